This design comes from an exercise in tuning for small area on the open sky130 flow, not from production work. In this exercise RTL edits were held to simulation tests only and were not proved equivalent to the original. Order is by start time. A run may have started before the one above it ended, and the first run may already hold edits. Some runs may be left out. An edit can pass the tests and still lose a function that they never use. The clock port is modelled as an ideal driver; clocking choices that lean on that would not hold on a real chip. Power and IR drop assume default switching activity.

<file path="design/flow/design.v">
`timescale 1ns / 1ps
module display(
    input [2:0] NUM, 
    input [3:0] BITS, 
    output reg [7:0] ZERO_ONE,
    output [3:0] LED_BITS
    );
    assign LED_BITS = BITS;
    always @(*)
      begin
        case(NUM)
        0:ZERO_ONE=8'b11111100;
        1:ZERO_ONE=8'b01100000;
        2:ZERO_ONE=8'b10011110; 
        3:ZERO_ONE=8'b00000000;
        4:ZERO_ONE=8'b11111101; 
        5:ZERO_ONE=8'b01100001; 
        default:ZERO_ONE=8'b00000001;
        endcase
      end
endmodule
module project_basic(
    input clk,
    input clr,
    input x1,
    input x0,
    input add,
    input sub,
    input result,
    output [7:0] zero_one,
    output [7:0] sign_zero_one,
    output [3:0] led_bits,
    output [3:0] sign_led_bits
    );
    reg [3:0] a;
    reg [3:0] b;
    reg a_or_b;
    integer i; 
    integer cnt; 
    reg carry;
    reg [3:0] bcom;  
    reg [30:0] count; 
    reg [4:0] ans;   
    reg [3:0] t_led_bits;
    reg [3:0] sign_t_led_bits;
    reg [2:0] num;
    reg [2:0] signnum;
    reg error;
    reg ifadd; 
    reg ifsub; 
    reg ifresult; 
    reg sw01;
    reg if_delay_count;
    reg [11:0] delay;
    reg [3:0] v_a, v_b, n_a, n_b;
    reg v_a_or_b;
    integer v_cnt;
    reg [30:0] v_count;
    reg [4:0] v_ans;
    reg v_error, v_ifadd, v_ifsub, v_ifresult, v_sw01, v_if_delay_count;
    reg [11:0] v_delay;
    always @ (posedge clk)
        begin
        v_a = a; v_b = b; v_a_or_b = a_or_b; v_cnt = cnt; v_count = count;
        v_ans = ans; v_error = error; v_ifadd = ifadd; v_ifsub = ifsub;
        v_ifresult = ifresult; v_sw01 = sw01; v_if_delay_count = if_delay_count;
        v_delay = delay;
        carry = 0;
        bcom = 0;
        if (clr)
            begin
            v_count = 0;
            v_ans = 0;
            v_a = 0;
            v_b = 0;
            v_ifadd = 0;
            v_ifsub = 0;
            v_ifresult = 0;
            v_cnt = 0;
            v_error = 0;
            v_a_or_b = 1;
            v_sw01 = 0;
            v_if_delay_count = 0;
            v_delay = 0;
            end
        else v_count = v_count + 1;
        if (v_cnt == 4)
        begin
        v_a_or_b = ~v_a_or_b;
        v_cnt = 0;
        end
        n_a = v_a;
        n_b = v_b;
        if (x1| x0)
            begin
            v_if_delay_count = 1;
            if (v_a_or_b)
                begin
                if (x1) n_a[3-v_cnt] = 1;
                else if (x0) n_a[3-v_cnt] = 0;
                end
            else
                begin
                if (x1) n_b[3-v_cnt] = 1;
                else if (x0) n_b[3-v_cnt] = 0;
                end
            v_sw01 = 1;
            end
        else if (v_sw01 & ~v_if_delay_count)
            begin
            v_cnt = v_cnt + 1;
            v_sw01 = 0;
            end
        if (v_if_delay_count)
            begin
            v_delay = v_delay + 1;
            if (v_delay[11])
                begin
                v_delay = 0;
                v_if_delay_count = 0;
                end
            end
        if (add)
            begin
            v_ifadd = 1;
            v_ifsub = 0;
            end
        if (sub)
            begin
            v_ifsub = 1;
            v_ifadd = 0;
            end
        if (result)
            begin
            if (v_ifadd)
                begin
                carry = 0;
                for(i = 0; i < 4; i = i + 1)
                    begin
                    v_ans[i] = (v_a[i]^v_b[i])^carry;
                    carry = (v_a[i]&v_b[i])|((v_a[i]^v_b[i])&carry);
                    end
                v_error = carry;
                v_ans[4] = 0;
                end
            else if (v_ifsub)
                begin
                bcom = ~v_b;
                carry = 1;
                for (i = 0; i < 4; i = i + 1)
                    begin
                    v_ans[i] = (v_a[i]^bcom[i])^carry;
                    carry = (v_a[i]&bcom[i])|((v_a[i]^bcom[i])&carry);
                    end
                v_ans[4] = ~carry;
                v_error = 0;
                end
            v_ifresult = 1;
            end
        a <= n_a;
        b <= n_b;
        a_or_b <= v_a_or_b;
        cnt <= v_cnt;
        count <= v_count;
        ans <= v_ans;
        error <= v_error;
        ifadd <= v_ifadd;
        ifsub <= v_ifsub;
        ifresult <= v_ifresult;
        sw01 <= v_sw01;
        if_delay_count <= v_if_delay_count;
        delay <= v_delay;
        end
    always@(*)
        begin
        if (~ifresult)
            begin
            if (error)
            case(count[15:14])
            0:begin num <= 2;signnum <= 2;t_led_bits <= 4'b0001;sign_t_led_bits <= 4'b0001;end
            1:begin num <= 2;signnum <= 2;t_led_bits <= 4'b0010;sign_t_led_bits <= 4'b0010;end
            2:begin num <= 2;signnum <= 2;t_led_bits <= 4'b0100;sign_t_led_bits <= 4'b0100;end
            3:begin num <= 2;signnum <= 2;t_led_bits <= 4'b1000;sign_t_led_bits <= 4'b1000;end
            endcase
            else if (ifadd)
            case(count[15:14])
            0:begin num <= b[0] + 4;signnum <= a[0];t_led_bits <= 4'b0001;sign_t_led_bits <= 4'b0001;end
            1:begin num <= b[1] + 4;signnum <= a[1];t_led_bits <= 4'b0010;sign_t_led_bits <= 4'b0010;end
            2:begin num <= b[2] + 4;signnum <= a[2];t_led_bits <= 4'b0100;sign_t_led_bits <= 4'b0100;end
            3:begin num <= b[3] + 4;signnum <= a[3];t_led_bits <= 4'b1000;sign_t_led_bits <= 4'b1000;end
            endcase
            else if (ifsub)
            case(count[15:14])
            0:begin num <= b[0];signnum <= a[0] + 4;t_led_bits <= 4'b0001;sign_t_led_bits <= 4'b0001;end
            1:begin num <= b[1];signnum <= a[1] + 4;t_led_bits <= 4'b0010;sign_t_led_bits <= 4'b0010;end
            2:begin num <= b[2];signnum <= a[2] + 4;t_led_bits <= 4'b0100;sign_t_led_bits <= 4'b0100;end
            3:begin num <= b[3];signnum <= a[3] + 4;t_led_bits <= 4'b1000;sign_t_led_bits <= 4'b1000;end
            endcase
            else
            case(count[15:14])
            0:begin num <= b[0];signnum <= a[0];t_led_bits <= 4'b0001;sign_t_led_bits <= 4'b0001;end
            1:begin num <= b[1];signnum <= a[1];t_led_bits <= 4'b0010;sign_t_led_bits <= 4'b0010;end
            2:begin num <= b[2];signnum <= a[2];t_led_bits <= 4'b0100;sign_t_led_bits <= 4'b0100;end
            3:begin num <= b[3];signnum <= a[3];t_led_bits <= 4'b1000;sign_t_led_bits <= 4'b1000;end
            endcase
            end
        else
            begin
            if (~error & ans[4])
            case(count[14:13])
            0:begin num <= ans[0];signnum <= 1;t_led_bits <= 4'b0001;sign_t_led_bits <= 4'b0001;end
            1:begin num <= ans[1];signnum <= 3;t_led_bits <= 4'b0010;sign_t_led_bits <= 4'b0010;end
            2:begin num <= ans[2];signnum <= 3;t_led_bits <= 4'b0100;sign_t_led_bits <= 4'b0100;end
            3:begin num <= ans[3];signnum <= 3;t_led_bits <= 4'b1000;sign_t_led_bits <= 4'b1000;end
            endcase
            else if (~error)
            case(count[15:14])
            0:begin num <= ans[0];signnum <= 3;t_led_bits <= 4'b0001;sign_t_led_bits <= 4'b0001;end
            1:begin num <= ans[1];signnum <= 3;t_led_bits <= 4'b0010;sign_t_led_bits <= 4'b0010;end
            2:begin num <= ans[2];signnum <= 3;t_led_bits <= 4'b0100;sign_t_led_bits <= 4'b0100;end
            3:begin num <= ans[3];signnum <= 3;t_led_bits <= 4'b1000;sign_t_led_bits <= 4'b1000;end
            endcase
            else
            case(count[15:14])
            0:begin num <= 2;signnum <= 2;t_led_bits <= 4'b0001;sign_t_led_bits <= 4'b0001;end
            1:begin num <= 2;signnum <= 2;t_led_bits <= 4'b0010;sign_t_led_bits <= 4'b0010;end
            2:begin num <= 2;signnum <= 2;t_led_bits <= 4'b0100;sign_t_led_bits <= 4'b0100;end
            3:begin num <= 2;signnum <= 2;t_led_bits <= 4'b1000;sign_t_led_bits <= 4'b1000;end
            endcase
            end
        end
      display display1(.NUM(num),.BITS(t_led_bits),.ZERO_ONE(zero_one),.LED_BITS(led_bits));
      display display2(.NUM(signnum),.BITS(sign_t_led_bits),.ZERO_ONE(sign_zero_one),.LED_BITS(sign_led_bits));
endmodule
</file>
<file path="design/flow/constraint.sdc">
create_clock -name core_clock -period 10.0 [get_ports {clk}]
set_input_delay 2.0000 -clock core_clock [delete_from_list [all_inputs] [get_ports {clk}]]
set_output_delay 2.0000 -clock core_clock [all_outputs]
set_load 0.01 [all_outputs]
</file>
<file path="design/flow/config.mk">
export PLATFORM = sky130hd
export DESIGN_NAME = project_basic
export DESIGN_NICKNAME = project_basic
export VERILOG_FILES = /design/flow/design.v
export SDC_FILE = /design/flow/constraint.sdc
export NUM_CORES = 4
export LEC_CHECK = 0
export CAP_MARGIN = 20
export CORE_MARGIN = 2
export CORE_UTILIZATION = 40
export SLEW_MARGIN = 20
</file>
<file path="design/flow/run.sh">
#!/bin/bash
# synth_recipe.tcl (not shown) runs the flow's synth.tcl, then flattens the netlist and writes it again
# the make line also repeats each setting of config.mk as NAME=value (left out here)
make -C /OpenROAD-flow-scripts/flow DESIGN_CONFIG=/design/flow/config.mk WORK_HOME=/design/flow/orfs CLKGATE_MAP_FILE= SYNTH_SCRIPT=/design/flow/synth_recipe.tcl finish
</file>
==> results of run 1 <==
## layer usage
| metal | track usage [%] | up-vias | share of wire (%) |
|---|---|---|---|
| met1 | 28.82 | 2821 | 49 |
| met2 | 31.82 | 140 | 45 |
| met5 | 0 | - | 0 |
| met4 | 9.074 | 0 | 2.4 |
| met3 | 2.850 | 30 | 3.7 |
| li1 | - | 3004 | - |
## power groups by stage
stage,clock network (uW),registers [uW],logic [uW]
floorplan,0,334,30.7
global placement,0,336,42.0
detailed placement,0,336,42.3
CTS,390,329,42.6
global route,401,330,47.4
finish,378,329,42.3
## synthesized netlist by cell type, types with 7 or more instances
cell type                  instances  share of area (%)
sky130_fd_sc_hd__inv_1            27                1.6
sky130_fd_sc_hd__and3_1           23                2.2
sky130_fd_sc_hd__xnor2_1          29                3.9
sky130_fd_sc_hd__dfxtp_1          80                 25
sky130_fd_sc_hd__buf_4            13                1.5
sky130_fd_sc_hd__mux2i_1           8                1.2
sky130_fd_sc_hd__or3_1            11                1.1
sky130_fd_sc_hd__a21oi_1          30                2.3
sky130_fd_sc_hd__xor2_1           37                5.0
sky130_fd_sc_hd__o21ai_0          40                3.1
sky130_fd_sc_hd__nand2b_1         10               0.97
sky130_fd_sc_hd__nand2_1          70                4.1
sky130_fd_sc_hd__ha_1              8                1.6
sky130_fd_sc_hd__nor2_1           82                4.8
sky130_fd_sc_hd__nand3_1          43                3.3
sky130_fd_sc_hd__nor2b_1          19                1.8
sky130_fd_sc_hd__buf_2             9               0.70
sky130_fd_sc_hd__a31oi_1          12                1.2
sky130_fd_sc_hd__nor3_1           30                2.3
sky130_fd_sc_hd__clkbuf_1         41                2.4
sky130_fd_sc_hd__nand4_1          23                2.2
sky130_fd_sc_hd__nor3b_1          11                1.3
sky130_fd_sc_hd__a22o_1            7               0.95
sky130_fd_sc_hd__nor4_1           18                1.7
sky130_fd_sc_hd__or4_1             9                1.0
## through the flow
step	cells	hold WS, ps
floorplan	839	397.9
global placement	1020	409.8
detailed placement	1020	425.6
CTS	1036	436.3
global route	1036	480.9
finish	1036	429.6
## registers in the layout, indices dropped and copies added (netlist names), 4 cells and up
register  cells
b             4
delay        12
count        16
ans           5
cnt          32
a             4
## layout make-up
cell class,count,area share [%]
sequential,80,22.70
tap,216,3.831
inverter,28,1.490
timing repair buffer,35,4.753
clock inverter,7,1.525
clock buffer,9,3.193
multi-input combinational,661,62.50
## cell families (layout without fill, tap and decap cells)
group / after synthesis / after routing / share of synthesized area (%)
mux: 14 / 14 / 2.986
fa+ha+maj: 14 / 14 / 3.412
flops: 80 / 80 / 24.82
buf+inv: 98 / 79 / 6.863
xor+xnor: 66 / 66 / 8.957
simple gates: 402 / 402 / 35.60
compound gates: 165 / 165 / 17.37
## final timing paths
| check | start | endpoint | slack, ps |
|---|---|---|---|
| min reg2reg | count[0] | count[0] | 430 |
| max | clr | a[0] | 2670 |
| max reg2reg | cnt[20] | a[0] | 3200 |
| min | count[0] | count[0] | 430 |
==> notes.md, run 1 <==
- Worst min-delay path category: reg -> reg
- Clk Tree Root Cell: sky130_fd_sc_hd__clkbuf_16
- GRT Total Usage: 20.67%
- First-pass GRT wire length: 28090 um
- Minimum clock period: 7334 ps
- Final hold violation count: 0
- Fraction of power consumed by sequential logic: a little over two fifths
- Number of primary I/O pins: 31
- Master of the slowest instance on the critical path: sky130_fd_sc_hd__or4_1
- Area after DPL: 6721 um2
- Headroom to the max-slew limit: 42.20%
- Unrepaired setup endpoints after global routing: false
- Length of the first detailed-routing pass in iterations: 5
- Port Buffer Count: 30
- Clock tree from TritonCTS: done
- Growth of design area from synthesis to finish: 9.306%
- Hold path cells: 1
- Max VDD drop: about 0.084 mV
- Final worst-path setup slack: 2666 ps
- Share of the clock period used by the worst path: 73.34%
- Sequential Area: 1602 um2
- Remaining design rule violation count: 0
- Longest individual stage delay on the worst path: about 750 ps
- Final design utilization: 44.57%
- Routed via count: 5995
- Static Leakage: between 0.002 and 0.003 uW
- Maximum level of the CTS H-tree: 3
- Maxcap violations: 0
- Count of cells resized by post-cts repair: 0
- Max Fclk: 136.3 MHz
- Number of design-rule violations left by the first detailed-router iteration: 510
- Post-place setup slack: roughly 2400 ps
- TritonCTS buffer count: 9
- Max-slew violation total from the final report: 0
- Sort of element at the end of the critical path: flop
- Actual transition at the worst max-transition pin: 859.1 ps
- Area of all placed cells without fillers: about 7000 um2
- Number of setup buffers added after CTS: 0
- Largest net degree at the start of global routing: 69
- Cell chain of the critical path: buf_4 > nor2_1 > nand2_1 > ha_1 > inv_1 > nor4b_1 > nor3_1 > o31ai_2 > nand4_2 > or4_1 > or4b_1 > o311a_1 > a211o_1 > or4b_4 > nor3_4 > a22o_1
- Core Area: 15830 um2
- Part of the power in combinational logic: 5.6%
- Area enclosed by the die boundary: 17170 um2
- Diodes inserted: 0
- Synth Area per Inst: 7.692 um2
- Area of the multi-input gates: 4409 um2
- Number of buffers on the longest clock path: 2
- Total design power: 749.9 uW
- Sequential cell area fraction in the yosys report: between 20 and 25%
- Stages on worst setup path: 16
- Required time of the critical path: 10300 ps
- Cts-stage hold buffer count: 0
- Cell count of the worst reg-to-reg path: 17
- Setup TNS: 0 ps
- Detailed placement HPWL: between 10000 and 15000 um
- Worst-case clock skew: 5.293 ps
- Number of cell rows: 46
- Int Pwr: 566.2 uW
- Filler cells: 1584
- Most used flip-flop cell after synthesis: sky130_fd_sc_hd__dfxtp_1
- Commonest cells after routing, fill and taps aside: 82 x sky130_fd_sc_hd__nor2_1, 80 x sky130_fd_sc_hd__dfxtp_1, 70 x sky130_fd_sc_hd__nand2_1, 43 x sky130_fd_sc_hd__nand3_1, 40 x sky130_fd_sc_hd__o21ai_0
- CTS Sinks: 80
- Fraction of final layout cells with drive strength greater than 1: 7.805%
- Post-synthesis instance total: 839
- Critical Path Fanout Max: 32
- Remaining Overflow, GRT: 0
- Critical path type: in -> reg
- Number of enable flip-flop cells after synthesis: 0
- Async S/R FF share, synth: 0%
- PD cells: 106.3 nW/um2
- Cell family with the largest share of critical-path delay: simple AND/OR/NAND/NOR gates
- Final GP Congestion: 0.9354
- Die H: around 130 um
- Clock Latency Late Sink: approximately 350 ps
- Outcome: finished clean
- Commonest non-fill, non-tap cell in the layout: sky130_fd_sc_hd__nor2_1
- Reported net switching power: between 150 and 200 uW
- Final wirelength: 17040 um
- Critical path buffers and inverters: 2
- Warnings from Yosys: 2
- Number of synthesized register bits: 80
- Setup crit start kind: input port
- Synth cell types: 89
- Syn_nets: 860
- Sw Share: 24.50%
- Number of antenna violations at the first check in global routing: 0
- Starting density of the core: just over 40%
- Die span in x: approximately 130 um
- Average wire length per cell after detail routing: about 16 um
- Critical path data arrival time: 7630 ps
- Proportion of power drawn by the clock network: 50.5%
- Final number of setup-violating endpoints: 0
- Netlist Area Pre-Place: approximately 6500 um2
- Worst-path clk slew: 70 ps
- Total Nets Final: roughly 840
- Number of routed nets with antenna violations: 0
- Vias per Instance: 5.787
- Via count of the first global-routing pass: 5477
==> run 2, diff against run 1 <==
==> design/flow/design.v (replaced) <==
`timescale 1ns / 1ps
module project_basic(
    input clk,
    input clr,
    input x1,
    input x0,
    input add,
    input sub,
    input result,
    output [7:0] zero_one,
    output [7:0] sign_zero_one,
    output [3:0] led_bits,
    output [3:0] sign_led_bits
    );
    reg [3:0] a, b;
    reg [2:0] pos;       
    reg sw01;            
    reg [10:0] delay;    
    reg [15:0] count;    
    reg [4:0] ans;       
    reg error, ifadd, ifsub, ifresult;
    wire key = x1 | x0;
    wire busy = |delay;
    wire [3:0] ca = clr ? 4'd0 : a;
    wire [3:0] cb = clr ? 4'd0 : b;
    wire [2:0] cpos = clr ? 3'd0 : pos;
    wire csw = ~clr & sw01;
    wire cbusy = ~clr & busy;
    wire cadd = ~clr & ifadd;
    wire csub = ~clr & ifsub;
    wire nadd = sub ? 1'b0 : (add | cadd);
    wire nsub = sub | (~add & csub);
    wire [4:0] sum = {1'b0, ca} + {1'b0, cb};
    wire [4:0] dif = {1'b0, ca} - {1'b0, cb};
    integer i;
    reg [3:0] na, nb;
    always @(*) begin
        na = ca; nb = cb;
        for (i = 0; i < 4; i = i + 1) begin
            if (key && !cpos[2] && cpos[1:0] == 3 - i) na[i] = x1;
            if (key &&  cpos[2] && cpos[1:0] == 3 - i) nb[i] = x1;
        end
    end
    always @(posedge clk) begin
        a <= na;
        b <= nb;
        count <= clr ? 16'd0 : count + 16'd1;
        delay <= (key | cbusy) ? (clr ? 11'd0 : delay) + 11'd1 : 11'd0;
        if (key) sw01 <= 1'b1;
        else if (csw & ~cbusy) sw01 <= 1'b0;
        else sw01 <= csw;
        pos <= (~key & csw & ~cbusy) ? cpos + 3'd1 : cpos;
        ifadd <= nadd;
        ifsub <= nsub;
        if (result & nadd) begin
            ans <= {1'b0, sum[3:0]};
            error <= sum[4];
        end else if (result & nsub) begin
            ans <= dif;
            error <= 1'b0;
        end else if (clr) begin
            ans <= 5'd0;
            error <= 1'b0;
        end
        ifresult <= result | (~clr & ifresult);
    end
    wire neg = ifresult & ~error & ans[4];
    wire [1:0] sel = neg ? count[14:13] : count[15:14];
    wire [3:0] onehot = 4'b0001 << sel;
    assign led_bits = onehot;
    assign sign_led_bits = onehot;
    wire vm = ifresult ? ans[sel] : b[sel];
    wire vs = ifresult ? (neg & sel == 2'd0) : a[sel];
    wire blank = ifresult & ~error & ~(neg & sel == 2'd0);
    wire E = ifresult & error;
    assign zero_one[6:5] = {2{~E}};
    assign zero_one[1] = E;
    assign {zero_one[7], zero_one[4:2]} = {4{E | ~vm}};
    assign zero_one[0] = ~ifresult & ifadd;
    assign sign_zero_one[6:5] = {2{~E & ~blank}};
    assign sign_zero_one[1] = E;
    assign {sign_zero_one[7], sign_zero_one[4:2]} = {4{E | (~blank & ~vs)}};
    assign sign_zero_one[0] = ~ifresult & ifsub;
endmodule
==> notes.md, run 2 <==
- Required time of the critical path: 8000 ps (was 10300 ps)
- Diodes inserted: 0 (unchanged)
- Max Fclk: 207.0 MHz (was 136.3 MHz)
- Post-synthesis instance total: 317 (was 839)
- Outcome: finished clean (unchanged)
- Commonest cells after routing, fill and taps aside: 43 x sky130_fd_sc_hd__dfxtp_1, 36 x sky130_fd_sc_hd__nor2_1, 30 x sky130_fd_sc_hd__clkdlybuf4s50_1, 20 x sky130_fd_sc_hd__nand2_1 (was 82 x sky130_fd_sc_hd__nor2_1, 80 x sky130_fd_sc_hd__dfxtp_1, 70 x sky130_fd_sc_hd__nand2_1, 43 x sky130_fd_sc_hd__nand3_1, 40 x sky130_fd_sc_hd__o21ai_0)
- TritonCTS buffer count: 5 (was 9)
- Routed via count: 2214 (was 5995)
- Average wire length per cell after detail routing: 13.38 um (was 16.45 um)
- Maxcap violations: 0 (unchanged)
- Clock tree from TritonCTS: done (unchanged)
- Number of setup buffers added after CTS: 0 (unchanged)
- Netlist Area Pre-Place: 2774 um2 (was 6454 um2)
- Vias per Instance: 5.400 (was 5.787)
- Port Buffer Count: 30 (unchanged)
- Length of the first detailed-routing pass in iterations: 4 (was 5)
- Cts-stage hold buffer count: 0 (unchanged)
- Critical path type: reg -> out (was in -> reg)
- Biggest regs: count (16), delay (11), ans (5) (was cnt (32), count (16), delay (12))
- Unrepaired setup endpoints after global routing: false (unchanged)
- Sequential cell area fraction in the yosys report: 36.45% (was 24.82%)
- Warnings from Yosys: 1 (was 2)
- Worst-path clk slew: 80 ps (was 70 ps)
- Filler cells: 656 (was 1584)
- Commonest non-fill, non-tap cell in the layout: sky130_fd_sc_hd__dfxtp_1 (was sky130_fd_sc_hd__nor2_1)
- Cell type with the largest total area after synthesis: sky130_fd_sc_hd__dfxtp_1 (unchanged)
- Minimum clock period: 4830 ps (was 7334 ps)
- Die span in x: 87.28 um (was 131.0 um)
- Share of the clock period used by the worst path: 48.30% (was 73.34%)
- Number of routed nets with antenna violations: 0 (unchanged)
- Synth Area per Inst: 8.751 um2 (was 7.692 um2)
- PD cells: 116.5 nW/um2 (was 106.3 nW/um2)
- Starting density of the core: 41.06% (was 40.77%)
- Critical path data arrival time: 2830 ps (was 7630 ps)
- Final GP Congestion: 0.7906 (was 0.9354)
- Worst min-delay path category: reg -> reg (unchanged)
- Most used standard cells in the synthesized netlist: 43 x sky130_fd_sc_hd__dfxtp_1, 36 x sky130_fd_sc_hd__nor2_1, 20 x sky130_fd_sc_hd__nand2_1, 16 x sky130_fd_sc_hd__nor2b_1, 16 x sky130_fd_sc_hd__xor2_1 (was 82 x sky130_fd_sc_hd__nor2_1, 80 x sky130_fd_sc_hd__dfxtp_1, 70 x sky130_fd_sc_hd__nand2_1, 43 x sky130_fd_sc_hd__nand3_1, 41 x sky130_fd_sc_hd__clkbuf_1)
- First-pass GRT wire length: 9508 um (was 28090 um)
- Remaining Overflow, GRT: 0 (unchanged)
- Number of antenna violations at the first check in global routing: 0 (unchanged)
- Total Nets Final: 351 (was 836)
- Via count of the first global-routing pass: 1992 (was 5477)
- Max-slew violation total from the final report: 0 (unchanged)
- Maximum level of the CTS H-tree: 2 (was 3)
- Remaining design rule violation count: 0 (unchanged)
- CTS Sinks: 48 (was 80)
- Die H: 87.28 um (was 131.0 um)
- Area enclosed by the die boundary: 7617 um2 (was 17170 um2)
- Fraction of final layout cells with drive strength greater than 1: 6.061% (was 7.805%)
- Critical Path Fanout Max: 10 (was 32)
- Growth of design area from synthesis to finish: 12.04% (was 9.306%)
- Flip-flop count of the largest register after layout: 16 (was 32)
- Syn_nets: 338 (was 860)
- Number of primary I/O pins: 31 (unchanged)
- Clk Tree Root Cell: sky130_fd_sc_hd__clkbuf_8 (was sky130_fd_sc_hd__clkbuf_16)
- Number of enable flip-flop cells after synthesis: 5 (was 0)
- Max VDD drop: 0.05212 mV (was 0.08398 mV)
- Headroom to the max-slew limit: 66.30% (was 42.20%)
- Final hold violation count: 0 (unchanged)
- Register ranked first by flip-flop count: count (was cnt)
- Top post-synthesis cells by area: sky130_fd_sc_hd__dfxtp_1 31%, sky130_fd_sc_hd__ha_1 6.3%, sky130_fd_sc_hd__edfxtp_1 5.4%, sky130_fd_sc_hd__xor2_1 5.1%, sky130_fd_sc_hd__nor2_1 4.9% (was sky130_fd_sc_hd__dfxtp_1 25%, sky130_fd_sc_hd__xor2_1 5.0%, sky130_fd_sc_hd__nor2_1 4.8%, sky130_fd_sc_hd__nand2_1 4.1%, sky130_fd_sc_hd__xnor2_1 3.9%)
- Core Area: 6756 um2 (was 15830 um2)
- Number of cell rows: 30 (was 46)
- Number of synthesized register bits: 48 (was 80)
- Number of design-rule violations left by the first detailed-router iteration: 150 (was 510)
- Static Leakage: 0.001245 uW (was 0.002799 uW)
- Synth cell types: 63 (was 89)
- Actual transition at the worst max-transition pin: 505.4 ps (was 859.1 ps)
- Setup TNS: 0 ps (unchanged)
- Sequential Area: 1011 um2 (was 1602 um2)
- Setup crit start kind: flop (was input port)
- Final wirelength: 5484 um (was 17040 um)
- Sort of element at the end of the critical path: primary output (was flop)
- Largest net degree at the start of global routing: 50 (was 69)
- Final worst-path setup slack: 5170 ps (was 2666 ps)
- Async S/R FF share, synth: 0% (unchanged)
- Clock Latency Late Sink: 310 ps (was 350 ps)
- Post-place setup slack: 5380 ps (was 2397 ps)
- Count of cells resized by post-cts repair: 0 (unchanged)
- Hold path cells: 2 (was 1)
- Worst-case clock skew: 5.307 ps (was 5.293 ps)
- Number of buffers on the longest clock path: 2 (unchanged)
- Most frequently used cell type in the post-synthesis netlist: sky130_fd_sc_hd__dfxtp_1 (was sky130_fd_sc_hd__nor2_1)
- Cell count of the worst reg-to-reg path: 6 (was 17)
- Area of the multi-input gates: 1544 um2 (was 4409 um2)
- Most used flip-flop cell after synthesis: sky130_fd_sc_hd__dfxtp_1 (unchanged)
- Detailed placement HPWL: 4029 um (was 12360 um)
- Share of Yosys cell area claimed by the top area cell type: 31.03% (was 24.82%)
- GRT Total Usage: 15.67% (was 20.67%)
- Final number of setup-violating endpoints: 0 (unchanged)
run 2: final timing paths:
check / from / end / slack, ps
hold / removal: sw01 / sw01 / 460
hold reg to reg: sw01 / sw01 / 460
setup reg to reg: a[2] / ans[3] / 8150
setup / recovery: ifresult / zero_one[3] / 5170
run 2: cell families after synthesis:
family                   share of synthesized area, %
AND/OR/NAND/NOR                                 25.21
AO/OA/AOI/OAI                                   13.98
flip-flops                                      36.45
buffers and inverters                           7.893
XOR/XNOR                                        6.946
adder cells (fa/ha/maj)                         6.676
multiplexers                                    2.841
run 2: worst max-delay path, stage by stage, from the launching register on:
cell and delay (ps):
sky130_fd_sc_hd__dfxtp_1 580, sky130_fd_sc_hd__nand3b_4 170, sky130_fd_sc_hd__mux2i_2 390, sky130_fd_sc_hd__mux4_2 560, sky130_fd_sc_hd__o221ai_2 240, sky130_fd_sc_hd__clkdlybuf4s50_1 590
run 2: power by group:
part	switching (uW)	internal (uW)	leakage (uW)	total [uW]
registers	5.49	201	0.000404	206
logic	22.1	21.4	0.000801	43.5
clock network	65.0	47.4	0.0000400	112
total	92.6	270	0.00124	362
run 2: area by class of cell:
| class | instances | area share, % |
|---|---|---|
| Multi-Input combinational cell | 227 | 49.68 |
| Sequential cell | 48 | 32.53 |
| Timing Repair Buffer | 31 | 9.903 |
| Tap cell | 80 | 3.221 |
| Clock buffer | 5 | 2.214 |
| Inverter | 17 | 2.053 |
| Clock inverter | 2 | 0.4026 |
run 2: through the flow:
stage | utilization (%) | cells | hold WS, ps | total power, uW | instance area, um2
after floorplan | - | 317 | 426.4 | 240.8 | 2774
after global placement | 44.80 | 403 | 441.3 | 254.3 | 3027
after detailed placement | 44.80 | 403 | 448.0 | 254.6 | 3027
after CTS | 46.00 | 410 | 460.9 | 367.3 | 3108
after global routing | 46.00 | 410 | 493.3 | 381.9 | 3108
final | 46.00 | 410 | 456.7 | 362.2 | 3108
run 2: per-layer routing:
layer / global-route usage, % / up-vias / wire length (um)
li1: - / 1126 / -
met1: 21.99 / 1040 / 2771
met2: 24.38 / 42 / 2459
met3: 3.128 / 6 / 190
met4: 4.615 / 0 / 63
met5: 0 / - / 0
==> run 3, diff against run 2 <==
==> design/flow/design.v (replaced) <==
`timescale 1ns / 1ps
module project_basic(
    input clk,
    input clr,
    input x1,
    input x0,
    input add,
    input sub,
    input result,
    output [7:0] zero_one,
    output [7:0] sign_zero_one,
    output [3:0] led_bits,
    output [3:0] sign_led_bits
    );
    reg [3:0] a, b;
    reg [2:0] pos;       
    reg sw01;            
    localparam [10:0] DM = 11'b01010101010;
    localparam [12:0] CM = 13'b0101010101010;
    reg [10:0] dlq;      
    reg [12:0] clq;      
    wire [10:0] dl = dlq ^ DM;   
    wire [12:0] cl = clq ^ CM;   
    reg [2:0] hi;        
    reg [3:0] ans;
    reg neg, error, ifadd, ifsub, ifresult;
    wire key = x1 | x0;
    wire [3:0] ca = clr ? 4'd0 : a;
    wire [3:0] cb = clr ? 4'd0 : b;
    wire [2:0] cpos = clr ? 3'd0 : pos;
    wire [10:0] cdl = clr ? 11'd0 : dl;
    wire [12:0] ccl = clr ? 13'd0 : cl;
    wire csw = ~clr & sw01;
    wire cadd = ~clr & ifadd;
    wire csub = ~clr & ifsub;
    wire dlow0 = ~|cdl[9:0];
    wire cbusy = cdl[10] | ~dlow0;
    wire dfb = cdl[10] ^ cdl[8] ^ (dlow0 & (cdl[10] | key));
    wire clow0 = ~|cl[11:0];
    wire tick = cl[12] & clow0;      
    wire cfb = ccl[12] ^ ccl[3] ^ ccl[2] ^ ccl[0] ^ (~|ccl[11:0]);
    wire nadd = ~sub & (add | cadd);
    wire nsub = sub | (~add & csub);
    wire [3:0] bx = cb ^ {4{nsub}};
    wire [4:0] c;
    wire [3:0] s;
    assign c[0] = nsub;
    genvar g;
    generate for (g = 0; g < 4; g = g + 1) begin : rca
        assign s[g] = ca[g] ^ bx[g] ^ c[g];
        assign c[g+1] = (ca[g] & bx[g]) | (ca[g] & c[g]) | (bx[g] & c[g]);
    end endgenerate
    wire ld = clr | (result & (nadd | nsub));
    wire [3:0] wbit = {cpos[1:0] == 2'd0, cpos[1:0] == 2'd1, cpos[1:0] == 2'd2, cpos[1:0] == 2'd3};
    wire [3:0] wa = {4{key & ~cpos[2]}} & wbit;
    wire [3:0] wb = {4{key & cpos[2]}} & wbit;
    wire inc = ~key & csw & ~cbusy;
    always @(posedge clk) begin
        a <= (wa & {4{x1}}) | (~wa & ca);
        b <= (wb & {4{x1}}) | (~wb & cb);
        clq <= (clr ? 13'd0 : {cl[11:0], cfb}) ^ CM;
        hi[0] <= ~clr & (hi[0] ^ tick);
        hi[1] <= ~clr & (hi[1] ^ (tick & hi[0]));
        hi[2] <= ~clr & (hi[2] ^ (tick & hi[0] & hi[1]));
        dlq <= {cdl[9:0], dfb} ^ DM;
        sw01 <= key | (csw & cbusy);
        pos[0] <= cpos[0] ^ inc;
        pos[1] <= cpos[1] ^ (inc & cpos[0]);
        pos[2] <= cpos[2] ^ (inc & cpos[0] & cpos[1]);
        ifadd <= nadd;
        ifsub <= nsub;
        if (ld) begin
            ans <= s;
            neg <= nsub & ~c[4];
            error <= ~nsub & c[4];
        end
        ifresult <= result | (~clr & ifresult);
    end
    wire rneg = ifresult & neg;
    wire [1:0] sel = rneg ? hi[1:0] : hi[2:1];
    wire [3:0] onehot = 4'b0001 << sel;
    assign led_bits = onehot;
    assign sign_led_bits = onehot;
    wire first = rneg & (sel == 2'd0);
    wire vm = ifresult ? ans[sel] : b[sel];
    wire vs = ifresult ? first : a[sel];
    wire blank = ifresult & ~error & ~first;
    wire E = ifresult & error;
    assign zero_one[6:5] = {2{~E}};
    assign zero_one[1] = E;
    assign {zero_one[7], zero_one[4:2]} = {4{E | ~vm}};
    assign zero_one[0] = ~ifresult & ifadd;
    assign sign_zero_one[6:5] = {2{~E & ~blank}};
    assign sign_zero_one[1] = E;
    assign {sign_zero_one[7], sign_zero_one[4:2]} = {4{E | (~blank & ~vs)}};
    assign sign_zero_one[0] = ~ifresult & ifsub;
endmodule
==> notes.md, run 3 <==
- Worst-path clk slew: 90 ps (was 80 ps)
- Critical Path Fanout Max: 33 (was 10)
- Cell type with the largest total area after synthesis: sky130_fd_sc_hd__dfxtp_1 (unchanged)
- Final number of setup-violating endpoints: 0 (unchanged)
- Syn_nets: 233 (was 338)
- Number of primary I/O pins: 31 (unchanged)
- Commonest cells after routing, fill and taps aside: 42 x sky130_fd_sc_hd__dfxtp_1, 30 x sky130_fd_sc_hd__clkdlybuf4s50_1, 25 x sky130_fd_sc_hd__nor2_1, 22 x sky130_fd_sc_hd__nand2_1, 11 x sky130_fd_sc_hd__nor2b_1 (was 43 x sky130_fd_sc_hd__dfxtp_1, 36 x sky130_fd_sc_hd__nor2_1, 30 x sky130_fd_sc_hd__clkdlybuf4s50_1, 20 x sky130_fd_sc_hd__nand2_1)
- Sequential cell area fraction in the yosys report: 47.72% (was 36.45%)
- Post-synthesis instance total: 219 (was 317)
- Warnings from Yosys: 1 (unchanged)
- Clk Tree Root Cell: sky130_fd_sc_hd__clkbuf_8 (unchanged)
- Average wire length per cell after detail routing: 13.27 um (was 13.38 um)
- Register ranked first by flip-flop count: clq (was count)
- Cell count of the worst reg-to-reg path: 8 (was 6)
- Port Buffer Count: 30 (unchanged)
- Fraction of final layout cells with drive strength greater than 1: 6.383% (was 6.061%)
- Sort of element at the end of the critical path: flop (was primary output)
- Longest individual stage delay on the worst path: 450 ps (was 590 ps)
- Max Fclk: 209.6 MHz (was 207.0 MHz)
- Number of design-rule violations left by the first detailed-router iteration: 68 (was 150)
- Max-slew violation total from the final report: 0 (unchanged)
- Critical path type: in -> reg (was reg -> out)
- Via count of the first global-routing pass: 1395 (was 1992)
- Core Area: 5140 um2 (was 6756 um2)
- PD cells: 161.8 nW/um2 (was 116.5 nW/um2)
- Number of buffers on the longest clock path: 2 (unchanged)
- Remaining Overflow, GRT: 0 (unchanged)
- Actual transition at the worst max-transition pin: 614.4 ps (was 505.4 ps)
- Routed via count: 1496 (was 2214)
- Final worst hold slack: 387.6 ps (was 456.7 ps)
- Number of cell rows: 26 (was 30)
- Setup TNS: 0 ps (unchanged)
- Async S/R FF share, synth: 0% (unchanged)
- Remaining design rule violation count: 0 (unchanged)
- CTS Sinks: 48 (unchanged)
- Die H: 77.14 um (was 87.28 um)
- R2R setup slack: 7490 ps (was 8150 ps)
- Vias per Instance: 4.905 (was 5.400)
- Number of enable flip-flop cells after synthesis: 6 (was 5)
- Number of antenna violations at the first check in global routing: 0 (unchanged)
- Flip-flop count of the largest register after layout: 13 (was 16)
- Critical R2R Capture: ans[3] (unchanged)
- Clock tree from TritonCTS: done (unchanged)
- Final GP Congestion: 0.7663 (was 0.7906)
- Headroom to the max-slew limit: 58.61% (was 66.30%)
- Area enclosed by the die boundary: 5950 um2 (was 7617 um2)
- Largest net degree at the start of global routing: 34 (was 50)
- Minimum clock period: 4771 ps (was 4830 ps)
- Required time of the critical path: 10170 ps (was 8000 ps)
- Share of the clock period used by the worst path: 47.71% (was 48.30%)
- Critical path data arrival time: 4940 ps (was 2830 ps)
- Count of cells resized by post-cts repair: 0 (unchanged)
- Number of routed nets with antenna violations: 0 (unchanged)
- Final design utilization: 48.56% (was 46.00%)
- Diodes inserted: 0 (unchanged)
- Worst-case clock skew: 9.303 ps (was 5.307 ps)
- Synth Area per Inst: 9.770 um2 (was 8.751 um2)
- Post-place setup slack: 4923 ps (was 5380 ps)
- Starting density of the core: 41.63% (was 41.06%)
- Number of synthesized register bits: 48 (unchanged)
- TritonCTS buffer count: 5 (unchanged)
- Final wirelength: 4048 um (was 5484 um)
- Most frequently used cell type in the post-synthesis netlist: sky130_fd_sc_hd__dfxtp_1 (unchanged)
- Final hold violation count: 0 (unchanged)
- Master of the slowest instance on the critical path: sky130_fd_sc_hd__clkdlybuf4s50_1 (unchanged)
- Share of Yosys cell area claimed by the top area cell type: 39.30% (was 31.03%)
- Commonest non-fill, non-tap cell in the layout: sky130_fd_sc_hd__dfxtp_1 (unchanged)
- Biggest regs: clq (13), dlq (11) (was count (16), delay (11), ans (5))
- Maximum level of the CTS H-tree: 2 (unchanged)
- Total Nets Final: 248 (was 351)
- Outcome: finished clean (unchanged)
- Synth cell types: 44 (was 63)
- Cts-stage hold buffer count: 0 (unchanged)
- Clock Latency Late Sink: 290 ps (was 310 ps)
- Maxcap violations: 0 (unchanged)
- First-pass GRT wire length: 6589 um (was 9508 um)
- Max VDD drop: 0.1001 mV (was 0.05212 mV)
- Top post-synthesis cells by area: sky130_fd_sc_hd__dfxtp_1 39%, sky130_fd_sc_hd__edfxtp_1 8.4%, sky130_fd_sc_hd__buf_4 5.3%, sky130_fd_sc_hd__nor2_1 4.4%, sky130_fd_sc_hd__nand2_1 3.9% (was sky130_fd_sc_hd__dfxtp_1 31%, sky130_fd_sc_hd__ha_1 6.3%, sky130_fd_sc_hd__edfxtp_1 5.4%, sky130_fd_sc_hd__xor2_1 5.1%, sky130_fd_sc_hd__nor2_1 4.9%)
- Final worst-path setup slack: 5229 ps (was 5170 ps)
- Setup crit start kind: input port (was flop)
- Area of all placed cells without fillers: 2496 um2 (was 3108 um2)
- GRT Total Usage: 13.76% (was 15.67%)
- End point of the critical path: ans[3] (was zero_one[3])
- Static Leakage: 0.0009856 uW (was 0.001245 uW)
- Cell chain of the critical path: clkdlybuf4s50_1 > buf_4 > inv_1 > nand2_1 > mux2_2 > fa_1 > fa_1 > inv_1 > fa_1 > inv_1 (was nand3b_4 > mux2i_2 > mux4_2 > o221ai_2 > clkdlybuf4s50_1)
- Most used flip-flop cell after synthesis: sky130_fd_sc_hd__dfxtp_1 (unchanged)
- Unrepaired setup endpoints after global routing: false (unchanged)
- Die span in x: 77.14 um (was 87.28 um)
- Detailed placement HPWL: 2984 um (was 4029 um)
- Netlist Area Pre-Place: 2140 um2 (was 2774 um2)
- Worst setup path startpoint: clr (was ifresult)
- Most used standard cells in the synthesized netlist: 42 x sky130_fd_sc_hd__dfxtp_1, 25 x sky130_fd_sc_hd__nor2_1, 22 x sky130_fd_sc_hd__nand2_1, 15 x sky130_fd_sc_hd__buf_4, 11 x sky130_fd_sc_hd__nor2b_1 (was 43 x sky130_fd_sc_hd__dfxtp_1, 36 x sky130_fd_sc_hd__nor2_1, 20 x sky130_fd_sc_hd__nand2_1, 16 x sky130_fd_sc_hd__nor2b_1, 16 x sky130_fd_sc_hd__xor2_1)
- Worst min-delay path category: reg -> reg (unchanged)
- Length of the first detailed-routing pass in iterations: 4 (unchanged)
- Number of setup buffers added after CTS: 0 (unchanged)
- Growth of design area from synthesis to finish: 16.67% (was 12.04%)
- Area after DPL: 2390 um2 (was 3027 um2)
- Worst r2r src: ifsub (was a[2])
[run 3: cell count changes after synthesis, moves of 6 or more]
cell / previous run / this run
sky130_fd_sc_hd__ha_1: 14 / 4
sky130_fd_sc_hd__nor2_1: 36 / 25
sky130_fd_sc_hd__xor2_1: 16 / 2
sky130_fd_sc_hd__nand3_1: 14 / 0
sky130_fd_sc_hd__inv_1: 15 / 9
sky130_fd_sc_hd__a21oi_1: 13 / 5
[run 3: logic make-up after synthesis]
group | Yosys count | synth area share [%]
simple gates | 89 | 22.11
xor+xnor | 9 | 4.328
buf+inv | 32 | 8.362
compound gates | 25 | 7.954
fa+ha+maj | 7 | 5.146
flops | 48 | 47.72
mux | 9 | 4.386
[run 3: how the worst min path moves through the flow]
stage                          to  cells after the start  slack, ps     from
final                     clq[11]                      1        390  clq[10]
after global routing      clq[11]                      1        400  clq[10]
after CTS                 clq[11]                      1        390  clq[10]
after detailed placement  clq[11]                      1        370  clq[10]
after global placement     dlq[3]                      1        380   dlq[2]
after floorplan           clq[11]                      1        360  clq[10]
[run 3: layer usage]
| layer | up-vias | GRT usage [%] | wire (um) |
|---|---|---|---|
| li1 | 758 | - | - |
| met1 | 696 | 18.47 | 1957 |
| met2 | 40 | 22.35 | 1868 |
| met3 | 2 | 3.059 | 198 |
| met4 | 0 | 3.750 | 24 |
| met5 | - | 0 | 0 |
[run 3: critical path: cells and delay by family]
family                     cells  cell delay, ps
muxes                          1             350
and+or+nand+nor                1             150
buffers and inverters          5            1260
adders and majority gates      3            1180
[run 3: area by class of cell]
type / count / area, um2
timing repair buffer: 31 / 307.8
clock buffer: 5 / 68.82
inverter: 9 / 33.78
sequential: 48 / 1021
fill: 490 / 2644
clock inverter: 3 / 37.54
tap: 70 / 87.58
multi-input combinational: 139 / 939.7
[run 3: report_power, final]
part / total (uW) / leakage (uW) / switching (uW) / internal (uW)
sequential: 213 / 0.000404 / 7.70 / 206
combinational: 56.0 / 0.000528 / 24.6 / 31.5
clock: 135 / 0.0000532 / 61.8 / 72.9
total: 404 / 0.000986 / 94.0 / 310
[run 3: stage by stage]
stage	cells	power [uW]
final	305	403.9
after global routing	305	420.3
after CTS	305	408.3
after global placement	297	273.1
after detailed placement	297	273.8
after floorplan	219	258.1
==> run 4, diff against run 3 <==
==> design/flow/flow/run.sh (new file) <==
#!/bin/bash
# The standard layout, with the smallest buffer on each port and power
# recovery (which downsizes gates that have slack) after global routing.
set -euo pipefail
export BUFFER_PORTS_ARGS="-buffer_cell sky130_fd_sc_hd__buf_1"
export RECOVER_POWER=100
bash standard.sh > standard.log 2>&1
==> design/flow/standard.sh (new file) <==
#!/bin/bash
# synth_recipe.tcl (not shown) runs the flow's synth.tcl, then flattens the netlist and writes it again
# the make line also repeats each setting of config.mk as NAME=value (left out here)
make -C /OpenROAD-flow-scripts/flow DESIGN_CONFIG=/design/flow/config.mk WORK_HOME=/design/flow/orfs CLKGATE_MAP_FILE= SYNTH_SCRIPT=/design/flow/synth_recipe.tcl "${@:-finish}"
removed: design/flow/run.sh
==> notes.md, run 4 <==
- Warnings from Yosys: 1 (unchanged)
- Area of all placed cells without fillers: 2316 um2 (was 2496 um2)
- Cell family with the largest share of critical-path delay: buffers and inverters (unchanged)
- Vias per Instance: 4.875 (was 4.905)
- Actual transition at the worst max-transition pin: 1368 ps (was 614.4 ps)
- Unrepaired setup endpoints after global routing: false (unchanged)
- Outcome: finished clean (unchanged)
- Cts-stage hold buffer count: 0 (unchanged)
- Worst min-delay path category: reg -> reg (unchanged)
- Share of Yosys cell area claimed by the top area cell type: 39.30% (unchanged)
- Final wirelength: 3848 um (was 4048 um)
- Static Leakage: 0.0009066 uW (was 0.0009856 uW)
- Number of synthesized register bits: 48 (unchanged)
- Critical path type: in -> reg (unchanged)
- CTS Sinks: 48 (unchanged)
- Synth Area in Compound Gates: 7.953% (unchanged)
- Most used standard cells in the synthesized netlist: 42 x sky130_fd_sc_hd__dfxtp_1, 25 x sky130_fd_sc_hd__nor2_1, 22 x sky130_fd_sc_hd__nand2_1, 15 x sky130_fd_sc_hd__buf_4, 11 x sky130_fd_sc_hd__nor2b_1 (unchanged)
- Final number of setup-violating endpoints: 0 (unchanged)
- Final hold violation count: 0 (unchanged)
- Dominant combinational cell family by area after synthesis: simple AND/OR/NAND/NOR gates (unchanged)
- Critical Path Fanout Max: 33 (unchanged)
- Routed via count: 1487 (was 1496)
- Area enclosed by the die boundary: 5950 um2 (unchanged)
- Number of cell rows: 26 (unchanged)
- Portion of netlist area occupied by mux cells: 4.386% (unchanged)
- Worst-case clock skew: 6.538 ps (was 9.303 ps)
- Fraction of final layout cells with drive strength greater than 1: 6.383% (unchanged)
- Sequential cell area fraction in the yosys report: 47.72% (unchanged)
- Average wire length per cell after detail routing: 12.62 um (was 13.27 um)
- Largest net degree at the start of global routing: 34 (unchanged)
- Number of enable flip-flop cells after synthesis: 6 (unchanged)
- Final worst-path setup slack: 4549 ps (was 5229 ps)
- Final design utilization: 45.06% (was 48.56%)
- Synth cell types: 44 (unchanged)
- Die span in x: 77.14 um (unchanged)
- Detail Route met2 WL: 1694 um (was 1868 um)
- Die H: 77.14 um (unchanged)
- Post-place setup slack: 5323 ps (was 4923 ps)
- Area after DPL: 2202 um2 (was 2390 um2)
- Number of antenna violations at the first check in global routing: 0 (unchanged)
- Flip-flop count of the largest register after layout: 13 (unchanged)
- Cell chain of the critical path: buf_1 > clkbuf_1 > inv_1 > nand2_1 > mux2_2 > fa_1 > fa_1 > inv_1 > fa_1 > inv_1 (was clkdlybuf4s50_1 > buf_4 > inv_1 > nand2_1 > mux2_2 > fa_1 > fa_1 > inv_1 > fa_1 > inv_1)
- Count of cells resized by post-cts repair: 0 (unchanged)
- Maxcap violations: 0 (unchanged)
- Core Area: 5140 um2 (unchanged)
- Critical path buffers and inverters: 5 (unchanged)
- Setup TNS: 0 ps (unchanged)
- Max VDD drop: 0.1032 mV (was 0.1001 mV)
- Total Nets Final: 248 (unchanged)
- Uppermost layer routed: met4 (unchanged)
- Final GP Congestion: 0.7815 (was 0.7663)
- Biggest regs: clq (13), dlq (11) (unchanged)
- Master of the slowest instance on the critical path: sky130_fd_sc_hd__clkbuf_1 (was sky130_fd_sc_hd__clkdlybuf4s50_1)
- Maximum level of the CTS H-tree: 2 (unchanged)
- Synth Area per Inst: 9.770 um2 (unchanged)
- First-pass GRT wire length: 6679 um (was 6589 um)
- XOR/XNOR share of the synthesized area: 4.327% (unchanged)
- Synthesized-area fraction occupied by adder cells: 5.146% (unchanged)
- Port Buffer Count: 30 (unchanged)
- Number of setup buffers added after CTS: 0 (unchanged)
- Simple-gate area share of the yosys netlist: 22.11% (unchanged)
- Number of design-rule violations left by the first detailed-router iteration: 59 (was 68)
- Number of buffers on the longest clock path: 2 (unchanged)
- Detailed placement HPWL: 2762 um (was 2984 um)
- Headroom to the max-slew limit: 8.778% (was 58.61%)
- Via count of the first global-routing pass: 1431 (was 1395)
- Required time of the critical path: 10170 ps (about the same)
- Async S/R FF share, synth: 0% (unchanged)
- Worst-path clk slew: 80 ps (was 90 ps)
- Register ranked first by flip-flop count: clq (unchanged)
- Most frequently used cell type in the post-synthesis netlist: sky130_fd_sc_hd__dfxtp_1 (unchanged)
- Max-slew violation total from the final report: 0 (unchanged)
- Diodes inserted: 0 (unchanged)
- GRT Total Usage: 14.30% (was 13.76%)
- Clock tree from TritonCTS: done (unchanged)
- Commonest non-fill, non-tap cell in the layout: sky130_fd_sc_hd__dfxtp_1 (unchanged)
- Longest individual stage delay on the worst path: 990 ps (was 450 ps)
- Most used flip-flop cell after synthesis: sky130_fd_sc_hd__dfxtp_1 (unchanged)
- Setup crit start kind: input port (unchanged)
- Remaining design rule violation count: 0 (unchanged)
- Detailed route wirelength on metal3: 192 um (was 198 um)
- Growth of design area from synthesis to finish: 8.246% (was 16.67%)
- Critical path data arrival time: 5620 ps (was 4940 ps)
- Sort of element at the end of the critical path: flop (unchanged)
- TritonCTS buffer count: 5 (unchanged)
- Clk Tree Root Cell: sky130_fd_sc_hd__clkbuf_8 (unchanged)
- Length of the first detailed-routing pass in iterations: 4 (unchanged)
- Share of the clock period used by the worst path: 54.51% (was 47.71%)
- DRT met1 WL: 1917 um (was 1957 um)
- Commonest cells after routing, fill and taps aside: 42 x sky130_fd_sc_hd__dfxtp_1, 30 x sky130_fd_sc_hd__buf_1, 25 x sky130_fd_sc_hd__nor2_1, 22 x sky130_fd_sc_hd__nand2_1, 11 x sky130_fd_sc_hd__nor2b_1 (was 42 x sky130_fd_sc_hd__dfxtp_1, 30 x sky130_fd_sc_hd__clkdlybuf4s50_1, 25 x sky130_fd_sc_hd__nor2_1, 22 x sky130_fd_sc_hd__nand2_1, 11 x sky130_fd_sc_hd__nor2b_1)
- Starting density of the core: 41.63% (unchanged)
- Cell type with the largest total area after synthesis: sky130_fd_sc_hd__dfxtp_1 (unchanged)
- Remaining Overflow, GRT: 0 (unchanged)
- Top post-synthesis cells by area: sky130_fd_sc_hd__dfxtp_1 39%, sky130_fd_sc_hd__edfxtp_1 8.4%, sky130_fd_sc_hd__buf_4 5.3%, sky130_fd_sc_hd__nor2_1 4.4%, sky130_fd_sc_hd__nand2_1 3.9% (unchanged)
- Minimum clock period: 5451 ps (was 4771 ps)
- Number of routed nets with antenna violations: 0 (unchanged)
- Post-synthesis instance total: 219 (unchanged)
- Number of primary I/O pins: 31 (unchanged)
- Netlist Area Pre-Place: 2140 um2 (unchanged)
- Syn_nets: 233 (unchanged)
- PD cells: 174.7 nW/um2 (was 161.8 nW/um2)
- Max Fclk: 183.5 MHz (was 209.6 MHz)
- Clock Latency Late Sink: 300 ps (was 290 ps)
==> run 4: cell counts after synthesis <==
No cell type changed its count.
==> run 4: logic make-up after synthesis <==
kind of cell,count (synthesis)
flip-flops,48
AO/OA/AOI/OAI,25
multiplexers,9
buffers and inverters,32
XOR/XNOR,9
AND/OR/NAND/NOR,89
adder cells (fa/ha/maj),7
==> run 4: final timing paths <==
path         cells after the start  slack [ps]    start  endpoint
max                             10        4550      clr    ans[3]
min                              1         390  clq[10]   clq[11]
max reg2reg                      8        7470    ifsub    ans[3]
min reg2reg                      1         390  clq[10]   clq[11]
==> run 4: where the power goes <==
part | leakage, uW | total (uW) | internal, uW | switching [uW]
logic | 0.000441 | 46.7 | 23.0 | 23.6
registers | 0.000404 | 213 | 205 | 7.70
clock network | 0.0000614 | 145 | 81.7 | 63.0
total | 0.000907 | 405 | 310 | 94.3
==> run 4: final cells by class <==
| type | count | area, um2 |
|---|---|---|
| Clock inverter | 2 | 38.79 |
| Inverter | 9 | 33.78 |
| Multi-Input combinational cell | 139 | 935.9 |
| Timing Repair Buffer | 31 | 116.4 |
| Sequential cell | 48 | 1021 |
| Tap cell | 70 | 87.58 |
| Fill cell | 526 | 2824 |
| Clock buffer | 6 | 82.58 |
==> run 4: worst reg2reg max path, delay by kind of cell (launching register included) <==
kind            cells  cell delay, ps
fa+ha+maj           3            1170
flops               1             330
buf+inv             3             320
mux                 1             310
compound gates      1             280
==> run 4: layer usage <==
layer  vias to the layer above  GRT usage, %
met5                         -             0
met4                         0         4.821
met3                         5         4.588
met2                        40         21.83
met1                       682         19.14
li1                        760             -
==> run 4: metrics by stage <==
| stage | total power, uW | std cells | hold slack [ps] |
|---|---|---|---|
| 2_1_floorplan | 258.1 | 219 | 361.1 |
| 3_3_place_gp | 264.3 | 297 | 376.8 |
| 3_5_place_dp | 265.1 | 297 | 370.8 |
| 4_1_cts | 410.5 | 305 | 391.6 |
| 5_1_grt | 425.8 | 305 | 414.7 |
| 6_report | 404.6 | 305 | 387.9 |
==> run 5, diff against run 4 <==
--- a/design/flow/design.v
+++ b/design/flow/design.v
@@ -78,4 +78,3 @@
     end
-    wire rneg = ifresult & neg;
-    wire [1:0] sel = rneg ? hi[1:0] : hi[2:1];
+    wire [1:0] sel = neg ? hi[1:0] : hi[2:1];
     wire [3:0] onehot = 4'b0001 << sel;
@@ -83,7 +82,7 @@
     assign sign_led_bits = onehot;
-    wire first = rneg & (sel == 2'd0);
-    wire vm = ifresult ? ans[sel] : b[sel];
-    wire vs = ifresult ? first : a[sel];
+    wire first = neg & (sel == 2'd0);
+    wire vm = ans[sel] | (~ifresult & b[sel]);
+    wire vs = first | (~ifresult & a[sel]);
     wire blank = ifresult & ~error & ~first;
-    wire E = ifresult & error;
+    wire E = error;
     assign zero_one[6:5] = {2{~E}};
==> design/flow/flow/run.sh (replaced) <==
#!/bin/bash
# The standard layout (standard.sh), with three changes:
#  - synthesis maps the logic with an area-oriented ABC script (flow/abc_area.script)
#    in place of ORFS's speed script; everything else in synth_recipe.tcl is kept,
#    so the registers and their names are those of the standard synthesis
#  - each port gets the smallest buffer, buf_1
#  - clock tree synthesis uses clkbuf_4 buffers
set -euo pipefail
W=$PWD
{
  cat <<'EOT'
proc abc {args} {
  set i [lsearch $args -script]
  if {$i >= 0} { lset args [expr {$i + 1}] $::env(MY_ABC_SCRIPT) }
  yosys abc {*}$args
}
EOT
  cat "$W/synth_recipe.tcl"
} > "$W/flow_synth.tcl"
sed -e "s|SYNTH_SCRIPT=[^ ]*|SYNTH_SCRIPT=$W/flow_synth.tcl|" "$W/standard.sh" > "$W/flow_standard.sh"
grep -q "SYNTH_SCRIPT=$W/flow_synth.tcl" "$W/flow_standard.sh"
export MY_ABC_SCRIPT=$W/flow/abc_area.script
export BUFFER_PORTS_ARGS="-buffer_cell sky130_fd_sc_hd__buf_1"
export CTS_ARGS="-sink_clustering_enable -repair_clock_nets -buf_list sky130_fd_sc_hd__clkbuf_8 -root_buf sky130_fd_sc_hd__clkbuf_8 -sink_clustering_size 24 -dont_use_dummy_load"
bash "$W/flow_standard.sh" > "$W/flow_standard.log" 2>&1
==> design/flow/flow/abc_area.script (new file) <==
strash
dch -f
amap
topo
==> notes.md, run 5 <==
- Outcome: finished clean (unchanged)
- Busiest layer in global routing: met2 (unchanged)
- Syn_nets: 236 (was 233)
- PD cells: 169.8 nW/um2 (was 174.7 nW/um2)
- Warnings from Yosys: 1 (unchanged)
- Async S/R FF share, synth: 0% (unchanged)
- Average wire length per cell after detail routing: 11.82 um (was 12.62 um)
- Worst min-delay path category: reg -> reg (unchanged)
- Die H: 73.92 um (was 77.14 um)
- Synthesized-area fraction occupied by adder cells: 5.630% (was 5.146%)
- Share of Yosys cell area claimed by the top area cell type: 42.99% (was 39.30%)
- Fraction of final layout cells with drive strength greater than 1: 2.459% (was 6.383%)
- Actual transition at the worst max-transition pin: 831.9 ps (was 1368 ps)
- Max VDD drop: 0.05363 mV (was 0.1032 mV)
- Unrepaired setup endpoints after global routing: false (unchanged)
- Remaining design rule violation count: 0 (unchanged)
- Total Nets Final: 260 (was 248)
- Number of design-rule violations left by the first detailed-router iteration: 130 (was 59)
- Flip-flop count of the largest register after layout: 13 (unchanged)
- Clock Latency Late Sink: 300 ps (about the same)
- Vias per Instance: 4.778 (was 4.875)
- Required time of the critical path: 10180 ps (was 10170 ps)
- Met3 track demand over resource in global routing: 4.527% (was 4.588%)
- Minimum clock period: 5083 ps (was 5451 ps)
- End point of the critical path: ans[3] (unchanged)
- Die span in x: 73.92 um (was 77.14 um)
- Critical path data arrival time: 5260 ps (was 5620 ps)
- Static Leakage: 0.0008241 uW (was 0.0009066 uW)
- Count of cells resized by post-cts repair: 0 (unchanged)
- Port Buffer Count: 30 (unchanged)
- Final number of setup-violating endpoints: 0 (unchanged)
- Sequential Area: 1021 um2 (unchanged)
- Number of setup buffers added after CTS: 0 (unchanged)
- Diodes inserted: 0 (unchanged)
- Synth Area per Inst: 8.809 um2 (was 9.770 um2)
- Synth cell types: 26 (was 44)
- Starting density of the core: 41.40% (was 41.63%)
- Top post-synthesis cells by area: sky130_fd_sc_hd__dfxtp_1 43%, sky130_fd_sc_hd__edfxtp_1 9.2%, sky130_fd_sc_hd__nor2_1 7.3%, sky130_fd_sc_hd__buf_4 5.4%, sky130_fd_sc_hd__nand2_1 5.0% (was sky130_fd_sc_hd__dfxtp_1 39%, sky130_fd_sc_hd__edfxtp_1 8.4%, sky130_fd_sc_hd__buf_4 5.3%, sky130_fd_sc_hd__nor2_1 4.4%, sky130_fd_sc_hd__nand2_1 3.9%)
- Synth Area in Compound Gates: 12.48% (was 7.953%)
- Final worst hold slack: 394.2 ps (was 387.9 ps)
- Worst setup path startpoint: clr (unchanged)
- Growth of design area from synthesis to finish: 8.573% (was 8.246%)
- Cts-stage hold buffer count: 0 (unchanged)
- Met2 GRT Util: 21.92% (was 21.83%)
- Max Fclk: 196.7 MHz (was 183.5 MHz)
- Register ranked first by flip-flop count: clq (unchanged)
- Final hold violation count: 0 (unchanged)
- Simple-gate area share of the yosys netlist: 20.28% (was 22.11%)
- Final design utilization: 44.95% (was 45.06%)
- Core Area: 4723 um2 (was 5140 um2)
- Cell count of the worst reg-to-reg path: 9 (was 8)
- Area enclosed by the die boundary: 5464 um2 (was 5950 um2)
- Most used standard cells in the synthesized netlist: 42 x sky130_fd_sc_hd__dfxtp_1, 38 x sky130_fd_sc_hd__nor2_1, 26 x sky130_fd_sc_hd__nand2_1, 21 x sky130_fd_sc_hd__clkinv_1, 17 x sky130_fd_sc_hd__a21oi_1 (was 42 x sky130_fd_sc_hd__dfxtp_1, 25 x sky130_fd_sc_hd__nor2_1, 22 x sky130_fd_sc_hd__nand2_1, 15 x sky130_fd_sc_hd__buf_4, 11 x sky130_fd_sc_hd__nor2b_1)
- Biggest regs: clq (13), dlq (11) (unchanged)
- Filler cells: 473 (was 526)
- Number of antenna violations at the first check in global routing: 0 (unchanged)
- Clk Tree Root Cell: sky130_fd_sc_hd__clkbuf_8 (unchanged)
- Routed via count: 1486 (was 1487)
- R2R setup slack: 7360 ps (was 7470 ps)
- Maxcap violations: 0 (unchanged)
- Via count of the first global-routing pass: 1278 (was 1431)
- Worst-case clock skew: 26.02 ps (was 6.538 ps)
- Netlist Area Pre-Place: 1956 um2 (was 2140 um2)
- Sequential cell area fraction in the yosys report: 52.21% (was 47.72%)
- TritonCTS buffer count: 5 (unchanged)
- Worst-path clk slew: 90 ps (was 80 ps)
- Number of primary I/O pins: 31 (unchanged)
- Remaining Overflow, GRT: 0 (unchanged)
- Portion of netlist area occupied by mux cells: 0% (was 4.386%)
- Post-synthesis instance total: 222 (was 219)
- Dominant combinational cell family by area after synthesis: simple AND/OR/NAND/NOR gates (unchanged)
- Max-slew violation total from the final report: 0 (unchanged)
- CTS Sinks: 48 (unchanged)
- First-pass GRT wire length: 5989 um (was 6679 um)
- Number of synthesized register bits: 48 (unchanged)
- Detailed placement HPWL: 2770 um (was 2762 um)
- Cell type with the largest total area after synthesis: sky130_fd_sc_hd__dfxtp_1 (unchanged)
- Critical R2R Capture: ans[3] (unchanged)
- Setup TNS: 0 ps (unchanged)
- Share of the clock period used by the worst path: 50.83% (was 54.51%)
- Worst r2r src: ifsub (unchanged)
- Clock tree from TritonCTS: done (unchanged)
- Headroom to the max-slew limit: 43.95% (was 8.778%)
- XOR/XNOR share of the synthesized area: 0% (was 4.327%)
- Number of cell rows: 25 (was 26)
- Most used flip-flop cell after synthesis: sky130_fd_sc_hd__dfxtp_1 (unchanged)
- Commonest cells after routing, fill and taps aside: 42 x sky130_fd_sc_hd__dfxtp_1, 38 x sky130_fd_sc_hd__nor2_1, 30 x sky130_fd_sc_hd__buf_1, 26 x sky130_fd_sc_hd__nand2_1, 21 x sky130_fd_sc_hd__clkinv_1 (was 42 x sky130_fd_sc_hd__dfxtp_1, 30 x sky130_fd_sc_hd__buf_1, 25 x sky130_fd_sc_hd__nor2_1, 22 x sky130_fd_sc_hd__nand2_1, 11 x sky130_fd_sc_hd__nor2b_1)
- Maximum level of the CTS H-tree: 2 (unchanged)
- Most frequently used cell type in the post-synthesis netlist: sky130_fd_sc_hd__dfxtp_1 (unchanged)
- Length of the first detailed-routing pass in iterations: 4 (unchanged)
- Met1 GRT Util: 19.88% (was 19.14%)
- Number of enable flip-flop cells after synthesis: 6 (unchanged)
- Largest net degree at the start of global routing: 26 (was 34)
- Sort of element at the end of the critical path: flop (unchanged)
- Final GP Congestion: 0.8859 (was 0.7815)
- Number of routed nets with antenna violations: 0 (unchanged)
- Critical path type: in -> reg (unchanged)
- Critical Path Fanout Max: 25 (was 33)
- Commonest non-fill, non-tap cell in the layout: sky130_fd_sc_hd__dfxtp_1 (unchanged)
- Final wirelength: 3677 um (was 3848 um)
- Number of buffers on the longest clock path: 2 (unchanged)
- Setup crit start kind: input port (unchanged)
- GRT Total Usage: 14.71% (was 14.30%)
- Area of the multi-input gates: 750.7 um2 (was 935.9 um2)
-- run 5: cell count changes after synthesis, sizes merged, moves of 4 or more --
cell and change:
clkinv +21, nor2 +13, a21oi +12, inv -9, mux2i -6, xnor2 -6, clkbuf -5, nor3 +5
o21ai +5, buf -4, nand2 +4
-- run 5: worst max-delay path, stage by stage --
cell and delay (ps):
sky130_fd_sc_hd__buf_1 70, sky130_fd_sc_hd__buf_4 260, sky130_fd_sc_hd__clkinv_1 550, sky130_fd_sc_hd__a31oi_1 550, sky130_fd_sc_hd__clkinv_1 290, sky130_fd_sc_hd__nor2_1 150, sky130_fd_sc_hd__a21oi_1 70, sky130_fd_sc_hd__fa_1 430
sky130_fd_sc_hd__fa_1 380, sky130_fd_sc_hd__clkinv_1 70, sky130_fd_sc_hd__fa_1 400, sky130_fd_sc_hd__clkinv_1 50
-- run 5: final cells by class --
cell class                 count  share of cell area, %
sequential                    48                  48.08
inverter                      21                  3.712
clock buffer                   5                  3.241
multi-input combinational    139                  35.36
tap                           67                  3.948
timing repair buffer          31                  5.657
-- run 5: where the power goes --
part | internal, uW | leakage [uW] | switching [uW]
clock network | 45.2 | 0.0000359 | 57.3
logic | 16.2 | 0.000384 | 32.0
registers | 205 | 0.000404 | 5.10
-- run 5: per-stage QoR --
step,total power [uW],area [um2],instances,setup WS [ps]
2_1_floorplan,255.0,1956,222,5482
3_3_place_gp,261.9,2054,306,4728
3_5_place_dp,262.8,2054,306,4586
4_1_cts,364.9,2123,311,4903
5_1_grt,378.7,2123,311,4613
6_report,360.5,2123,311,4917
-- run 5: per-layer routing --
layer	up-vias	routed length [um]
li1	780	-
met1	654	1772
met2	46	1621
met3	6	214
met4	0	68
met5	-	0
-- run 5: worst min path at each step --
stage / to / slack (ps) / depth (start not counted) / from
final: dlq[10] / 390 / 1 / dlq[9]
after global routing: dlq[4] / 420 / 1 / dlq[3]
after CTS: dlq[10] / 400 / 1 / dlq[9]
after detailed placement: dlq[1] / 380 / 1 / dlq[0]
after global placement: dlq[1] / 370 / 1 / dlq[0]
after floorplan: clq[11] / 360 / 1 / clq[10]
-- run 5: cells by family after synthesis --
logic type,Yosys count
compound gates,41
buf+inv,35
simple gates,91
flops,48
fa+ha+maj,7
==> run 6, diff against run 5 <==
--- a/design/flow/config.mk
+++ b/design/flow/config.mk
@@ -9,3 +9,4 @@
 export CORE_MARGIN = 2
-export CORE_UTILIZATION = 40
+export CORE_UTILIZATION = 85
+export PLACE_DENSITY = 0.9
 export SLEW_MARGIN = 20
==> notes.md, run 6 <==
- Outcome: finished clean (unchanged)
- Clk Tree Root Cell: sky130_fd_sc_hd__clkbuf_8 (unchanged)
- Fraction of final layout cells with drive strength greater than 1: 2.459% (unchanged)
- Area enclosed by the die boundary: 2700 um2 (was 5464 um2)
- Core Area: 2191 um2 (was 4723 um2)
- Register ranked first by flip-flop count: clq (unchanged)
- Fraction of power consumed by sequential logic: 57.5% (was 58.2%)
- Number of enable flip-flop cells after synthesis: 6 (unchanged)
- Critical path buffers and inverters: 6 (unchanged)
- Number of design-rule violations left by the first detailed-router iteration: 130 (unchanged)
- Average wire length per cell after detail routing: 18.46 um (was 11.82 um)
- Maxcap violations: 0 (unchanged)
- Final GP Congestion: 0.8991 (was 0.8859)
- Unrepaired setup endpoints after global routing: false (unchanged)
- Sequential cell area fraction in the yosys report: 52.21% (unchanged)
- Commonest cells after routing, fill and taps aside: 42 x sky130_fd_sc_hd__dfxtp_1, 38 x sky130_fd_sc_hd__nor2_1, 30 x sky130_fd_sc_hd__buf_1, 26 x sky130_fd_sc_hd__nand2_1, 21 x sky130_fd_sc_hd__clkinv_1 (unchanged)
- Length of the first detailed-routing pass in iterations: 7 (was 4)
- Hold Startpoint: clq[10] (was dlq[9])
- Busiest layer in global routing: met2 (unchanged)
- Final design utilization: 94.69% (was 44.95%)
- Port Buffer Count: 30 (unchanged)
- Cell family with the largest share of critical-path delay: buffers and inverters (unchanged)
- Vias per Instance: 6.438 (was 4.778)
- Post-synthesis instance total: 222 (unchanged)
- Sort of element at the end of the critical path: flop (unchanged)
- Setup crit start kind: input port (unchanged)
- Worst min-delay path category: reg -> reg (unchanged)
- Biggest regs: clq (13), dlq (11) (unchanged)
- Synthesized-area fraction occupied by adder cells: 5.630% (unchanged)
- Critical R2R Capture: ans[3] (unchanged)
- XOR/XNOR share of the synthesized area: 0% (unchanged)
- Flip-flop count of the largest register after layout: 13 (unchanged)
- Critical path's most frequent cell: sky130_fd_sc_hd__clkinv_1 (unchanged)
- PD cells: 177.1 nW/um2 (was 169.8 nW/um2)
- Via count of the first global-routing pass: 1656 (was 1278)
- Syn_nets: 236 (unchanged)
- Cell chain of the critical path: buf_1 > buf_4 > clkinv_1 > a31oi_1 > clkinv_1 > nor2_1 > a21oi_1 > fa_1 > fa_1 > clkinv_1 > fa_1 > clkinv_1 (unchanged)
- Stages on worst setup path: 12 (unchanged)
- Number of synthesized register bits: 48 (unchanged)
- Final hold violation count: 0 (unchanged)
- Met3 track demand over resource in global routing: 12.93% (was 4.527%)
- End point of the critical path: ans[3] (unchanged)
- Cell count of the worst reg-to-reg path: 9 (unchanged)
- Final wirelength: 5021 um (was 3677 um)
- Worst-path clk slew: 80 ps (was 90 ps)
- Critical Path Fanout Max: 25 (unchanged)
- Static Leakage: 0.0008241 uW (unchanged)
- Synth Area per Inst: 8.809 um2 (unchanged)
- Required time of the critical path: 10160 ps (was 10180 ps)
- Proportion of power drawn by the clock network: 28.2% (was 28.4%)
- Dominant combinational cell family by area after synthesis: simple AND/OR/NAND/NOR gates (unchanged)
- Netlist Area Pre-Place: 1956 um2 (unchanged)
- Minimum clock period: 5228 ps (was 5083 ps)
- GRT Total Usage: 41.56% (was 14.71%)
- Growth of design area from synthesis to finish: 6.078% (was 8.573%)
- Headroom to the max-slew limit: 43.16% (was 43.95%)
- Die span in x: 51.97 um (was 73.92 um)
- Number of routed nets with antenna violations: 0 (unchanged)
- Share of the clock period used by the worst path: 52.28% (was 50.83%)
- Diodes inserted: 0 (unchanged)
- Setup TNS: 0 ps (unchanged)
- Starting density of the core: 89.26% (was 41.40%)
- Most used flip-flop cell after synthesis: sky130_fd_sc_hd__dfxtp_1 (unchanged)
- Total Nets Final: 260 (unchanged)
- Reported net switching power: 101.0 uW (was 94.38 uW)
- Cell type with the largest total area after synthesis: sky130_fd_sc_hd__dfxtp_1 (unchanged)
- Maximum level of the CTS H-tree: 2 (unchanged)
- Clock Latency Late Sink: 300 ps (about the same)
- Worst setup path startpoint: clr (unchanged)
- TritonCTS buffer count: 5 (unchanged)
- Critical path data arrival time: 5390 ps (was 5260 ps)
- Cts-stage hold buffer count: 0 (unchanged)
- Final number of setup-violating endpoints: 0 (unchanged)
- Most used standard cells in the synthesized netlist: 42 x sky130_fd_sc_hd__dfxtp_1, 38 x sky130_fd_sc_hd__nor2_1, 26 x sky130_fd_sc_hd__nand2_1, 21 x sky130_fd_sc_hd__clkinv_1, 17 x sky130_fd_sc_hd__a21oi_1 (unchanged)
- Max VDD drop: 0.2165 mV (was 0.05363 mV)
- Synth cell types: 26 (unchanged)
- Sw Share: 27.50% (was 26.18%)
- Remaining design rule violation count: 0 (unchanged)
- Most frequently used cell type in the post-synthesis netlist: sky130_fd_sc_hd__dfxtp_1 (unchanged)
- Number of setup buffers added after CTS: 0 (unchanged)
- Number of cell rows: 17 (was 25)
- Count of cells resized by post-cts repair: 0 (unchanged)
- Synth Area in Compound Gates: 12.48% (unchanged)
- Top post-synthesis cells by area: sky130_fd_sc_hd__dfxtp_1 43%, sky130_fd_sc_hd__edfxtp_1 9.2%, sky130_fd_sc_hd__nor2_1 7.3%, sky130_fd_sc_hd__buf_4 5.4%, sky130_fd_sc_hd__nand2_1 5.0% (unchanged)
- Met2 GRT Util: 69.41% (was 21.92%)
- Worst r2r src: ifsub (unchanged)
- Portion of netlist area occupied by mux cells: 0% (unchanged)
- Warnings from Yosys: 1 (unchanged)
- Simple-gate area share of the yosys netlist: 20.28% (unchanged)
- Critical path type: in -> reg (unchanged)
- Filler cells: 66 (was 473)
- Share of Yosys cell area claimed by the top area cell type: 42.99% (unchanged)
- Master of the slowest instance on the critical path: sky130_fd_sc_hd__a31oi_1 (was sky130_fd_sc_hd__clkinv_1)
- Int Pwr: 266.4 uW (was 266.1 uW)
- R2R setup slack: 7230 ps (was 7360 ps)
- Commonest non-fill, non-tap cell in the layout: sky130_fd_sc_hd__dfxtp_1 (unchanged)
- Clock tree from TritonCTS: done (unchanged)
- Async S/R FF share, synth: 0% (unchanged)
- Met1 GRT Util: 47.69% (was 19.88%)
- Number of buffers on the longest clock path: 2 (unchanged)
- Number of antenna violations at the first check in global routing: 0 (unchanged)
- Die H: 51.97 um (was 73.92 um)
- Detailed placement HPWL: 3188 um (was 2770 um)
- Longest individual stage delay on the worst path: 570 ps (was 550 ps)
- Number of primary I/O pins: 31 (unchanged)
- Worst-case clock skew: 16.42 ps (was 26.02 ps)
- Largest net degree at the start of global routing: 26 (unchanged)
- Max Fclk: 191.3 MHz (was 196.7 MHz)
- Actual transition at the worst max-transition pin: 843.7 ps (was 831.9 ps)
- First-pass GRT wire length: 7755 um (was 5989 um)
- Routed via count: 1751 (was 1486)
- Max-slew violation total from the final report: 0 (unchanged)
- Part of the power in combinational logic: 14.4% (was 13.4%)
- Remaining Overflow, GRT: 0 (unchanged)
- CTS Sinks: 48 (unchanged)
==> run 6: cell counts after synthesis <==
Identical to the previous run, type by type.
==> run 6: worst min-delay path by stage <==
stage                   end  slack [ps]  cells past startpoint
detailed placement  clq[11]         380                      1
floorplan           clq[11]         360                      1
CTS                 clq[11]         400                      1
global route        dlq[10]         410                      1
global placement    clq[11]         380                      1
finish              clq[11]         400                      1
==> run 6: area by class of cell <==
cell class	count	area [um2]	share of cell area [%]
clock buffers	5	68.82	3.317
flip-flops and latches	48	1021	49.22
multi-input cells	139	750.7	36.19
inverters	21	78.83	3.800
repair buffers	31	120.1	5.790
well taps	28	35.03	1.689
==> run 6: power by group through the flow <==
stage	registers, uW	clock network [uW]	logic, uW
floorplan	213	0	42.4
global placement	214	0	46.2
detailed placement	215	0	49.5
CTS	211	102	51.8
global route	212	111	57.6
finish	211	104	52.7
==> run 6: cell families (layout without fill, tap and decap cells) <==
family / count (synthesis) / in the layout
adders and majority gates: 7 / 7
AOI/OAI and AO/OA: 41 / 41
DFF: 48 / 48
buffers and inverters: 35 / 57
and+or+nand+nor: 91 / 91
==> run 6: metal layers <==
layer / vias up / part of all wire [%] / wire, um
met5: - / 0 / 0
met4: 0 / 5.2 / 263
met3: 37 / 10 / 518
met2: 141 / 48 / 2387
met1: 792 / 37 / 1852
li1: 781 / - / -
==> run 6: per-stage QoR <==
step | hold WS (ps) | cell area (um2) | cells | setup slack, ps | total power [uW]
detailed placement | 384.4 | 2006 | 267 | 4741 | 264.1
CTS | 399.4 | 2074 | 272 | 4869 | 365.0
finish | 403.7 | 2074 | 272 | 4772 | 367.4
floorplan | 361.2 | 1956 | 222 | 5482 | 255.0
global route | 413.2 | 2074 | 272 | 4562 | 380.0
global placement | 375.3 | 2006 | 267 | 4860 | 259.9
==> run 7, diff against run 6 <==
--- a/design/flow/flow/run.sh
+++ b/design/flow/flow/run.sh
@@ -1,3 +1,3 @@
 #!/bin/bash
-# The standard layout (standard.sh), with three changes:
+# The standard layout (standard.sh), with these changes:
 #  - synthesis maps the logic with an area-oriented ABC script (flow/abc_area.script)
@@ -6,3 +6,5 @@
 #  - each port gets the smallest buffer, buf_1
-#  - clock tree synthesis uses clkbuf_4 buffers
+#  - clock tree synthesis uses clkbuf_8 buffers without dummy loads, and then
+#    flow/post_cts.tcl downsizes each clock buffer as far as the clock-pin slew allows
+# Each tool's output goes to ORFS's own logs (orfs/logs/...) and to flow_standard.log.
 set -euo pipefail
@@ -23,3 +25,4 @@
 export BUFFER_PORTS_ARGS="-buffer_cell sky130_fd_sc_hd__buf_1"
-export CTS_ARGS="-sink_clustering_enable -repair_clock_nets -buf_list sky130_fd_sc_hd__clkbuf_8 -root_buf sky130_fd_sc_hd__clkbuf_8 -sink_clustering_size 24 -dont_use_dummy_load"
+export CTS_ARGS="-sink_clustering_enable -repair_clock_nets -buf_list sky130_fd_sc_hd__clkbuf_8 -root_buf sky130_fd_sc_hd__clkbuf_8 -dont_use_dummy_load"
+export POST_CTS_TCL=$W/flow/post_cts.tcl
 bash "$W/flow_standard.sh" > "$W/flow_standard.log" 2>&1
==> design/flow/flow/post_cts.tcl (new file) <==
proc my_max_clk_slew {} {
  set mx 0
  foreach pin [get_pins -hierarchical */CLK] {
    foreach p {slew_max_rise slew_max_fall} {
      set s [get_property $pin $p]
      if {$s > $mx} { set mx $s }
    }
  }
  return $mx
}

estimate_parasitics -placement
puts "post_cts: max clock-pin slew before [my_max_clk_slew]"
foreach c [get_cells clkbuf_*] {
  set orig [get_property $c ref_name]
  foreach size {1 2 4 8} {
    set cell sky130_fd_sc_hd__clkbuf_$size
    if {$cell == $orig} { break }
    replace_cell $c $cell
    estimate_parasitics -placement
    set s [my_max_clk_slew]
    if {$s <= 0.110} {
      puts "post_cts: [get_full_name $c] $orig -> $cell, max clock-pin slew $s"
      break
    }
    replace_cell $c $orig
    estimate_parasitics -placement
  }
}
puts "post_cts: max clock-pin slew after [my_max_clk_slew]"
detailed_placement
check_placement -verbose
estimate_parasitics -placement
--- a/design/flow/config.mk
+++ b/design/flow/config.mk
@@ -9,4 +9,4 @@
 export CORE_MARGIN = 2
-export CORE_UTILIZATION = 85
-export PLACE_DENSITY = 0.9
+export CORE_UTILIZATION = 40
+export GPL_TIMING_DRIVEN = 0
 export SLEW_MARGIN = 20
==> notes.md, run 7 <==
- Max VDD drop: 0.04894 mV (was 0.2165 mV)
- Worst min-delay path category: reg -> reg (unchanged)
- Detailed route wirelength on metal3: 157 um (was 518 um)
- Most used standard cells in the synthesized netlist: 42 x sky130_fd_sc_hd__dfxtp_1, 38 x sky130_fd_sc_hd__nor2_1, 26 x sky130_fd_sc_hd__nand2_1, 21 x sky130_fd_sc_hd__clkinv_1, 17 x sky130_fd_sc_hd__a21oi_1 (unchanged)
- Vias per Instance: 4.657 (was 6.438)
- Critical path data arrival time: 6110 ps (was 5390 ps)
- Area after DPL: 2152 um2 (was 2006 um2)
- Fraction of final layout cells with drive strength greater than 1: 7.004% (was 2.459%)
- First-pass GRT wire length: 5947 um (was 7755 um)
- Clock Latency Late Sink: 530 ps (was 300 ps)
- Most frequently used cell type in the post-synthesis netlist: sky130_fd_sc_hd__dfxtp_1 (unchanged)
- Number of antenna violations at the first check in global routing: 0 (unchanged)
- Async S/R FF share, synth: 0% (unchanged)
- GRT Total Usage: 14.64% (was 41.56%)
- Die span in x: 73.92 um (was 51.97 um)
- Post-synthesis instance total: 222 (unchanged)
- Critical Path Fanout Max: 25 (unchanged)
- Remaining Overflow, GRT: 0 (unchanged)
- Critical path buffers and inverters: 5 (was 6)
- Synth Area per Inst: 8.809 um2 (unchanged)
- Final hold violation count: 0 (unchanged)
- Final GP Congestion: 0.7944 (was 0.8991)
- Setup TNS: 0 ps (unchanged)
- Uppermost layer routed: met4 (unchanged)
- Worst-path clk slew: 70 ps (was 80 ps)
- Syn_nets: 236 (unchanged)
- Unrepaired setup endpoints after global routing: false (unchanged)
- Number of cell rows: 25 (was 17)
- Max Fclk: 175.4 MHz (was 191.3 MHz)
- Number of enable flip-flop cells after synthesis: 6 (unchanged)
- Netlist Area Pre-Place: 1956 um2 (unchanged)
- Detail Route met2 WL: 1551 um (was 2387 um)
- Port Buffer Count: 30 (unchanged)
- Via count of the first global-routing pass: 1297 (was 1656)
- Area of all placed cells without fillers: 2211 um2 (was 2074 um2)
- Number of routed nets with antenna violations: 0 (unchanged)
- Sort of element at the end of the critical path: flop (unchanged)
- Longest individual stage delay on the worst path: 860 ps (was 570 ps)
- Number of design-rule violations left by the first detailed-router iteration: 66 (was 130)
- Flip-flop count of the largest register after layout: 13 (unchanged)
- Cell chain of the critical path: buf_1 > clkinv_1 > a31oi_1 > clkinv_1 > nor2_1 > a21oi_1 > fa_1 > fa_1 > clkinv_1 > fa_1 > clkinv_1 (was buf_1 > buf_4 > clkinv_1 > a31oi_1 > clkinv_1 > nor2_1 > a21oi_1 > fa_1 > fa_1 > clkinv_1 > fa_1 > clkinv_1)
- Share of the clock period used by the worst path: 57.02% (was 52.28%)
- CTS Sinks: 48 (unchanged)
- Most used flip-flop cell after synthesis: sky130_fd_sc_hd__dfxtp_1 (unchanged)
- Final wirelength: 3633 um (was 5021 um)
- Share of Yosys cell area claimed by the top area cell type: 42.99% (unchanged)
- Die H: 73.92 um (was 51.97 um)
- Core Area: 4723 um2 (was 2191 um2)
- Headroom to the max-slew limit: 32.64% (was 43.16%)
- R2R setup slack: 7260 ps (was 7230 ps)
- Register ranked first by flip-flop count: clq (unchanged)
- Worst-case clock skew: 11.81 ps (was 16.42 ps)
- Detailed placement HPWL: 2763 um (was 3188 um)
- Max-slew violation total from the final report: 0 (unchanged)
- Total Nets Final: 273 (was 260)
- Critical path's most frequent cell: sky130_fd_sc_hd__clkinv_1 (unchanged)
- Cell type with the largest total area after synthesis: sky130_fd_sc_hd__dfxtp_1 (unchanged)
- Final number of setup-violating endpoints: 0 (unchanged)
- Length of the first detailed-routing pass in iterations: 4 (was 7)
- Commonest cells after routing, fill and taps aside: 42 x sky130_fd_sc_hd__dfxtp_1, 38 x sky130_fd_sc_hd__nor2_1, 30 x sky130_fd_sc_hd__buf_1, 26 x sky130_fd_sc_hd__nand2_1, 21 x sky130_fd_sc_hd__clkinv_1 (unchanged)
- Minimum clock period: 5702 ps (was 5228 ps)
- Largest net degree at the start of global routing: 26 (unchanged)
- DRT met1 WL: 1841 um (was 1852 um)
- Average wire length per cell after detail routing: 11.21 um (was 18.46 um)
- Static Leakage: 0.0008814 uW (was 0.0008241 uW)
- Maxcap violations: 0 (unchanged)
- Cell family with the largest share of critical-path delay: buffers and inverters (unchanged)
- Critical path type: in -> reg (unchanged)
- Growth of design area from synthesis to finish: 13.05% (was 6.078%)
- Warnings from Yosys: 1 (unchanged)
- Clock tree from TritonCTS: done (unchanged)
- Biggest regs: clq (13), dlq (11) (unchanged)
- Master of the slowest instance on the critical path: sky130_fd_sc_hd__clkinv_1 (was sky130_fd_sc_hd__a31oi_1)
- Number of primary I/O pins: 31 (unchanged)
- Required time of the critical path: 10410 ps (was 10160 ps)
- Routed via count: 1509 (was 1751)
- Top post-synthesis cells by area: sky130_fd_sc_hd__dfxtp_1 43%, sky130_fd_sc_hd__edfxtp_1 9.2%, sky130_fd_sc_hd__nor2_1 7.3%, sky130_fd_sc_hd__buf_4 5.4%, sky130_fd_sc_hd__nand2_1 5.0% (unchanged)
- Actual transition at the worst max-transition pin: 1010 ps (was 843.7 ps)
- Diodes inserted: 0 (unchanged)
- Final design utilization: 46.81% (was 94.69%)
- Starting density of the core: 41.40% (was 89.26%)
- PD cells: 163.4 nW/um2 (was 177.1 nW/um2)
- Synth cell types: 26 (unchanged)
- Commonest non-fill, non-tap cell in the layout: sky130_fd_sc_hd__dfxtp_1 (unchanged)
- Total design power: 361.3 uW (was 367.4 uW)
- Remaining design rule violation count: 0 (unchanged)
- Area enclosed by the die boundary: 5464 um2 (was 2700 um2)
- Sequential cell area fraction in the yosys report: 52.21% (unchanged)
- Outcome: finished clean (unchanged)
- Setup crit start kind: input port (unchanged)
- Number of synthesized register bits: 48 (unchanged)
## run 7: layer usage
layer / vias to the layer above / global-route usage (%)
met2: 40 / 22.22
met5: - / 0
met4: 0 / 7.273
met1: 656 / 19.13
li1: 806 / -
met3: 7 / 4.115
## run 7: worst paths after layout
kind,from,to,depth (start not counted)
max,clr,ans[3],11
min,dlq[9],dlq[10],1
max reg2reg,ifsub,ans[3],9
min reg2reg,dlq[9],dlq[10],1
## run 7: area by class of cell
type	instances	area (um2)
inverters	21	78.83
repair buffers	30	112.6
flip-flops and latches	48	1021
fillers	487	2512
well taps	67	83.83
plain buffers	14	105.1
clock buffers	5	58.81
multi-input cells	139	750.7
## run 7: logic make-up after synthesis
kind of cell	after synthesis	synth area share [%]
AO/OA/AOI/OAI	41	12.48
buffers and inverters	35	9.405
flip-flops	48	52.21
adder cells (fa/ha/maj)	7	5.630
AND/OR/NAND/NOR	91	20.28
## run 7: through the flow
| stage | hold WS [ps] | worst slack (ps) | cells |
|---|---|---|---|
| floorplan | 361.2 | 5482 | 222 |
| global placement | 372.6 | 3649 | 319 |
| detailed placement | 377.3 | 3664 | 319 |
| global route | 406.5 | 3901 | 324 |
| finish | 391.2 | 4298 | 324 |
## run 7: where the power goes
part / switching [uW] / total, uW / internal [uW]
sequential: 4.62 / 209 / 205
combinational: 33.9 / 58.4 / 24.4
clock: 56.8 / 93.6 / 36.8
==> run 8, diff against run 7 <==
--- a/design/flow/config.mk
+++ b/design/flow/config.mk
@@ -10,3 +10,2 @@
 export CORE_UTILIZATION = 40
-export GPL_TIMING_DRIVEN = 0
 export SLEW_MARGIN = 20
==> notes.md, run 8 <==
- Outcome: finished clean (unchanged)
- Sequential cell area fraction in the yosys report: 52.21% (unchanged)
- Share of Yosys cell area claimed by the top area cell type: 42.99% (unchanged)
- Required time of the critical path: 10380 ps (was 10410 ps)
- Total design power: 347.4 uW (was 361.3 uW)
- Routed via count: 1490 (was 1509)
- Die H: 73.92 um (unchanged)
- Number of antenna violations at the first check in global routing: 0 (unchanged)
- Most used flip-flop cell after synthesis: sky130_fd_sc_hd__dfxtp_1 (unchanged)
- Most used standard cells in the synthesized netlist: 42 x sky130_fd_sc_hd__dfxtp_1, 38 x sky130_fd_sc_hd__nor2_1, 26 x sky130_fd_sc_hd__nand2_1, 21 x sky130_fd_sc_hd__clkinv_1, 17 x sky130_fd_sc_hd__a21oi_1 (unchanged)
- Worst min-delay path category: reg -> reg (unchanged)
- Critical R2R Capture: ans[3] (unchanged)
- Minimum clock period: 4879 ps (was 5702 ps)
- Worst setup path startpoint: clr (unchanged)
- Growth of design area from synthesis to finish: 7.741% (was 13.05%)
- Commonest cells after routing, fill and taps aside: 42 x sky130_fd_sc_hd__dfxtp_1, 38 x sky130_fd_sc_hd__nor2_1, 30 x sky130_fd_sc_hd__buf_1, 26 x sky130_fd_sc_hd__nand2_1, 21 x sky130_fd_sc_hd__clkinv_1 (unchanged)
- Worst-path clk slew: 90 ps (was 70 ps)
- PD cells: 164.9 nW/um2 (was 163.4 nW/um2)
- Setup crit start kind: input port (unchanged)
- Post-synthesis instance total: 222 (unchanged)
- Async S/R FF share, synth: 0% (unchanged)
- Fraction of final layout cells with drive strength greater than 1: 2.049% (was 7.004%)
- Maxcap violations: 0 (unchanged)
- Total Nets Final: 260 (was 273)
- Area enclosed by the die boundary: 5464 um2 (unchanged)
- Final worst-path setup slack: 5121 ps (was 4298 ps)
- Vias per Instance: 4.791 (was 4.657)
- Unrepaired setup endpoints after global routing: false (unchanged)
- Remaining Overflow, GRT: 0 (unchanged)
- Via count of the first global-routing pass: 1278 (was 1297)
- Length of the first detailed-routing pass in iterations: 4 (unchanged)
- Number of enable flip-flop cells after synthesis: 6 (unchanged)
- Core Area: 4723 um2 (unchanged)
- Cell count of the worst reg-to-reg path: 9 (unchanged)
- Critical Path Fanout Max: 25 (unchanged)
- Area after DPL: 2054 um2 (was 2152 um2)
- Port Buffer Count: 30 (unchanged)
- Die span in x: 73.92 um (unchanged)
- Headroom to the max-slew limit: 45.73% (was 32.64%)
- Critical path data arrival time: 5260 ps (was 6110 ps)
- Register ranked first by flip-flop count: clq (unchanged)
- Cell type with the largest total area after synthesis: sky130_fd_sc_hd__dfxtp_1 (unchanged)
- Worst r2r src: ifsub (unchanged)
- R2R setup slack: 7360 ps (was 7260 ps)
- Syn_nets: 236 (unchanged)
- Flip-flop count of the largest register after layout: 13 (unchanged)
- Number of cell rows: 25 (unchanged)
- Area of all placed cells without fillers: 2107 um2 (was 2211 um2)
- Final design utilization: 44.61% (was 46.81%)
- Worst-case clock skew: 16.00 ps (was 11.81 ps)
- Commonest non-fill, non-tap cell in the layout: sky130_fd_sc_hd__dfxtp_1 (unchanged)
- GRT Total Usage: 14.71% (was 14.64%)
- Sort of element at the end of the critical path: flop (unchanged)
- First-pass GRT wire length: 5989 um (was 5947 um)
- Most frequently used cell type in the post-synthesis netlist: sky130_fd_sc_hd__dfxtp_1 (unchanged)
- Number of design-rule violations left by the first detailed-router iteration: 130 (was 66)
- Static Leakage: 0.0008155 uW (was 0.0008814 uW)
- Synth cell types: 26 (unchanged)
- Detailed placement HPWL: 2770 um (was 2763 um)
- Final hold violation count: 0 (unchanged)
- Max VDD drop: 0.05343 mV (was 0.04894 mV)
- Final GP Congestion: 0.8859 (was 0.7944)
- Final number of setup-violating endpoints: 0 (unchanged)
- Clock Latency Late Sink: 510 ps (was 530 ps)
- Synth Area per Inst: 8.809 um2 (unchanged)
- Average wire length per cell after detail routing: 11.84 um (was 11.21 um)
- Setup TNS: 0 ps (unchanged)
- Clock tree from TritonCTS: done (unchanged)
- Netlist Area Pre-Place: 1956 um2 (unchanged)
- Starting density of the core: 41.40% (unchanged)
- Critical path type: in -> reg (unchanged)
- Max-slew violation total from the final report: 0 (unchanged)
- CTS Sinks: 48 (unchanged)
- Post-place setup slack: 4586 ps (was 3664 ps)
- Largest net degree at the start of global routing: 26 (unchanged)
- Number of routed nets with antenna violations: 0 (unchanged)
- End point of the critical path: ans[3] (unchanged)
- Biggest regs: clq (13), dlq (11) (unchanged)
- Warnings from Yosys: 1 (unchanged)
- Hold path cells: 1 (unchanged)
- Actual transition at the worst max-transition pin: 805.6 ps (was 1010 ps)
- Number of synthesized register bits: 48 (unchanged)
- Top post-synthesis cells by area: sky130_fd_sc_hd__dfxtp_1 43%, sky130_fd_sc_hd__edfxtp_1 9.2%, sky130_fd_sc_hd__nor2_1 7.3%, sky130_fd_sc_hd__buf_4 5.4%, sky130_fd_sc_hd__nand2_1 5.0% (unchanged)
- Share of the clock period used by the worst path: 48.79% (was 57.02%)
- Number of primary I/O pins: 31 (unchanged)
- Max Fclk: 205.0 MHz (was 175.4 MHz)
- Remaining design rule violation count: 0 (unchanged)
- Final wirelength: 3681 um (was 3633 um)
- Diodes inserted: 0 (unchanged)
==> run 8: stage by stage <==
step	hold WS, ps	instances
after floorplan	361.2	222
after global placement	374.6	306
after detailed placement	378.1	306
after global routing	417.2	311
final	394.6	311
==> run 8: how the worst min path moves through the flow <==
| stage | to | startpoint | slack, ps |
|---|---|---|---|
| 6_report | dlq[10] | dlq[9] | 390 |
| 2_1_floorplan | clq[11] | clq[10] | 360 |
| 5_1_grt | dlq[4] | dlq[3] | 420 |
| 3_3_place_gp | dlq[1] | dlq[0] | 370 |
| 3_5_place_dp | dlq[1] | dlq[0] | 380 |
==> run 8: layer usage <==
metal  track usage, %  wire (um)  up-vias
met5                0          0        -
met4            6.061         49        0
met3            4.527        200        4
met2            21.92       1637       46
met1            19.88       1794      657
li1                 -          -      783
==> run 8: worst max-delay path, stage by stage <==
cell	delay, ps
sky130_fd_sc_hd__buf_1	70
sky130_fd_sc_hd__buf_4	260
sky130_fd_sc_hd__clkinv_1	550
sky130_fd_sc_hd__a31oi_1	550
sky130_fd_sc_hd__clkinv_1	290
sky130_fd_sc_hd__nor2_1	150
sky130_fd_sc_hd__a21oi_1	70
sky130_fd_sc_hd__fa_1	430
sky130_fd_sc_hd__fa_1	380
sky130_fd_sc_hd__clkinv_1	60
sky130_fd_sc_hd__fa_1	400
sky130_fd_sc_hd__clkinv_1	50
==> run 8: cells by family after synthesis <==
group           after synthesis  share of synthesized area [%]
flops                        48                          52.21
compound gates               41                          12.48
buf+inv                      35                          9.405
simple gates                 91                          20.28
fa+ha+maj                     7                          5.630
==> run 8: area by class of cell <==
class	count	area (um2)
Clock buffer	5	52.55
Fill cell	475	2616
Inverter	21	78.83
Multi-Input combinational cell	139	750.7
Sequential cell	48	1021
Tap cell	67	83.83
Timing Repair Buffer	31	120.1
==> run 8: report_power, final <==
part | internal, uW | leakage [uW] | total, uW | switching (uW)
Combinational | 16.2 | 0.000384 | 48.1 | 31.9
Clock | 32.6 | 0.0000274 | 89.5 | 56.9
Sequential | 205 | 0.000404 | 210 | 5.10
Total | 254 | 0.000815 | 347 | 93.9
==> run 9, diff against run 8 <==
--- a/design/flow/design.v
+++ b/design/flow/design.v
@@ -25,3 +25,3 @@
     reg [3:0] ans;
-    reg neg, error, ifadd, ifsub, ifresult;
+    reg nr, er, ifadd, ifsub;
     wire key = x1 | x0;
@@ -71,9 +71,11 @@
         ifsub <= nsub;
-        if (ld) begin
-            ans <= s;
-            neg <= nsub & ~c[4];
-            error <= ~nsub & c[4];
+        if (ld) ans <= s;
+        if (clr | result) begin
+            nr <= ~result | (nsub & ~c[4]);
+            er <= ~result | (nadd & c[4]);
         end
-        ifresult <= result | (~clr & ifresult);
     end
+    wire ifresult = ~(nr & er);
+    wire neg = nr & ~er;
+    wire error = er & ~nr;
     wire [1:0] sel = neg ? hi[1:0] : hi[2:1];
==> notes.md, run 9 <==
- Total Nets Final: 265 (was 260)
- Critical path data arrival time: 2710 ps (was 5260 ps)
- Area enclosed by the die boundary: 5448 um2 (was 5464 um2)
- Fraction of power consumed by sequential logic: 59.3% (was 60.4%)
- Final hold violation count: 0 (unchanged)
- Sw Share: 26.61% (was 27.02%)
- R2R setup slack: 7420 ps (was 7360 ps)
- Number of primary I/O pins: 31 (unchanged)
- PD cells: 163.0 nW/um2 (was 164.9 nW/um2)
- Die H: 73.81 um (was 73.92 um)
- Worst r2r src: ifsub (unchanged)
- Maxcap violations: 0 (unchanged)
- Final number of setup-violating endpoints: 0 (unchanged)
- Sort of element at the end of the critical path: primary output (was flop)
- Setup crit start kind: flop (was input port)
- Number of synthesized register bits: 47 (was 48)
- Remaining design rule violation count: 0 (unchanged)
- Worst-case clock skew: 5.874 ps (was 16.00 ps)
- Synth Area per Inst: 8.588 um2 (was 8.809 um2)
- Cell type with the largest total area after synthesis: sky130_fd_sc_hd__dfxtp_1 (unchanged)
- Part of the power in combinational logic: 13.6% (was 13.9%)
- Fraction of final layout cells with drive strength greater than 1: 2.008% (was 2.049%)
- Die span in x: 73.81 um (was 73.92 um)
- Minimum clock period: 4711 ps (was 4879 ps)
- Length of the first detailed-routing pass in iterations: 5 (was 4)
- Critical path's most frequent cell: sky130_fd_sc_hd__clkinv_1 (unchanged)
- Average wire length per cell after detail routing: 11.66 um (was 11.84 um)
- Master of the slowest instance on the critical path: sky130_fd_sc_hd__edfxtp_1 (was sky130_fd_sc_hd__clkinv_1)
- Most used flip-flop cell after synthesis: sky130_fd_sc_hd__dfxtp_1 (unchanged)
- Worst-path clk slew: 80 ps (was 90 ps)
- Critical R2R Capture: ans[3] (unchanged)
- Clock Latency Late Sink: 510 ps (about the same)
- Share of Yosys cell area claimed by the top area cell type: 42.11% (was 42.99%)
- Synth cell types: 27 (was 26)
- Actual transition at the worst max-transition pin: 640.1 ps (was 805.6 ps)
- Critical Path Fanout Max: 6 (was 25)
- Growth of design area from synthesis to finish: 8.087% (was 7.741%)
- Hold Path End: dlq[10] (unchanged)
- Setup TNS: 0 ps (unchanged)
- CTS Sinks: 47 (was 48)
- Register ranked first by flip-flop count: clq (unchanged)
- Worst min-delay path category: reg -> reg (unchanged)
- Warnings from Yosys: 1 (unchanged)
- Top post-synthesis cells by area: sky130_fd_sc_hd__dfxtp_1 42%, sky130_fd_sc_hd__edfxtp_1 9.2%, sky130_fd_sc_hd__nor2_1 7.5%, sky130_fd_sc_hd__nand2_1 6.7%, sky130_fd_sc_hd__buf_4 5.4% (was sky130_fd_sc_hd__dfxtp_1 43%, sky130_fd_sc_hd__edfxtp_1 9.2%, sky130_fd_sc_hd__nor2_1 7.3%, sky130_fd_sc_hd__buf_4 5.4%, sky130_fd_sc_hd__nand2_1 5.0%)
- Filler cells: 496 (was 475)
- Cell chain of the critical path: clkinv_1 > nand2_1 > clkinv_1 > o22ai_1 > clkinv_1 > nor2_1 > a222oi_1 > o21ai_0 > nand2_1 > buf_1 (was buf_1 > buf_4 > clkinv_1 > a31oi_1 > clkinv_1 > nor2_1 > a21oi_1 > fa_1 > fa_1 > clkinv_1 > fa_1 > clkinv_1)
- Flip-flop count of the largest register after layout: 13 (unchanged)
- Required time of the critical path: 8000 ps (was 10380 ps)
- Most frequently used cell type in the post-synthesis netlist: sky130_fd_sc_hd__dfxtp_1 (unchanged)
- Biggest regs: clq (13), dlq (11) (unchanged)
- Core Area: 4723 um2 (unchanged)
- Unrepaired setup endpoints after global routing: false (unchanged)
- Number of antenna violations at the first check in global routing: 0 (unchanged)
- Int Pwr: 252.0 uW (was 253.5 uW)
- Number of placed instances with taps included: 311 (was 306)
- Async S/R FF share, synth: 0% (unchanged)
- Routed via count: 1480 (was 1490)
- Detailed placement HPWL: 2768 um (was 2770 um)
- Cell family with the largest share of critical-path delay: compound AO/OA/AOI/OAI gates (was buffers and inverters)
- Cell count of the worst reg-to-reg path: 9 (unchanged)
- Reported net switching power: 91.37 uW (was 93.89 uW)
- Number of enable flip-flop cells after synthesis: 6 (unchanged)
- GRT Total Usage: 13.98% (was 14.71%)
- Number of routed nets with antenna violations: 0 (unchanged)
- Static Leakage: 0.0008228 uW (was 0.0008155 uW)
- Number of design-rule violations left by the first detailed-router iteration: 52 (was 130)
- Hold Startpoint: dlq[9] (unchanged)
- Syn_nets: 241 (was 236)
- Non-filler instance count after layout: 316 (was 311)
- Headroom to the max-slew limit: 57.06% (was 45.73%)
- Final wirelength: 3683 um (was 3681 um)
- Share of the clock period used by the worst path: 47.11% (was 48.79%)
- Via count of the first global-routing pass: 1284 (was 1278)
- Proportion of power drawn by the clock network: 27.1% (was 25.8%)
- Most used standard cells in the synthesized netlist: 41 x sky130_fd_sc_hd__dfxtp_1, 39 x sky130_fd_sc_hd__nor2_1, 35 x sky130_fd_sc_hd__nand2_1, 21 x sky130_fd_sc_hd__clkinv_1, 19 x sky130_fd_sc_hd__a21oi_1 (was 42 x sky130_fd_sc_hd__dfxtp_1, 38 x sky130_fd_sc_hd__nor2_1, 26 x sky130_fd_sc_hd__nand2_1, 21 x sky130_fd_sc_hd__clkinv_1, 17 x sky130_fd_sc_hd__a21oi_1)
- First-pass GRT wire length: 5747 um (was 5989 um)
- Hold path cells: 1 (unchanged)
- Largest net degree at the start of global routing: 27 (was 26)
- Longest individual stage delay on the worst path: 420 ps (was 550 ps)
- Remaining Overflow, GRT: 0 (unchanged)
- Final GP Congestion: 0.7966 (was 0.8859)
- Starting density of the core: 41.27% (was 41.40%)
- Max Fclk: 212.3 MHz (was 205.0 MHz)
- Commonest cells after routing, fill and taps aside: 41 x sky130_fd_sc_hd__dfxtp_1, 39 x sky130_fd_sc_hd__nor2_1, 35 x sky130_fd_sc_hd__nand2_1, 30 x sky130_fd_sc_hd__buf_1, 21 x sky130_fd_sc_hd__clkinv_1 (was 42 x sky130_fd_sc_hd__dfxtp_1, 38 x sky130_fd_sc_hd__nor2_1, 30 x sky130_fd_sc_hd__buf_1, 26 x sky130_fd_sc_hd__nand2_1, 21 x sky130_fd_sc_hd__clkinv_1)
- Commonest non-fill, non-tap cell in the layout: sky130_fd_sc_hd__dfxtp_1 (unchanged)
- Post-synthesis instance total: 227 (was 222)
- Port Buffer Count: 30 (unchanged)
- Critical path type: reg -> out (was in -> reg)
- Sequential cell area fraction in the yosys report: 51.35% (was 52.21%)
- Max VDD drop: 0.1114 mV (was 0.05343 mV)
- Vias per Instance: 4.684 (was 4.791)
- Diodes inserted: 0 (unchanged)
- Critical path buffers and inverters: 4 (was 6)
- Number of cell rows: 25 (unchanged)
- Netlist Area Pre-Place: 1949 um2 (was 1956 um2)
- Max-slew violation total from the final report: 0 (unchanged)
- Clock tree from TritonCTS: done (unchanged)
- Outcome: finished clean (unchanged)
## run 9: cell count changes in the layout (fill, tap and decap cells not counted), moves of 2 or more
cell,change
sky130_fd_sc_hd__nand2_1,+9
sky130_fd_sc_hd__o21ai_0,-5
sky130_fd_sc_hd__nor2b_1,-4
sky130_fd_sc_hd__a21oi_1,+2
sky130_fd_sc_hd__and3_1,+2
## run 9: cells by family after synthesis
logic type      after synthesis  share of synthesized area, %
simple gates                 99                         21.63
flops                        47                         51.35
compound gates               39                         11.94
buf+inv                      35                         9.435
fa+ha+maj                     7                         5.648
## run 9: final cells by class
type / count / area (um2) / area share [%]
Sequential cell: 47 / 1001 / 47.51
Multi-Input combinational cell: 145 / 764.5 / 36.28
Timing Repair Buffer: 31 / 120.1 / 5.701
Tap cell: 67 / 83.83 / 3.979
Inverter: 21 / 78.83 / 3.741
Clock buffer: 5 / 58.81 / 2.791
## run 9: worst register-to-register path, stage by stage (launching register included)
cell and delay (ps):
sky130_fd_sc_hd__dfxtp_1 330, sky130_fd_sc_hd__a21oi_1 380, sky130_fd_sc_hd__clkinv_1 240, sky130_fd_sc_hd__nor2_1 130, sky130_fd_sc_hd__a21oi_1 70, sky130_fd_sc_hd__fa_1 420
sky130_fd_sc_hd__fa_1 380, sky130_fd_sc_hd__clkinv_1 70, sky130_fd_sc_hd__fa_1 400, sky130_fd_sc_hd__clkinv_1 50
## run 9: metrics by stage
step / setup WS [ps] / cell area (um2) / hold WS (ps) / util (%) / total power [uW]
finish: 5289 / 2107 / 390.6 / 44.61 / 343.4
global placement: 5207 / 2048 / 384.3 / 43.36 / 254.8
global route: 5035 / 2107 / 407.7 / 44.61 / 359.9
detailed placement: 5116 / 2048 / 379.6 / 43.36 / 255.5
floorplan: 5917 / 1949 / 370.4 / - / 246.7
## run 9: worst max path at each step
stage                     cells past startpoint  slack, ps     endpoint  from
after global placement                       11       5210       ans[3]   clr
after detailed placement                     11       5120       ans[3]   clr
after global routing                         10       5030  zero_one[3]    er
final                                        10       5290  zero_one[3]    er
after floorplan                              10       5920       ans[3]   clr
## run 9: layer usage
| metal | vias up | track usage, % | part of all wire, % |
|---|---|---|---|
| met5 | - | 0 | 0 |
| met4 | 0 | 5.455 | 1.5 |
| met3 | 5 | 2.881 | 4.0 |
| met2 | 43 | 22.02 | 44 |
| met1 | 633 | 18.75 | 51 |
| li1 | 799 | - | - |
## run 9: power groups by stage
stage                     combinational (uW)  clock (uW)  sequential, uW
final                                   46.8        92.9             204
after detailed placement                47.3           0             208
after floorplan                         39.9           0             207
after global placement                  46.7           0             208
after global routing                    53.7         102             204
==> run 10, diff against run 9 <==
--- a/design/flow/flow/run.sh
+++ b/design/flow/flow/run.sh
@@ -25,3 +25,3 @@
 export BUFFER_PORTS_ARGS="-buffer_cell sky130_fd_sc_hd__buf_1"
-export CTS_ARGS="-sink_clustering_enable -repair_clock_nets -buf_list sky130_fd_sc_hd__clkbuf_8 -root_buf sky130_fd_sc_hd__clkbuf_8 -dont_use_dummy_load"
+export CTS_ARGS="-sink_clustering_enable -repair_clock_nets -buf_list sky130_fd_sc_hd__clkbuf_4 -root_buf sky130_fd_sc_hd__clkbuf_4 -sink_clustering_size 10 -sink_clustering_max_diameter 30 -dont_use_dummy_load"
 export POST_CTS_TCL=$W/flow/post_cts.tcl
==> notes.md, run 10 <==
- Static Leakage: 0.0008159 uW (was 0.0008228 uW)
- Die H: 73.81 um (unchanged)
- Largest net degree at the start of global routing: 27 (unchanged)
- Setup crit start kind: flop (unchanged)
- Hold Startpoint: dlq[9] (unchanged)
- Setup TNS: 0 ps (unchanged)
- Headroom to the max-slew limit: 57.06% (about the same)
- CTS Sinks: 47 (unchanged)
- Critical Path Fanout Max: 6 (unchanged)
- Critical path type: reg -> out (unchanged)
- Share of Yosys cell area claimed by the top area cell type: 42.11% (unchanged)
- Filler cells: 496 (unchanged)
- Most used flip-flop cell after synthesis: sky130_fd_sc_hd__dfxtp_1 (unchanged)
- Final worst-path setup slack: 5433 ps (was 5289 ps)
- Average wire length per cell after detail routing: 11.65 um (was 11.66 um)
- Via count of the first global-routing pass: 1288 (was 1284)
- Sort of element at the end of the critical path: primary output (unchanged)
- Outcome: finished clean (unchanged)
- Fraction of final layout cells with drive strength greater than 1: 2.410% (was 2.008%)
- Unrepaired setup endpoints after global routing: false (unchanged)
- Hold Path End: dlq[10] (unchanged)
- Die span in x: 73.81 um (unchanged)
- Starting density of the core: 41.27% (unchanged)
- Clock tree from TritonCTS: done (unchanged)
- Final wirelength: 3681 um (was 3683 um)
- Met3 track demand over resource in global routing: 4.115% (was 2.881%)
- Final GP Congestion: 0.7966 (unchanged)
- Routed via count: 1480 (unchanged)
- Most frequently used cell type in the post-synthesis netlist: sky130_fd_sc_hd__dfxtp_1 (unchanged)
- Number of antenna violations at the first check in global routing: 0 (unchanged)
- Cell count of the worst reg-to-reg path: 9 (unchanged)
- Cell type with the largest total area after synthesis: sky130_fd_sc_hd__dfxtp_1 (unchanged)
- Longest individual stage delay on the worst path: 430 ps (was 420 ps)
- Commonest non-fill, non-tap cell in the layout: sky130_fd_sc_hd__dfxtp_1 (unchanged)
- Area enclosed by the die boundary: 5448 um2 (unchanged)
- Worst-path clk slew: 120 ps (was 80 ps)
- Number of synthesized register bits: 47 (unchanged)
- Register ranked first by flip-flop count: clq (unchanged)
- Area of all placed cells without fillers: 2086 um2 (was 2107 um2)
- Remaining Overflow, GRT: 0 (unchanged)
- Diodes inserted: 0 (unchanged)
- GRT Total Usage: 14.15% (was 13.98%)
- Critical path data arrival time: 2570 ps (was 2710 ps)
- Top post-synthesis cells by area: sky130_fd_sc_hd__dfxtp_1 42%, sky130_fd_sc_hd__edfxtp_1 9.2%, sky130_fd_sc_hd__nor2_1 7.5%, sky130_fd_sc_hd__nand2_1 6.7%, sky130_fd_sc_hd__buf_4 5.4% (unchanged)
- Clock Latency Late Sink: 340 ps (was 510 ps)
- Flip-flop count of the largest register after layout: 13 (unchanged)
- Number of enable flip-flop cells after synthesis: 6 (unchanged)
- Met2 GRT Util: 22.42% (was 22.02%)
- Master of the slowest instance on the critical path: sky130_fd_sc_hd__edfxtp_1 (unchanged)
- First-pass GRT wire length: 5768 um (was 5747 um)
- Commonest cells after routing, fill and taps aside: 41 x sky130_fd_sc_hd__dfxtp_1, 39 x sky130_fd_sc_hd__nor2_1, 35 x sky130_fd_sc_hd__nand2_1, 30 x sky130_fd_sc_hd__buf_1, 21 x sky130_fd_sc_hd__clkinv_1 (unchanged)
- Final hold violation count: 0 (unchanged)
- Minimum clock period: 4567 ps (was 4711 ps)
- Core Area: 4723 um2 (unchanged)
- Biggest regs: clq (13), dlq (11) (unchanged)
- Met1 GRT Util: 18.41% (was 18.75%)
- Sequential cell area fraction in the yosys report: 51.35% (unchanged)
- Synth cell types: 27 (unchanged)
- Detailed placement HPWL: 2768 um (unchanged)
- Synth Area per Inst: 8.588 um2 (unchanged)
- Number of cell rows: 25 (unchanged)
- Number of routed nets with antenna violations: 0 (unchanged)
- Port Buffer Count: 30 (unchanged)
- Critical path's most frequent cell: sky130_fd_sc_hd__clkinv_1 (unchanged)
- Most used standard cells in the synthesized netlist: 41 x sky130_fd_sc_hd__dfxtp_1, 39 x sky130_fd_sc_hd__nor2_1, 35 x sky130_fd_sc_hd__nand2_1, 21 x sky130_fd_sc_hd__clkinv_1, 19 x sky130_fd_sc_hd__a21oi_1 (unchanged)
- Share of the clock period used by the worst path: 45.67% (was 47.11%)
- Length of the first detailed-routing pass in iterations: 4 (was 5)
- Hold path cells: 1 (unchanged)
- Max VDD drop: 0.06598 mV (was 0.1114 mV)
- Worst min-delay path category: reg -> reg (unchanged)
- Growth of design area from synthesis to finish: 6.996% (was 8.087%)
- Total Nets Final: 265 (unchanged)
- R2R setup slack: 7410 ps (was 7420 ps)
- Warnings from Yosys: 1 (unchanged)
- Required time of the critical path: 8000 ps (about the same)
- Worst-case clock skew: 10.36 ps (was 5.874 ps)
- Sequential Area: 1001 um2 (unchanged)
- Non-filler instance count after layout: 316 (unchanged)
- Area after DPL: 2048 um2 (unchanged)
- Critical R2R Capture: ans[3] (unchanged)
- Post-place setup slack: 5116 ps (unchanged)
- Netlist Area Pre-Place: 1949 um2 (unchanged)
- Syn_nets: 241 (unchanged)
- Worst r2r src: ifsub (unchanged)
- Area of the multi-input gates: 764.5 um2 (unchanged)
- Actual transition at the worst max-transition pin: 640.1 ps (about the same)
- Async S/R FF share, synth: 0% (unchanged)
- Max-slew violation total from the final report: 0 (unchanged)
- Busiest layer in global routing: met2 (unchanged)
- Vias per Instance: 4.684 (unchanged)
- Number of design-rule violations left by the first detailed-router iteration: 62 (was 52)
- Maxcap violations: 0 (unchanged)
- Cell chain of the critical path: clkinv_1 > nand2_1 > clkinv_1 > o22ai_1 > clkinv_1 > nor2_1 > a222oi_1 > o21ai_0 > nand2_1 > buf_1 (unchanged)
- Number of placed instances with taps included: 311 (unchanged)
- Number of primary I/O pins: 31 (unchanged)
- Post-synthesis instance total: 227 (unchanged)
- PD cells: 156.7 nW/um2 (was 163.0 nW/um2)
- Final number of setup-violating endpoints: 0 (unchanged)
- Remaining design rule violation count: 0 (unchanged)
- Max Fclk: 219.0 MHz (was 212.3 MHz)
-- run 10: changes by cell type in the layout (fill, tap and decap cells not counted) --
cell	previous run	this run
sky130_fd_sc_hd__clkbuf_4	0	5
sky130_fd_sc_hd__clkbuf_8	4	0
sky130_fd_sc_hd__clkbuf_1	1	0
-- run 10: stage by stage --
step	total power, uW	util, %	hold slack [ps]
after floorplan	246.7	-	370.4
after detailed placement	255.5	43.36	379.6
after global placement	254.8	43.36	384.3
after global routing	345.3	44.16	414.1
final	326.7	44.16	396.1
-- run 10: kinds of logic (layout without fill, tap and decap cells) --
family / count (synthesis) / count (layout) / synth area share [%]
AOI/OAI and AO/OA: 39 / 39 / 11.94
adders and majority gates: 7 / 7 / 5.648
buffers and inverters: 35 / 57 / 9.435
DFF: 47 / 47 / 51.35
and+or+nand+nor: 99 / 99 / 21.63
-- run 10: where the power goes --
group          internal (uW)  leakage [uW]  total (uW)  switching [uW]
Combinational           15.3      0.000399        46.9            31.6
Sequential               200      0.000394         204            3.73
Clock                   23.6     0.0000230        76.0            52.4
Total                    239      0.000816         327            87.7
-- run 10: metal layers --
layer / routed length (um) / vias to the layer above / part of all wire (%)
met5: 0 / - / 0
li1: - / 805 / -
met4: 21 / 0 / 0.57
met3: 131 / 2 / 3.6
met1: 1867 / 639 / 51
met2: 1660 / 34 / 45
-- run 10: how the worst max path moves through the flow --
stage / from / to / slack, ps / cells after the start
floorplan: clr / ans[3] / 5920 / 10
global route: er / zero_one[3] / 5160 / 10
finish: er / zero_one[3] / 5430 / 10
detailed placement: clr / ans[3] / 5120 / 11
global placement: clr / ans[3] / 5210 / 11
-- run 10: cell type report --
cell class              count  share of cell area, %
clock buffers               5                  1.800
inverters                  21                  3.779
multi-input cells         145                  36.65
flip-flops and latches     47                  47.99
well taps                  67                  4.019
repair buffers             31                  5.759
-- run 10: worst max-delay path: cells and delay by family, from the launching register on --
kind                   cells  cell delay, ps
AOI/OAI and AO/OA          3             680
and+or+nand+nor            3             590
DFF                        1             430
buffers and inverters      4             520
==> run 11, diff against run 10 <==
--- a/design/flow/flow/run.sh
+++ b/design/flow/flow/run.sh
@@ -25,3 +25,3 @@
 export BUFFER_PORTS_ARGS="-buffer_cell sky130_fd_sc_hd__buf_1"
-export CTS_ARGS="-sink_clustering_enable -repair_clock_nets -buf_list sky130_fd_sc_hd__clkbuf_4 -root_buf sky130_fd_sc_hd__clkbuf_4 -sink_clustering_size 10 -sink_clustering_max_diameter 30 -dont_use_dummy_load"
+export CTS_ARGS="-sink_clustering_enable -repair_clock_nets -buf_list sky130_fd_sc_hd__clkbuf_4 -root_buf sky130_fd_sc_hd__clkbuf_4 -sink_clustering_size 8 -sink_clustering_max_diameter 25 -sink_clustering_levels 1 -dont_use_dummy_load"
 export POST_CTS_TCL=$W/flow/post_cts.tcl
==> notes.md, run 11 <==
- Outcome: finished clean (unchanged)
- CTS Sinks: 47 (unchanged)
- Worst-case clock skew: 10.36 ps (unchanged)
- Max-slew violation total from the final report: 0 (unchanged)
- Remaining Overflow, GRT: 0 (unchanged)
- Setup TNS: 0 ps (unchanged)
- Die H: 73.81 um (unchanged)
- Commonest non-fill, non-tap cell in the layout: sky130_fd_sc_hd__dfxtp_1 (unchanged)
- Part of the power in combinational logic: 14.4% (about the same)
- Final number of setup-violating endpoints: 0 (unchanged)
- Top post-synthesis cells by area: sky130_fd_sc_hd__dfxtp_1 42%, sky130_fd_sc_hd__edfxtp_1 9.2%, sky130_fd_sc_hd__nor2_1 7.5%, sky130_fd_sc_hd__nand2_1 6.7%, sky130_fd_sc_hd__buf_4 5.4% (unchanged)
- Netlist Area Pre-Place: 1949 um2 (unchanged)
- Max Fclk: 219.0 MHz (unchanged)
- Required time of the critical path: 8000 ps (about the same)
- Most used standard cells in the synthesized netlist: 41 x sky130_fd_sc_hd__dfxtp_1, 39 x sky130_fd_sc_hd__nor2_1, 35 x sky130_fd_sc_hd__nand2_1, 21 x sky130_fd_sc_hd__clkinv_1, 19 x sky130_fd_sc_hd__a21oi_1 (unchanged)
- Sort of element at the end of the critical path: primary output (unchanged)
- Synth Area per Inst: 8.588 um2 (unchanged)
- Growth of design area from synthesis to finish: 6.996% (unchanged)
- Warnings from Yosys: 1 (unchanged)
- Commonest cells after routing, fill and taps aside: 41 x sky130_fd_sc_hd__dfxtp_1, 39 x sky130_fd_sc_hd__nor2_1, 35 x sky130_fd_sc_hd__nand2_1, 30 x sky130_fd_sc_hd__buf_1, 21 x sky130_fd_sc_hd__clkinv_1 (unchanged)
- Fraction of final layout cells with drive strength greater than 1: 2.410% (unchanged)
- Vias per Instance: 4.684 (unchanged)
- Sequential cell area fraction in the yosys report: 51.35% (unchanged)
- Reported net switching power: 87.72 uW (unchanged)
- Cell type with the largest total area after synthesis: sky130_fd_sc_hd__dfxtp_1 (unchanged)
- Actual transition at the worst max-transition pin: 640.1 ps (unchanged)
- Sw Share: 26.85% (unchanged)
- First-pass GRT wire length: 5768 um (unchanged)
- Routed via count: 1480 (unchanged)
- Register ranked first by flip-flop count: clq (unchanged)
- Headroom to the max-slew limit: 57.06% (unchanged)
- Total Nets Final: 265 (unchanged)
- Cell family with the largest share of critical-path delay: compound AO/OA/AOI/OAI gates (unchanged)
- Final wirelength: 3681 um (unchanged)
- Critical path type: reg -> out (unchanged)
- Share of Yosys cell area claimed by the top area cell type: 42.11% (unchanged)
- Worst-path clk slew: 120 ps (about the same)
- Most used flip-flop cell after synthesis: sky130_fd_sc_hd__dfxtp_1 (unchanged)
- GRT Total Usage: 14.15% (unchanged)
- Master of the slowest instance on the critical path: sky130_fd_sc_hd__edfxtp_1 (unchanged)
- Int Pwr: 239.0 uW (unchanged)
- Setup crit start kind: flop (unchanged)
- Final hold violation count: 0 (unchanged)
- Remaining design rule violation count: 0 (unchanged)
- Number of antenna violations at the first check in global routing: 0 (unchanged)
- Fraction of power consumed by sequential logic: 62.4% (about the same)
- Critical Path Fanout Max: 6 (unchanged)
- Critical path's most frequent cell: sky130_fd_sc_hd__clkinv_1 (unchanged)
- Via count of the first global-routing pass: 1288 (unchanged)
- Number of enable flip-flop cells after synthesis: 6 (unchanged)
- Synth cell types: 27 (unchanged)
- Clock tree from TritonCTS: done (unchanged)
- Worst min-delay path category: reg -> reg (unchanged)
- Minimum clock period: 4567 ps (unchanged)
- Number of cell rows: 25 (unchanged)
- Share of the clock period used by the worst path: 45.67% (unchanged)
- Detailed placement HPWL: 2768 um (unchanged)
- Post-synthesis instance total: 227 (unchanged)
- Length of the first detailed-routing pass in iterations: 4 (unchanged)
- Cell chain of the critical path: clkinv_1 > nand2_1 > clkinv_1 > o22ai_1 > clkinv_1 > nor2_1 > a222oi_1 > o21ai_0 > nand2_1 > buf_1 (unchanged)
- Area of all placed cells without fillers: 2086 um2 (unchanged)
- Proportion of power drawn by the clock network: 23.3% (about the same)
- Number of design-rule violations left by the first detailed-router iteration: 62 (unchanged)
- Max VDD drop: 0.06598 mV (unchanged)
- Async S/R FF share, synth: 0% (unchanged)
- Area enclosed by the die boundary: 5448 um2 (unchanged)
- Largest net degree at the start of global routing: 27 (unchanged)
- Biggest regs: clq (13), dlq (11) (unchanged)
- Flip-flop count of the largest register after layout: 13 (unchanged)
- Number of synthesized register bits: 47 (unchanged)
- Unrepaired setup endpoints after global routing: false (unchanged)
- Port Buffer Count: 30 (unchanged)
- Static Leakage: 0.0008159 uW (unchanged)
- Final GP Congestion: 0.7966 (unchanged)
- PD cells: 156.7 nW/um2 (unchanged)
- Diodes inserted: 0 (unchanged)
- Clock Latency Late Sink: 340 ps (about the same)
- Syn_nets: 241 (unchanged)
- Core Area: 4723 um2 (unchanged)
- Critical path buffers and inverters: 4 (unchanged)
- Die span in x: 73.81 um (unchanged)
- Most frequently used cell type in the post-synthesis netlist: sky130_fd_sc_hd__dfxtp_1 (unchanged)
- Longest individual stage delay on the worst path: 430 ps (about the same)
- Area after DPL: 2048 um2 (unchanged)
- Number of primary I/O pins: 31 (unchanged)
- Average wire length per cell after detail routing: 11.65 um (unchanged)
- Critical path data arrival time: 2570 ps (about the same)
- Number of routed nets with antenna violations: 0 (unchanged)
- Starting density of the core: 41.27% (unchanged)
- Maxcap violations: 0 (unchanged)
==> run 11: cell counts after synthesis <==
No cell type changed its count.
==> run 11: logic make-up (layout without fill, tap and decap cells) <==
| kind of cell | after synthesis | count (layout) | share of synthesized area [%] |
|---|---|---|---|
| compound gates | 39 | 39 | 11.94 |
| simple gates | 99 | 99 | 21.63 |
| fa+ha+maj | 7 | 7 | 5.648 |
| buf+inv | 35 | 57 | 9.435 |
| flops | 47 | 47 | 51.35 |
==> run 11: worst paths after layout <==
kind          start  depth (start not counted)           to  slack (ps)
max              er                         10  zero_one[3]        5430
min          dlq[9]                          1      dlq[10]         400
max reg2reg   ifsub                          9       ans[3]        7410
min reg2reg  dlq[9]                          1      dlq[10]         400
==> run 11: power groups by stage <==
stage,clock network (uW),registers [uW],logic (uW)
after global routing,87.0,205,53.7
after detailed placement,0,208,47.3
final,76.0,204,46.9
after global placement,0,208,46.7
after floorplan,0,207,39.9
==> run 11: per-layer routing <==
metal / part of all wire [%] / up-vias / track usage [%]
li1: - / 805 / -
met1: 51 / 639 / 18.41
met2: 45 / 34 / 22.42
met3: 3.6 / 2 / 4.115
met4: 0.57 / 0 / 4.848
met5: 0 / - / 0
==> run 11: metrics by stage <==
stage	cells	hold slack, ps	setup slack [ps]	power [uW]	utilization, %
6_report	316	396.1	5433	326.7	44.16
3_5_place_dp	311	379.6	5116	255.5	43.36
3_3_place_gp	311	384.3	5207	254.8	43.36
5_1_grt	316	414.1	5165	345.3	44.16
2_1_floorplan	227	370.4	5917	246.7	-
==> run 11: cell type report <==
class | count | area [um2]
Multi-Input combinational cell | 145 | 764.5
Tap cell | 67 | 83.83
Sequential cell | 47 | 1001
Timing Repair Buffer | 31 | 120.1
Fill cell | 496 | 2638
Inverter | 21 | 78.83
Clock buffer | 5 | 37.54
==> run 12, diff against run 11 <==
--- a/design/flow/flow/run.sh
+++ b/design/flow/flow/run.sh
@@ -6,4 +6,4 @@
 #  - each port gets the smallest buffer, buf_1
-#  - clock tree synthesis uses clkbuf_8 buffers without dummy loads, and then
-#    flow/post_cts.tcl downsizes each clock buffer as far as the clock-pin slew allows
+#  - clock tree synthesis uses clkbuf_4 buffers without dummy loads, and then
+#    flow/post_cts.tcl resizes each clock buffer to the smallest that keeps the clock-pin slew within 118 ps
 # Each tool's output goes to ORFS's own logs (orfs/logs/...) and to flow_standard.log.
@@ -25,3 +25,3 @@
 export BUFFER_PORTS_ARGS="-buffer_cell sky130_fd_sc_hd__buf_1"
-export CTS_ARGS="-sink_clustering_enable -repair_clock_nets -buf_list sky130_fd_sc_hd__clkbuf_4 -root_buf sky130_fd_sc_hd__clkbuf_4 -sink_clustering_size 8 -sink_clustering_max_diameter 25 -sink_clustering_levels 1 -dont_use_dummy_load"
+export CTS_ARGS="-sink_clustering_enable -repair_clock_nets -buf_list sky130_fd_sc_hd__clkbuf_4 -root_buf sky130_fd_sc_hd__clkbuf_4 -sink_clustering_size 10 -sink_clustering_max_diameter 30 -dont_use_dummy_load"
 export POST_CTS_TCL=$W/flow/post_cts.tcl
==> design/flow/flow/post_cts.tcl (replaced) <==
set my_clk_limit 0.118
set my_clk_sizes {1 2 4 8 16}

proc my_clk_pins {} {
  return [get_pins -hierarchical */CLK]
}

proc my_pin_slew {pin} {
  set mx 0
  foreach p {slew_max_rise slew_max_fall} {
    set s [get_property $pin $p]
    if {$s > $mx} { set mx $s }
  }
  return $mx
}

# the worst clock pin: {slew pin}
proc my_worst_clk {} {
  set mx 0
  set worst ""
  foreach pin [my_clk_pins] {
    set s [my_pin_slew $pin]
    if {$s > $mx} { set mx $s; set worst $pin }
  }
  return [list $mx $worst]
}

proc my_size_of {c} {
  regexp {clkbuf_([0-9]+)$} [get_property $c ref_name] -> n
  return $n
}

proc my_resize {c n} {
  replace_cell $c sky130_fd_sc_hd__clkbuf_$n
  estimate_parasitics -placement
}

estimate_parasitics -placement
set bufs [get_cells -quiet clkbuf_*]
puts "post_cts: [llength $bufs] clock buffers, worst clock-pin slew [lindex [my_worst_clk] 0]"

for {set i 0} {$i < 20} {incr i} {
  lassign [my_worst_clk] s pin
  if {$s <= $my_clk_limit || $pin == ""} { break }
  set net [get_nets -of_objects $pin]
  set drv ""
  foreach p [get_pins -of_objects $net] {
    if {[get_property $p direction] == "output"} { set drv [get_cells -of_objects $p] }
  }
  if {$drv == "" || ![string match clkbuf_* [get_full_name $drv]]} { break }
  set n [my_size_of $drv]
  set k [lsearch $my_clk_sizes $n]
  if {$k < 0 || $k + 1 >= [llength $my_clk_sizes]} { break }
  set m [lindex $my_clk_sizes [expr {$k + 1}]]
  my_resize $drv $m
  puts "post_cts: [get_full_name $drv] clkbuf_$n -> clkbuf_$m, worst clock-pin slew [lindex [my_worst_clk] 0]"
}

# downsize each buffer as far as the limit allows
foreach c $bufs {
  set n [my_size_of $c]
  foreach m $my_clk_sizes {
    if {$m >= $n} { break }
    my_resize $c $m
    set s [lindex [my_worst_clk] 0]
    if {$s <= $my_clk_limit} {
      puts "post_cts: [get_full_name $c] clkbuf_$n -> clkbuf_$m, worst clock-pin slew $s"
      break
    }
    my_resize $c $n
  }
}
puts "post_cts: worst clock-pin slew after [lindex [my_worst_clk] 0]"
detailed_placement
check_placement -verbose
estimate_parasitics -placement
==> notes.md, run 12 <==
- Outcome: finished clean (unchanged)
- Cell count of the worst reg-to-reg path: 9 (unchanged)
- Final GP Congestion: 0.7966 (unchanged)
- Final hold violation count: 0 (unchanged)
- Number of synthesized register bits: 47 (unchanged)
- Warnings from Yosys: 1 (unchanged)
- Remaining Overflow, GRT: 0 (unchanged)
- Synth cell types: 27 (unchanged)
- Clock tree from TritonCTS: done (unchanged)
- Most frequently used cell type in the post-synthesis netlist: sky130_fd_sc_hd__dfxtp_1 (unchanged)
- Setup crit start kind: flop (unchanged)
- Number of placed instances with taps included: 311 (unchanged)
- Max-slew violation total from the final report: 0 (unchanged)
- Number of antenna violations at the first check in global routing: 0 (unchanged)
- Length of the first detailed-routing pass in iterations: 4 (unchanged)
- Detailed route wirelength on metal3: 158 um (was 131 um)
- Worst setup path startpoint: er (unchanged)
- Commonest cells after routing, fill and taps aside: 41 x sky130_fd_sc_hd__dfxtp_1, 39 x sky130_fd_sc_hd__nor2_1, 35 x sky130_fd_sc_hd__nand2_1, 30 x sky130_fd_sc_hd__buf_1, 21 x sky130_fd_sc_hd__clkinv_1 (unchanged)
- R2R setup slack: 7410 ps (about the same)
- Detailed placement HPWL: 2768 um (unchanged)
- Number of design-rule violations left by the first detailed-router iteration: 51 (was 62)
- GRT Total Usage: 14.15% (unchanged)
- Clock Latency Late Sink: 380 ps (was 340 ps)
- Average wire length per cell after detail routing: 11.72 um (was 11.65 um)
- Maxcap violations: 0 (unchanged)
- Largest net degree at the start of global routing: 27 (unchanged)
- Biggest regs: clq (13), dlq (11) (unchanged)
- Die span in x: 73.81 um (unchanged)
- Die H: 73.81 um (unchanged)
- Register ranked first by flip-flop count: clq (unchanged)
- Flip-flop count of the largest register after layout: 13 (unchanged)
- Max VDD drop: 0.06584 mV (was 0.06598 mV)
- Top post-synthesis cells by area: sky130_fd_sc_hd__dfxtp_1 42%, sky130_fd_sc_hd__edfxtp_1 9.2%, sky130_fd_sc_hd__nor2_1 7.5%, sky130_fd_sc_hd__nand2_1 6.7%, sky130_fd_sc_hd__buf_4 5.4% (unchanged)
- Synth Area per Inst: 8.588 um2 (unchanged)
- Detail Route met2 WL: 1699 um (was 1660 um)
- Worst-path clk slew: 110 ps (was 120 ps)
- PD cells: 159.5 nW/um2 (was 156.7 nW/um2)
- Headroom to the max-slew limit: 56.92% (was 57.06%)
- Share of Yosys cell area claimed by the top area cell type: 42.11% (unchanged)
- Cell type with the largest total area after synthesis: sky130_fd_sc_hd__dfxtp_1 (unchanged)
- Diodes inserted: 0 (unchanged)
- Fraction of final layout cells with drive strength greater than 1: 2.410% (unchanged)
- Critical Path Fanout Max: 6 (unchanged)
- End point of the critical path: zero_one[3] (unchanged)
- Most used standard cells in the synthesized netlist: 41 x sky130_fd_sc_hd__dfxtp_1, 39 x sky130_fd_sc_hd__nor2_1, 35 x sky130_fd_sc_hd__nand2_1, 21 x sky130_fd_sc_hd__clkinv_1, 19 x sky130_fd_sc_hd__a21oi_1 (unchanged)
- Commonest non-fill, non-tap cell in the layout: sky130_fd_sc_hd__dfxtp_1 (unchanged)
- Sort of element at the end of the critical path: primary output (unchanged)
- Via count of the first global-routing pass: 1288 (unchanged)
- Worst-case clock skew: 31.77 ps (was 10.36 ps)
- Share of the clock period used by the worst path: 45.51% (was 45.67%)
- Worst r2r src: ifsub (unchanged)
- Required time of the critical path: 8000 ps (about the same)
- Final wirelength: 3703 um (was 3681 um)
- CTS Sinks: 47 (unchanged)
- Most used flip-flop cell after synthesis: sky130_fd_sc_hd__dfxtp_1 (unchanged)
- DRT met1 WL: 1826 um (was 1867 um)
- Port Buffer Count: 30 (unchanged)
- Number of primary I/O pins: 31 (unchanged)
- Total Nets Final: 265 (unchanged)
- Number of cell rows: 25 (unchanged)
- Worst min-delay path category: reg -> reg (unchanged)
- Minimum clock period: 4551 ps (was 4567 ps)
- Non-filler instance count after layout: 316 (unchanged)
- Growth of design area from synthesis to finish: 7.510% (was 6.996%)
- Number of routed nets with antenna violations: 0 (unchanged)
- Critical R2R Capture: ans[3] (unchanged)
- Post-synthesis instance total: 227 (unchanged)
- Core Area: 4723 um2 (unchanged)
- Actual transition at the worst max-transition pin: 642.2 ps (was 640.1 ps)
- Critical path data arrival time: 2550 ps (was 2570 ps)
- Remaining design rule violation count: 0 (unchanged)
- Area enclosed by the die boundary: 5448 um2 (unchanged)
- Static Leakage: 0.0008206 uW (was 0.0008159 uW)
- Async S/R FF share, synth: 0% (unchanged)
- Netlist Area Pre-Place: 1949 um2 (unchanged)
- Uppermost layer routed: met4 (unchanged)
- Final number of setup-violating endpoints: 0 (unchanged)
- Syn_nets: 241 (unchanged)
- Filler cells: 499 (was 496)
- Starting density of the core: 41.27% (unchanged)
- First-pass GRT wire length: 5768 um (unchanged)
- Setup TNS: 0 ps (unchanged)
- Critical path type: reg -> out (unchanged)
- Max Fclk: 219.7 MHz (was 219.0 MHz)
- Number of enable flip-flop cells after synthesis: 6 (unchanged)
- Vias per Instance: 4.703 (was 4.684)
- Sequential cell area fraction in the yosys report: 51.35% (unchanged)
- Routed via count: 1486 (was 1480)
- Unrepaired setup endpoints after global routing: false (unchanged)
## run 12: cell families after synthesis
kind of cell,Yosys count,share of synthesized area (%)
fa+ha+maj,7,5.648
flops,47,51.35
simple gates,99,21.63
buf+inv,35,9.435
compound gates,39,11.94
## run 12: worst max-delay path, cell delays in order (launching register included)
cell and delay, ps:
sky130_fd_sc_hd__edfxtp_1 420, sky130_fd_sc_hd__clkinv_1 100, sky130_fd_sc_hd__nand2_1 110, sky130_fd_sc_hd__clkinv_1 100, sky130_fd_sc_hd__o22ai_1 340, sky130_fd_sc_hd__clkinv_1 180
sky130_fd_sc_hd__nor2_1 370, sky130_fd_sc_hd__a222oi_1 180, sky130_fd_sc_hd__o21ai_0 160, sky130_fd_sc_hd__nand2_1 110, sky130_fd_sc_hd__buf_1 140
## run 12: area by class of cell
class / instances / area (um2) / share of cell area (%)
clock buffer: 5 / 47.55 / 2.269
inverter: 21 / 78.83 / 3.761
multi-input combinational: 145 / 764.5 / 36.48
sequential: 47 / 1001 / 47.76
tap: 67 / 83.83 / 4.000
timing repair buffer: 31 / 120.1 / 5.731
## run 12: how the worst min path moves through the flow
stage,from,endpoint,slack (ps),cells after the start
2_1_floorplan,clq[2],clq[3],370,1
3_3_place_gp,dlq[9],dlq[10],380,1
3_5_place_dp,dlq[9],dlq[10],380,1
5_1_grt,dlq[4],dlq[5],380,1
6_report,dlq[4],dlq[5],370,1
## run 12: power breakdown
| part | internal, uW | total [uW] | switching [uW] |
|---|---|---|---|
| logic | 15.3 | 46.9 | 31.6 |
| clock network | 29.9 | 83.7 | 53.8 |
| registers | 200 | 204 | 3.77 |
| total | 245 | 334 | 89.1 |
## run 12: per-stage QoR
stage | cell area (um2) | setup WS [ps] | power (uW) | utilization, % | hold WS [ps]
after floorplan | 1949 | 5917 | 246.7 | - | 370.4
after global placement | 2048 | 5207 | 254.8 | 43.36 | 384.3
after detailed placement | 2048 | 5116 | 255.5 | 43.36 | 379.6
after global routing | 2096 | 5182 | 352.3 | 44.37 | 384.3
final | 2096 | 5449 | 334.3 | 44.37 | 372.1
## run 12: per-layer routing
metal  track usage [%]  vias up
met5                 0        -
met4             4.848        0
met3             4.115        2
met2             22.42       41
met1             18.41      642
li1                  -      801
==> run 13, diff against run 12 <==
==> design/flow/flow/abc_area.script (replaced) <==
strash
balance
rewrite
refactor
balance
rewrite
rewrite -z
balance
refactor -z
rewrite -z
balance
balance
rewrite
refactor
balance
rewrite
rewrite -z
balance
refactor -z
rewrite -z
balance
balance
rewrite
refactor
balance
rewrite
rewrite -z
balance
refactor -z
rewrite -z
balance
dch -f
amap
topo
==> notes.md, run 13 <==
- Unrepaired setup endpoints after global routing: false (unchanged)
- Diodes inserted: 0 (unchanged)
- Largest net degree at the start of global routing: 27 (unchanged)
- Critical path type: reg -> out (unchanged)
- Critical path buffers and inverters: 5 (was 4)
- Final worst hold slack: 380.6 ps (was 372.1 ps)
- Number of synthesized register bits: 47 (unchanged)
- Die span in x: 73.59 um (was 73.81 um)
- Netlist Area Pre-Place: 1937 um2 (was 1949 um2)
- Minimum clock period: 4748 ps (was 4551 ps)
- Growth of design area from synthesis to finish: 6.654% (was 7.510%)
- Longest individual stage delay on the worst path: 400 ps (was 420 ps)
- Cell chain of the critical path: clkinv_1 > nor2_1 > clkinv_1 > o22ai_1 > clkinv_1 > nor2_1 > clkinv_1 > o22ai_1 > a221oi_1 > nor2_1 > o21ai_0 > buf_1 (was clkinv_1 > nand2_1 > clkinv_1 > o22ai_1 > clkinv_1 > nor2_1 > a222oi_1 > o21ai_0 > nand2_1 > buf_1)
- Number of enable flip-flop cells after synthesis: 6 (unchanged)
- Cell family with the largest share of critical-path delay: buffers and inverters (was compound AO/OA/AOI/OAI gates)
- Most used standard cells in the synthesized netlist: 41 x sky130_fd_sc_hd__dfxtp_1, 41 x sky130_fd_sc_hd__nor2_1, 26 x sky130_fd_sc_hd__nand2_1, 25 x sky130_fd_sc_hd__clkinv_1, 14 x sky130_fd_sc_hd__buf_4 (was 41 x sky130_fd_sc_hd__dfxtp_1, 39 x sky130_fd_sc_hd__nor2_1, 35 x sky130_fd_sc_hd__nand2_1, 21 x sky130_fd_sc_hd__clkinv_1, 19 x sky130_fd_sc_hd__a21oi_1)
- Outcome: finished clean (unchanged)
- Required time of the critical path: 8000 ps (about the same)
- Max-slew violation total from the final report: 0 (unchanged)
- Fraction of final layout cells with drive strength greater than 1: 2.041% (was 2.410%)
- Final wirelength: 3409 um (was 3703 um)
- Cell count of the worst reg-to-reg path: 7 (was 9)
- Length of the first detailed-routing pass in iterations: 4 (unchanged)
- Number of primary I/O pins: 31 (unchanged)
- Final number of setup-violating endpoints: 0 (unchanged)
- Headroom to the max-slew limit: 54.30% (was 56.92%)
- Hold Startpoint: clq[8] (was dlq[4])
- R2R setup slack: 7420 ps (was 7410 ps)
- GRT Total Usage: 13.95% (was 14.15%)
- Commonest cells after routing, fill and taps aside: 41 x sky130_fd_sc_hd__nor2_1, 41 x sky130_fd_sc_hd__dfxtp_1, 30 x sky130_fd_sc_hd__buf_1, 26 x sky130_fd_sc_hd__nand2_1, 25 x sky130_fd_sc_hd__clkinv_1 (was 41 x sky130_fd_sc_hd__dfxtp_1, 39 x sky130_fd_sc_hd__nor2_1, 35 x sky130_fd_sc_hd__nand2_1, 30 x sky130_fd_sc_hd__buf_1, 21 x sky130_fd_sc_hd__clkinv_1)
- Sequential cell area fraction in the yosys report: 51.68% (was 51.35%)
- Biggest regs: clq (13), dlq (11) (unchanged)
- Hold Path End: clq[9] (was dlq[5])
- Via count of the first global-routing pass: 1303 (was 1288)
- Max Fclk: 210.6 MHz (was 219.7 MHz)
- Remaining Overflow, GRT: 0 (unchanged)
- Share of Yosys cell area claimed by the top area cell type: 42.38% (was 42.11%)
- Clock Latency Late Sink: 510 ps (was 380 ps)
- Number of cell rows: 25 (unchanged)
- Synth cell types: 24 (was 27)
- Final GP Congestion: 0.7762 (was 0.7966)
- Area enclosed by the die boundary: 5415 um2 (was 5448 um2)
- Port Buffer Count: 30 (unchanged)
- Warnings from Yosys: 1 (unchanged)
- Maxcap violations: 0 (unchanged)
- Total Nets Final: 261 (was 265)
- Hold path cells: 1 (unchanged)
- Number of antenna violations at the first check in global routing: 0 (unchanged)
- Register ranked first by flip-flop count: clq (unchanged)
- Syn_nets: 237 (was 241)
- Final hold violation count: 0 (unchanged)
- CTS Sinks: 47 (unchanged)
- Setup crit start kind: flop (unchanged)
- Remaining design rule violation count: 0 (unchanged)
- Starting density of the core: 41.28% (was 41.27%)
- Static Leakage: 0.0008020 uW (was 0.0008206 uW)
- Sort of element at the end of the critical path: primary output (unchanged)
- Most used flip-flop cell after synthesis: sky130_fd_sc_hd__dfxtp_1 (unchanged)
- Async S/R FF share, synth: 0% (unchanged)
- Core Area: 4692 um2 (was 4723 um2)
- First-pass GRT wire length: 5775 um (was 5768 um)
- Routed via count: 1446 (was 1486)
- Actual transition at the worst max-transition pin: 685.5 ps (was 642.2 ps)
- Critical path data arrival time: 2750 ps (was 2550 ps)
- Die H: 73.59 um (was 73.81 um)
- Worst r2r src: ifsub (unchanged)
- Master of the slowest instance on the critical path: sky130_fd_sc_hd__edfxtp_1 (unchanged)
- Worst min-delay path category: reg -> reg (unchanged)
- Flip-flop count of the largest register after layout: 13 (unchanged)
- Detailed placement HPWL: 2634 um (was 2768 um)
- Worst-path clk slew: 110 ps (about the same)
- Top post-synthesis cells by area: sky130_fd_sc_hd__dfxtp_1 42%, sky130_fd_sc_hd__edfxtp_1 9.3%, sky130_fd_sc_hd__nor2_1 7.9%, sky130_fd_sc_hd__buf_4 5.4%, sky130_fd_sc_hd__nand2_1 5.0% (was sky130_fd_sc_hd__dfxtp_1 42%, sky130_fd_sc_hd__edfxtp_1 9.2%, sky130_fd_sc_hd__nor2_1 7.5%, sky130_fd_sc_hd__nand2_1 6.7%, sky130_fd_sc_hd__buf_4 5.4%)
- Share of the clock period used by the worst path: 47.48% (was 45.51%)
- Critical R2R Capture: ans[3] (unchanged)
- Critical path's most frequent cell: sky130_fd_sc_hd__clkinv_1 (unchanged)
- Number of design-rule violations left by the first detailed-router iteration: 56 (was 51)
- Number of routed nets with antenna violations: 0 (unchanged)
- Critical Path Fanout Max: 4 (was 6)
- Vias per Instance: 4.836 (was 4.703)
- Synth Area per Inst: 8.685 um2 (was 8.588 um2)
- Cell type with the largest total area after synthesis: sky130_fd_sc_hd__dfxtp_1 (unchanged)
- Post-synthesis instance total: 223 (was 227)
- Worst-case clock skew: 34.74 ps (was 31.77 ps)
- PD cells: 160.1 nW/um2 (was 159.5 nW/um2)
- Average wire length per cell after detail routing: 11.40 um (was 11.72 um)
- Setup TNS: 0 ps (unchanged)
- Max VDD drop: 0.09447 mV (was 0.06584 mV)
- Clock tree from TritonCTS: done (unchanged)
run 13: changes by cell type after synthesis, sizes merged, moves of 2 or more:
| cell | delta |
|---|---|
| a21oi | -7 |
| a222oi | -2 |
| a22oi | +2 |
| clkinv | +4 |
| nand2 | -9 |
| nor2 | +2 |
| nor4 | -2 |
| o21ai | +2 |
| or4b | +3 |
run 13: power breakdown:
| group | switching (uW) | internal [uW] | total (uW) | leakage (uW) |
|---|---|---|---|---|
| registers | 3.57 | 200 | 204 | 0.000394 |
| logic | 29.9 | 15.0 | 44.9 | 0.000383 |
| clock network | 53.9 | 28.4 | 82.3 | 0.0000248 |
run 13: per-stage QoR:
step / utilization (%) / power [uW] / instances / cell area [um2] / setup WS, ps
floorplan: - / 245.3 / 223 / 1937 / 5795
global placement: 43.04 / 252.5 / 294 / 2019 / 5074
finish: 44.03 / 330.8 / 299 / 2066 / 5252
global route: 44.03 / 349.3 / 299 / 2066 / 4818
detailed placement: 43.04 / 253.5 / 294 / 2019 / 5033
run 13: layout make-up:
type,count,area [um2]
Inverter,25,93.84
Timing Repair Buffer,31,120.1
Fill cell,451,2626
Clock buffer,5,46.29
Multi-Input combinational cell,137,737.0
Tap cell,54,67.56
Sequential cell,47,1001
run 13: worst max-delay path by stage:
stage                     cells past startpoint  start  slack [ps]     endpoint
after floorplan                               9    clr        5800       pos[2]
after global placement                       11    clr        5070       pos[2]
after detailed placement                     11    clr        5030       pos[2]
after global routing                         12     nr        4820  zero_one[7]
final                                        12     nr        5250  zero_one[3]
run 13: cells by family (layout without fill, tap and decap cells):
kind of cell / count (synthesis) / count (layout) / share of synthesized area (%)
and+or+nand+nor: 97 / 97 / 22.42
DFF: 47 / 47 / 51.68
buffers and inverters: 39 / 61 / 10.27
AOI/OAI and AO/OA: 33 / 33 / 9.949
adders and majority gates: 7 / 7 / 5.685
run 13: per-layer routing:
layer  track usage, %  wire length, um  vias up
met2            21.83             1469       33
met3            4.115              155        7
met4            4.848               46        0
met1            18.36             1736      627
met5                0                0        -
li1                 -                -      779
run 13: worst reg2reg max path, cell delays in order (launching register included):
cell and delay [ps]:
sky130_fd_sc_hd__dfxtp_1 340, sky130_fd_sc_hd__a21oi_1 540, sky130_fd_sc_hd__o21ai_0 220, sky130_fd_sc_hd__fa_1 450, sky130_fd_sc_hd__fa_1 380, sky130_fd_sc_hd__clkinv_1 70, sky130_fd_sc_hd__fa_1 410, sky130_fd_sc_hd__clkinv_1 60
==> run 14, diff against run 13 <==
--- a/design/flow/design.v
+++ b/design/flow/design.v
@@ -72,6 +72,4 @@
         if (ld) ans <= s;
-        if (clr | result) begin
-            nr <= ~result | (nsub & ~c[4]);
-            er <= ~result | (nadd & c[4]);
-        end
+        nr <= (clr & ~result) | (result & nsub & ~c[4]) | (~clr & ~result & nr);
+        er <= (clr & ~result) | (result & nadd & c[4]) | (~clr & ~result & er);
     end
==> notes.md, run 14 <==
- Outcome: finished clean (unchanged)
- Netlist Area Pre-Place: 1914 um2 (was 1937 um2)
- Sequential cell area fraction in the yosys report: 51.24% (was 51.68%)
- Remaining design rule violation count: 0 (unchanged)
- Max VDD drop: 0.09651 mV (was 0.09447 mV)
- Syn_nets: 237 (unchanged)
- Diodes inserted: 0 (unchanged)
- Max-slew violation total from the final report: 0 (unchanged)
- Cell chain of the critical path: buf_1 > buf_4 > clkinv_1 > a31oi_1 > o21ai_0 > fa_1 > fa_1 > fa_1 > o32ai_1 (was clkinv_1 > nor2_1 > clkinv_1 > o22ai_1 > clkinv_1 > nor2_1 > clkinv_1 > o22ai_1 > a221oi_1 > nor2_1 > o21ai_0 > buf_1)
- Static Leakage: 0.0007959 uW (was 0.0008020 uW)
- Fraction of power consumed by sequential logic: 60.7% (was 61.6%)
- First-pass GRT wire length: 5616 um (was 5775 um)
- Number of design-rule violations left by the first detailed-router iteration: 79 (was 56)
- Final hold violation count: 0 (unchanged)
- Starting density of the core: 41.07% (was 41.28%)
- Area enclosed by the die boundary: 5355 um2 (was 5415 um2)
- Share of Yosys cell area claimed by the top area cell type: 44.97% (was 42.38%)
- Worst min-delay path category: reg -> reg (unchanged)
- Worst-path clk slew: 110 ps (about the same)
- Vias per Instance: 4.906 (was 4.836)
- Most frequently used cell type in the post-synthesis netlist: sky130_fd_sc_hd__dfxtp_1
- Synth Area per Inst: 8.584 um2 (was 8.685 um2)
- Async S/R FF share, synth: 0% (unchanged)
- Minimum clock period: 5135 ps (was 4748 ps)
- Die span in x: 73.18 um (was 73.59 um)
- Most used standard cells in the synthesized netlist: 43 x sky130_fd_sc_hd__dfxtp_1, 42 x sky130_fd_sc_hd__nor2_1, 28 x sky130_fd_sc_hd__nand2_1, 23 x sky130_fd_sc_hd__clkinv_1, 14 x sky130_fd_sc_hd__buf_4 (was 41 x sky130_fd_sc_hd__dfxtp_1, 41 x sky130_fd_sc_hd__nor2_1, 26 x sky130_fd_sc_hd__nand2_1, 25 x sky130_fd_sc_hd__clkinv_1, 14 x sky130_fd_sc_hd__buf_4)
- Critical Path Fanout Max: 24 (was 4)
- Clock tree from TritonCTS: done (unchanged)
- Maxcap violations: 0 (unchanged)
- Most used flip-flop cell after synthesis: sky130_fd_sc_hd__dfxtp_1 (unchanged)
- Core Area: 4661 um2 (was 4692 um2)
- Routed via count: 1467 (was 1446)
- Warnings from Yosys: 1 (unchanged)
- Post-synthesis instance total: 223 (unchanged)
- Setup TNS: 0 ps (unchanged)
- Sort of element at the end of the critical path: flop (was primary output)
- Reported net switching power: 94.62 uW (was 87.33 uW)
- Via count of the first global-routing pass: 1303 (unchanged)
- Part of the power in combinational logic: 16.6% (was 13.6%)
- Worst-case clock skew: 23.44 ps (was 34.74 ps)
- Port Buffer Count: 30 (unchanged)
- CTS Sinks: 47 (unchanged)
- Number of antenna violations at the first check in global routing: 0 (unchanged)
- Clock Latency Late Sink: 360 ps (was 510 ps)
- Critical path data arrival time: 5390 ps (was 2750 ps)
- Unrepaired setup endpoints after global routing: false (unchanged)
- Final GP Congestion: 0.8405 (was 0.7762)
- GRT Total Usage: 13.86% (was 13.95%)
- Fraction of final layout cells with drive strength greater than 1: 2.449% (was 2.041%)
- PD cells: 167.8 nW/um2 (was 160.1 nW/um2)
- Master of the slowest instance on the critical path: sky130_fd_sc_hd__a31oi_1 (was sky130_fd_sc_hd__edfxtp_1)
- Register ranked first by flip-flop count: clq (unchanged)
- Max Fclk: 194.7 MHz (was 210.6 MHz)
- Commonest non-fill, non-tap cell in the layout: sky130_fd_sc_hd__dfxtp_1
- Largest net degree at the start of global routing: 25 (was 27)
- Critical path buffers and inverters: 3 (was 5)
- Top post-synthesis cells by area: sky130_fd_sc_hd__dfxtp_1 45%, sky130_fd_sc_hd__nor2_1 8.2%, sky130_fd_sc_hd__edfxtp_1 6.3%, sky130_fd_sc_hd__buf_4 5.5%, sky130_fd_sc_hd__nand2_1 5.5% (was sky130_fd_sc_hd__dfxtp_1 42%, sky130_fd_sc_hd__edfxtp_1 9.3%, sky130_fd_sc_hd__nor2_1 7.9%, sky130_fd_sc_hd__buf_4 5.4%, sky130_fd_sc_hd__nand2_1 5.0%)
- Number of routed nets with antenna violations: 0 (unchanged)
- Final number of setup-violating endpoints: 0 (unchanged)
- Critical path type: in -> reg (was reg -> out)
- Setup crit start kind: input port (was flop)
- Final wirelength: 3390 um (was 3409 um)
- Cell type with the largest total area after synthesis: sky130_fd_sc_hd__dfxtp_1 (unchanged)
- Remaining Overflow, GRT: 0 (unchanged)
- Int Pwr: 247.4 uW (was 243.5 uW)
- Number of cell rows: 25 (unchanged)
- Detailed placement HPWL: 2572 um (was 2634 um)
- Average wire length per cell after detail routing: 11.34 um (was 11.40 um)
- Die H: 73.18 um (was 73.59 um)
- Cell family with the largest share of critical-path delay: adder cells (was buffers and inverters)
- Biggest regs: clq (13), dlq (11) (unchanged)
- Headroom to the max-slew limit: 56.18% (was 54.30%)
- Synth cell types: 23 (was 24)
- Longest individual stage delay on the worst path: 720 ps (was 400 ps)
- Number of enable flip-flop cells after synthesis: 4 (was 6)
- Critical path's most frequent cell: sky130_fd_sc_hd__fa_1 (was sky130_fd_sc_hd__clkinv_1)
- Length of the first detailed-routing pass in iterations: 4 (unchanged)
- Required time of the critical path: 10250 ps (was 8000 ps)
- Share of the clock period used by the worst path: 51.35% (was 47.48%)
- Commonest cells after routing, fill and taps aside: 43 x sky130_fd_sc_hd__dfxtp_1, 42 x sky130_fd_sc_hd__nor2_1, 30 x sky130_fd_sc_hd__buf_1, 28 x sky130_fd_sc_hd__nand2_1, 23 x sky130_fd_sc_hd__clkinv_1 (was 41 x sky130_fd_sc_hd__nor2_1, 41 x sky130_fd_sc_hd__dfxtp_1, 30 x sky130_fd_sc_hd__buf_1, 26 x sky130_fd_sc_hd__nand2_1, 25 x sky130_fd_sc_hd__clkinv_1)
- Actual transition at the worst max-transition pin: 654.3 ps (was 685.5 ps)
- Number of primary I/O pins: 31 (unchanged)
- Total Nets Final: 261 (unchanged)
- Sw Share: 27.66% (was 26.40%)
- Growth of design area from synthesis to finish: 6.470% (was 6.654%)
- Number of synthesized register bits: 47 (unchanged)
- Final design utilization: 43.73% (was 44.03%)
- Flip-flop count of the largest register after layout: 13 (unchanged)
- Proportion of power drawn by the clock network: 22.7% (was 24.9%)
==> run 14: cell types whose count changed after synthesis, sizes merged, moves of 2 or more <==
cell / change
dfxtp: +2
a31oi: +2
nand2: +2
edfxtp: -2
clkinv: -2
==> run 14: final timing paths <==
| path | end | cells past startpoint | start | slack (ps) |
|---|---|---|---|---|
| max reg2reg | nr | 6 | ifsub | 7320 |
| min | clq[7] | 1 | clq[6] | 370 |
| min reg2reg | clq[7] | 1 | clq[6] | 370 |
| max | nr | 9 | clr | 4860 |
==> run 14: logic make-up (layout without fill, tap and decap cells) <==
logic type,count (synthesis),after routing,synth area share (%)
AO/OA/AOI/OAI,36,36,11.05
adder cells (fa/ha/maj),7,7,5.752
buffers and inverters,37,59,10.00
AND/OR/NAND/NOR,96,96,21.96
flip-flops,47,47,51.24
==> run 14: routing by layer <==
metal  share of wire [%]  GRT usage (%)  wire (um)  vias up
met5                   0              0          0        -
met4                 1.1          5.761         36        0
met3                 4.8          5.249        163        4
met2                  44          22.42       1501       45
met1                  50          16.44       1689      643
li1                    -              -          -      775
==> run 14: area by class of cell <==
type / count / area [um2]
fillers: 494 / 2623
flip-flops and latches: 47 / 980.9
clock buffers: 5 / 41.29
repair buffers: 31 / 120.1
multi-input cells: 139 / 742.0
well taps: 54 / 67.56
inverters: 23 / 86.33
==> run 14: power by group through the flow <==
stage | registers [uW] | logic [uW] | clock network, uW
after floorplan | 210 | 49.2 | 0
after global placement | 212 | 56.4 | 0
after detailed placement | 212 | 57.0 | 0
final | 208 | 56.7 | 77.7
after global routing | 209 | 65.1 | 89.5
==> run 14: worst reg2reg max path, stage by stage, from the launching register on <==
cell and delay [ps]:
sky130_fd_sc_hd__dfxtp_1 320, sky130_fd_sc_hd__a31oi_1 520, sky130_fd_sc_hd__o21ai_0 220, sky130_fd_sc_hd__fa_1 450, sky130_fd_sc_hd__fa_1 390, sky130_fd_sc_hd__fa_1 420, sky130_fd_sc_hd__o32ai_1 270
==> run 14: through the flow <==
stage | instance area [um2] | worst slack (ps) | power (uW) | hold WS (ps) | instances
after floorplan | 1914 | 5445 | 259.0 | 361.3 | 223
after global placement | 1997 | 4640 | 268.0 | 374.8 | 294
after detailed placement | 1997 | 4498 | 268.8 | 371.2 | 294
after global routing | 2038 | 4570 | 363.3 | 386.2 | 299
final | 2038 | 4865 | 342.0 | 374.6 | 299
==> run 15, diff against run 14 <==
--- a/design/flow/config.mk
+++ b/design/flow/config.mk
@@ -7,5 +7,5 @@
 export LEC_CHECK = 0
-export CAP_MARGIN = 20
+export CAP_MARGIN = 0
 export CORE_MARGIN = 2
 export CORE_UTILIZATION = 40
-export SLEW_MARGIN = 20
+export SLEW_MARGIN = 0
==> notes.md, run 15 <==
- Most used standard cells in the synthesized netlist: 43 x sky130_fd_sc_hd__dfxtp_1, 42 x sky130_fd_sc_hd__nor2_1, 28 x sky130_fd_sc_hd__nand2_1, 23 x sky130_fd_sc_hd__clkinv_1, 14 x sky130_fd_sc_hd__buf_4 (unchanged)
- Commonest non-fill, non-tap cell in the layout: sky130_fd_sc_hd__dfxtp_1 (unchanged)
- Clock tree from TritonCTS: done (unchanged)
- Diodes inserted: 0 (unchanged)
- Post-synthesis instance total: 223 (unchanged)
- Unrepaired setup endpoints after global routing: false (unchanged)
- Max Fclk: 194.7 MHz (unchanged)
- Fraction of final layout cells with drive strength greater than 1: 2.449% (unchanged)
- Cell count of the worst reg-to-reg path: 6 (unchanged)
- Critical path buffers and inverters: 3 (unchanged)
- Sort of element at the end of the critical path: flop (unchanged)
- Area of all placed cells without fillers: 2038 um2 (unchanged)
- Max VDD drop: 0.09651 mV (unchanged)
- Post-place setup slack: 4498 ps (unchanged)
- Most used flip-flop cell after synthesis: sky130_fd_sc_hd__dfxtp_1 (unchanged)
- Syn_nets: 237 (unchanged)
- Number of primary I/O pins: 31 (unchanged)
- Synth Area per Inst: 8.584 um2 (unchanged)
- Area of the multi-input gates: 742.0 um2 (unchanged)
- Critical path's most frequent cell: sky130_fd_sc_hd__fa_1 (unchanged)
- GRT Total Usage: 13.86% (unchanged)
- Sequential cell area fraction in the yosys report: 51.24% (unchanged)
- Final hold violation count: 0 (unchanged)
- Starting density of the core: 41.07% (unchanged)
- Total Nets Final: 261 (unchanged)
- Core Area: 4661 um2 (unchanged)
- PD cells: 167.8 nW/um2 (unchanged)
- Async S/R FF share, synth: 0% (unchanged)
- Synth cell types: 23 (unchanged)
- Port Buffer Count: 30 (unchanged)
- Fraction of power consumed by sequential logic: 60.7% (about the same)
- Worst-case clock skew: 23.44 ps (unchanged)
- Setup crit start kind: input port (unchanged)
- Routed via count: 1467 (unchanged)
- Critical path type: in -> reg (unchanged)
- Critical path data arrival time: 5390 ps (about the same)
- Remaining design rule violation count: 0 (unchanged)
- Critical Path Fanout Max: 24 (unchanged)
- Share of the clock period used by the worst path: 51.35% (unchanged)
- Part of the power in combinational logic: 16.6% (about the same)
- Filler cells: 494 (unchanged)
- Number of design-rule violations left by the first detailed-router iteration: 79 (unchanged)
- Number of cell rows: 25 (unchanged)
- Headroom to the max-slew limit: 56.18% (unchanged)
- Commonest cells after routing, fill and taps aside: 43 x sky130_fd_sc_hd__dfxtp_1, 42 x sky130_fd_sc_hd__nor2_1, 30 x sky130_fd_sc_hd__buf_1, 28 x sky130_fd_sc_hd__nand2_1, 23 x sky130_fd_sc_hd__clkinv_1 (unchanged)
- Int Pwr: 247.4 uW (unchanged)
- Final number of setup-violating endpoints: 0 (unchanged)
- Length of the first detailed-routing pass in iterations: 4 (unchanged)
- Warnings from Yosys: 1 (unchanged)
- Setup TNS: 0 ps (unchanged)
- Cell chain of the critical path: buf_1 > buf_4 > clkinv_1 > a31oi_1 > o21ai_0 > fa_1 > fa_1 > fa_1 > o32ai_1 (unchanged)
- Remaining Overflow, GRT: 0 (unchanged)
- Number of routed nets with antenna violations: 0 (unchanged)
- Worst min-delay path category: reg -> reg (unchanged)
- Register ranked first by flip-flop count: clq (unchanged)
- Max-slew violation total from the final report: 0 (unchanged)
- Biggest regs: clq (13), dlq (11) (unchanged)
- Hold path cells: 1 (unchanged)
- Outcome: finished clean (unchanged)
- R2R setup slack: 7320 ps (about the same)
- Via count of the first global-routing pass: 1303 (unchanged)
- Final wirelength: 3390 um (unchanged)
- Hold Path End: clq[7] (unchanged)
- Die H: 73.18 um (unchanged)
- Number of enable flip-flop cells after synthesis: 4 (unchanged)
- Maxcap violations: 0 (unchanged)
- Static Leakage: 0.0007959 uW (unchanged)
- Minimum clock period: 5135 ps (unchanged)
- Area after DPL: 1997 um2 (unchanged)
- Share of Yosys cell area claimed by the top area cell type: 44.97% (unchanged)
- Sequential Area: 980.9 um2 (unchanged)
- CTS Sinks: 47 (unchanged)
- Number of antenna violations at the first check in global routing: 0 (unchanged)
- Detailed placement HPWL: 2572 um (unchanged)
- Vias per Instance: 4.906 (unchanged)
- Top post-synthesis cells by area: sky130_fd_sc_hd__dfxtp_1 45%, sky130_fd_sc_hd__nor2_1 8.2%, sky130_fd_sc_hd__edfxtp_1 6.3%, sky130_fd_sc_hd__buf_4 5.5%, sky130_fd_sc_hd__nand2_1 5.5% (unchanged)
- Final GP Congestion: 0.8405 (unchanged)
- Die span in x: 73.18 um (unchanged)
- First-pass GRT wire length: 5616 um (unchanged)
- Actual transition at the worst max-transition pin: 654.3 ps (unchanged)
- Most frequently used cell type in the post-synthesis netlist: sky130_fd_sc_hd__dfxtp_1 (unchanged)
- Number of synthesized register bits: 47 (unchanged)
- Critical R2R Capture: nr (unchanged)
- Final worst-path setup slack: 4865 ps (unchanged)
- Cell type with the largest total area after synthesis: sky130_fd_sc_hd__dfxtp_1 (unchanged)
- Flip-flop count of the largest register after layout: 13 (unchanged)
- Sw Share: 27.66% (unchanged)
- Reported net switching power: 94.62 uW (unchanged)
- Growth of design area from synthesis to finish: 6.470% (unchanged)
- Average wire length per cell after detail routing: 11.34 um (unchanged)
- Area enclosed by the die boundary: 5355 um2 (unchanged)
- Master of the slowest instance on the critical path: sky130_fd_sc_hd__a31oi_1 (unchanged)
- Clock Latency Late Sink: 360 ps (about the same)
- Longest individual stage delay on the worst path: 720 ps (about the same)
- Required time of the critical path: 10250 ps (about the same)
- Worst r2r src: ifsub (unchanged)
- Worst-path clk slew: 110 ps (about the same)
- Proportion of power drawn by the clock network: 22.7% (about the same)
- Cell family with the largest share of critical-path delay: adder cells (unchanged)
- Hold Startpoint: clq[6] (unchanged)
- Netlist Area Pre-Place: 1914 um2 (unchanged)
- Largest net degree at the start of global routing: 25 (unchanged)
## run 15: cell counts after synthesis
Identical to the previous run, type by type.
## run 15: worst max path at each step
stage	cells after the start	start	end
floorplan	7	clr	nr
global placement	9	clr	nr
detailed placement	9	clr	nr
global route	9	clr	nr
finish	9	clr	nr
## run 15: kinds of logic (layout without fill, tap and decap cells)
family / Yosys count / count (layout) / share of synthesized area [%]
AO/OA/AOI/OAI: 36 / 36 / 11.05
adder cells (fa/ha/maj): 7 / 7 / 5.752
buffers and inverters: 37 / 59 / 10.00
flip-flops: 47 / 47 / 51.24
AND/OR/NAND/NOR: 96 / 96 / 21.96
## run 15: stage by stage
| stage | power, uW | util, % | instances | hold WS, ps |
|---|---|---|---|---|
| after floorplan | 259.0 | - | 223 | 361.3 |
| after global placement | 268.0 | 42.85 | 294 | 374.8 |
| after detailed placement | 268.8 | 42.85 | 294 | 371.2 |
| after global routing | 363.3 | 43.73 | 299 | 386.2 |
| final | 342.0 | 43.73 | 299 | 374.6 |
## run 15: per-layer routing
layer | vias to the layer above | GRT usage, % | share of wire, %
met5 | - | 0 | 0
met1 | 643 | 16.44 | 50
met2 | 45 | 22.42 | 44
met3 | 4 | 5.249 | 4.8
met4 | 0 | 5.761 | 1.1
li1 | 775 | - | -
## run 15: final cells by class
type	count	share of cell area [%]
sequential	47	48.13
multi-input combinational	139	36.40
clock buffer	5	2.026
timing repair buffer	31	5.893
tap	54	3.315
inverter	23	4.236
## run 15: power by group through the flow
stage                     Combinational, uW  Clock (uW)  Sequential, uW
after global routing                   65.1        89.5             209
after global placement                 56.4           0             212
final                                  56.7        77.7             208
after floorplan                        49.2           0             210
after detailed placement               57.0           0             212
## run 15: worst register-to-register path: stages (launching register included)
cell and delay (ps):
sky130_fd_sc_hd__dfxtp_1 320, sky130_fd_sc_hd__a31oi_1 520, sky130_fd_sc_hd__o21ai_0 220, sky130_fd_sc_hd__fa_1 450
sky130_fd_sc_hd__fa_1 390, sky130_fd_sc_hd__fa_1 420, sky130_fd_sc_hd__o32ai_1 270
==> run 16, diff against run 15 <==
--- a/design/flow/flow/run.sh
+++ b/design/flow/flow/run.sh
@@ -8,2 +8,3 @@
 #    flow/post_cts.tcl resizes each clock buffer to the smallest that keeps the clock-pin slew within 118 ps
+#  - flow/pre_resize.tcl replaces the buffer that placement adds after the clr port buffer by a larger port buffer
 # Each tool's output goes to ORFS's own logs (orfs/logs/...) and to flow_standard.log.
@@ -27,2 +28,3 @@
 export POST_CTS_TCL=$W/flow/post_cts.tcl
+export PRE_RESIZE_TCL=$W/flow/pre_resize.tcl
 bash "$W/flow_standard.sh" > "$W/flow_standard.log" 2>&1
==> design/flow/flow/pre_resize.tcl (new file) <==
# Sourced by ORFS's resize.tcl (PRE_RESIZE_TCL) before repair_design. A buffer
# that timing-driven global placement inserted right after an input port's
# buffer (for the high fanout of clr) is removed, and the port's buffer is
# upsized to buf_2 to drive the load itself; repair_design then checks the net.
foreach inst [get_cells -quiet place*] {
  if {![string match sky130_fd_sc_hd__buf_* [get_property $inst ref_name]]} { continue }
  set in_net [get_nets -of_objects [get_pins [get_full_name $inst]/A]]
  set drv ""
  foreach p [get_pins -of_objects $in_net] {
    if {[get_property $p direction] == "output"} { set drv [get_cells -of_objects $p] }
  }
  if {$drv == "" || ![string match input* [get_full_name $drv]]} { continue }
  puts "pre_resize: removing [get_full_name $inst], [get_full_name $drv] -> buf_2"
  remove_buffers $inst
  replace_cell $drv sky130_fd_sc_hd__buf_2
}
--- a/design/flow/config.mk
+++ b/design/flow/config.mk
@@ -7,5 +7,5 @@
 export LEC_CHECK = 0
-export CAP_MARGIN = 0
+export CAP_MARGIN = 20
 export CORE_MARGIN = 2
 export CORE_UTILIZATION = 40
-export SLEW_MARGIN = 0
+export SLEW_MARGIN = 20
==> notes.md, run 16 <==
- Biggest regs: clq (13), dlq (11) (unchanged)
- GRT Total Usage: 14.09% (was 13.86%)
- Worst-path clk slew: 110 ps (about the same)
- Core Area: 4661 um2 (unchanged)
- Growth of design area from synthesis to finish: 6.079% (was 6.470%)
- Total Nets Final: 260 (was 261)
- Number of synthesized register bits: 47 (unchanged)
- Share of Yosys cell area claimed by the top area cell type: 44.97% (unchanged)
- Met1 GRT Util: 17.30% (was 16.44%)
- Setup crit start kind: input port (unchanged)
- Port Buffer Count: 30 (unchanged)
- Critical path buffers and inverters: 2 (was 3)
- Warnings from Yosys: 1 (unchanged)
- Max-slew violation total from the final report: 0 (unchanged)
- Cell type with the largest total area after synthesis: sky130_fd_sc_hd__dfxtp_1 (unchanged)
- Area after DPL: 1991 um2 (was 1997 um2)
- Maxcap violations: 0 (unchanged)
- Headroom to the max-slew limit: 55.47% (was 56.18%)
- Number of enable flip-flop cells after synthesis: 4 (unchanged)
- Max Fclk: 196.9 MHz (was 194.7 MHz)
- Area enclosed by the die boundary: 5355 um2 (unchanged)
- Number of routed nets with antenna violations: 0 (unchanged)
- Final wirelength: 3403 um (was 3390 um)
- Cell chain of the critical path: buf_2 > clkinv_1 > a31oi_1 > o21ai_0 > fa_1 > fa_1 > fa_1 > o32ai_1 (was buf_1 > buf_4 > clkinv_1 > a31oi_1 > o21ai_0 > fa_1 > fa_1 > fa_1 > o32ai_1)
- Met3 track demand over resource in global routing: 4.834% (was 5.249%)
- Minimum clock period: 5080 ps (was 5135 ps)
- Master of the slowest instance on the critical path: sky130_fd_sc_hd__a31oi_1 (unchanged)
- Actual transition at the worst max-transition pin: 664.9 ps (was 654.3 ps)
- R2R setup slack: 7320 ps (about the same)
- Cell family with the largest share of critical-path delay: adder cells (unchanged)
- Critical path type: in -> reg (unchanged)
- Critical path data arrival time: 5490 ps (was 5390 ps)
- Filler cells: 489 (was 494)
- Flip-flop count of the largest register after layout: 13 (unchanged)
- Number of antenna violations at the first check in global routing: 0 (unchanged)
- Most frequently used cell type in the post-synthesis netlist: sky130_fd_sc_hd__dfxtp_1 (unchanged)
- Remaining Overflow, GRT: 0 (unchanged)
- Area of the multi-input gates: 742.0 um2 (unchanged)
- Largest net degree at the start of global routing: 25 (unchanged)
- CTS Sinks: 47 (unchanged)
- Clock Latency Late Sink: 520 ps (was 360 ps)
- Share of the clock period used by the worst path: 50.80% (was 51.35%)
- Number of design-rule violations left by the first detailed-router iteration: 43 (was 79)
- Die span in x: 73.18 um (unchanged)
- Sw Share: 27.82% (was 27.66%)
- Final GP Congestion: 0.8405 (unchanged)
- Part of the power in combinational logic: 16.6% (about the same)
- Detailed placement HPWL: 2564 um (was 2572 um)
- Outcome: finished clean (unchanged)
- Routed via count: 1468 (was 1467)
- Number of placed instances with taps included: 293 (was 294)
- Remaining design rule violation count: 0 (unchanged)
- Number of primary I/O pins: 31 (unchanged)
- Via count of the first global-routing pass: 1317 (was 1303)
- Starting density of the core: 41.07% (unchanged)
- Synth Area per Inst: 8.584 um2 (unchanged)
- Static Leakage: 0.0007909 uW (was 0.0007959 uW)
- Async S/R FF share, synth: 0% (unchanged)
- Most used flip-flop cell after synthesis: sky130_fd_sc_hd__dfxtp_1 (unchanged)
- Area of all placed cells without fillers: 2031 um2 (was 2038 um2)
- Proportion of power drawn by the clock network: 22.5% (was 22.7%)
- Vias per Instance: 4.926 (was 4.906)
- Worst r2r src: ifsub (unchanged)
- Register ranked first by flip-flop count: clq (unchanged)
- Most used standard cells in the synthesized netlist: 43 x sky130_fd_sc_hd__dfxtp_1, 42 x sky130_fd_sc_hd__nor2_1, 28 x sky130_fd_sc_hd__nand2_1, 23 x sky130_fd_sc_hd__clkinv_1, 14 x sky130_fd_sc_hd__buf_4 (unchanged)
- Post-synthesis instance total: 223 (unchanged)
- Diodes inserted: 0 (unchanged)
- Setup TNS: 0 ps (unchanged)
- Length of the first detailed-routing pass in iterations: 4 (unchanged)
- Unrepaired setup endpoints after global routing: false (unchanged)
- Required time of the critical path: 10410 ps (was 10250 ps)
- Met2 GRT Util: 22.42% (unchanged)
- Fraction of power consumed by sequential logic: 61.0% (was 60.7%)
- End point of the critical path: nr (unchanged)
- Non-filler instance count after layout: 298 (was 299)
- Critical Path Fanout Max: 24 (unchanged)
- Commonest non-fill, non-tap cell in the layout: sky130_fd_sc_hd__dfxtp_1 (unchanged)
- Sequential cell area fraction in the yosys report: 51.24% (unchanged)
- Total design power: 340.1 uW (was 342.0 uW)
- Die H: 73.18 um (unchanged)
- Top post-synthesis cells by area: sky130_fd_sc_hd__dfxtp_1 45%, sky130_fd_sc_hd__nor2_1 8.2%, sky130_fd_sc_hd__edfxtp_1 6.3%, sky130_fd_sc_hd__buf_4 5.5%, sky130_fd_sc_hd__nand2_1 5.5% (unchanged)
- Commonest cells after routing, fill and taps aside: 43 x sky130_fd_sc_hd__dfxtp_1, 42 x sky130_fd_sc_hd__nor2_1, 29 x sky130_fd_sc_hd__buf_1, 28 x sky130_fd_sc_hd__nand2_1, 23 x sky130_fd_sc_hd__clkinv_1 (was 43 x sky130_fd_sc_hd__dfxtp_1, 42 x sky130_fd_sc_hd__nor2_1, 30 x sky130_fd_sc_hd__buf_1, 28 x sky130_fd_sc_hd__nand2_1, 23 x sky130_fd_sc_hd__clkinv_1)
- Average wire length per cell after detail routing: 11.42 um (was 11.34 um)
- Syn_nets: 237 (unchanged)
- Final number of setup-violating endpoints: 0 (unchanged)
- Clock tree from TritonCTS: done (unchanged)
- Critical path's most frequent cell: sky130_fd_sc_hd__fa_1 (unchanged)
- Longest individual stage delay on the worst path: 730 ps (was 720 ps)
- Hold Startpoint: clq[8] (was clq[6])
- Sequential Area: 980.9 um2 (unchanged)
- Reported net switching power: 94.60 uW (was 94.62 uW)
- Sort of element at the end of the critical path: flop (unchanged)
- Critical R2R Capture: nr (unchanged)
- Busiest layer in global routing: met2 (unchanged)
- Worst-case clock skew: 27.18 ps (was 23.44 ps)
- Netlist Area Pre-Place: 1914 um2 (unchanged)
- Worst min-delay path category: reg -> reg (unchanged)
- Synth cell types: 23 (unchanged)
- PD cells: 167.5 nW/um2 (was 167.8 nW/um2)
- First-pass GRT wire length: 5740 um (was 5616 um)
- Stages on worst setup path: 8 (was 9)
- Worst setup path startpoint: clr (unchanged)
- Max VDD drop: 0.07581 mV (was 0.09651 mV)
- Final hold violation count: 0 (unchanged)
- Cell count of the worst reg-to-reg path: 6 (unchanged)
- Int Pwr: 245.5 uW (was 247.4 uW)
- Fraction of final layout cells with drive strength greater than 1: 2.049% (was 2.449%)
- Number of cell rows: 25 (unchanged)
## run 16: cell counts after synthesis
No cell type changed its count.
## run 16: worst min-delay path by stage
stage                    to  slack [ps]  cells past startpoint
finish               clq[9]         390                      1
global route         clq[9]         400                      1
detailed placement  clq[11]         370                      1
global placement    clq[11]         370                      1
floorplan            clq[5]         360                      1
## run 16: power groups by stage
stage | combinational (uW) | clock, uW | sequential, uW
after floorplan | 49.2 | 0 | 210
after global placement | 56.4 | 0 | 212
after detailed placement | 56.7 | 0 | 212
after global routing | 65.0 | 86.1 | 209
final | 56.3 | 76.4 | 207
## run 16: cells by family (layout without fill, tap and decap cells)
logic type / Yosys count / count (layout) / share of synthesized area (%)
and+or+nand+nor: 96 / 96 / 21.96
DFF: 47 / 47 / 51.24
buffers and inverters: 37 / 58 / 10.00
AOI/OAI and AO/OA: 36 / 36 / 11.05
adders and majority gates: 7 / 7 / 5.752
## run 16: metrics by stage
| stage | utilization (%) | setup slack [ps] | hold slack, ps |
|---|---|---|---|
| floorplan | - | 5445 | 361.3 |
| global placement | 42.85 | 4640 | 374.8 |
| detailed placement | 42.71 | 4380 | 370.7 |
| global route | 43.57 | 4516 | 399.7 |
| finish | 43.57 | 4920 | 390.0 |
## run 16: routing by layer
layer / part of all wire (%) / wire (um)
met4: 2.5 / 85
met2: 44 / 1497
met5: 0 / 0
met1: 48 / 1639
met3: 5.3 / 181
## run 16: layout make-up
cell class	instances	share of cell area, %
tap	54	3.327
multi-input combinational	139	36.54
sequential	47	48.31
clock buffer	5	1.972
inverter	23	4.251
timing repair buffer	30	5.607
==> run 17, diff against run 16 <==
--- a/design/flow/flow/abc_area.script
+++ b/design/flow/flow/abc_area.script
@@ -1,9 +1,3 @@
 strash
-balance
-rewrite
-refactor
-balance
-rewrite
 rewrite -z
-balance
 refactor -z
==> notes.md, run 17 <==
- Sort of element at the end of the critical path: flop (unchanged)
- Sequential cell area fraction in the yosys report: 50.68% (was 51.24%)
- Growth of design area from synthesis to finish: 6.076% (was 6.079%)
- Final GP Congestion: 0.8638 (was 0.8405)
- Top post-synthesis cells by area: sky130_fd_sc_hd__dfxtp_1 44%, sky130_fd_sc_hd__nor2_1 8.3%, sky130_fd_sc_hd__edfxtp_1 6.2%, sky130_fd_sc_hd__buf_4 5.4%, sky130_fd_sc_hd__nand2_1 5.2% (was sky130_fd_sc_hd__dfxtp_1 45%, sky130_fd_sc_hd__nor2_1 8.2%, sky130_fd_sc_hd__edfxtp_1 6.3%, sky130_fd_sc_hd__buf_4 5.5%, sky130_fd_sc_hd__nand2_1 5.5%)
- Worst-case clock skew: 38.09 ps (was 27.18 ps)
- Hold path cells: 1 (unchanged)
- Max-slew violation total from the final report: 0 (unchanged)
- Die span in x: 73.57 um (was 73.18 um)
- Critical R2R Capture: nr (unchanged)
- Critical path buffers and inverters: 2 (unchanged)
- Detailed placement HPWL: 2588 um (was 2564 um)
- Number of placed instances with taps included: 296 (was 293)
- Max Fclk: 199.5 MHz (was 196.9 MHz)
- Remaining Overflow, GRT: 0 (unchanged)
- Worst r2r src: ifsub (unchanged)
- Worst min-delay path category: reg -> reg (unchanged)
- Hold Startpoint: dlq[6] (was clq[8])
- Largest net degree at the start of global routing: 26 (was 25)
- PD cells: 170.7 nW/um2 (was 167.5 nW/um2)
- Number of cell rows: 25 (unchanged)
- Number of primary I/O pins: 31 (unchanged)
- Non-filler instance count after layout: 301 (was 298)
- Total Nets Final: 263 (was 260)
- Required time of the critical path: 10310 ps (was 10410 ps)
- Sw Share: 28.79% (was 27.82%)
- Fraction of power consumed by sequential logic: 59.2% (was 61.0%)
- Syn_nets: 240 (was 237)
- Actual transition at the worst max-transition pin: 662.9 ps (was 664.9 ps)
- Headroom to the max-slew limit: 54.66% (was 55.47%)
- Cell family with the largest share of critical-path delay: adder cells (unchanged)
- Starting density of the core: 41.25% (was 41.07%)
- Warnings from Yosys: 1 (unchanged)
- Met2 GRT Util: 22.82% (was 22.42%)
- Final number of setup-violating endpoints: 0 (unchanged)
- Fraction of final layout cells with drive strength greater than 1: 2.429% (was 2.049%)
- Most used flip-flop cell after synthesis: sky130_fd_sc_hd__dfxtp_1 (unchanged)
- GRT Total Usage: 14.03% (was 14.09%)
- Share of Yosys cell area claimed by the top area cell type: 44.47% (was 44.97%)
- Core Area: 4692 um2 (was 4661 um2)
- Unrepaired setup endpoints after global routing: false (unchanged)
- Part of the power in combinational logic: 18.1% (was 16.6%)
- R2R setup slack: 7410 ps (was 7320 ps)
- Routed via count: 1496 (was 1468)
- Total design power: 350.5 uW (was 340.1 uW)
- Average wire length per cell after detail routing: 11.37 um (was 11.42 um)
- Number of design-rule violations left by the first detailed-router iteration: 64 (was 43)
- Met1 GRT Util: 17.14% (was 17.30%)
- Final wirelength: 3423 um (was 3403 um)
- Hold Path End: dlq[7] (was clq[9])
- Async S/R FF share, synth: 0% (unchanged)
- Area of all placed cells without fillers: 2053 um2 (was 2031 um2)
- Maxcap violations: 0 (unchanged)
- Critical path data arrival time: 5320 ps (was 5490 ps)
- Number of synthesized register bits: 47 (unchanged)
- Met3 track demand over resource in global routing: 4.252% (was 4.834%)
- Int Pwr: 249.6 uW (was 245.5 uW)
- Final hold violation count: 0 (unchanged)
- CTS Sinks: 47 (unchanged)
- Remaining design rule violation count: 0 (unchanged)
- Flip-flop count of the largest register after layout: 13 (unchanged)
- Final design utilization: 43.76% (was 43.57%)
- Critical path's most frequent cell: sky130_fd_sc_hd__fa_1 (unchanged)
- Length of the first detailed-routing pass in iterations: 4 (unchanged)
- Area enclosed by the die boundary: 5412 um2 (was 5355 um2)
- Worst-path clk slew: 120 ps (was 110 ps)
- Synth cell types: 27 (was 23)
- Minimum clock period: 5013 ps (was 5080 ps)
- Port Buffer Count: 30 (unchanged)
- Number of routed nets with antenna violations: 0 (unchanged)
- Post-synthesis instance total: 226 (was 223)
- Via count of the first global-routing pass: 1312 (was 1317)
- Outcome: finished clean (unchanged)
- Cell chain of the critical path: buf_2 > clkinv_1 > a31oi_1 > o21ai_0 > fa_1 > fa_1 > fa_1 > nand2_1 > o31ai_1 > a21oi_1 (was buf_2 > clkinv_1 > a31oi_1 > o21ai_0 > fa_1 > fa_1 > fa_1 > o32ai_1)
- Critical path type: in -> reg (unchanged)
- Longest individual stage delay on the worst path: 670 ps (was 730 ps)
- Register ranked first by flip-flop count: clq (unchanged)
- Area after DPL: 2012 um2 (was 1991 um2)
- Cell type with the largest total area after synthesis: sky130_fd_sc_hd__dfxtp_1 (unchanged)
- Number of antenna violations at the first check in global routing: 0 (unchanged)
- Reported net switching power: 100.9 uW (was 94.60 uW)
- Critical Path Fanout Max: 25 (was 24)
- Biggest regs: clq (13), dlq (11) (unchanged)
- Proportion of power drawn by the clock network: 22.7% (was 22.5%)
- Share of the clock period used by the worst path: 50.13% (was 50.80%)
- Busiest layer in global routing: met2 (unchanged)
- Commonest cells after routing, fill and taps aside: 43 x sky130_fd_sc_hd__nor2_1, 43 x sky130_fd_sc_hd__dfxtp_1, 29 x sky130_fd_sc_hd__buf_1, 27 x sky130_fd_sc_hd__nand2_1, 25 x sky130_fd_sc_hd__clkinv_1 (was 43 x sky130_fd_sc_hd__dfxtp_1, 42 x sky130_fd_sc_hd__nor2_1, 29 x sky130_fd_sc_hd__buf_1, 28 x sky130_fd_sc_hd__nand2_1, 23 x sky130_fd_sc_hd__clkinv_1)
- Synth Area per Inst: 8.565 um2 (was 8.584 um2)
- Master of the slowest instance on the critical path: sky130_fd_sc_hd__a31oi_1 (unchanged)
- Setup crit start kind: input port (unchanged)
- Clock Latency Late Sink: 380 ps (was 520 ps)
- First-pass GRT wire length: 5720 um (was 5740 um)
- Max VDD drop: 0.09769 mV (was 0.07581 mV)
- Diodes inserted: 0 (unchanged)
- Die H: 73.57 um (was 73.18 um)
- Cell count of the worst reg-to-reg path: 8 (was 6)
- Netlist Area Pre-Place: 1936 um2 (was 1914 um2)
- Setup TNS: 0 ps (unchanged)
- Most used standard cells in the synthesized netlist: 43 x sky130_fd_sc_hd__dfxtp_1, 43 x sky130_fd_sc_hd__nor2_1, 27 x sky130_fd_sc_hd__nand2_1, 25 x sky130_fd_sc_hd__clkinv_1, 14 x sky130_fd_sc_hd__buf_4 (was 43 x sky130_fd_sc_hd__dfxtp_1, 42 x sky130_fd_sc_hd__nor2_1, 28 x sky130_fd_sc_hd__nand2_1, 23 x sky130_fd_sc_hd__clkinv_1, 14 x sky130_fd_sc_hd__buf_4)
- Number of enable flip-flop cells after synthesis: 4 (unchanged)
- Vias per Instance: 4.970 (was 4.926)
- Clock tree from TritonCTS: done (unchanged)
- Static Leakage: 0.0007991 uW (was 0.0007909 uW)
[run 17: cell count changes after synthesis, moves of 2 or more]
cell                       delta
sky130_fd_sc_hd__a31oi_1      -2
sky130_fd_sc_hd__o31ai_1      +3
sky130_fd_sc_hd__a22oi_1      -2
sky130_fd_sc_hd__clkinv_1     +2
[run 17: layout make-up]
type | instances | area [um2]
Tap cell | 54 | 67.56
Clock buffer | 5 | 41.29
Timing Repair Buffer | 30 | 113.9
Multi-Input combinational cell | 140 | 755.7
Fill cell | 473 | 2639
Inverter | 25 | 93.84
Sequential cell | 47 | 980.9
[run 17: worst max-delay path by stage]
stage,cells past startpoint,slack [ps],from,to
2_1_floorplan,6,5500,clr,ans[3]
3_3_place_gp,8,4750,clr,ans[3]
3_5_place_dp,7,4560,clr,ans[3]
5_1_grt,10,4660,clr,nr
6_report,10,4990,clr,nr
[run 17: worst register-to-register path, cell delays in order, from the launching register on]
cell	delay, ps
sky130_fd_sc_hd__dfxtp_1	340
sky130_fd_sc_hd__a31oi_1	510
sky130_fd_sc_hd__o21ai_0	220
sky130_fd_sc_hd__fa_1	440
sky130_fd_sc_hd__fa_1	390
sky130_fd_sc_hd__fa_1	360
sky130_fd_sc_hd__nand2_1	90
sky130_fd_sc_hd__o31ai_1	60
sky130_fd_sc_hd__a21oi_1	120
[run 17: cell families after synthesis]
kind of cell	count (synthesis)	share of synthesized area (%)
and+or+nand+nor	97	22.04
DFF	47	50.68
buffers and inverters	39	10.28
AOI/OAI and AO/OA	36	11.31
adders and majority gates	7	5.689
[run 17: per-layer routing]
layer	part of all wire (%)	routed length [um]
met5	0	0
met4	2.1	71
met3	4.3	148
met2	43	1479
met1	50	1724
[run 17: power groups by stage]
stage	Combinational (uW)	Sequential [uW]	Clock [uW]
6_report	63.4	208	79.4
5_1_grt	73.9	209	88.6
3_5_place_dp	63.8	212	0
3_3_place_gp	63.4	212	0
2_1_floorplan	56.0	210	0
[run 17: through the flow]
step                      worst slack (ps)  hold slack (ps)
after floorplan                       5501            361.3
after global placement                4748            372.9
after detailed placement              4558            373.4
final                                 4987            356.7
after global routing                  4665            380.7

## afterwards: timing with drivers on the ports
The results above use ideal ports. As a check the final layouts listed here were re-extracted and re-timed, cells and wires unchanged. Step 1: set_driving_cell puts a clkbuf_16 on clk and a buf_2 on each other input, an assumption about the parent block. Step 2 adds t to the input delays and takes it off the output delays; t is the mean of the earliest and latest rising clock arrival at the registers after step 1. Input paths then give back, and output paths get back, about the clock's delay inside the block. a / b / c = ideal ports / drivers / drivers and shift; a / b = the first two.
run | shift t [ns] | setup slack, ns | worst setup path at the end
run 1 | 0.391 | 2.666 / 2.680 / 2.289 | input to register
run 2 | 0.329 | 5.170 / 5.144 / 5.361 | input to register
run 3 | 0.312 | 5.229 / 5.233 / 4.920 | input to register
run 4 | 0.318 | 4.549 / 4.551 / 4.233 | input to register
run 5 | 0.313 | 4.917 / 4.919 / 4.606 | input to register
run 6 | 0.317 | 4.772 / 4.769 / 4.453 | input to register
run 7 | 0.552 | 4.298 / 4.294 / 3.741 | input to register
run 8 | 0.525 | 5.121 / 5.121 / 4.596 | input to register
run 9 | 0.529 | 5.289 / 5.265 / 5.132 | input to register
run 10 | 0.361 | 5.433 / 5.410 / 5.132 | input to register
run 11 | 0.361 | 5.433 / 5.410 / 5.132 | input to register
run 12 | 0.382 | 5.449 / 5.426 / 5.114 | input to register
run 13 | 0.514 | 5.252 / 5.228 / 5.103 | input to register
run 14 | 0.374 | 4.865 / 4.864 / 4.490 | input to register
run 15 | 0.374 | 4.865 / 4.864 / 4.490 | input to register
run 16 | 0.528 | 4.920 / 4.921 / 4.393 | input to register
run 17 | 0.387 | 4.987 / 4.992 / 4.605 | input to register
After both steps setup and hold are still met in every run listed. The setup slack of run 7, which loses most, moves by -0.004 ns with the drivers and by -0.557 ns with both steps.
